Background: an optimization exercise with open tools, aiming at small area, a short achievable clock period and few clock cycles. Do not read the settings as production practice.
RTL that was checked went through simulation tests only; none was proved equivalent to the original.
The runs stand in the order in which they began. Some may have run side by side, so a run need not build on the results above it, and the first need not be the original design.
The series may have gaps, and a smaller design here may also do less where the tests do not look.
The RTL of runs 1 to 3, 5 to 8 and 10 was laid out without a check of its function.
Power figures rest on the tool's default switching activity, not on a simulated workload.

<file path="design/flow/design.v">
module JAM (
input CLK,
input RST,
output reg [2:0] W,
output reg [2:0] J,
input [6:0] Cost,
output reg [3:0] MatchCount,
output reg [9:0] MinCost,
output reg Valid );
reg [5:0]state;
reg [2:0]num[0:7];
reg [2:0]num_tmp[0:7];
reg [9:0]tmp_cost;
reg [3:0]ix;
reg [9:0]min_cost;
reg [3:0]match_count;
always @(posedge CLK or posedge RST) 
begin
	if(RST)
	begin
		state<=8;
		num_tmp[0]<=0;
		num_tmp[1]<=1;
		num_tmp[2]<=2;
		num_tmp[3]<=3;
		num_tmp[4]<=4;
		num_tmp[5]<=5;
		num_tmp[6]<=6;
		num_tmp[7]<=7;
		num[0]<=0;
		num[1]<=1;
		num[2]<=2;
		num[3]<=3;
		num[4]<=4;
		num[5]<=5;
		num[6]<=6;
		num[7]<=7;
		Valid<=0;
		MinCost<=0;
		MatchCount<=0;
    	end
	else if(Valid)
	begin
		Valid<=0;
	end
    	else 
    	begin
		case(state)
			5'd9:begin
				if(ix==8)
				begin
					num_tmp[0]<=num[0];
					num_tmp[1]<=num[1];
					num_tmp[2]<=num[2];
					num_tmp[3]<=num[3];
					num_tmp[4]<=num[4];
					num_tmp[5]<=num[5];
					num_tmp[6]<=num[6];
					num_tmp[7]<=num[7];
					state<=8;
				end
			end
			5'd8:begin
				if(num[7]>num[6])
				begin
					num[6]<=num[7];
					num[7]<=num[6];
					state<=9;
				end
				else if(num[6]>num[5])
				begin
					if(num[7]>num[5])
					begin
						num[5]<=num[7];
						num[7]<=num[5];
						state<=5;
					end
					else
					begin
						num[5]<=num[6];
						num[6]<=num[5];
						state<=5;
					end
				end
				else if(num[5]>num[4])
				begin
					if(num[7]>num[4])
					begin
						num[4]<=num[7];
						num[7]<=num[4];
						state<=4;
					end
					else if(num[6]>num[4])
					begin
						num[4]<=num[6];
						num[6]<=num[4];
						state<=4;
					end
					else
					begin
						num[4]<=num[5];
						num[5]<=num[4];
						state<=4;
					end
				end
				else if(num[4]>num[3])
				begin
					if(num[7]>num[3])
					begin
						num[3]<=num[7];
						num[7]<=num[3];
						state<=3;
					end
					else if(num[6]>num[3])
					begin
						num[3]<=num[6];
						num[6]<=num[3];
						state<=3;
					end
					else if(num[5]>num[3])
					begin
						num[3]<=num[5];
						num[5]<=num[3];
						state<=3;
					end
					else
					begin
						num[3]<=num[4];
						num[4]<=num[3];
						state<=3;
					end
				end
				else if(num[3]>num[2])
				begin
					if(num[7]>num[2])
					begin
						num[2]<=num[7];
						num[7]<=num[2];
						state<=2;
					end
					else if(num[6]>num[2])
					begin
						num[2]<=num[6];
						num[6]<=num[2];
						state<=2;
					end
					else if(num[5]>=num[2])
					begin
						num[2]<=num[5];
						num[5]<=num[2];
						state<=2;
					end
					else if(num[4]>=num[2])
					begin
						num[2]<=num[4];
						num[4]<=num[2];
						state<=2;
					end
					else
					begin
						num[2]<=num[3];
						num[3]<=num[2];
						state<=2;
					end
				end
				else if(num[2]>num[1])
				begin
					if(num[7]>num[1])
					begin
						num[1]<=num[7];
						num[7]<=num[1];
						state<=1;
					end
					else if(num[6]>num[1])
					begin
						num[1]<=num[6];
						num[6]<=num[1];
						state<=1;
					end
					else if(num[5]>num[1])
					begin
						num[1]<=num[5];
						num[5]<=num[1];
						state<=1;
					end
					else if(num[4]>num[1])
					begin
						num[1]<=num[4];
						num[4]<=num[1];
						state<=1;
					end
					else if(num[3]>num[1])
					begin
						num[1]<=num[3];
						num[3]<=num[1];
						state<=1;
					end
					else
					begin
						num[1]<=num[2];
						num[2]<=num[1];
						state<=1;
					end
				end
				else if(num[1]>num[0])
				begin
					if(num[7]>num[0])
					begin
						num[0]<=num[7];
						num[7]<=num[0];
						state<=0;
					end
					else if(num[6]>num[0])
					begin
						num[0]<=num[6];
						num[6]<=num[0];
						state<=0;
					end
					else if(num[5]>num[0])
					begin
						num[0]<=num[5];
						num[5]<=num[0];
						state<=0;
					end
					else if(num[4]>num[0])
					begin
						num[0]<=num[4];
						num[4]<=num[0];
						state<=0;
					end
					else if(num[3]>num[0])
					begin
						num[0]<=num[3];
						num[3]<=num[0];
						state<=0;
					end
					else if(num[2]>num[0])
					begin
						num[0]<=num[2];
						num[2]<=num[0];
						state<=0;
					end
					else
					begin
						num[0]<=num[1];
						num[1]<=num[0];
						state<=0;
					end
				end
				else
				begin
					state<=10;
				end
			end
			5'd10:begin
				if(ix==9)
					state<=11;
			end
			5'd11:begin
				Valid<=1;
				MinCost<=min_cost;
				MatchCount<=match_count;
				state<=12;
			end
			5'd12:begin
			end
			5'd5:begin
				num[6]<=num[7];
				num[7]<=num[6];
				state<=9;
			end
			5'd4:begin
				num[5]<=num[7];
				num[7]<=num[5];
				state<=9;
			end
			5'd3:begin
				num[4]<=num[7];
				num[5]<=num[6];
				num[6]<=num[5];
				num[7]<=num[4];
				state<=9;
			end
			5'd2:begin
				num[3]<=num[7];
				num[4]<=num[6];
				num[6]<=num[4];
				num[7]<=num[3];
				state<=9;
			end
			5'd1:begin
				num[2]<=num[7];
				num[3]<=num[6];
				num[4]<=num[5];
				num[5]<=num[4];
				num[6]<=num[3];
				num[7]<=num[2];
				state<=9;
			end
			5'd0:begin
				num[1]<=num[7];
				num[2]<=num[6];
				num[3]<=num[5];
				num[5]<=num[3];
				num[6]<=num[2];
				num[7]<=num[1];
				state<=9;
			end
		endcase
    	end
end
always @(posedge CLK or posedge RST)
begin
	if(RST)
	begin
		ix<=0;
		J<=0;
		W<=0;
	end
	else
	begin
		if(ix==8)
		begin
			ix<=ix+1;
		end
		else if(ix==9)
		begin
			ix<=0;
		end
		else
		begin
			J<=num_tmp[ix];
			W<=ix;
			ix<=ix+1;
		end
	end	
end
always @(posedge CLK or posedge RST)
begin
	if(RST)
	begin
		min_cost<=1023;
		match_count<=0;
		tmp_cost<=0;
	end
	else
	begin
		if(ix==9 && Valid==0)
		begin
			if(tmp_cost<min_cost)
			begin
				min_cost<=tmp_cost;
				match_count<=1;
				tmp_cost<=0;
			end
			else if(tmp_cost==min_cost)
			begin
				match_count<=match_count+1;
				tmp_cost<=0;
			end
			else
			begin
				tmp_cost<=0;
			end
		end
		else if(ix>0 && Valid==0)
		begin
			tmp_cost<=tmp_cost+Cost;
		end
	end
end
endmodule
</file>
<file path="design/flow/run.sh">
#!/bin/bash
# synth_recipe.tcl (not shown) runs the flow's synth.tcl, then flattens the netlist and writes it again
# the make line also repeats each setting of config.mk as NAME=value (left out here)
make -C /OpenROAD-flow-scripts/flow DESIGN_CONFIG=/design/flow/config.mk WORK_HOME=/design/flow/orfs CLKGATE_MAP_FILE= SYNTH_SCRIPT=/design/flow/synth_recipe.tcl finish
</file>
<file path="design/flow/config.mk">
export PLATFORM = sky130hd
export DESIGN_NAME = JAM
export DESIGN_NICKNAME = JAM
export VERILOG_FILES = /design/flow/design.v
export SDC_FILE = /design/flow/constraint.sdc
export NUM_CORES = 4
export LEC_CHECK = 0
export CAP_MARGIN = 20
export CORE_MARGIN = 2
export CORE_UTILIZATION = 40
export PLACE_DENSITY = 0.6
export SLEW_MARGIN = 20
</file>
<file path="design/flow/constraint.sdc">
create_clock -name core_clock -period 5.0 [get_ports {CLK}]
set_input_delay 1.0000 -clock core_clock [delete_from_list [all_inputs] [get_ports {CLK}]]
set_output_delay 1.0000 -clock core_clock [all_outputs]
set_load 0.01 [all_outputs]
</file>
==> flow_metrics.tcl, run 1 <==
set metrics [dict create \
    hold_buffers 0 \
    cts_buffer_depth 2 \
    antenna_found_initial 0 \
    dp_hpwl_mm 20.9 \
    htree_levels 3 \
    route.vias.total 8289 \
    syn_inst 1016 \
    clockRootBuffer "clkbuf_16" \
    worst_r2r_path_depth 10 \
    cp-endpoint "num[1][2]$_DFFE_PP0P_" \
    crit_arrival_ns 4.00 \
    cts_resized 0 \
    r2r-end "num[1][2]$_DFFE_PP0P_" \
    slew_viol_final 0 \
    start_util 0.407 \
    row_count 55 \
    period_share 0.751 \
    fin_crit_ns 3.75 \
    hp-class "register to register" \
    synth_area_sq_mm 0.00919 \
    rr_startpoint "num[6][1]$_DFFE_PP1P_" \
    globalRouteOverflowTotal 0 \
    numCtsBuffers 9 \
    io_buffers 29 \
    ant_nets 0 \
    crit_start "num[6][1]$_DFFE_PP1P_" \
    wl_met2_mm 13.1 \
    ff2ff_setup_slack_ns 1.25 \
    setup_viol 0 \
    dr.max_layer_used "met4" \
    core_sq_mm 0.0226 \
    finClkSkew_ns 0.00818 \
    synth.avg_cell_area_sq_um 9.05 \
    path_max_fanout 19 \
    wl_met3_mm 2.09 \
    place_congestion 1.05 \
    synth.distinct_cells 89 \
    grt_max_degree 68 \
    wl_per_cell_microns 22.1 \
    crit_type "register to register" \
    chipWidth_microns 156 \
    synth-seq-cells 101 \
    wirelength_mm 29.1 \
    ys_seq_area_frac 0.280 \
    die_h_microns 156 \
    diodes 0 \
    drive_above_1_share 0.164 \
    tightest_slew_ns 1.15 \
    io_pins 30 \
    grtUsageTotal 0.245 \
    synth_commonest_cells "ha_1, nand2_1, nor2_1" \
    ys_warn_count 3 \
    area_growth_pct 9.33 \
    avgViaCountPerCell 6.30 \
    cap_violations 0 \
    place_ws_ns 1.38 \
    fmax_mhz 266 \
    post_cts_buffers 0 \
    leakage_nw 4.07 \
    rsz0062_at_grt "false" \
    ys.flop_type "dfrtp_1" \
    grt_pass1_vias 7909 \
    grt_pass1_wl_mm 46.1 \
    synth-edff-count 0 \
    final_nets 1143 \
    worst_slack_ns 1.25 \
    start_kind "register" \
    power_w 0.00245 \
    drtIter0Drc 546 \
    synthArstFlopShare 1.00 \
    drc_errors 0 \
    slew-limit-headroom 0.236 \
    synth_top_area_cell "dfrtp_1" \
    clk_pin_slew_ns 0.08 \
    run_status "timing/DRC/antenna clean" \
    powerDensity_mw_per_mm2 244 \
    finalHoldViolCount 0 \
    cp-end-kind "register" \
    wl_met1_mm 12.9 \
    cp.required_ns 5.25 \
    clock-sinks 101 \
    clock_latency_ns 0.36 \
    syn_nets 1134 \
    ir_worst_vdd_mv 0.292 \
    cts_tree "done" \
    synth_most_common_cell "ha_1" \
    synth_top_area_frac 0.180 \
    synth_area_leaders "dfrtp_1, ha_1, dfstp_2" \
    first_pass_iters 5 \
    die_area_sq_mm 0.0242 \
    fin_tns_setup_ns 0 \
]
## critical path: stages, from the launching register on
cell     delay [ns]
dfstp_2        0.92
inv_1          0.33
ha_1           0.40
nor2b_1        0.14
o21ai_1        0.15
a32oi_1        0.08
buf_4          0.20
a21oi_1        0.33
inv_1          0.19
nor4_2         0.50
mux2_2         0.38
## metal layers
layer | GRT usage | vias up
met5 | 0 | -
met2 | 0.386 | 337
met4 | 0.100 | 0
met1 | 0.335 | 4025
met3 | 0.0425 | 73
li1 | - | 3854
## worst min-delay path by stage
| stage | startpoint | endpoint | slack (ns) | cells past startpoint |
|---|---|---|---|---|
| after CTS | num_tmp[1][1]$_DFFE_PP0P_ | num_tmp[1][1]$_DFFE_PP0P_ | 0.51 | 1 |
| after global placement | num_tmp[6][0]$_DFFE_PP0P_ | num_tmp[6][0]$_DFFE_PP0P_ | 0.48 | 1 |
| after detailed placement | num_tmp[1][1]$_DFFE_PP0P_ | num_tmp[1][1]$_DFFE_PP0P_ | 0.49 | 1 |
| after floorplan | min_cost[1]$_DFFE_PP1P_ | min_cost[1]$_DFFE_PP1P_ | 0.47 | 2 |
| after global routing | num_tmp[1][1]$_DFFE_PP0P_ | num_tmp[1][1]$_DFFE_PP0P_ | 0.52 | 1 |
| final | num_tmp[2][2]$_DFFE_PP0P_ | num_tmp[2][2]$_DFFE_PP0P_ | 0.51 | 1 |
## area by class of cell
class	instances	area, sq um
Clock buffer	10	229
Clock inverter	6	55.1
Fill cell	2256	12500
Inverter	68	258
Multi-Input combinational cell	803	6190
Sequential cell	101	2570
Tap cell	285	357
Timing Repair Buffer	42	388
## registers in the layout (all words and copies together), names as in the netlist
| signal | count |
|---|---|
| ix | 4 |
| MatchCount | 4 |
| num | 24 |
| min_cost | 10 |
| J | 3 |
| tmp_cost | 10 |
| match_count | 4 |
| W | 3 |
| num_tmp | 24 |
| MinCost | 10 |
| Valid | 1 |
| state | 4 |
## logic make-up (layout without fill, tap and decap cells)
| family | Yosys count | after routing | share of synthesized area |
|---|---|---|---|
| XOR/XNOR | 8 | 8 | 0.00762 |
| flip-flops | 101 | 101 | 0.280 |
| multiplexers | 99 | 99 | 0.117 |
| adder cells (fa/ha/maj) | 109 | 109 | 0.149 |
| AO/OA/AOI/OAI | 308 | 308 | 0.245 |
| buffers and inverters | 112 | 126 | 0.0482 |
| AND/OR/NAND/NOR | 279 | 279 | 0.153 |
## cells in the final DEF (no fill, tap or decap), types with 8 or more instances in the layout
cell             synthesis  routed
o211ai_1                17      17
dfrtp_1                 66      66
nand2_1                 69      69
o21ai_1                 14      14
or3_1                    8       8
nand3_1                 32      32
mux2i_1                 29      29
a211oi_1                26      26
o21a_1                  12      12
dfstp_2                 35      35
mux2_2                  63      63
o21ai_0                 56      56
clkdlybuf4s50_1          0      29
nor3_1                  20      20
inv_1                   66      65
buf_4                    2      13
nor2_1                  68      67
a21oi_1                 49      49
a21o_1                   8       8
a31oi_1                 15      15
nor2b_1                 30      30
o31ai_1                  8       8
ha_1                   108     108
clkbuf_16                0       9
## through the flow
stage | cell area, sq um | instances | hold slack (ns) | util
after floorplan | 9190 | 1016 | 0.467 | -
after global placement | 9750 | 1299 | 0.484 | 0.432
after detailed placement | 9760 | 1299 | 0.492 | 0.432
after CTS | 10000 | 1315 | 0.510 | 0.445
after global routing | 10000 | 1315 | 0.521 | 0.445
final | 10000 | 1315 | 0.506 | 0.445
## where the power goes
part	switching [W]	internal, W	total, W
registers	0.0000958	0.000969	0.00106
logic	0.000323	0.000372	0.000695
clock network	0.000346	0.000348	0.000695
==> inputs of run 2 (changes only) <==
==> design/flow/design.v (replaced) <==
module JAM (
input CLK,
input RST,
output reg [2:0] W,
output reg [2:0] J,
input [6:0] Cost,
output reg [3:0] MatchCount,
output reg [9:0] MinCost,
output reg Valid );
localparam S_SCAN  = 3'd0;
localparam S_TRANS = 3'd1;
localparam S_UPD   = 3'd2;
localparam S_AUG   = 3'd3;
localparam S_BMP   = 3'd4;
localparam S_DFS   = 3'd5;
localparam S_IDLE  = 3'd6;
reg [2:0] st;
reg [2:0] i;                  
reg [7:0] u  [0:7];           
reg [6:0] nv [0:7];           
reg [6:0] m  [0:7];           
reg [7:0] minf;               
reg [2:0] way [0:7];          
reg [2:0] p  [0:7];           
reg [7:0] pv;                 
reg [7:0] used;               
reg [7:0] rv;                 
reg [63:0] bm;                
reg [9:0] s;                  
reg [6:0] mj;                 
reg       mjinf;
reg [6:0] bestm;
reg       bestinf;
reg [2:0] bestj;
reg [3:0] f;                  
function [3:0] first_zero;    
	input [7:0] msk;
	input [3:0] lo;
	integer k;
	begin
		first_zero = 4'd0;
		for (k = 7; k >= 0; k = k - 1)
			if (!msk[k] && k >= lo)
				first_zero = {1'b1, k[2:0]};
	end
endfunction
function [3:0] first_one;
	input [7:0] msk;
	integer k;
	begin
		first_one = 4'd0;
		for (k = 7; k >= 0; k = k - 1)
			if (msk[k])
				first_one = {1'b1, k[2:0]};
	end
endfunction
wire [9:0] key  = {3'd0, Cost} + s;
wire       kfin = (key[9:7] == 3'd0);
wire       klt  = key[6:0] < mj;
wire       kltb = key[6:0] < bestm;
wire       kupd = kfin & (mjinf | klt);
wire       better = kupd ? (bestinf | kltb) : (~mjinf & (bestinf | (mj < bestm)));
wire [3:0] nxt  = first_zero(used, {1'b0, J} + 4'd1);
wire [2:0] pb   = p[bestj];
wire [7:0] usedb = used | (8'd1 << bestj);
wire [3:0] fzb  = first_zero(usedb, 4'd0);
wire [3:0] fou  = first_one(used);
wire [3:0] forv = first_one(rv);
wire [3:0] jn   = first_one(used & ~(8'd1 << J));
wire [2:0] wr = way[J];
reg  [2:0] nxc;
integer k;
always @(*) begin
	nxc = 3'd0;
	for (k = 0; k < 8; k = k + 1)
		if (pv[k] && p[k] == wr)
			nxc = k[2:0];
end
wire [5:0] wjn = {W, J} + 6'd1;
wire [7:0] row  = bm[{W, 3'd0} +: 8];
wire [7:0] ge   = 8'hff << f[2:0];
wire [7:0] cand = row & ~used & (f[3] ? 8'd0 : ge);
wire [3:0] c1   = first_one(cand);
wire [2:0] Wm1  = W - 3'd1;
wire [2:0] sp   = way[Wm1];
reg  [2:0] uidx;
reg  [2:0] nidx;
reg        uzero;
always @(*) begin
	uidx = W;
	nidx = nxt[2:0];
	uzero = 1'b0;
	case (st)
	S_SCAN:  begin uidx = W;          nidx = nxt[2:0]; end
	S_TRANS: begin uidx = pb;         nidx = pv[bestj] ? fzb[2:0] : fou[2:0]; uzero = ~pv[bestj]; end
	S_UPD:   begin uidx = forv[2:0];  nidx = jn[2:0];  uzero = 1'b1; end
	S_AUG:   begin uidx = 3'd0;       nidx = 3'd0;     uzero = (i != 3'd7); end
	default: begin uidx = wjn[5:3];   nidx = wjn[2:0]; end
	endcase
end
wire [7:0] uport = u[uidx];
wire [6:0] nport = nv[nidx];
wire [6:0] mport = m[nidx];
wire [7:0] anew  = uport - {1'b0, bestm};
wire [7:0] sub   = (st == S_TRANS && pv[bestj]) ? anew : (uzero ? 8'd0 : uport);
wire [9:0] snext = {3'd0, nport} - {{2{sub[7]}}, sub};
always @(posedge CLK or posedge RST) begin
	if (RST) begin
		st <= S_SCAN;
		i <= 3'd0;
		W <= 3'd0;
		J <= 3'd0;
		s <= 10'd0;
		mj <= 7'd0;
		mjinf <= 1'b1;
		minf <= 8'hff;
		bestinf <= 1'b1;
		bestm <= 7'd0;
		bestj <= 3'd0;
		used <= 8'd0;
		rv <= 8'd0;
		pv <= 8'd0;
		f <= 4'd0;
		for (k = 0; k < 8; k = k + 1) begin
			u[k] <= 8'd0;
			nv[k] <= 7'd0;
		end
		MinCost <= 10'd0;
		MatchCount <= 4'd0;
		Valid <= 1'b0;
	end else begin
		case (st)
		S_SCAN: begin
			if (kupd) begin
				m[J] <= key[6:0];
				minf[J] <= 1'b0;
				way[J] <= W;
			end
			if (better) begin
				bestm <= kupd ? key[6:0] : mj;
				bestj <= J;
				bestinf <= 1'b0;
			end
			if (nxt[3]) begin
				J <= nxt[2:0];
				s <= snext;
				mj <= mport;
				mjinf <= minf[nxt[2:0]];
			end else
				st <= S_TRANS;
		end
		S_TRANS: begin
			bestinf <= 1'b1;
			if (pv[bestj]) begin
				u[pb] <= anew;
				rv[pb] <= 1'b1;
				used[bestj] <= 1'b1;
				W <= pb;
				J <= fzb[2:0];
				s <= snext;
				mj <= mport;
				mjinf <= minf[fzb[2:0]];
				st <= S_SCAN;
			end else begin
				MinCost <= MinCost + {3'd0, bestm};
				u[i] <= {1'b0, bestm};
				if (fou[3]) begin
					J <= fou[2:0];
					s <= snext;
					mj <= mport;
					st <= S_UPD;
				end else begin
					J <= bestj;
					st <= S_AUG;
				end
			end
		end
		S_UPD: begin
			u[forv[2:0]] <= uport + {1'b0, bestm};
			rv[forv[2:0]] <= 1'b0;
			nv[J] <= s[6:0] + bestm - mj;
			used[J] <= 1'b0;
			if (jn[3]) begin
				J <= jn[2:0];
				s <= snext;
				mj <= mport;
			end else begin
				J <= bestj;
				st <= S_AUG;
			end
		end
		S_AUG: begin
			p[J] <= wr;
			pv[J] <= 1'b1;
			if (wr == i) begin
				i <= i + 3'd1;
				minf <= 8'hff;
				mjinf <= 1'b1;
				J <= 3'd0;
				s <= snext;
				if (i == 3'd7) begin
					W <= 3'd0;
					st <= S_BMP;
				end else begin
					W <= i + 3'd1;
					st <= S_SCAN;
				end
			end else
				J <= nxc;
		end
		S_BMP: begin
			bm[{W, J}] <= (key == 10'd0);
			{W, J} <= wjn;
			s <= snext;
			if ({W, J} == 6'd63) begin
				f <= 4'd0;
				st <= S_DFS;
			end
		end
		S_DFS: begin
			if (c1[3] && W != 3'd7) begin
				way[W] <= c1[2:0];
				used[c1[2:0]] <= 1'b1;
				W <= W + 3'd1;
				f <= 4'd0;
			end else begin
				if (c1[3])
					MatchCount <= MatchCount + 4'd1;
				if (W == 3'd0) begin
					Valid <= 1'b1;
					st <= S_IDLE;
				end else begin
					W <= Wm1;
					used[sp] <= 1'b0;
					f <= {1'b0, sp} + 4'd1;
				end
			end
		end
		default: ;
		endcase
	end
end
endmodule
==> run 2 against run 1 <==
  * Final area grew to 2.8 times the previous value
  * Via count is 130% higher
  * Global-route usage is 0.34 points lower
  * Now fails the layout checks on setup timing
  * Cell count grew to 2.5 times the previous value
  * Critical endpoint is now s[7]$_DFFE_PP0P_
  * Sequential share of layout area is 11 points higher
  * Fmax is 30% lower
  * Worst setup slack worse by 1.6 ns
==> flow_metrics.tcl, run 2 <==
set metrics [dict create \
    crit_arrival_ns 5.81 \
    cp.required_ns 5.46 \
    drtIter0Drc 1883 \
    drive_above_1_share 0.248 \
    final_cell_mix "buf_4, o21ai_0, nand2_1" \
    syn_inst 2251 \
    ant_nets 0 \
    io_pins 30 \
    fmax_mhz 187 \
    avgViaCountPerCell 5.86 \
    dp_hpwl_mm 53.7 \
    htree_levels 2 \
    fin_crit_ns 5.35 \
    worst_slack_ns -0.352 \
    crit_type "register to register" \
    slew-limit-headroom 0.305 \
    n_fill_cell 5202 \
    synth.avg_cell_area_sq_um 10.2 \
    post_dp_cell_area_sq_mm 0.0260 \
    wirelength_mm 72.8 \
    grt_pass1_vias 19032 \
    finalHoldViolCount 0 \
    violations "setup timing" \
    antenna_found_initial 2 \
    grtUsageTotal 0.242 \
    hold_buffers 0 \
    grt_max_degree 131 \
    die_area_sq_mm 0.0595 \
    clock-sinks 379 \
    synth_commonest_cells "o21ai_0, dfrtp_1, nand2_1" \
    clock_latency_ns 0.60 \
    start_kind "register" \
    synth_most_common_cell "o21ai_0" \
    run_status "finished with violations" \
    ys_warn_count 6 \
    route.vias.total 19422 \
    slowest_stage "or4_4" \
    synth_area_sq_mm 0.0230 \
    clk_pin_slew_ns 0.06 \
    die_h_microns 244 \
    synth_top_area_cell "edfxtp_1" \
    synth_top_area_frac 0.219 \
    cp-end-kind "register" \
    slew_viol_final 0 \
    cap_violations 0 \
    grt_pass1_wl_mm 113 \
    hp-class "register to register" \
    globalRouteOverflowTotal 0 \
    cts_buffer_depth 3 \
    ys.flop_type "dfrtp_1" \
    io_buffers 29 \
    finClkSkew_ns 0.0316 \
    multi_input_area_sq_mm 0.0124 \
    core_sq_mm 0.0566 \
    path_max_fanout 6 \
    design_area_sq_mm 0.0283 \
    final_nets 2663 \
    syn_nets 2393 \
    ys_seq_area_frac 0.449 \
    synth-edff-count 168 \
    largestRegisters "bm (64), u (64)" \
    row_count 87 \
    tightest_slew_ns 1.03 \
    synth_area_leaders "edfxtp_1, dfrtp_1, ha_1" \
    first_pass_iters 8 \
    seq_area_sq_mm 0.0103 \
    period_share 1.07 \
    synthArstFlopShare 0.557 \
    diodes 0 \
    wl_per_cell_microns 22.0 \
    chipWidth_microns 244 \
    area_growth_pct 23.0 \
    drc_errors 0 \
    place_ws_ns -0.521 \
    synth.distinct_cells 98 \
    final_common_cell "buf_4" \
    cpPeakStageDelay_ns 0.46 \
    setup_viol 11 \
    cts_tree "done" \
    synth-seq-cells 379 \
    start_util 0.407 \
    clockRootBuffer "clkbuf_16" \
    numCtsBuffers 46 \
    rsz0062_at_grt "true" \
    place_congestion 0.970 \
]
-- run 2: metrics by stage --
step	util	hold slack [ns]	std cells	setup TNS, ns
detailed placement	0.460	0.460	3193	-8.79
global placement	0.460	0.456	3193	-4.49
global route	0.500	0.501	3314	-2.88
CTS	0.490	0.479	3287	-0.711
finish	0.500	0.473	3314	-0.857
floorplan	-	0.437	2251	-0.335
-- run 2: critical path, delay by kind of cell, from the launching register on --
family	cells	cell delay [ns]
buf+inv	4	0.38
fa+ha+maj	4	0.98
simple gates	1	0.46
mux	2	0.62
xor+xnor	1	0.15
flops	1	0.38
compound gates	13	2.25
-- run 2: layout make-up --
type / instances / area share
well taps: 756 / 0.0334
multi-input cells: 1663 / 0.437
inverters: 99 / 0.0139
repair buffers: 332 / 0.0961
flip-flops and latches: 379 / 0.365
clock buffers: 63 / 0.0451
clock inverters: 22 / 0.00937
-- run 2: kinds of logic after synthesis --
| kind of cell | after synthesis | synth area share |
|---|---|---|
| flip-flops | 379 | 0.449 |
| adder cells (fa/ha/maj) | 133 | 0.0759 |
| XOR/XNOR | 73 | 0.0278 |
| buffers and inverters | 209 | 0.0368 |
| AO/OA/AOI/OAI | 668 | 0.185 |
| AND/OR/NAND/NOR | 582 | 0.119 |
| multiplexers | 207 | 0.106 |
-- run 2: path summary, 6_finish.rpt --
kind	start	to	slack [ns]	cells past startpoint
setup / recovery	bestj[1]$_DFFE_PP0P_	s[7]$_DFFE_PP0P_	-0.35	25
hold / removal	nv[1][4]$_DFFE_PP0P_	nv[1][4]$_DFFE_PP0P_	0.47	2
setup reg to reg	bestj[1]$_DFFE_PP0P_	s[7]$_DFFE_PP0P_	-0.35	25
hold reg to reg	nv[1][4]$_DFFE_PP0P_	nv[1][4]$_DFFE_PP0P_	0.47	2
max in group asynchronous	RST	minf[4]$_DFFE_PP1P_	2.73	4
min in group asynchronous	RST	pv[7]$_DFFE_PP0P_	0.91	2
-- run 2: repair_timing --
item,in CTS,in global routing
setup buffers,9,28
pin swaps,29,40
gates cloned,0,1
gates resized for setup,31,75
setup endpoints to repair,12,47
-- run 2: routing by layer --
metal | part of all wire | GRT usage
met5 | 0.00018 | 0
met4 | 0.033 | 0.0832
met3 | 0.067 | 0.0383
met2 | 0.45 | 0.380
met1 | 0.45 | 0.340
Power of run 2 is not shown: default switching activity piles up to over one toggle a cycle in this logic, so the estimate is an artifact.
==> inputs of run 3 (changes only) <==
--- a/design/flow/design.v
+++ b/design/flow/design.v
@@ -18,3 +18,3 @@
 reg [2:0] i;                  
-reg [7:0] u  [0:7];           
+reg [6:0] uq [0:7];           
 reg [6:0] nv [0:7];           
@@ -26,4 +26,4 @@
 reg [7:0] used;               
-reg [7:0] rv;                 
 reg [63:0] bm;                
+reg [7:0] a;                  
 reg [9:0] s;                  
@@ -63,3 +63,2 @@
 wire [3:0] nxt  = first_zero(used, {1'b0, J} + 4'd1);
-wire [2:0] pb   = p[bestj];
 wire [7:0] usedb = used | (8'd1 << bestj);
@@ -67,4 +66,5 @@
 wire [3:0] fou  = first_one(used);
-wire [3:0] forv = first_one(rv);
+wire [7:0] anew = {1'b0, uq[bestj]} - {1'b0, bestm};
 wire [3:0] jn   = first_one(used & ~(8'd1 << J));
+wire [6:0] diff = bestm - mj;
 wire [2:0] wr = way[J];
@@ -78,3 +78,3 @@
 end
-wire [5:0] wjn = {W, J} + 6'd1;
+wire [2:0] in1 = i + 3'd1;
 wire [7:0] row  = bm[{W, 3'd0} +: 8];
@@ -85,22 +85,19 @@
 wire [2:0] sp   = way[Wm1];
-reg  [2:0] uidx;
 reg  [2:0] nidx;
-reg        uzero;
+reg  [2:0] qidx;
+reg  [7:0] sub;
 always @(*) begin
-	uidx = W;
 	nidx = nxt[2:0];
-	uzero = 1'b0;
+	qidx = in1;
+	sub = a;
 	case (st)
-	S_SCAN:  begin uidx = W;          nidx = nxt[2:0]; end
-	S_TRANS: begin uidx = pb;         nidx = pv[bestj] ? fzb[2:0] : fou[2:0]; uzero = ~pv[bestj]; end
-	S_UPD:   begin uidx = forv[2:0];  nidx = jn[2:0];  uzero = 1'b1; end
-	S_AUG:   begin uidx = 3'd0;       nidx = 3'd0;     uzero = (i != 3'd7); end
-	default: begin uidx = wjn[5:3];   nidx = wjn[2:0]; end
+	S_SCAN:  begin nidx = nxt[2:0]; sub = a; end
+	S_TRANS: begin nidx = pv[bestj] ? fzb[2:0] : fou[2:0]; sub = pv[bestj] ? anew : 8'd0; end
+	S_UPD:   begin nidx = jn[2:0];  sub = 8'd0; end
+	S_AUG:   begin nidx = 3'd0;     qidx = 3'd0; sub = (i != 3'd7) ? 8'd0 : (J == 3'd0) ? {1'b0, bestm} : {1'b0, uq[0]}; end
+	default: begin nidx = J + 3'd1; qidx = (J == 3'd7) ? in1 : i; sub = {1'b0, uq[qidx]}; end
 	endcase
 end
-wire [7:0] uport = u[uidx];
 wire [6:0] nport = nv[nidx];
 wire [6:0] mport = m[nidx];
-wire [7:0] anew  = uport - {1'b0, bestm};
-wire [7:0] sub   = (st == S_TRANS && pv[bestj]) ? anew : (uzero ? 8'd0 : uport);
 wire [9:0] snext = {3'd0, nport} - {{2{sub[7]}}, sub};
@@ -112,2 +109,3 @@
 		J <= 3'd0;
+		a <= 8'd0;
 		s <= 10'd0;
@@ -120,9 +118,6 @@
 		used <= 8'd0;
-		rv <= 8'd0;
 		pv <= 8'd0;
 		f <= 4'd0;
-		for (k = 0; k < 8; k = k + 1) begin
-			u[k] <= 8'd0;
+		for (k = 0; k < 8; k = k + 1)
 			nv[k] <= 7'd0;
-		end
 		MinCost <= 10'd0;
@@ -154,6 +149,5 @@
 			if (pv[bestj]) begin
-				u[pb] <= anew;
-				rv[pb] <= 1'b1;
+				a <= anew;
 				used[bestj] <= 1'b1;
-				W <= pb;
+				W <= p[bestj];
 				J <= fzb[2:0];
@@ -165,3 +159,2 @@
 				MinCost <= MinCost + {3'd0, bestm};
-				u[i] <= {1'b0, bestm};
 				if (fou[3]) begin
@@ -178,5 +171,4 @@
 		S_UPD: begin
-			u[forv[2:0]] <= uport + {1'b0, bestm};
-			rv[forv[2:0]] <= 1'b0;
-			nv[J] <= s[6:0] + bestm - mj;
+			nv[J] <= s[6:0] + diff;
+			uq[J] <= uq[J] + diff;
 			used[J] <= 1'b0;
@@ -195,24 +187,34 @@
 			if (wr == i) begin
-				i <= i + 3'd1;
+				uq[J] <= bestm;
 				minf <= 8'hff;
 				mjinf <= 1'b1;
+				a <= 8'd0;
 				J <= 3'd0;
 				s <= snext;
+				if (i == 3'd7) begin
+					i <= 3'd0;
+					W <= (J == 3'd0) ? wr : p[0];
+					st <= S_BMP;
+				end else begin
+					i <= i + 3'd1;
+					W <= i + 3'd1;
+					st <= S_SCAN;
+				end
+			end else begin
+				uq[J] <= uq[nxc];
+				J <= nxc;
+			end
+		end
+		S_BMP: begin
+			bm[{i, J}] <= (key == 10'd0);
+			J <= J + 3'd1;
+			s <= snext;
+			if (J == 3'd7) begin
+				i <= in1;
+				W <= p[in1];
 				if (i == 3'd7) begin
 					W <= 3'd0;
-					st <= S_BMP;
-				end else begin
-					W <= i + 3'd1;
-					st <= S_SCAN;
-				end
-			end else
-				J <= nxc;
-		end
-		S_BMP: begin
-			bm[{W, J}] <= (key == 10'd0);
-			{W, J} <= wjn;
-			s <= snext;
-			if ({W, J} == 6'd63) begin
-				f <= 4'd0;
-				st <= S_DFS;
+					f <= 4'd0;
+					st <= S_DFS;
+				end
 			end
==> run 3 against run 2 <==
  * The run now finishes clean
  * Final area shrank 5.8%
  * Clock skew grew 0.0014 ns
  * Register-to-register slack gained 0.53 ns
  * Die area grew 0.30%
  * Routed wire length grew 5.1%
  * Utilization shrank 3.5 points
  * Worst hold slack lost 0.0048 ns
  * Non-clock buffer count shrank 140
  * Global-route usage grew 1.3 points
  * Cell count shrank 4.8%
  * Worst setup slack gained 0.53 ns
  * Largest cell class unchanged
  * Sequential share of layout area grew 2.5 points
==> flow_metrics.tcl, run 3 <==
set metrics [dict create \
    crit_type "register to register" \
    finClkSkew_ns 0.0330 \
    first_pass_iters 7 \
    hold_buffers 0 \
    cts_tree "done" \
    wl_per_cell_microns 24.2 \
    row_count 88 \
    synth_commonest_cells "nand2_1, edfxtp_1, o21ai_0" \
    synth_compound_area_frac 0.206 \
    die_h_microns 244 \
    grt_pass1_wl_mm 117 \
    syn_inst 2243 \
    ys_seq_area_frac 0.451 \
    synth.area.mux_share 0.0989 \
    synth.avg_cell_area_sq_um 10.3 \
    design_area_sq_mm 0.0267 \
    syn_nets 2362 \
    crit_top_cell "a21o_1" \
    final_nets 2474 \
    hp-class "register to register" \
    start_util 0.402 \
    grt_max_degree 156 \
    numCtsBuffers 43 \
    crit_arrival_ns 5.28 \
    clk_pin_slew_ns 0.07 \
    ant_nets 0 \
    slew-limit-headroom 0.282 \
    cp-end-kind "register" \
    largest-register "bm" \
    start_kind "register" \
    ys.flop_type "edfxtp_1" \
    synth_area_sq_mm 0.0231 \
    cpPeakStageDelay_ns 0.46 \
    dp_hpwl_mm 55.9 \
    tightest_slew_ns 1.07 \
    largest_reg_flops 64 \
    wirelength_mm 76.5 \
    globalRouteOverflowTotal 0 \
    final_common_cell "nand2_1" \
    post_dp_cell_area_sq_mm 0.0251 \
    drtIter0Drc 1965 \
    antenna_found_initial 0 \
    grt_pass1_vias 19072 \
    clock-sinks 371 \
    crit_chain "ha_1, ha_2, nor2b_1, o22ai_1, nand2b_1, a221oi_1, buf_4, a21o_1, o22ai_4, buf_12, buf_4, mux2_2, o21ai_0, mux2_2, inv_1, ha_1, a21o_1, a21oi_1, o21bai_1, a21o_1, a21o_1, a21oi_1, xnor2_1, a21oi_1" \
    path_max_fanout 6 \
    avgViaCountPerCell 6.07 \
    grtUsageTotal 0.255 \
    period_share 0.965 \
    synthArstFlopShare 0.396 \
    synth-xor-area-share 0.0211 \
    clockRootBuffer "clkbuf_16" \
    yosys.area_share.simple 0.123 \
    die_area_sq_mm 0.0597 \
    place_ws_ns -0.0971 \
    chipWidth_microns 244 \
    htree_levels 2 \
    worst_slack_ns 0.175 \
    fin_crit_ns 4.83 \
    synth-edff-count 224 \
    synth_area_leaders "edfxtp_1, dfrtp_1, ha_1" \
    synth_top_area_cell "edfxtp_1" \
    synth-seq-cells 371 \
    slowest_stage "dfrtp_2" \
    setup_viol 0 \
    synth_top_family_by_area "compound AO/OA/AOI/OAI gates" \
    io_pins 30 \
    area_growth_pct 15.5 \
    synthAdderAreaFrac 0.0619 \
    ys_warn_count 6 \
    synth_most_common_cell "nand2_1" \
    route.vias.total 19137 \
    cp.required_ns 5.45 \
    cts_buffer_depth 3 \
    slew_viol_final 0 \
    diodes 0 \
    cap_violations 0 \
    finalHoldViolCount 0 \
    drc_errors 0 \
    final_cell_mix "nand2_1, edfxtp_1, o21ai_0" \
    clock_latency_ns 0.60 \
    fmax_mhz 207 \
    synth.distinct_cells 101 \
    run_status "timing/DRC/antenna clean" \
    place_congestion 0.966 \
    core_sq_mm 0.0574 \
    synth_top_area_frac 0.291 \
    io_buffers 29 \
    drive_above_1_share 0.170 \
    final_core_util 0.465 \
]
==> run 3: layer usage <==
layer | part of all wire | vias up | track usage
met5 | 0 | - | 0
met4 | 0.045 | 0 | 0.110
met3 | 0.073 | 189 | 0.0441
met2 | 0.47 | 864 | 0.421
met1 | 0.41 | 9376 | 0.329
li1 | - | 8708 | -
==> run 3: final timing paths <==
| path | from | end | slack, ns | depth (start not counted) |
|---|---|---|---|---|
| setup / recovery | J[0]$_DFFE_PP0P_ | s[7]$_DFFE_PP0P_ | 0.17 | 24 |
| hold / removal | MatchCount[3]$_DFFE_PP0P_ | MatchCount[3]$_DFFE_PP0P_ | 0.47 | 1 |
| setup reg to reg | J[0]$_DFFE_PP0P_ | s[7]$_DFFE_PP0P_ | 0.17 | 24 |
| hold reg to reg | MatchCount[3]$_DFFE_PP0P_ | MatchCount[3]$_DFFE_PP0P_ | 0.47 | 1 |
| max in group asynchronous | RST | nv[3][4]$_DFFE_PP0P_ | 2.65 | 3 |
| min in group asynchronous | RST | st[1]$_DFFE_PP0P_ | 1.66 | 3 |
==> run 3: cell families (layout without fill, tap and decap cells) <==
family	Yosys count	after routing
AO/OA/AOI/OAI	709	709
AND/OR/NAND/NOR	603	603
flip-flops	371	371
buffers and inverters	210	357
multiplexers	186	186
adder cells (fa/ha/maj)	110	110
XOR/XNOR	54	54
==> run 3: repair_timing <==
item | 4_1_cts | 5_1_grt
setup buffers | 0 | 4
pin swaps | 0 | 2
setup endpoints to repair | 10 | 36
resized for setup | 2 | 17
==> run 3: critical path, delay by kind of cell, from the launching register on <==
kind	cells	cell delay, ns
and+or+nand+nor	2	0.22
muxes	2	0.55
DFF	1	0.46
buffers and inverters	4	0.45
xor gates and xnor gates	1	0.14
AOI/OAI and AO/OA	12	1.90
adders and majority gates	3	0.99
==> run 3: layout make-up <==
class                           count  area (sq um)
Timing Repair Buffer              192          1580
Multi-Input combinational cell   1662         11900
Tap cell                          765           957
Sequential cell                   371         10400
Fill cell                        5324         30700
Inverter                           85           329
Clock inverter                     30           337
Clock buffer                       50          1110
==> run 3: metrics by stage <==
| step | hold WS [ns] | instances | TNS (ns) |
|---|---|---|---|
| final | 0.469 | 3155 | 0 |
| after floorplan | 0.438 | 2243 | 0 |
| after global routing | 0.494 | 3155 | -0.395 |
| after CTS | 0.473 | 3151 | 0 |
| after detailed placement | 0.462 | 3071 | -1.37 |
| after global placement | 0.456 | 3071 | -0.928 |
Power of run 3 is left out for the same reason.
==> inputs of run 4 (changes only) <==
--- a/design/flow/design.v
+++ b/design/flow/design.v
@@ -13,5 +13,4 @@
 localparam S_AUG   = 3'd3;
-localparam S_BMP   = 3'd4;
-localparam S_DFS   = 3'd5;
-localparam S_IDLE  = 3'd6;
+localparam S_CNT   = 3'd4;
+localparam S_IDLE  = 3'd5;
 reg [2:0] st;
@@ -27,2 +26,4 @@
 reg [63:0] bm;                
+reg       bdone;              
+reg [2:0] lv;                 
 reg [7:0] a;                  
@@ -79,3 +80,17 @@
 wire [2:0] in1 = i + 3'd1;
-wire [7:0] row  = bm[{W, 3'd0} +: 8];
+wire [3:0] jp1 = {1'b0, J} + 4'd1;
+wire [3:0] jnb = (jp1 == {1'b0, i}) ? jp1 + 4'd1 : jp1;    
+wire       rowend = jnb[3];
+wire [2:0] jfirst = (in1 == 3'd0) ? 3'd1 : 3'd0;           
+reg  [63:0] bmw;
+reg  [7:0] rdy;              
+integer q;
+always @(*) begin
+	bmw = bm;
+	for (q = 0; q < 8; q = q + 1) begin
+		bmw[q * 9] = 1'b1;
+		rdy[q] = bdone | (q < i);
+	end
+end
+wire [7:0] row  = bmw[{lv, 3'd0} +: 8];
 wire [7:0] ge   = 8'hff << f[2:0];
@@ -83,4 +98,12 @@
 wire [3:0] c1   = first_one(cand);
-wire [2:0] Wm1  = W - 3'd1;
-wire [2:0] sp   = way[Wm1];
+wire [7:0] nu   = used | (8'd1 << c1[2:0]);
+reg        ok;
+always @(*) begin
+	ok = 1'b1;
+	for (q = 0; q < 8; q = q + 1)
+		if (q > lv && rdy[q] && ((bmw[q * 8 +: 8] & ~nu) == 8'd0))
+			ok = 1'b0;
+end
+wire [2:0] lm1  = lv - 3'd1;
+wire [2:0] sp   = way[lm1];
 reg  [2:0] nidx;
@@ -96,4 +119,4 @@
 	S_UPD:   begin nidx = jn[2:0];  sub = 8'd0; end
-	S_AUG:   begin nidx = 3'd0;     qidx = 3'd0; sub = (i != 3'd7) ? 8'd0 : (J == 3'd0) ? {1'b0, bestm} : {1'b0, uq[0]}; end
-	default: begin nidx = J + 3'd1; qidx = (J == 3'd7) ? in1 : i; sub = {1'b0, uq[qidx]}; end
+	S_AUG:   begin nidx = (i == 3'd7) ? 3'd1 : 3'd0;     qidx = 3'd0; sub = (i != 3'd7) ? 8'd0 : (J == 3'd0) ? {1'b0, bestm} : {1'b0, uq[0]}; end
+	default: begin nidx = rowend ? jfirst : jnb[2:0]; qidx = rowend ? in1 : i; sub = {1'b0, uq[qidx]}; end
 	endcase
@@ -120,2 +143,4 @@
 		f <= 4'd0;
+		bdone <= 1'b0;
+		lv <= 3'd0;
 		for (k = 0; k < 8; k = k + 1)
@@ -191,3 +216,2 @@
 				a <= 8'd0;
-				J <= 3'd0;
 				s <= snext;
@@ -195,6 +219,8 @@
 					i <= 3'd0;
+					J <= 3'd1;
 					W <= (J == 3'd0) ? wr : p[0];
-					st <= S_BMP;
+					st <= S_CNT;
 				end else begin
 					i <= i + 3'd1;
+					J <= 3'd0;
 					W <= i + 3'd1;
@@ -207,32 +233,34 @@
 		end
-		S_BMP: begin
-			bm[{i, J}] <= (key == 10'd0);
-			J <= J + 3'd1;
-			s <= snext;
-			if (J == 3'd7) begin
-				i <= in1;
-				W <= p[in1];
-				if (i == 3'd7) begin
-					W <= 3'd0;
+		S_CNT: begin
+			if (!bdone) begin
+				bm[{i, J}] <= (key == 10'd0);
+				s <= snext;
+				if (rowend) begin
+					J <= jfirst;
+					i <= in1;
+					W <= p[in1];
+					if (i == 3'd7)
+						bdone <= 1'b1;
+				end else
+					J <= jnb[2:0];
+			end
+			if (rdy[lv]) begin
+				if (c1[3] && !ok)
+					f <= {1'b0, c1[2:0]} + 4'd1;
+				else if (c1[3] && lv != 3'd7) begin
+					way[lv] <= c1[2:0];
+					used[c1[2:0]] <= 1'b1;
+					lv <= lv + 3'd1;
 					f <= 4'd0;
-					st <= S_DFS;
-				end
-			end
-		end
-		S_DFS: begin
-			if (c1[3] && W != 3'd7) begin
-				way[W] <= c1[2:0];
-				used[c1[2:0]] <= 1'b1;
-				W <= W + 3'd1;
-				f <= 4'd0;
-			end else begin
-				if (c1[3])
-					MatchCount <= MatchCount + 4'd1;
-				if (W == 3'd0) begin
-					Valid <= 1'b1;
-					st <= S_IDLE;
 				end else begin
-					W <= Wm1;
-					used[sp] <= 1'b0;
-					f <= {1'b0, sp} + 4'd1;
+					if (c1[3])
+						MatchCount <= MatchCount + 4'd1;
+					if (lv == 3'd0) begin
+						Valid <= 1'b1;
+						st <= S_IDLE;
+					end else begin
+						lv <= lm1;
+						used[sp] <= 1'b0;
+						f <= {1'b0, sp} + 4'd1;
+					end
 				end
==> run 4 against run 3 <==
  * Worst hold slack better by 0.0041 ns
  * First-iteration DRC count increased by 34%
  * Critical path depth shrank 7
  * Count of clock-buffer cells in the layout up 10
  * Non-clock buffer count rose by 84
  * Sequential share of layout area down 1.6 points
  * Area after synthesis fell by 0.23%
  * Highest routed layer is now met5
==> flow_metrics.tcl, run 4 <==
set metrics [dict create \
    slew-limit-headroom 0.335 \
    start_util 0.406 \
    worst_slack_ns 0.159 \
    antenna_found_initial 1 \
    finClkSkew_ns 0.0185 \
    place_congestion 0.961 \
    synth_most_common_cell "o21ai_0" \
    hold_buffers 0 \
    rr_startpoint "J[0]$_DFFE_PP0P_" \
    hp-class "register to register" \
    htree_levels 2 \
    cts_tree "done" \
    wirelength_mm 83.2 \
    cp.required_ns 5.33 \
    route.vias.total 20902 \
    ys.flop_type "edfxtp_1" \
    clock_latency_ns 0.59 \
    crit_start "J[0]$_DFFE_PP0P_" \
    tightest_slew_ns 0.987 \
    ys_seq_area_frac 0.446 \
    multi_input_area_sq_mm 0.0122 \
    path_max_fanout 9 \
    first_pass_iters 7 \
    setup_viol 0 \
    core_sq_mm 0.0567 \
    cp-end-kind "register" \
    synth-seq-cells 367 \
    synth_area_sq_mm 0.0230 \
    run_status "timing/DRC/antenna clean" \
    die_h_microns 244 \
    synthArstFlopShare 0.411 \
    crit_buf_inv 4 \
    slew_viol_final 0 \
    ff2ff_setup_slack_ns 0.16 \
    chipWidth_microns 244 \
    holdWs_ns 0.473 \
    synth.avg_cell_area_sq_um 9.61 \
    area_growth_pct 19.2 \
    grt_max_degree 116 \
    fmax_mhz 207 \
    final_common_cell "nand2_1" \
    io_pins 30 \
    synth_commonest_cells "o21ai_0, nand2_1, edfxtp_1" \
    final_cell_mix "nand2_1, o21ai_0, buf_4" \
    hold_end "MinCost[9]$_DFFE_PP0P_" \
    period_share 0.968 \
    synth_top_area_frac 0.282 \
    ant_nets 0 \
    finalHoldViolCount 0 \
    numCtsBuffers 43 \
    globalRouteOverflowTotal 0 \
    hold_depth 1 \
    fin_tns_setup_ns 0 \
    wl_per_cell_microns 24.7 \
    crit_top_cell "buf_4" \
    drive_above_1_share 0.181 \
    io_buffers 29 \
    avgViaCountPerCell 6.21 \
    die_area_sq_mm 0.0595 \
    critPathTopFamily "compound AO/OA/AOI/OAI gates" \
    slowest_stage "or4_1" \
    cpPeakStageDelay_ns 0.61 \
    clockRootBuffer "clkbuf_16" \
    syn_inst 2398 \
    fin_crit_ns 4.84 \
    final_nets 2692 \
    grt_pass1_vias 19867 \
    clock-sinks 367 \
    start_kind "register" \
    seq_area_sq_mm 0.0103 \
    r2r-end "uq[5][2]$_DFFE_PP_" \
    synth_top_area_cell "edfxtp_1" \
    worst_r2r_path_depth 17 \
    place_ws_ns -0.114 \
    cts_buffer_depth 3 \
    clk_pin_slew_ns 0.06 \
    row_count 87 \
    dp_hpwl_mm 62.0 \
    syn_nets 2515 \
    synth.distinct_cells 96 \
    crit_arrival_ns 5.17 \
    drc_errors 0 \
    n_fill_cell 5277 \
    cap_violations 0 \
    ys_warn_count 6 \
    crit_chain "buf_4, ha_1, buf_4, or4_1, or2_4, a31oi_1, buf_4, xnor2_1, a311oi_1, a31oi_1, o21ai_1, a31oi_2, nand2_2, mux2_1, a21oi_1, o21ai_1, buf_4" \
    hp-start "MinCost[9]$_DFFE_PP0P_" \
    grt_pass1_wl_mm 125 \
    crit_type "register to register" \
    synth-edff-count 216 \
    drtIter0Drc 2633 \
    synth_area_leaders "edfxtp_1, dfrtp_1, o21ai_0" \
    grtUsageTotal 0.273 \
]
run 4: cell families (layout without fill, tap and decap cells):
| family | count (synthesis) | count (layout) | synth area share |
|---|---|---|---|
| AND/OR/NAND/NOR | 676 | 676 | 0.135 |
| XOR/XNOR | 76 | 76 | 0.0289 |
| multiplexers | 118 | 118 | 0.0581 |
| other | 0 | 1 | 0 |
| adder cells (fa/ha/maj) | 108 | 108 | 0.0609 |
| flip-flops | 367 | 367 | 0.446 |
| AO/OA/AOI/OAI | 835 | 836 | 0.233 |
| buffers and inverters | 218 | 429 | 0.0376 |
run 4: area by class of cell:
class,instances,share of cell area
Clock buffer,60,0.0441
Sequential cell,367,0.375
Multi-Input combinational cell,1814,0.446
Timing Repair Buffer,276,0.0829
Tap cell,756,0.0345
Antenna cell,1,0.0000912
Clock inverter,20,0.00766
Inverter,73,0.0102
run 4: how the worst max path moves through the flow:
stage | to | cells after the start | slack [ns]
2_1_floorplan | s[7]$_DFFE_PP0P_ | 24 | 0.002
3_3_place_gp | s[7]$_DFFE_PP0P_ | 22 | -0.03
3_5_place_dp | s[7]$_DFFE_PP0P_ | 22 | -0.11
4_1_cts | s[7]$_DFFE_PP0P_ | 23 | 0.01
5_1_grt | s[6]$_DFFE_PP0P_ | 24 | -0.01
6_report | uq[5][2]$_DFFE_PP_ | 17 | 0.16
run 4: per-stage QoR:
step                instance area, sq um  std cells  utilization
floorplan                          23100       2398            -
global placement                   25600       3269        0.451
detailed placement                 25600       3269        0.451
CTS                                27000       3349        0.476
global route                       27400       3366        0.484
finish                             27500       3367        0.484
run 4: timing repair:
action	CTS	global route
resized for setup	4	84
pin swaps	0	20
buffers inserted	0	14
cloned	0	3
setup endpoints to repair	21	101
run 4: metal layers:
layer	up-vias	share of wire	routed length (microns)	GRT usage
met5	-	0.00016	13	0
met4	2	0.021	1770	0.0619
met3	132	0.082	6820	0.0430
met2	1031	0.44	36500	0.417
met1	10366	0.46	38000	0.404
li1	9371	-	-	-
Testbench counts for the RTL of run 4, summed over its fixed seeds: cycles 3,315.
Power of run 4 is left out for the same reason.
==> inputs of run 5 (changes only) <==
--- a/design/flow/design.v
+++ b/design/flow/design.v
@@ -25,2 +25,3 @@
 reg [7:0] used;               
+reg [7:0] rem;                
 reg [63:0] bm;                
@@ -36,14 +37,3 @@
 reg [3:0] f;                  
-function [3:0] first_zero;    
-	input [7:0] msk;
-	input [3:0] lo;
-	integer k;
-	begin
-		first_zero = 4'd0;
-		for (k = 7; k >= 0; k = k - 1)
-			if (!msk[k] && k >= lo)
-				first_zero = {1'b1, k[2:0]};
-	end
-endfunction
-function [3:0] first_one;
+function [3:0] first_one;     
 	input [7:0] msk;
@@ -57,15 +47,20 @@
 endfunction
-wire [9:0] key  = {3'd0, Cost} + s;
-wire       kfin = (key[9:7] == 3'd0);
-wire       klt  = key[6:0] < mj;
-wire       kltb = key[6:0] < bestm;
-wire       kupd = kfin & (mjinf | klt);
-wire       better = kupd ? (bestinf | kltb) : (~mjinf & (bestinf | (mj < bestm)));
-wire [3:0] nxt  = first_zero(used, {1'b0, J} + 4'd1);
-wire [7:0] usedb = used | (8'd1 << bestj);
-wire [3:0] fzb  = first_zero(usedb, 4'd0);
-wire [3:0] fou  = first_one(used);
-wire [7:0] anew = {1'b0, uq[bestj]} - {1'b0, bestm};
-wire [3:0] jn   = first_one(used & ~(8'd1 << J));
-wire [6:0] diff = bestm - mj;
+function lt_c;                
+	input [6:0] c;
+	input [9:0] thr;
+	lt_c = $signed({4'd0, c}) < $signed({thr[9], thr});
+endfunction
+wire [9:0] key   = {3'd0, Cost} + s;
+wire [9:0] thr_m = {2'd0, mjinf, mjinf ? 7'd0 : mj} - s;
+wire [9:0] thr_b = {3'd0, bestm} - s;
+wire       kupd  = lt_c(Cost, thr_m);
+wire       better = kupd ? (bestinf | lt_c(Cost, thr_b)) : (~mjinf & (bestinf | (mj < bestm)));
+wire [3:0] nxt   = first_one(rem);
+wire [7:0] remn  = rem & (rem - 8'd1);
+wire [7:0] freeb = ~(used | (8'd1 << bestj));
+wire [3:0] fzb   = first_one(freeb);
+wire [3:0] fou   = first_one(used);
+wire [7:0] anew  = {1'b0, uq[bestj]} - {1'b0, bestm};
+wire [7:0] usedn = used & (used - 8'd1);
+wire [3:0] jn    = first_one(usedn);
 wire [2:0] wr = way[J];
@@ -79,7 +74,5 @@
 end
-wire [2:0] in1 = i + 3'd1;
-wire [3:0] jp1 = {1'b0, J} + 4'd1;
-wire [3:0] jnb = (jp1 == {1'b0, i}) ? jp1 + 4'd1 : jp1;    
-wire       rowend = jnb[3];
-wire [2:0] jfirst = (in1 == 3'd0) ? 3'd1 : 3'd0;           
+wire [2:0] in1    = i + 3'd1;
+wire       rowend = (rem == 8'd0);
+wire [7:0] rem1   = 8'hfe & ~(8'd1 << in1);    
 reg  [63:0] bmw;
@@ -111,12 +104,15 @@
 reg  [7:0] sub;
+reg        mdiff;
 always @(*) begin
 	nidx = nxt[2:0];
-	qidx = in1;
+	qidx = i;
 	sub = a;
+	mdiff = 1'b0;
 	case (st)
 	S_SCAN:  begin nidx = nxt[2:0]; sub = a; end
-	S_TRANS: begin nidx = pv[bestj] ? fzb[2:0] : fou[2:0]; sub = pv[bestj] ? anew : 8'd0; end
-	S_UPD:   begin nidx = jn[2:0];  sub = 8'd0; end
-	S_AUG:   begin nidx = (i == 3'd7) ? 3'd1 : 3'd0;     qidx = 3'd0; sub = (i != 3'd7) ? 8'd0 : (J == 3'd0) ? {1'b0, bestm} : {1'b0, uq[0]}; end
-	default: begin nidx = rowend ? jfirst : jnb[2:0]; qidx = rowend ? in1 : i; sub = {1'b0, uq[qidx]}; end
+	S_TRANS: begin nidx = pv[bestj] ? fzb[2:0] : fou[2:0]; sub = pv[bestj] ? anew : 8'd0; mdiff = ~pv[bestj]; end
+	S_UPD:   begin nidx = jn[2:0];  sub = 8'd0; mdiff = 1'b1; end
+	S_AUG:   begin nidx = (i == 3'd7) ? 3'd1 : 3'd0; qidx = 3'd0;
+	               sub = (i != 3'd7) ? 8'd0 : (J == 3'd0) ? {1'b0, bestm} : {1'b0, uq[0]}; end
+	default: begin nidx = rowend ? 3'd0 : nxt[2:0]; qidx = rowend ? in1 : i; sub = {1'b0, uq[qidx]}; end
 	endcase
@@ -126,2 +122,3 @@
 wire [9:0] snext = {3'd0, nport} - {{2{sub[7]}}, sub};
+wire [6:0] mnext = mdiff ? bestm - mport : mport;
 always @(posedge CLK or posedge RST) begin
@@ -141,2 +138,3 @@
 		used <= 8'd0;
+		rem <= 8'hfe;
 		pv <= 8'd0;
@@ -165,4 +163,5 @@
 				J <= nxt[2:0];
-				s <= snext;
-				mj <= mport;
+				rem <= remn;
+				s <= snext;
+				mj <= mnext;
 				mjinf <= minf[nxt[2:0]];
@@ -178,4 +177,5 @@
 				J <= fzb[2:0];
-				s <= snext;
-				mj <= mport;
+				rem <= freeb & (freeb - 8'd1);
+				s <= snext;
+				mj <= mnext;
 				mjinf <= minf[fzb[2:0]];
@@ -187,3 +187,3 @@
 					s <= snext;
-					mj <= mport;
+					mj <= mnext;
 					st <= S_UPD;
@@ -196,5 +196,5 @@
 		S_UPD: begin
-			nv[J] <= s[6:0] + diff;
-			uq[J] <= uq[J] + diff;
-			used[J] <= 1'b0;
+			nv[J] <= s[6:0] + mj;
+			uq[J] <= uq[J] + mj;
+			used <= usedn;
 			if (jn[3]) begin
@@ -202,3 +202,3 @@
 				s <= snext;
-				mj <= mport;
+				mj <= mnext;
 			end else begin
@@ -220,2 +220,3 @@
 					J <= 3'd1;
+					rem <= 8'hfc;
 					W <= (J == 3'd0) ? wr : p[0];
@@ -225,2 +226,3 @@
 					J <= 3'd0;
+					rem <= 8'hfe;
 					W <= i + 3'd1;
@@ -238,3 +240,4 @@
 				if (rowend) begin
-					J <= jfirst;
+					J <= 3'd0;
+					rem <= rem1;
 					i <= in1;
@@ -243,4 +246,6 @@
 						bdone <= 1'b1;
-				end else
-					J <= jnb[2:0];
+				end else begin
+					J <= nxt[2:0];
+					rem <= remn;
+				end
 			end
--- a/design/flow/config.mk
+++ b/design/flow/config.mk
@@ -11,2 +11,3 @@
 export PLACE_DENSITY = 0.6
+export SETUP_SLACK_MARGIN = 1.5
 export SLEW_MARGIN = 20
==> run 5 against run 4 <==
  * Largest cell class unchanged
  * Critical path depth is 6 higher
  * Routed wire length is 13% higher
  * Still clean on timing, DRC and antenna
  * Fmax is 2.4% higher
  * Utilization is 5.9 points higher
  * Cell count is 9.7% higher
  * Synthesized cell count is 6.0% higher
==> flow_metrics.tcl, run 5 <==
set metrics [dict create \
    hp-class "register to register" \
    placed_cells 3412 \
    io_buffers 29 \
    cap_violations 0 \
    clk_pin_slew_ns 0.07 \
    grt_max_degree 159 \
    antenna_found_initial 0 \
    drtIter0Drc 2782 \
    synth.avg_cell_area_sq_um 9.50 \
    htree_levels 2 \
    row_count 90 \
    fmax_mhz 211 \
    dp_hpwl_mm 64.2 \
    ys_warn_count 6 \
    slew_viol_final 0 \
    synth_area_leaders "edfxtp_1, dfrtp_1, ha_1" \
    die_area_sq_mm 0.0623 \
    wl_per_cell_microns 25.5 \
    fin_crit_ns 4.73 \
    seq_area_sq_mm 0.0105 \
    io_pins 30 \
    grt_pass1_wl_mm 139 \
    rsz0062_at_grt "true" \
    final_cells 3693 \
    critPathTopFamily "compound AO/OA/AOI/OAI gates" \
    start_util 0.402 \
    syn_nets 2682 \
    wirelength_mm 94.1 \
    run_status "timing/DRC/antenna clean" \
    synth_commonest_cells "o21ai_0, nand2_1, edfxtp_1" \
    cp.required_ns 5.47 \
    clock_latency_ns 0.61 \
    chipWidth_microns 250 \
    synthArstFlopShare 0.422 \
    drive_above_1_share 0.312 \
    crit_arrival_ns 5.20 \
    crit_type "register to register" \
    area_growth_pct 35.0 \
    finalHoldViolCount 0 \
    avgViaCountPerCell 6.25 \
    cts_tree "done" \
    start_kind "register" \
    cts_buffer_depth 3 \
    synth_top_area_frac 0.269 \
    synth.distinct_cells 90 \
    diodes 0 \
    final_common_cell "buf_4" \
    route.vias.total 23067 \
    tightest_slew_ns 1.01 \
    crit_top_cell "buf_4" \
    period_share 0.946 \
    final_cell_mix "buf_4, nand2_1, o21ai_0" \
    core_sq_mm 0.0600 \
    cp-end-kind "register" \
    first_pass_iters 9 \
    slowest_stage "dfrtp_2" \
    place_congestion 0.978 \
    final_nets 3014 \
    setup_viol 0 \
    crit_chain "buf_12, buf_8, nand2b_4, a32o_2, o311a_1, o21ba_4, nand2_4, a31oi_4, inv_2, ha_4, ha_4, nor2_4, buf_4, a22oi_1, o311ai_1, a221o_1, a211oi_2, a211o_1, nor3_1, buf_4, a21oi_1, buf_4, o32a_1" \
    crit_buf_inv 6 \
    cpPeakStageDelay_ns 0.42 \
    globalRouteOverflowTotal 0 \
    n_fill_cell 5219 \
    finClkSkew_ns 0.0418 \
    multi_input_area_sq_mm 0.0151 \
    die_h_microns 250 \
    numCtsBuffers 45 \
    synth_top_area_cell "edfxtp_1" \
    slew-limit-headroom 0.321 \
    drc_errors 0 \
    synth_area_sq_mm 0.0241 \
    clockRootBuffer "clkbuf_16" \
    grtUsageTotal 0.289 \
    ys.flop_type "edfxtp_1" \
    ant_nets 0 \
    synth_most_common_cell "o21ai_0" \
    clock-sinks 374 \
    synth-edff-count 216 \
    synth-seq-cells 374 \
    ys_seq_area_frac 0.433 \
    path_max_fanout 11 \
    grt_pass1_vias 21903 \
    syn_inst 2542 \
]
==> run 5: cell types whose count changed after synthesis, moves of 10 or more <==
| cell | delta |
|---|---|
| o21ai_0 | +13 |
| o21ai_1 | -15 |
| a21oi_1 | +16 |
| nand3_1 | -10 |
| clkbuf_1 | +10 |
| o21a_1 | +13 |
| ha_1 | +21 |
| nor3_1 | +19 |
| inv_1 | +13 |
| nand2b_1 | +11 |
| nor2_1 | +43 |
| a31oi_1 | -14 |
| mux2i_1 | +28 |
==> run 5: path summary, 6_finish.rpt <==
path | start | end | slack [ns] | depth (start not counted)
setup / recovery | lv[0]$_DFFE_PP0P_ | used[7]$_DFFE_PP0P_ | 0.27 | 23
hold / removal | minf[3]$_DFFE_PP1P_ | minf[3]$_DFFE_PP1P_ | 0.46 | 2
setup reg to reg | lv[0]$_DFFE_PP0P_ | used[7]$_DFFE_PP0P_ | 0.27 | 23
hold reg to reg | minf[3]$_DFFE_PP1P_ | minf[3]$_DFFE_PP1P_ | 0.46 | 2
max in group asynchronous | RST | s[0]$_DFFE_PP0P_ | 3.00 | 4
min in group asynchronous | RST | a[0]$_DFFE_PP0P_ | 1.31 | 4
==> run 5: layout make-up <==
cell class | count | share of cell area
Tap cell | 782 | 0.0300
Timing Repair Buffer | 429 | 0.130
Multi-Input combinational cell | 1939 | 0.462
Sequential cell | 374 | 0.321
Clock buffer | 58 | 0.0370
Inverter | 85 | 0.0102
Clock inverter | 26 | 0.00959
==> run 5: tightest hold or removal path: cells and delay by family, from the launching register on <==
kind	cells	cell delay [ns]
DFF	1	0.37
and+or+nand+nor	1	0.05
AOI/OAI and AO/OA	1	0.04
==> run 5: layer usage <==
layer	global-route usage	vias to the layer above	wire, microns
li1	-	10198	-
met3	0.0549	240	8890
met5	0	-	0
met2	0.444	1289	41800
met4	0.106	0	3480
met1	0.405	11340	39900
==> run 5: logic make-up after synthesis <==
kind of cell | share of synthesized area
AOI/OAI and AO/OA | 0.234
and+or+nand+nor | 0.136
DFF | 0.433
buffers and inverters | 0.0378
adders and majority gates | 0.0715
muxes | 0.0568
xor gates and xnor gates | 0.0312
==> run 5: metrics by stage <==
stage	TNS, ns	utilization	area (sq um)	hold slack (ns)	setup WS [ns]
floorplan	0	-	24400	0.438	0.181
global placement	0	0.444	26700	0.456	0.0312
detailed placement	-0.549	0.444	26700	0.447	-0.0575
CTS	0	0.513	30800	0.467	0.248
global route	0	0.543	32600	0.471	0.115
finish	0	0.543	32600	0.459	0.271
==> run 5: what timing repair did <==
item / CTS / global route
buffers inserted: 120 / 67
gates cloned: 7 / 3
endpoints found under the hold margin: 0 / 0
gates resized for setup: 319 / 305
hold buffers: 0 / 0
pin swaps: 131 / 193
setup endpoints to repair: 281 / 272
Power of run 5 is not shown: the default activity estimate is doubtful for this run.
==> inputs of run 6 (changes only) <==
--- a/design/flow/config.mk
+++ b/design/flow/config.mk
@@ -11,3 +11,2 @@
 export PLACE_DENSITY = 0.6
-export SETUP_SLACK_MARGIN = 1.5
 export SLEW_MARGIN = 20
==> run 6 against run 5 <==
  * Still clean on timing, DRC and antenna
  * Area after synthesis stayed put
  * Utilization down 6.5 points
  * Worst setup slack got worse by 0.17 ns
  * Synthesized cell count unchanged
  * Via count down 5.4%
  * Register-to-register slack worse by 0.17 ns
  * Count of clock-buffer cells in the layout fell by 5
  * Non-clock buffer count down 156
  * Fmax fell by 3.4%
  * Critical path depth increased by 1
  * Routed wire length shrank 6.7%
  * Critical path type unchanged
  * Critical endpoint is now st[0]$_DFFE_PP0P_
==> flow_metrics.tcl, run 6 <==
set metrics [dict create \
    run_status "timing/DRC/antenna clean" \
    setup_viol 0 \
    die_h_microns 250 \
    synth-seq-cells 374 \
    period_share 0.979 \
    htree_levels 2 \
    grt_pass1_vias 21039 \
    cp-end-kind "register" \
    synthAdderAreaFrac 0.0715 \
    syn_nets 2682 \
    dp_hpwl_mm 65.1 \
    worst_r2r_path_depth 24 \
    cp.required_ns 5.52 \
    synth.distinct_cells 90 \
    synth-edff-count 216 \
    post_dp_cell_area_sq_mm 0.0266 \
    synth-xor-area-share 0.0312 \
    rsz0062_at_grt "true" \
    fmax_mhz 204 \
    row_count 90 \
    final_common_cell "o21ai_0" \
    ys.flop_type "edfxtp_1" \
    ant_nets 0 \
    antenna_found_initial 2 \
    synth_top_area_frac 0.269 \
    synth_top_family_by_area "compound AO/OA/AOI/OAI gates" \
    numCtsBuffers 44 \
    clock-sinks 374 \
    seq_area_sq_mm 0.0105 \
    multi_input_area_sq_mm 0.0132 \
    grt_max_degree 81 \
    final_cell_mix "o21ai_0, nand2_1, buf_4" \
    ys_seq_area_frac 0.433 \
    drive_above_1_share 0.173 \
    route.vias.total 21824 \
    area_growth_pct 19.0 \
    synth_top_area_cell "edfxtp_1" \
    yosys.area_share.simple 0.136 \
    crit_type "register to register" \
    syn_inst 2542 \
    slew_viol_final 0 \
    hold_depth 1 \
    ys_warn_count 6 \
    first_pass_iters 9 \
    io_buffers 29 \
    place_congestion 0.999 \
    die_area_sq_mm 0.0623 \
    grtUsageTotal 0.275 \
    cts_buffer_depth 3 \
    tightest_slew_ns 0.999 \
    cts_tree "done" \
    io_pins 30 \
    core_sq_mm 0.0600 \
    synth_area_leaders "edfxtp_1, dfrtp_1, ha_1" \
    cap_violations 0 \
    chipWidth_microns 250 \
    drc_errors 0 \
    slew-limit-headroom 0.332 \
    grt_pass1_wl_mm 132 \
    synth.avg_cell_area_sq_um 9.50 \
    clock_latency_ns 0.60 \
    crit_arrival_ns 5.42 \
    avgViaCountPerCell 6.17 \
    synthArstFlopShare 0.422 \
    hp-class "register to register" \
    drtIter0Drc 2437 \
    synth_commonest_cells "o21ai_0, nand2_1, edfxtp_1" \
    design_area_sq_mm 0.0287 \
    finalHoldViolCount 0 \
    synth_area_sq_mm 0.0241 \
    globalRouteOverflowTotal 0 \
    start_util 0.402 \
    synth_compound_area_frac 0.234 \
    path_max_fanout 7 \
    wirelength_mm 87.8 \
    synth.area.mux_share 0.0568 \
    wl_per_cell_microns 24.8 \
    clk_pin_slew_ns 0.06 \
    final_nets 2856 \
    fin_crit_ns 4.89 \
    start_kind "register" \
    synth_most_common_cell "o21ai_0" \
    n_fill_cell 5599 \
    finClkSkew_ns 0.0302 \
    ff2ff_setup_slack_ns 0.11 \
    clockRootBuffer "clkbuf_16" \
]
[run 6: cell type report]
type	instances	share of cell area
antenna	3	0.000261
clock buffer	53	0.0398
clock inverter	29	0.0107
inverter	85	0.0113
multi-input combinational	1938	0.459
sequential	374	0.364
tap	782	0.0341
timing repair buffer	273	0.0803
[run 6: routing by layer]
layer,share of wire,global-route usage
met5,0.00015,0
met3,0.089,0.0530
met2,0.43,0.418
met4,0.039,0.104
met1,0.44,0.388
[run 6: worst paths after layout]
check	startpoint	to
worst max-delay path	lv[0]$_DFFE_PP0P_	st[0]$_DFFE_PP0P_
worst min-delay path	Valid$_DFFE_PP0P_	Valid$_DFFE_PP0P_
worst max register to register	lv[0]$_DFFE_PP0P_	st[0]$_DFFE_PP0P_
worst min register to register	Valid$_DFFE_PP0P_	Valid$_DFFE_PP0P_
max in group asynchronous	RST	nv[3][4]$_DFFE_PP0P_
min in group asynchronous	RST	st[1]$_DFFE_PP0P_
[run 6: stage by stage]
step | utilization | TNS (ns) | instances | setup slack [ns] | hold slack (ns)
finish | 0.479 | 0 | 3537 | 0.106 | 0.462
global route | 0.479 | -0.105 | 3534 | -0.0564 | 0.480
CTS | 0.468 | 0 | 3513 | 0.0256 | 0.466
detailed placement | 0.444 | -0.544 | 3431 | -0.0748 | 0.452
global placement | 0.444 | 0 | 3431 | 0.0470 | 0.455
floorplan | - | -0.0513 | 2542 | -0.00734 | 0.438
[run 6: what timing repair did]
item | in CTS | in global routing
resized for setup | 4 | 103
pin swaps | 1 | 22
endpoints found under the hold margin | 0 | 0
buffers inserted | 0 | 19
endpoints found under the setup margin | 23 | 65
cloned | 0 | 3
hold buffers | 0 | 0
[run 6: worst max-delay path, cell delays in order, from the launching register on]
cell      delay [ns]
dfrtp_2         0.43
buf_12          0.16
clkbuf_4        0.19
mux2i_1         0.26
o21ai_2         0.09
a221oi_4        0.33
buf_4           0.19
o21ai_2         0.05
a31oi_1         0.14
buf_4           0.15
inv_1           0.07
ha_4            0.17
ha_4            0.16
nor2_4          0.11
buf_6           0.12
a22oi_1         0.08
o311ai_1        0.09
a221o_1         0.20
a211oi_2        0.05
a211o_1         0.35
nor4_4          0.43
buf_4           0.19
nor2_2          0.04
or4_4           0.60
a31oi_4         0.16
[run 6: cell families after synthesis]
group | after synthesis
AOI/OAI and AO/OA | 870
xor gates and xnor gates | 86
adders and majority gates | 133
buffers and inverters | 230
DFF | 374
muxes | 126
and+or+nand+nor | 723
Power of run 6 is not shown: the default activity estimate is doubtful for this run.
==> inputs of run 7 (changes only) <==
--- a/design/flow/design.v
+++ b/design/flow/design.v
@@ -27,4 +27,5 @@
 reg [63:0] bm;                
-reg       bdone;              
+reg [7:0] rdy;                
 reg [2:0] lv;                 
+reg [7:0] fm;                 
 reg [7:0] a;                  
@@ -36,3 +37,3 @@
 reg [2:0] bestj;
-reg [3:0] f;                  
+reg [6:0] ubest;              
 function [3:0] first_one;     
@@ -59,2 +60,4 @@
 wire [7:0] remn  = rem & (rem - 8'd1);
+wire       trmode   = (st == S_TRANS) | ((st == S_SCAN) & ~nxt[3]);
+wire       do_trans = (st == S_TRANS) | ((st == S_SCAN) & ~nxt[3] & ~better & ~bestinf);
 wire [7:0] freeb = ~(used | (8'd1 << bestj));
@@ -62,3 +65,2 @@
 wire [3:0] fou   = first_one(used);
-wire [7:0] anew  = {1'b0, uq[bestj]} - {1'b0, bestm};
 wire [7:0] usedn = used & (used - 8'd1);
@@ -78,9 +80,15 @@
 reg  [63:0] bmw;
-reg  [7:0] rdy;              
+reg  [7:0] bad;               
+reg  [7:0] fr;
 integer q;
+wire [7:0] deeper = 8'hfe << lv;
 always @(*) begin
 	bmw = bm;
+	for (q = 0; q < 8; q = q + 1)
+		bmw[q * 9] = 1'b1;
+	bad = 8'd0;
 	for (q = 0; q < 8; q = q + 1) begin
-		bmw[q * 9] = 1'b1;
-		rdy[q] = bdone | (q < i);
+		fr = bmw[q * 8 +: 8] & ~used;
+		if (deeper[q] && rdy[q] && ((fr & (fr - 8'd1)) == 8'd0))
+			bad = bad | fr | {8{fr == 8'd0}};
 	end
@@ -88,13 +96,4 @@
 wire [7:0] row  = bmw[{lv, 3'd0} +: 8];
-wire [7:0] ge   = 8'hff << f[2:0];
-wire [7:0] cand = row & ~used & (f[3] ? 8'd0 : ge);
+wire [7:0] cand = row & ~used & fm & ~bad;
 wire [3:0] c1   = first_one(cand);
-wire [7:0] nu   = used | (8'd1 << c1[2:0]);
-reg        ok;
-always @(*) begin
-	ok = 1'b1;
-	for (q = 0; q < 8; q = q + 1)
-		if (q > lv && rdy[q] && ((bmw[q * 8 +: 8] & ~nu) == 8'd0))
-			ok = 1'b0;
-end
 wire [2:0] lm1  = lv - 3'd1;
@@ -110,5 +109,5 @@
 	mdiff = 1'b0;
-	case (st)
+	case (trmode ? S_TRANS : st)
 	S_SCAN:  begin nidx = nxt[2:0]; sub = a; end
-	S_TRANS: begin nidx = pv[bestj] ? fzb[2:0] : fou[2:0]; sub = pv[bestj] ? anew : 8'd0; mdiff = ~pv[bestj]; end
+	S_TRANS: begin nidx = pv[bestj] ? fzb[2:0] : fou[2:0]; sub = 8'd0; mdiff = ~pv[bestj]; end
 	S_UPD:   begin nidx = jn[2:0];  sub = 8'd0; mdiff = 1'b1; end
@@ -122,2 +121,3 @@
 wire [9:0] snext = {3'd0, nport} - {{2{sub[7]}}, sub};
+wire [9:0] stran = {3'd0, nport} - {3'd0, ubest} + {3'd0, bestm};
 wire [6:0] mnext = mdiff ? bestm - mport : mport;
@@ -137,2 +137,3 @@
 		bestj <= 3'd0;
+		ubest <= 7'd0;
 		used <= 8'd0;
@@ -140,4 +141,4 @@
 		pv <= 8'd0;
-		f <= 4'd0;
-		bdone <= 1'b0;
+		fm <= 8'hff;
+		rdy <= 8'd0;
 		lv <= 3'd0;
@@ -159,2 +160,3 @@
 				bestj <= J;
+				ubest <= uq[J];
 				bestinf <= 1'b0;
@@ -167,9 +169,86 @@
 				mjinf <= minf[nxt[2:0]];
-			end else
+			end else if (better | bestinf)
 				st <= S_TRANS;
 		end
-		S_TRANS: begin
+		S_UPD: begin
+			nv[J] <= s[6:0] + mj;
+			uq[J] <= uq[J] + mj;
+			used <= usedn;
+			if (jn[3]) begin
+				J <= jn[2:0];
+				s <= snext;
+				mj <= mnext;
+			end else begin
+				J <= bestj;
+				st <= S_AUG;
+			end
+		end
+		S_AUG: begin
+			p[J] <= wr;
+			pv[J] <= 1'b1;
+			if (wr == i) begin
+				uq[J] <= bestm;
+				minf <= 8'hff;
+				mjinf <= 1'b1;
+				a <= 8'd0;
+				s <= snext;
+				if (i == 3'd7) begin
+					i <= 3'd0;
+					J <= 3'd1;
+					rem <= 8'hfc;
+					W <= (J == 3'd0) ? wr : p[0];
+					st <= S_CNT;
+				end else begin
+					i <= i + 3'd1;
+					J <= 3'd0;
+					rem <= 8'hfe;
+					W <= i + 3'd1;
+					st <= S_SCAN;
+				end
+			end else begin
+				uq[J] <= uq[nxc];
+				J <= nxc;
+			end
+		end
+		S_CNT: begin
+			if (!rdy[7]) begin
+				bm[{i, J}] <= (key == 10'd0);
+				s <= snext;
+				if (rowend) begin
+					rdy[i] <= 1'b1;
+					J <= 3'd0;
+					rem <= rem1;
+					i <= in1;
+					W <= p[in1];
+				end else begin
+					J <= nxt[2:0];
+					rem <= remn;
+				end
+			end
+			if (rdy[lv]) begin
+				if (c1[3] && lv != 3'd7) begin
+					way[lv] <= c1[2:0];
+					used[c1[2:0]] <= 1'b1;
+					lv <= lv + 3'd1;
+					fm <= 8'hff;
+				end else begin
+					if (c1[3])
+						MatchCount <= MatchCount + 4'd1;
+					if (lv == 3'd0) begin
+						Valid <= 1'b1;
+						st <= S_IDLE;
+					end else begin
+						lv <= lm1;
+						used[sp] <= 1'b0;
+						fm <= 8'hfe << sp;
+					end
+				end
+			end
+		end
+		default: ;
+		endcase
+		if (do_trans) begin
 			bestinf <= 1'b1;
 			if (pv[bestj]) begin
-				a <= anew;
+				a <= {1'b0, ubest} - {1'b0, bestm};
 				used[bestj] <= 1'b1;
@@ -178,5 +257,10 @@
 				rem <= freeb & (freeb - 8'd1);
-				s <= snext;
-				mj <= mnext;
-				mjinf <= minf[fzb[2:0]];
+				s <= stran;
+				if (st == S_SCAN && fzb[2:0] == J && kupd) begin
+					mj <= key[6:0];            
+					mjinf <= 1'b0;
+				end else begin
+					mj <= mnext;
+					mjinf <= minf[fzb[2:0]];
+				end
 				st <= S_SCAN;
@@ -195,82 +279,2 @@
 		end
-		S_UPD: begin
-			nv[J] <= s[6:0] + mj;
-			uq[J] <= uq[J] + mj;
-			used <= usedn;
-			if (jn[3]) begin
-				J <= jn[2:0];
-				s <= snext;
-				mj <= mnext;
-			end else begin
-				J <= bestj;
-				st <= S_AUG;
-			end
-		end
-		S_AUG: begin
-			p[J] <= wr;
-			pv[J] <= 1'b1;
-			if (wr == i) begin
-				uq[J] <= bestm;
-				minf <= 8'hff;
-				mjinf <= 1'b1;
-				a <= 8'd0;
-				s <= snext;
-				if (i == 3'd7) begin
-					i <= 3'd0;
-					J <= 3'd1;
-					rem <= 8'hfc;
-					W <= (J == 3'd0) ? wr : p[0];
-					st <= S_CNT;
-				end else begin
-					i <= i + 3'd1;
-					J <= 3'd0;
-					rem <= 8'hfe;
-					W <= i + 3'd1;
-					st <= S_SCAN;
-				end
-			end else begin
-				uq[J] <= uq[nxc];
-				J <= nxc;
-			end
-		end
-		S_CNT: begin
-			if (!bdone) begin
-				bm[{i, J}] <= (key == 10'd0);
-				s <= snext;
-				if (rowend) begin
-					J <= 3'd0;
-					rem <= rem1;
-					i <= in1;
-					W <= p[in1];
-					if (i == 3'd7)
-						bdone <= 1'b1;
-				end else begin
-					J <= nxt[2:0];
-					rem <= remn;
-				end
-			end
-			if (rdy[lv]) begin
-				if (c1[3] && !ok)
-					f <= {1'b0, c1[2:0]} + 4'd1;
-				else if (c1[3] && lv != 3'd7) begin
-					way[lv] <= c1[2:0];
-					used[c1[2:0]] <= 1'b1;
-					lv <= lv + 3'd1;
-					f <= 4'd0;
-				end else begin
-					if (c1[3])
-						MatchCount <= MatchCount + 4'd1;
-					if (lv == 3'd0) begin
-						Valid <= 1'b1;
-						st <= S_IDLE;
-					end else begin
-						lv <= lm1;
-						used[sp] <= 1'b0;
-						f <= {1'b0, sp} + 4'd1;
-					end
-				end
-			end
-		end
-		default: ;
-		endcase
 	end
==> run 7 against run 6 <==
  * Now fails the layout checks on setup timing
  * Global-route usage grew 0.91 points
  * Utilization grew 0.55 points
  * Via count grew 13%
  * Fmax shrank 2.7%
  * Critical path type unchanged
  * Largest cell class unchanged
==> flow_metrics.tcl, run 7 <==
set metrics [dict create \
    syn_nets 3002 \
    rsz0062_at_grt "true" \
    synth_commonest_cells "nand2_1, o21ai_0, edfxtp_1" \
    ys_seq_area_frac 0.410 \
    synthArstFlopShare 0.452 \
    setup_viol 4 \
    critPathTopFamily "compound AO/OA/AOI/OAI gates" \
    cts_tree "done" \
    synth-seq-cells 394 \
    crit_top_cell "a21oi_2" \
    numCtsBuffers 44 \
    synth.distinct_cells 106 \
    area_growth_pct 19.5 \
    violations "setup timing" \
    crit_cells 30 \
    ant_nets 0 \
    grtUsageMet1 0.392 \
    slowest_stage "fa_2" \
    io_buffers 29 \
    start_util 0.405 \
    antenna_found_initial 2 \
    die_area_sq_mm 0.0689 \
    fin_tns_setup_ns -0.0552 \
    crit_buf_inv 6 \
    fin_crit_ns 5.03 \
    synth.avg_cell_area_sq_um 9.40 \
    hp-class "register to register" \
    path_max_fanout 10 \
    io_pins 30 \
    finalHoldViolCount 0 \
    clockRootBuffer "clkbuf_16" \
    top_usage_layer "met2" \
    hold_depth 1 \
    grt_pass1_vias 23736 \
    place_ws_ns -0.235 \
    start_kind "register" \
    synth-edff-count 216 \
    dp_hpwl_mm 76.1 \
    slew_viol_final 0 \
    die_h_microns 263 \
    met3_usage 0.0515 \
    final_cell_mix "nand2_1, buf_4, o21ai_0" \
    wirelength_mm 101 \
    ys.flop_type "edfxtp_1" \
    cp-end-kind "register" \
    clock_latency_ns 0.60 \
    cpPeakStageDelay_ns 0.43 \
    run_status "finished with violations" \
    worst_r2r_path_depth 30 \
    htree_levels 2 \
    drive_above_1_share 0.194 \
    tightest_slew_ns 1.02 \
    cap_violations 0 \
    drtIter0Drc 2823 \
    row_count 94 \
    route.vias.total 24687 \
    final_core_util 0.484 \
    worst_slack_ns -0.0314 \
    place_congestion 0.953 \
    grtUsageTotal 0.284 \
    wl_per_cell_microns 25.3 \
    fmax_mhz 199 \
    crit_arrival_ns 5.54 \
    cts_buffer_depth 3 \
    placed_cells 3874 \
    syn_inst 2845 \
    slew-limit-headroom 0.321 \
    synth_most_common_cell "nand2_1" \
    finClkSkew_ns 0.0295 \
    grt_pass1_wl_mm 150 \
    core_sq_mm 0.0660 \
    synth_area_leaders "edfxtp_1, dfrtp_1, ha_1" \
    crit_type "register to register" \
    avgViaCountPerCell 6.20 \
    globalRouteMet2Util 0.455 \
    grt_max_degree 179 \
    synth_area_sq_mm 0.0267 \
    chipWidth_microns 263 \
    synth_top_area_cell "edfxtp_1" \
    globalRouteOverflowTotal 0 \
    cp.required_ns 5.51 \
    final_nets 3238 \
    final_common_cell "nand2_1" \
    first_pass_iters 8 \
    period_share 1.01 \
    clock-sinks 394 \
    synth_top_area_frac 0.243 \
    ys_warn_count 6 \
    final_cells 3981 \
    drc_errors 0 \
    clk_pin_slew_ns 0.06 \
]
[run 7: through the flow]
stage,hold slack (ns),instance area [sq um]
2_1_floorplan,0.435,26900
3_3_place_gp,0.456,29800
3_5_place_dp,0.468,29800
4_1_cts,0.480,31500
5_1_grt,0.499,31900
6_report,0.470,31900
[run 7: path summary, 6_finish.rpt]
path | from | endpoint | slack [ns]
max reg2reg | bestj[0]$_DFFE_PP0P_ | s[7]$_DFF_PP0_ | -0.03
min in group asynchronous | RST | st[1]$_DFFE_PP0P_ | 1.48
min | MatchCount[3]$_DFFE_PP0P_ | MatchCount[3]$_DFFE_PP0P_ | 0.47
min reg2reg | MatchCount[3]$_DFFE_PP0P_ | MatchCount[3]$_DFFE_PP0P_ | 0.47
max | bestj[0]$_DFFE_PP0P_ | s[7]$_DFF_PP0_ | -0.03
max in group asynchronous | RST | J[2]$_DFFE_PP0P_ | 2.76
[run 7: cell families (layout without fill, tap and decap cells)]
kind of cell               after synthesis  after routing  share of synthesized area
adders and majority gates              151            151                     0.0735
AOI/OAI and AO/OA                      923            923                      0.222
muxes                                  141            141                     0.0635
other                                    0              1                          0
xor gates and xnor gates                98             98                     0.0321
DFF                                    394            394                      0.410
buffers and inverters                  240            511                     0.0368
and+or+nand+nor                        898            898                      0.162
[run 7: per-layer routing]
layer  vias up  routed length (microns)
met1     12271                    43100
met2      1098                    46000
met3       186                     8450
met4         0                     3060
li1      11132                        -
met5         -                        0
[run 7: area by class of cell]
cell class              instances  area (sq um)
repair buffers                326          2660
multi-input cells            2211         15300
flip-flops and latches        394         11000
inverters                     104           394
clock buffers                  60          1270
fillers                      6087         34000
diodes                          1          2.50
well taps                     864          1080
clock inverters                21           309
[run 7: what timing repair did]
item	CTS	global route
pin swaps	9	28
hold buffers	0	0
buffers inserted	10	14
setup endpoints to repair	6	99
resized for setup	22	73
gates cloned	1	0
Power of run 7 is not shown: the default activity estimate is doubtful for this run.
==> inputs of run 8 (changes only) <==
--- a/design/flow/design.v
+++ b/design/flow/design.v
@@ -31,3 +31,3 @@
 reg [7:0] a;                  
-reg [9:0] s;                  
+reg [6:0] s;                  
 reg [6:0] mj;                 
@@ -48,2 +48,16 @@
 endfunction
+function amo;                 
+	input [7:0] x;
+	reg [3:0] a2, o2;
+	reg a4l, a4h, o4l, o4h;
+	begin
+		a2 = {~(x[7] & x[6]), ~(x[5] & x[4]), ~(x[3] & x[2]), ~(x[1] & x[0])};
+		o2 = {x[7] | x[6], x[5] | x[4], x[3] | x[2], x[1] | x[0]};
+		a4h = a2[3] & a2[2] & ~(o2[3] & o2[2]);
+		a4l = a2[1] & a2[0] & ~(o2[1] & o2[0]);
+		o4h = o2[3] | o2[2];
+		o4l = o2[1] | o2[0];
+		amo = a4h & a4l & ~(o4h & o4l);
+	end
+endfunction
 function lt_c;                
@@ -53,5 +67,6 @@
 endfunction
-wire [9:0] key   = {3'd0, Cost} + s;
-wire [9:0] thr_m = {2'd0, mjinf, mjinf ? 7'd0 : mj} - s;
-wire [9:0] thr_b = {3'd0, bestm} - s;
+wire [9:0] sa    = {3'd0, s} - {{2{a[7]}}, a};          
+wire [9:0] key   = {3'd0, Cost} + sa;
+wire [9:0] thr_m = {2'd0, mjinf, mjinf ? 7'd0 : mj} - sa;
+wire [9:0] thr_b = {3'd0, bestm} - sa;
 wire       kupd  = lt_c(Cost, thr_m);
@@ -91,3 +106,3 @@
 		fr = bmw[q * 8 +: 8] & ~used;
-		if (deeper[q] && rdy[q] && ((fr & (fr - 8'd1)) == 8'd0))
+		if (deeper[q] && rdy[q] && amo(fr))
 			bad = bad | fr | {8{fr == 8'd0}};
@@ -101,4 +116,2 @@
 reg  [2:0] nidx;
-reg  [2:0] qidx;
-reg  [7:0] sub;
 reg        mdiff;
@@ -106,18 +119,13 @@
 	nidx = nxt[2:0];
-	qidx = i;
-	sub = a;
 	mdiff = 1'b0;
 	case (trmode ? S_TRANS : st)
-	S_SCAN:  begin nidx = nxt[2:0]; sub = a; end
-	S_TRANS: begin nidx = pv[bestj] ? fzb[2:0] : fou[2:0]; sub = 8'd0; mdiff = ~pv[bestj]; end
-	S_UPD:   begin nidx = jn[2:0];  sub = 8'd0; mdiff = 1'b1; end
-	S_AUG:   begin nidx = (i == 3'd7) ? 3'd1 : 3'd0; qidx = 3'd0;
-	               sub = (i != 3'd7) ? 8'd0 : (J == 3'd0) ? {1'b0, bestm} : {1'b0, uq[0]}; end
-	default: begin nidx = rowend ? 3'd0 : nxt[2:0]; qidx = rowend ? in1 : i; sub = {1'b0, uq[qidx]}; end
+	S_SCAN:  nidx = nxt[2:0];
+	S_TRANS: begin nidx = pv[bestj] ? fzb[2:0] : fou[2:0]; mdiff = ~pv[bestj]; end
+	S_UPD:   begin nidx = jn[2:0]; mdiff = 1'b1; end
+	S_AUG:   nidx = (i == 3'd7) ? 3'd1 : 3'd0;
+	default: nidx = rowend ? 3'd0 : nxt[2:0];
 	endcase
 end
-wire [6:0] nport = nv[nidx];
+wire [6:0] nport = pv[nidx] ? nv[nidx] : 7'd0;    
 wire [6:0] mport = m[nidx];
-wire [9:0] snext = {3'd0, nport} - {{2{sub[7]}}, sub};
-wire [9:0] stran = {3'd0, nport} - {3'd0, ubest} + {3'd0, bestm};
 wire [6:0] mnext = mdiff ? bestm - mport : mport;
@@ -130,3 +138,3 @@
 		a <= 8'd0;
-		s <= 10'd0;
+		s <= 7'd0;
 		mj <= 7'd0;
@@ -144,4 +152,2 @@
 		lv <= 3'd0;
-		for (k = 0; k < 8; k = k + 1)
-			nv[k] <= 7'd0;
 		MinCost <= 10'd0;
@@ -166,3 +172,3 @@
 				rem <= remn;
-				s <= snext;
+				s <= nport;
 				mj <= mnext;
@@ -178,3 +184,3 @@
 				J <= jn[2:0];
-				s <= snext;
+				s <= nport;
 				mj <= mnext;
@@ -188,2 +194,4 @@
 			pv[J] <= 1'b1;
+			if (!pv[J])
+				nv[J] <= 7'd0;                 
 			if (wr == i) begin
@@ -192,4 +200,4 @@
 				mjinf <= 1'b1;
-				a <= 8'd0;
-				s <= snext;
+				a <= (i != 3'd7) ? 8'd0 : (J == 3'd0) ? {1'b0, bestm} : {1'b0, uq[0]};
+				s <= nport;
 				if (i == 3'd7) begin
@@ -215,5 +223,6 @@
 				bm[{i, J}] <= (key == 10'd0);
-				s <= snext;
+				s <= nport;
 				if (rowend) begin
 					rdy[i] <= 1'b1;
+					a <= {1'b0, uq[in1]};
 					J <= 3'd0;
@@ -257,3 +266,3 @@
 				rem <= freeb & (freeb - 8'd1);
-				s <= stran;
+				s <= nport;
 				if (st == S_SCAN && fzb[2:0] == J && kupd) begin
@@ -270,3 +279,3 @@
 					J <= fou[2:0];
-					s <= snext;
+					s <= nport;
 					mj <= mnext;
==> run 8 against run 7 <==
  * Still fails the layout checks on setup timing
  * Via count is 7.4% lower
  * Final area down 4.5%
  * Synthesized cell count down 10%
  * Worst hold slack got worse by 0.0010 ns
  * Routed wire length shrank 8.7%
  * Utilization is essentially flat
  * Die area down 4.7%
  * Highest routed layer is now met5
  * Global-route usage down 1.2 points
==> flow_metrics.tcl, run 8 <==
set metrics [dict create \
    clk_pin_slew_ns 0.06 \
    route.vias.total 22857 \
    fin_crit_ns 5.06 \
    synth_top_area_frac 0.321 \
    violations "setup timing" \
    avgViaCountPerCell 6.26 \
    ys_seq_area_frac 0.439 \
    die_area_sq_mm 0.0657 \
    design_area_sq_mm 0.0305 \
    synth_top_area_cell "edfxtp_1" \
    final_core_util 0.484 \
    antenna_found_initial 2 \
    row_count 92 \
    synth.distinct_cells 102 \
    synthArstFlopShare 0.304 \
    drtIter0Drc 2619 \
    cts_buffer_depth 3 \
    drc_errors 0 \
    synth_commonest_cells "edfxtp_1, nor2_1, o21ai_0" \
    cts_tree "done" \
    path_max_fanout 4 \
    crit_buf_inv 3 \
    ant_nets 0 \
    syn_inst 2556 \
    tightest_slew_ns 1.10 \
    n_fill_cell 5873 \
    ys.flop_type "edfxtp_1" \
    syn_nets 2695 \
    finalHoldViolCount 0 \
    place_congestion 0.955 \
    worst_slack_ns -0.0619 \
    final_cell_mix "edfxtp_1, buf_4, nor2_1" \
    core_sq_mm 0.0630 \
    synth-edff-count 272 \
    slowest_stage "or4_4" \
    rsz0062_at_grt "true" \
    critPathTopFamily "simple AND/OR/NAND/NOR gates" \
    clock-sinks 391 \
    ys_warn_count 6 \
    chipWidth_microns 256 \
    start_kind "register" \
    grt_pass1_vias 21957 \
    crit_start "a[0]$_DFF_PP0_" \
    slew_viol_final 0 \
    clock_latency_ns 0.61 \
    globalRouteOverflowTotal 0 \
    numCtsBuffers 45 \
    io_buffers 29 \
    synth.avg_cell_area_sq_um 9.96 \
    slew-limit-headroom 0.269 \
    cp-end-kind "register" \
    start_util 0.404 \
    synth_area_leaders "edfxtp_1, dfrtp_1, ha_1" \
    io_pins 30 \
    final_common_cell "edfxtp_1" \
    dp_hpwl_mm 69.7 \
    synth_area_sq_mm 0.0255 \
    grt_pass1_wl_mm 138 \
    cap_violations 0 \
    post_dp_cell_area_sq_mm 0.0282 \
    rr_startpoint "a[0]$_DFF_PP0_" \
    setup_viol 5 \
    hp-start "MatchCount[3]$_DFFE_PP0P_" \
    drive_above_1_share 0.202 \
    fmax_mhz 198 \
    hp-class "register to register" \
    wl_per_cell_microns 25.2 \
    cpPeakStageDelay_ns 0.54 \
    grt_max_degree 62 \
    hold_buffers 0 \
    htree_levels 2 \
    crit_type "register to register" \
    place_ws_ns -0.302 \
    cp.required_ns 5.51 \
    first_pass_iters 8 \
    synth_most_common_cell "edfxtp_1" \
    die_h_microns 256 \
    diodes 0 \
    period_share 1.01 \
    area_growth_pct 19.8 \
    final_nets 2907 \
    wirelength_mm 91.8 \
    clockRootBuffer "clkbuf_16" \
    crit_chain "ha_4, inv_2, fa_2, a211oi_2, nor2_1, buf_4, o21a_1, nor2_2, xnor2_2, inv_2, ha_4, xnor2_1, ha_1, o21a_1, o22ai_2, or4_4, a21oi_4, nor3_4, o31a_1, or3_4, or4_1, nand3_1" \
    run_status "finished with violations" \
    finClkSkew_ns 0.0461 \
    synth-seq-cells 391 \
    grtUsageTotal 0.272 \
    crit_arrival_ns 5.58 \
]
[run 8: final timing paths]
check	end	slack, ns	depth (start not counted)
max	used[0]$_DFF_PP0_	-0.06	22
min	MatchCount[3]$_DFFE_PP0P_	0.47	1
max reg2reg	used[0]$_DFF_PP0_	-0.06	22
min reg2reg	MatchCount[3]$_DFFE_PP0P_	0.47	1
max in group asynchronous	bestm[4]$_DFFE_PP0P_	2.43	5
min in group asynchronous	W[2]$_DFF_PP0_	1.20	4
[run 8: per-layer routing]
layer,up-vias,global-route usage,share of wire
li1,10196,-,-
met1,11321,0.393,0.44
met2,1162,0.411,0.43
met3,176,0.0549,0.093
met4,2,0.0841,0.030
met5,-,0,0.00013
[run 8: cell families (layout without fill, tap and decap cells)]
logic type | count (synthesis) | after routing | share of synthesized area
compound gates | 848 | 848 | 0.228
xor+xnor | 76 | 76 | 0.0261
fa+ha+maj | 131 | 131 | 0.0669
buf+inv | 242 | 490 | 0.0387
flops | 391 | 391 | 0.439
mux | 114 | 114 | 0.0555
simple gates | 754 | 754 | 0.145
[run 8: repair_timing]
action,in CTS,in global routing
pin swaps,32,35
setup endpoints to repair,80,160
buffers inserted,15,8
gates cloned,0,1
gates resized for setup,55,96
[run 8: metrics by stage]
| stage | TNS (ns) | cells | hold slack, ns |
|---|---|---|---|
| floorplan | 0 | 2556 | 0.432 |
| global placement | -6.05 | 3544 | 0.461 |
| detailed placement | -9.78 | 3544 | 0.462 |
| CTS | -0.000155 | 3641 | 0.474 |
| global route | -8.85 | 3650 | 0.499 |
| finish | -0.0996 | 3650 | 0.469 |
[run 8: layout make-up]
class,instances,area (sq um),share of cell area
clock inverter,28,284,0.00931
sequential,391,11200,0.367
clock buffer,55,1180,0.0389
inverter,109,415,0.0136
multi-input combinational,1923,13900,0.456
tap,846,1060,0.0347
timing repair buffer,298,2450,0.0805
Power of run 8 is left out: the tool's default activity adds up to more than one toggle a clock period on the data nets, which glitch-free logic cannot reach.
==> inputs of run 9 (changes only) <==
--- a/design/flow/design.v
+++ b/design/flow/design.v
@@ -65,3 +65,3 @@
 	input [9:0] thr;
-	lt_c = $signed({4'd0, c}) < $signed({thr[9], thr});
+	lt_c = ~thr[9] & ({3'd0, c} < thr);
 endfunction
==> run 9 against run 8 <==
  * The layout still fails its checks (setup timing)
  * Via count increased by 0.48%
  * Worst hold slack got worse by 0.0064 ns
  * Sequential cell count unchanged
  * Register-to-register slack barely moved
  * Synthesized cell count grew 1.6%
  * Cell count up 0.52%
  * Routed wire length up 2.2%
  * Largest cell class unchanged
  * Highest routed layer is now met4
==> flow_metrics.tcl, run 9 <==
set metrics [dict create \
    slew-limit-headroom 0.282 \
    finalHoldViolCount 0 \
    numCtsBuffers 44 \
    place_congestion 0.986 \
    drtIter0Drc 3230 \
    final_cell_mix "edfxtp_1, nand2_1, o21ai_0" \
    hold_buffers 0 \
    route.vias.total 22966 \
    die_area_sq_mm 0.0662 \
    crit_buf_inv 4 \
    first_pass_iters 9 \
    synth_commonest_cells "edfxtp_1, o21ai_0, nand2_1" \
    fmax_mhz 197 \
    final_common_cell "edfxtp_1" \
    wirelength_mm 93.8 \
    placed_cells 3559 \
    grt_pass1_vias 21569 \
    io_pins 30 \
    clockRootBuffer "clkbuf_16" \
    crit_type "register to register" \
    grt_pass1_wl_mm 138 \
    drive_above_1_share 0.212 \
    synth_top_area_cell "edfxtp_1" \
    cp-end-kind "register" \
    hp-class "register to register" \
    ant_nets 0 \
    avgViaCountPerCell 6.26 \
    period_share 1.01 \
    grt_max_degree 71 \
    crit_arrival_ns 5.60 \
    syn_inst 2597 \
    rsz0062_at_grt "true" \
    cts_tree "done" \
    cap_violations 0 \
    cpPeakStageDelay_ns 0.43 \
    ys.flop_type "edfxtp_1" \
    slowest_stage "a2111o_1" \
    area_growth_pct 20.7 \
    dp_hpwl_mm 70.1 \
    fin_crit_ns 5.07 \
    ff2ff_setup_slack_ns -0.07 \
    drc_errors 0 \
    final_nets 2924 \
    cp-endpoint "W[2]$_DFF_PP0_" \
    run_status "finished with violations" \
    slew_viol_final 0 \
    synth_top_area_frac 0.318 \
    synth.distinct_cells 111 \
    setup_viol 13 \
    synth-edff-count 272 \
    start_kind "register" \
    antenna_found_initial 1 \
    clock_latency_ns 0.62 \
    r2r-end "W[2]$_DFF_PP0_" \
    grtUsageTotal 0.272 \
    row_count 92 \
    globalRouteOverflowTotal 0 \
    cts_buffer_depth 3 \
    tightest_slew_ns 1.07 \
    path_max_fanout 5 \
    worst_r2r_path_depth 26 \
    worst_slack_ns -0.0663 \
    violations "setup timing" \
    synth-seq-cells 391 \
    wl_per_cell_microns 25.6 \
    final_cells 3669 \
    crit_cells 26 \
    cp.required_ns 5.53 \
    rr_startpoint "s[1]$_DFF_PP0_" \
    htree_levels 2 \
    finClkSkew_ns 0.0573 \
    chipWidth_microns 257 \
    synth_area_sq_mm 0.0257 \
    synth_area_leaders "edfxtp_1, dfrtp_1, ha_1" \
    final_core_util 0.489 \
    die_h_microns 257 \
    crit_start "s[1]$_DFF_PP0_" \
    critPathTopFamily "compound AO/OA/AOI/OAI gates" \
    clock-sinks 391 \
    syn_nets 2735 \
    core_sq_mm 0.0633 \
    synth_most_common_cell "edfxtp_1" \
    ys_warn_count 6 \
    ys_seq_area_frac 0.435 \
    io_buffers 29 \
    start_util 0.405 \
    synth.avg_cell_area_sq_um 9.88 \
    synthArstFlopShare 0.304 \
    clk_pin_slew_ns 0.06 \
]
run 9: metal layers:
layer / GRT usage / vias to the layer above / share of wire
met5: 0 / - / 0
met4: 0.0816 / 0 / 0.031
met3: 0.0760 / 167 / 0.12
met2: 0.392 / 1302 / 0.42
met1: 0.395 / 11210 / 0.43
li1: - / 10287 / -
run 9: area by class of cell:
cell class	count	area (sq um)
Tap cell	846	1060
Clock buffer	53	1160
Inverter	90	347
Fill cell	5768	32300
Multi-Input combinational cell	1973	14400
Antenna cell	1	2.50
Timing Repair Buffer	286	2490
Sequential cell	391	11200
Clock inverter	29	345
run 9: worst min path at each step:
| stage | from | endpoint | cells after the start |
|---|---|---|---|
| detailed placement | MatchCount[3]$_DFFE_PP0P_ | MatchCount[3]$_DFFE_PP0P_ | 1 |
| floorplan | fm[0]$_DFFE_PP1P_ | fm[0]$_DFFE_PP1P_ | 2 |
| CTS | MatchCount[3]$_DFFE_PP0P_ | MatchCount[3]$_DFFE_PP0P_ | 1 |
| global route | MatchCount[3]$_DFFE_PP0P_ | MatchCount[3]$_DFFE_PP0P_ | 1 |
| global placement | fm[0]$_DFFE_PP1P_ | fm[0]$_DFFE_PP1P_ | 2 |
| finish | MinCost[9]$_DFFE_PP0P_ | MinCost[9]$_DFFE_PP0P_ | 1 |
run 9: repair_timing:
item	in CTS	in global routing
gates cloned	0	6
pin swaps	10	59
gates resized for setup	61	175
buffers inserted	5	16
setup endpoints to repair	162	189
run 9: cells by family (layout without fill, tap and decap cells):
group                    Yosys count  count (layout)  synth area share
AO/OA/AOI/OAI                    859             859             0.223
AND/OR/NAND/NOR                  793             793             0.157
flip-flops                       391             391             0.435
buffers and inverters            233             458            0.0400
adder cells (fa/ha/maj)          131             131            0.0663
multiplexers                     108             108            0.0510
XOR/XNOR                          82              82            0.0280
other                              0               1                 0
run 9: through the flow:
stage / area, sq um / worst slack [ns] / TNS [ns] / hold WS [ns]
CTS: 30000 / 0.00476 / 0 / 0.476
global placement: 28200 / -0.651 / -33.37 / 0.449
global route: 31000 / -0.299 / -11.97 / 0.487
detailed placement: 28200 / -0.682 / -39.39 / 0.467
finish: 31000 / -0.0663 / -0.369 / 0.463
floorplan: 25700 / 0.00135 / 0 / 0.436
run 9: worst reg2reg max path, stage by stage (launching register included):
cell	delay, ns
dfrtp_1	0.40
ha_1	0.31
nor2b_4	0.13
o21ai_1	0.12
inv_1	0.06
or3_1	0.31
and2_4	0.18
inv_4	0.06
ha_4	0.19
o21a_1	0.11
o31ai_2	0.07
nand2_1	0.10
a21oi_2	0.13
xor2_1	0.16
ha_1	0.27
a2111o_1	0.43
o22ai_2	0.19
nor2_2	0.08
a41oi_2	0.21
o211ai_1	0.16
or2_4	0.29
a31oi_4	0.32
nand2b_4	0.28
buf_6	0.14
buf_6	0.13
nor2_4	0.04
a31oi_2	0.15
Testbench counts for the RTL of run 9, summed over its fixed seeds: cycles 3,065.
Power of run 9 is left out for the same reason.
==> inputs of run 10 (changes only) <==
--- a/design/flow/design.v
+++ b/design/flow/design.v
@@ -11,4 +11,4 @@
 localparam S_TRANS = 3'd1;
-localparam S_UPD   = 3'd2;
-localparam S_AUG   = 3'd3;
+localparam S_AUG   = 3'd2;
+localparam S_CS    = 3'd3;
 localparam S_CNT   = 3'd4;
@@ -17,3 +17,3 @@
 reg [2:0] i;                  
-reg [6:0] uq [0:7];           
+reg [6:0] u  [0:7];           
 reg [6:0] nv [0:7];           
@@ -22,2 +22,3 @@
 reg [2:0] way [0:7];          
+reg [7:0] rf;                 
 reg [2:0] p  [0:7];           
@@ -25,2 +26,5 @@
 reg [7:0] used;               
+reg [7:0] rv;                 
+reg [7:0] rvp;                
+reg [6:0] Dold;               
 reg [7:0] rem;                
@@ -31,3 +35,3 @@
 reg [7:0] a;                  
-reg [6:0] s;                  
+reg [9:0] s;                  
 reg [6:0] mj;                 
@@ -37,3 +41,5 @@
 reg [2:0] bestj;
-reg [6:0] ubest;              
+reg [2:0] ap;                 
+reg [2:0] ai;                 
+reg       aact;
 function [3:0] first_one;     
@@ -67,6 +73,7 @@
 endfunction
-wire [9:0] sa    = {3'd0, s} - {{2{a[7]}}, a};          
-wire [9:0] key   = {3'd0, Cost} + sa;
-wire [9:0] thr_m = {2'd0, mjinf, mjinf ? 7'd0 : mj} - sa;
-wire [9:0] thr_b = {3'd0, bestm} - sa;
+integer k;
+wire [7:0] acnt  = (st == S_CNT) ? a : 8'd0;
+wire [9:0] key   = {3'd0, Cost} + s - {{2{acnt[7]}}, acnt};
+wire [9:0] thr_m = {2'd0, mjinf, mjinf ? 7'd0 : mj} - s;
+wire [9:0] thr_b = {3'd0, bestm} - s;
 wire       kupd  = lt_c(Cost, thr_m);
@@ -75,3 +82,3 @@
 wire [7:0] remn  = rem & (rem - 8'd1);
-wire       trmode   = (st == S_TRANS) | ((st == S_SCAN) & ~nxt[3]);
+wire       rootscan = (W == i);                         
 wire       do_trans = (st == S_TRANS) | ((st == S_SCAN) & ~nxt[3] & ~better & ~bestinf);
@@ -79,8 +86,9 @@
 wire [3:0] fzb   = first_one(freeb);
-wire [3:0] fou   = first_one(used);
-wire [7:0] usedn = used & (used - 8'd1);
-wire [3:0] jn    = first_one(usedn);
-wire [2:0] wr = way[J];
+wire [2:0] pb    = p[bestj];
+wire [6:0] anew  = u[pb] - bestm;                      
+wire [7:0] anew8 = {1'b0, u[pb]} - {1'b0, bestm};
+wire [7:0] rfnow = (rf | ((st == S_SCAN && kupd && rootscan) ? (8'd1 << J) : 8'd0))
+                   & ~((st == S_SCAN && kupd && !rootscan) ? (8'd1 << J) : 8'd0);
+wire [2:0] wr = way[ap];
 reg  [2:0] nxc;
-integer k;
 always @(*) begin
@@ -91,2 +99,4 @@
 end
+wire aug_step = aact;
+wire aug_done = aact & (wr == ai);
 wire [2:0] in1    = i + 3'd1;
@@ -94,2 +104,4 @@
 wire [7:0] rem1   = 8'hfe & ~(8'd1 << in1);    
+wire [2:0] rown   = (st == S_CS) ? p[0] : p[in1];
+wire [6:0] urow   = u[rown] + (rvp[rown] ? Dold : 7'd0);
 reg  [63:0] bmw;
@@ -115,18 +127,24 @@
 wire [2:0] sp   = way[lm1];
-reg  [2:0] nidx;
-reg        mdiff;
+reg  [2:0] pidx;
+reg  [6:0] dsrc;
 always @(*) begin
-	nidx = nxt[2:0];
-	mdiff = 1'b0;
-	case (trmode ? S_TRANS : st)
-	S_SCAN:  nidx = nxt[2:0];
-	S_TRANS: begin nidx = pv[bestj] ? fzb[2:0] : fou[2:0]; mdiff = ~pv[bestj]; end
-	S_UPD:   begin nidx = jn[2:0]; mdiff = 1'b1; end
-	S_AUG:   nidx = (i == 3'd7) ? 3'd1 : 3'd0;
-	default: nidx = rowend ? 3'd0 : nxt[2:0];
-	endcase
+	dsrc = Dold;
+	if (st == S_CNT)
+		pidx = rowend ? 3'd0 : nxt[2:0];
+	else if (st == S_CS)
+		pidx = 3'd1;
+	else if (do_trans && pv[bestj])
+		pidx = fzb[2:0];
+	else if (do_trans) begin
+		pidx = 3'd0;                                    
+		dsrc = bestm;
+	end else
+		pidx = nxt[2:0];
 end
-wire [6:0] nport = pv[nidx] ? nv[nidx] : 7'd0;    
-wire [6:0] mport = m[nidx];
-wire [6:0] mnext = mdiff ? bestm - mport : mport;
+wire       owes  = used[pidx] & ((st != S_CNT) | (i == 3'd0));
+wire [6:0] mport = m[pidx];
+wire [6:0] nvr   = nv[pidx];
+wire [6:0] nvp   = nvr + (owes ? dsrc - mport : 7'd0);
+wire [9:0] sscan = owes ? {3'd0, nvp} : {3'd0, nvr} - {{2{a[7]}}, a};
+wire [9:0] stran = {3'd0, nv[fzb[2:0]]} - {3'd0, u[pb]} + {3'd0, bestm};
 always @(posedge CLK or posedge RST) begin
@@ -138,3 +156,3 @@
 		a <= 8'd0;
-		s <= 7'd0;
+		s <= 10'd0;
 		mj <= 7'd0;
@@ -145,4 +163,7 @@
 		bestj <= 3'd0;
-		ubest <= 7'd0;
 		used <= 8'd0;
+		rv <= 8'd0;
+		rvp <= 8'd0;
+		rf <= 8'd0;
+		Dold <= 7'd0;
 		rem <= 8'hfe;
@@ -152,2 +173,7 @@
 		lv <= 3'd0;
+		aact <= 1'b0;
+		ap <= 3'd0;
+		ai <= 3'd0;
+		for (k = 0; k < 8; k = k + 1)
+			nv[k] <= 7'd0;
 		MinCost <= 10'd0;
@@ -156,2 +182,10 @@
 	end else begin
+		if (aug_step) begin
+			p[ap] <= wr;
+			pv[ap] <= 1'b1;
+			if (aug_done)
+				aact <= 1'b0;
+			else
+				ap <= nxc;
+		end
 		case (st)
@@ -161,3 +195,8 @@
 				minf[J] <= 1'b0;
-				way[J] <= W;
+				if (rootscan)
+					rf[J] <= 1'b1;
+				else begin
+					way[J] <= W;
+					rf[J] <= 1'b0;
+				end
 			end
@@ -166,5 +205,8 @@
 				bestj <= J;
-				ubest <= uq[J];
 				bestinf <= 1'b0;
 			end
+			if (rootscan && rvp[J]) begin
+				u[J] <= u[J] + Dold;                       
+				rvp[J] <= 1'b0;
+			end
 			if (nxt[3]) begin
@@ -172,4 +214,8 @@
 				rem <= remn;
-				s <= nport;
-				mj <= mnext;
+				s <= sscan;
+				if (owes) begin
+					nv[pidx] <= nvp;
+					used[pidx] <= 1'b0;
+				end
+				mj <= mport;
 				mjinf <= minf[nxt[2:0]];
@@ -178,43 +224,18 @@
 		end
-		S_UPD: begin
-			nv[J] <= s[6:0] + mj;
-			uq[J] <= uq[J] + mj;
-			used <= usedn;
-			if (jn[3]) begin
-				J <= jn[2:0];
-				s <= nport;
-				mj <= mnext;
-			end else begin
-				J <= bestj;
-				st <= S_AUG;
-			end
-		end
 		S_AUG: begin
-			p[J] <= wr;
-			pv[J] <= 1'b1;
-			if (!pv[J])
-				nv[J] <= 7'd0;                 
-			if (wr == i) begin
-				uq[J] <= bestm;
-				minf <= 8'hff;
-				mjinf <= 1'b1;
-				a <= (i != 3'd7) ? 8'd0 : (J == 3'd0) ? {1'b0, bestm} : {1'b0, uq[0]};
-				s <= nport;
-				if (i == 3'd7) begin
-					i <= 3'd0;
-					J <= 3'd1;
-					rem <= 8'hfc;
-					W <= (J == 3'd0) ? wr : p[0];
-					st <= S_CNT;
-				end else begin
-					i <= i + 3'd1;
-					J <= 3'd0;
-					rem <= 8'hfe;
-					W <= i + 3'd1;
-					st <= S_SCAN;
-				end
-			end else begin
-				uq[J] <= uq[nxc];
-				J <= nxc;
+			if (aug_done)
+				st <= S_CS;
+		end
+		S_CS: begin
+			i <= 3'd0;
+			W <= rown;
+			a <= {1'b0, urow};
+			J <= 3'd1;
+			rem <= 8'hfc;
+			s <= {3'd0, nvp};
+			if (owes) begin
+				nv[pidx] <= nvp;
+				used[pidx] <= 1'b0;
 			end
+			st <= S_CNT;
 		end
@@ -223,6 +244,10 @@
 				bm[{i, J}] <= (key == 10'd0);
-				s <= nport;
+				s <= {3'd0, nvp};
+				if (owes) begin
+					nv[pidx] <= nvp;
+					used[pidx] <= 1'b0;
+				end
 				if (rowend) begin
 					rdy[i] <= 1'b1;
-					a <= {1'b0, uq[in1]};
+					a <= {1'b0, urow};
 					J <= 3'd0;
@@ -230,3 +255,3 @@
 					i <= in1;
-					W <= p[in1];
+					W <= rown;
 				end else begin
@@ -261,8 +286,10 @@
 			if (pv[bestj]) begin
-				a <= {1'b0, ubest} - {1'b0, bestm};
+				u[pb] <= anew;
+				rv[pb] <= 1'b1;
+				a <= anew8;
 				used[bestj] <= 1'b1;
-				W <= p[bestj];
+				W <= pb;
 				J <= fzb[2:0];
 				rem <= freeb & (freeb - 8'd1);
-				s <= nport;
+				s <= stran;
 				if (st == S_SCAN && fzb[2:0] == J && kupd) begin
@@ -271,3 +298,3 @@
 				end else begin
-					mj <= mnext;
+					mj <= mport;
 					mjinf <= minf[fzb[2:0]];
@@ -277,10 +304,29 @@
 				MinCost <= MinCost + {3'd0, bestm};
-				if (fou[3]) begin
-					J <= fou[2:0];
-					s <= nport;
-					mj <= mnext;
-					st <= S_UPD;
-				end else begin
-					J <= bestj;
+				u[i] <= bestm;
+				rvp <= rv;
+				rv <= 8'd0;
+				Dold <= bestm;
+				for (k = 0; k < 8; k = k + 1)
+					if (rfnow[k])
+						way[k] <= i;
+				rf <= 8'd0;
+				ap <= bestj;
+				ai <= i;
+				aact <= 1'b1;
+				if (i == 3'd7)
 					st <= S_AUG;
+				else begin
+					i <= i + 3'd1;
+					W <= i + 3'd1;
+					J <= 3'd0;
+					rem <= 8'hfe;
+					a <= 8'd0;
+					minf <= 8'hff;
+					mjinf <= 1'b1;
+					s <= {3'd0, nvp};
+					if (owes) begin
+						nv[pidx] <= nvp;
+						used[pidx] <= 1'b0;
+					end
+					st <= S_SCAN;
 				end
==> run 10 against run 9 <==
  * The layout still fails its checks (setup timing)
  * Cell count is 41% higher
  * Final area rose by 33%
  * Synthesized cell count is 39% higher
  * Die area grew 27%
  * First-iteration DRC count rose by 14%
  * Critical endpoint is now nv[4][6]$_DFF_PP0_
  * Largest cell class unchanged
==> flow_metrics.tcl, run 10 <==
set metrics [dict create \
    run_status "finished with violations" \
    violations "setup timing" \
    fmax_mhz 136 \
    ant_nets 0 \
    period_share 1.47 \
    hold_end "MinCost[9]$_DFFE_PP0P_" \
    die_area_sq_mm 0.0842 \
    cp.required_ns 5.51 \
    chipWidth_microns 290 \
    wl_per_cell_microns 24.7 \
    htree_levels 2 \
    io_pins 30 \
    dp_hpwl_mm 95.8 \
    cts_buffer_depth 3 \
    clock-sinks 425 \
    synth_top_area_frac 0.198 \
    synth_commonest_cells "nand2_1, o21ai_0, a21oi_1" \
    crit_arrival_ns 7.85 \
    grt_pass1_wl_mm 191 \
    slew-limit-headroom 0.217 \
    ys.flop_type "edfxtp_1" \
    synth-edff-count 216 \
    row_count 104 \
    synth_top_area_cell "edfxtp_1" \
    synth.avg_cell_area_sq_um 9.05 \
    clockRootBuffer "clkbuf_16" \
    synth-seq-cells 425 \
    cap_violations 0 \
    io_buffers 29 \
    path_max_fanout 8 \
    slew_viol_final 0 \
    antenna_found_initial 2 \
    hp-start "MinCost[9]$_DFFE_PP0P_" \
    crit_top_cell "ha_4" \
    ff2ff_setup_slack_ns -2.34 \
    syn_inst 3618 \
    synth.distinct_cells 102 \
    drtIter0Drc 3678 \
    fin_tns_setup_ns -149.20 \
    drive_above_1_share 0.259 \
    area_growth_pct 26.2 \
    n_fill_cell 7417 \
    drc_errors 0 \
    diodes 0 \
    finClkSkew_ns 0.0344 \
    finalHoldViolCount 0 \
    crit_type "register to register" \
    start_kind "register" \
    worst_r2r_path_depth 37 \
    core_sq_mm 0.0808 \
    hold_depth 1 \
    synth_most_common_cell "nand2_1" \
    route.vias.total 31654 \
    numCtsBuffers 51 \
    first_pass_iters 8 \
    cts_tree "done" \
    final_nets 4262 \
    tightest_slew_ns 1.17 \
    place_congestion 0.993 \
    synthArstFlopShare 0.492 \
    fin_crit_ns 7.34 \
    cpPeakStageDelay_ns 0.58 \
    holdWs_ns 0.464 \
    hp-class "register to register" \
    rr_startpoint "mjinf$_DFF_PP1_" \
    syn_nets 3817 \
    die_h_microns 290 \
    final_core_util 0.512 \
    ys_warn_count 6 \
    grt_max_degree 137 \
    avgViaCountPerCell 6.13 \
    start_util 0.405 \
    r2r-end "nv[4][6]$_DFF_PP0_" \
    ys_seq_area_frac 0.359 \
    worst_slack_ns -2.34 \
    final_cell_mix "buf_4, nand2_1, o21ai_0" \
    synth_area_sq_mm 0.0327 \
    grt_pass1_vias 30129 \
    setup_viol 116 \
    grtUsageTotal 0.293 \
    rsz0062_at_grt "true" \
    wirelength_mm 128 \
    clk_pin_slew_ns 0.07 \
    final_common_cell "buf_4" \
    slowest_stage "dfstp_2" \
    globalRouteOverflowTotal 0 \
    synth_area_leaders "edfxtp_1, dfrtp_1, ha_1" \
    cp-end-kind "register" \
    clock_latency_ns 0.63 \
]
-- run 10: changes by cell type after synthesis, sizes merged, moves of 83 or more --
cell,change
dfrtp,+90
a21oi,+94
clkbuf,+95
nand2,+106
mux2i,+83
mux2,+104
-- run 10: area by class of cell --
cell class                 instances  area (sq um)  share of cell area
sequential                       425         11800               0.284
tap                             1060          1330              0.0321
multi-input combinational       2800         20700               0.502
timing repair buffer             616          5180               0.125
inverter                         169           647              0.0156
clock buffer                      70          1430              0.0346
clock inverter                    26           260             0.00629
-- run 10: through the flow --
step / worst slack (ns) / std cells / instance area (sq um)
floorplan: -2.16 / 3618 / 33400
global placement: -2.28 / 5017 / 38300
detailed placement: -2.40 / 5017 / 38300
CTS: -2.23 / 5138 / 40700
global route: -2.58 / 5166 / 41300
finish: -2.34 / 5166 / 41300
-- run 10: what timing repair did --
item	in CTS	in global routing
hold buffers	0	0
pin swaps	35	42
setup buffers	46	35
cloned	0	0
endpoints found under the hold margin	0	0
setup endpoints to repair	139	174
resized for setup	105	103
-- run 10: how the worst max path moves through the flow --
stage | start | to | slack [ns] | depth (start not counted)
after floorplan | mjinf$_DFF_PP1_ | s[5]$_DFF_PP0_ | -2.16 | 36
after global placement | mjinf$_DFF_PP1_ | s[5]$_DFF_PP0_ | -2.28 | 37
after detailed placement | mjinf$_DFF_PP1_ | s[5]$_DFF_PP0_ | -2.40 | 37
after CTS | mjinf$_DFF_PP1_ | s[5]$_DFF_PP0_ | -2.23 | 37
after global routing | mjinf$_DFF_PP1_ | nv[4][6]$_DFF_PP0_ | -2.58 | 37
final | mjinf$_DFF_PP1_ | nv[4][6]$_DFF_PP0_ | -2.34 | 37
-- run 10: per-layer routing --
layer | GRT usage | vias up | share of wire
met5 | 0 | - | 0.000070
li1 | - | 14458 | -
met2 | 0.455 | 1523 | 0.44
met1 | 0.411 | 15408 | 0.44
met3 | 0.0548 | 263 | 0.087
met4 | 0.0951 | 2 | 0.033
-- run 10: cell families (layout without fill, tap and decap cells) --
family	Yosys count	after routing	share of synthesized area
adders and majority gates	191	191	0.0770
xor gates and xnor gates	112	112	0.0304
muxes	298	298	0.103
AOI/OAI and AO/OA	1204	1204	0.241
buffers and inverters	393	881	0.0467
DFF	425	425	0.359
and+or+nand+nor	995	995	0.143
-- run 10: worst max-delay path, delay by kind of cell (launching register included) --
family,cells,cell delay [ns]
AO/OA/AOI/OAI,12,2.16
XOR/XNOR,4,0.60
adder cells (fa/ha/maj),7,1.64
buffers and inverters,5,0.50
flip-flops,1,0.58
multiplexers,1,0.29
AND/OR/NAND/NOR,8,1.41
Power of run 10 is left out for the same reason.
==> inputs of run 11 (changes only) <==
==> design/flow/design.v (replaced) <==
module JAM (
input CLK,
input RST,
output reg [2:0] W,
output reg [2:0] J,
input [6:0] Cost,
output reg [3:0] MatchCount,
output reg [9:0] MinCost,
output reg Valid );
localparam S_SCAN  = 3'd0;
localparam S_TRANS = 3'd1;
localparam S_UPD   = 3'd2;
localparam S_AUG   = 3'd3;
localparam S_CNT   = 3'd4;
localparam S_IDLE  = 3'd5;
reg [2:0] st;
reg [2:0] i;                  
reg [6:0] uq [0:7];           
reg [6:0] nv [0:7];           
reg [6:0] m  [0:7];           
reg [7:0] minf;               
reg [2:0] way [0:7];          
reg [2:0] p  [0:7];           
reg [7:0] pv;                 
reg [7:0] used;               
reg [63:0] bm;                
reg       bdone;              
reg [2:0] lv;                 
reg [7:0] a;                  
reg [9:0] s;                  
reg [6:0] mj;                 
reg       mjinf;
reg [6:0] bestm;
reg       bestinf;
reg [2:0] bestj;
reg [3:0] f;                  
function [3:0] first_zero;    
	input [7:0] msk;
	input [3:0] lo;
	integer k;
	begin
		first_zero = 4'd0;
		for (k = 7; k >= 0; k = k - 1)
			if (!msk[k] && k >= lo)
				first_zero = {1'b1, k[2:0]};
	end
endfunction
function [3:0] first_one;
	input [7:0] msk;
	integer k;
	begin
		first_one = 4'd0;
		for (k = 7; k >= 0; k = k - 1)
			if (msk[k])
				first_one = {1'b1, k[2:0]};
	end
endfunction
wire [9:0] key  = {3'd0, Cost} + s;
wire       kfin = (key[9:7] == 3'd0);
wire       klt  = key[6:0] < mj;
wire       kltb = key[6:0] < bestm;
wire       kupd = kfin & (mjinf | klt);
wire       better = kupd ? (bestinf | kltb) : (~mjinf & (bestinf | (mj < bestm)));
wire [3:0] nxt  = first_zero(used, {1'b0, J} + 4'd1);
wire [7:0] usedb = used | (8'd1 << bestj);
wire [3:0] fzb  = first_zero(usedb, 4'd0);
wire [3:0] fou  = first_one(used);
wire [7:0] anew = {1'b0, uq[bestj]} - {1'b0, bestm};
wire [3:0] jn   = first_one(used & ~(8'd1 << J));
wire [6:0] diff = bestm - mj;
wire [2:0] wr = way[J];
reg  [2:0] nxc;
integer k;
always @(*) begin
	nxc = 3'd0;
	for (k = 0; k < 8; k = k + 1)
		if (pv[k] && p[k] == wr)
			nxc = k[2:0];
end
wire [2:0] in1 = i + 3'd1;
wire [3:0] jp1 = {1'b0, J} + 4'd1;
wire [3:0] jnb = (jp1 == {1'b0, i}) ? jp1 + 4'd1 : jp1;    
wire       rowend = jnb[3];
wire [2:0] jfirst = (in1 == 3'd0) ? 3'd1 : 3'd0;           
reg  [63:0] bmw;
reg  [7:0] rdy;              
integer q;
always @(*) begin
	bmw = bm;
	for (q = 0; q < 8; q = q + 1) begin
		bmw[q * 9] = 1'b1;
		rdy[q] = bdone | (q < i);
	end
end
wire [7:0] row  = bmw[{lv, 3'd0} +: 8];
wire [7:0] ge   = 8'hff << f[2:0];
wire [7:0] cand = row & ~used & (f[3] ? 8'd0 : ge);
wire [3:0] c1   = first_one(cand);
wire [7:0] nu   = used | (8'd1 << c1[2:0]);
reg        ok;
always @(*) begin
	ok = 1'b1;
	for (q = 0; q < 8; q = q + 1)
		if (q > lv && rdy[q] && ((bmw[q * 8 +: 8] & ~nu) == 8'd0))
			ok = 1'b0;
end
wire [2:0] lm1  = lv - 3'd1;
wire [2:0] sp   = way[lm1];
wire       trmode   = (st == S_TRANS) | ((st == S_SCAN) & ~nxt[3]);
wire       do_trans = (st == S_TRANS) | ((st == S_SCAN) & ~nxt[3] & ~better & ~bestinf);
reg  [2:0] nidx;
reg  [2:0] qidx;
reg  [7:0] sub;
always @(*) begin
	nidx = nxt[2:0];
	qidx = in1;
	sub = a;
	case (trmode ? S_TRANS : st)
	S_SCAN:  begin nidx = nxt[2:0]; sub = a; end
	S_TRANS: begin nidx = pv[bestj] ? fzb[2:0] : fou[2:0]; sub = pv[bestj] ? anew : 8'd0; end
	S_UPD:   begin nidx = jn[2:0];  sub = 8'd0; end
	S_AUG:   begin nidx = (i == 3'd7) ? 3'd1 : 3'd0;     qidx = 3'd0; sub = (i != 3'd7) ? 8'd0 : (J == 3'd0) ? {1'b0, bestm} : {1'b0, uq[0]}; end
	default: begin nidx = rowend ? jfirst : jnb[2:0]; qidx = rowend ? in1 : i; sub = {1'b0, uq[qidx]}; end
	endcase
end
wire [6:0] nport = pv[nidx] ? nv[nidx] : 7'd0;    
wire [6:0] mport = m[nidx];
wire [9:0] snext = {3'd0, nport} - {{2{sub[7]}}, sub};
always @(posedge CLK or posedge RST) begin
	if (RST) begin
		st <= S_SCAN;
		i <= 3'd0;
		W <= 3'd0;
		J <= 3'd0;
		a <= 8'd0;
		s <= 10'd0;
		mj <= 7'd0;
		mjinf <= 1'b1;
		minf <= 8'hff;
		bestinf <= 1'b1;
		bestm <= 7'd0;
		bestj <= 3'd0;
		used <= 8'd0;
		pv <= 8'd0;
		f <= 4'd0;
		bdone <= 1'b0;
		lv <= 3'd0;
		MinCost <= 10'd0;
		MatchCount <= 4'd0;
		Valid <= 1'b0;
	end else begin
		case (st)
		S_SCAN: begin
			if (kupd) begin
				m[J] <= key[6:0];
				minf[J] <= 1'b0;
				way[J] <= W;
			end
			if (better) begin
				bestm <= kupd ? key[6:0] : mj;
				bestj <= J;
				bestinf <= 1'b0;
			end
			if (nxt[3]) begin
				J <= nxt[2:0];
				s <= snext;
				mj <= mport;
				mjinf <= minf[nxt[2:0]];
			end else if (better | bestinf)
				st <= S_TRANS;
		end
		S_UPD: begin
			nv[J] <= s[6:0] + diff;
			uq[J] <= uq[J] + diff;
			used[J] <= 1'b0;
			if (jn[3]) begin
				J <= jn[2:0];
				s <= snext;
				mj <= mport;
			end else begin
				J <= bestj;
				st <= S_AUG;
			end
		end
		S_AUG: begin
			p[J] <= wr;
			pv[J] <= 1'b1;
			if (!pv[J])
				nv[J] <= 7'd0;                 
			if (wr == i) begin
				uq[J] <= bestm;
				minf <= 8'hff;
				mjinf <= 1'b1;
				a <= 8'd0;
				s <= snext;
				if (i == 3'd7) begin
					i <= 3'd0;
					J <= 3'd1;
					W <= (J == 3'd0) ? wr : p[0];
					st <= S_CNT;
				end else begin
					i <= i + 3'd1;
					J <= 3'd0;
					W <= i + 3'd1;
					st <= S_SCAN;
				end
			end else begin
				uq[J] <= uq[nxc];
				J <= nxc;
			end
		end
		S_CNT: begin
			if (!bdone) begin
				bm[{i, J}] <= (key == 10'd0);
				s <= snext;
				if (rowend) begin
					J <= jfirst;
					i <= in1;
					W <= p[in1];
					if (i == 3'd7)
						bdone <= 1'b1;
				end else
					J <= jnb[2:0];
			end
			if (rdy[lv]) begin
				if (c1[3] && !ok)
					f <= {1'b0, c1[2:0]} + 4'd1;
				else if (c1[3] && lv != 3'd7) begin
					way[lv] <= c1[2:0];
					used[c1[2:0]] <= 1'b1;
					lv <= lv + 3'd1;
					f <= 4'd0;
				end else begin
					if (c1[3])
						MatchCount <= MatchCount + 4'd1;
					if (lv == 3'd0) begin
						Valid <= 1'b1;
						st <= S_IDLE;
					end else begin
						lv <= lm1;
						used[sp] <= 1'b0;
						f <= {1'b0, sp} + 4'd1;
					end
				end
			end
		end
		default: ;
		endcase
		if (do_trans) begin
			bestinf <= 1'b1;
			if (pv[bestj]) begin
				a <= anew;
				used[bestj] <= 1'b1;
				W <= p[bestj];
				J <= fzb[2:0];
				s <= snext;
				if (st == S_SCAN && fzb[2:0] == J && kupd) begin
					mj <= key[6:0];            
					mjinf <= 1'b0;
				end else begin
					mj <= mport;
					mjinf <= minf[fzb[2:0]];
				end
				st <= S_SCAN;
			end else begin
				MinCost <= MinCost + {3'd0, bestm};
				if (fou[3]) begin
					J <= fou[2:0];
					s <= snext;
					mj <= mport;
					st <= S_UPD;
				end else begin
					J <= bestj;
					st <= S_AUG;
				end
			end
				end
	end
end
endmodule
--- a/design/flow/config.mk
+++ b/design/flow/config.mk
@@ -11,2 +11,3 @@
 export PLACE_DENSITY = 0.6
+export SETUP_SLACK_MARGIN = 0.3
 export SLEW_MARGIN = 20
==> run 11 against run 10 <==
  * Still fails the layout checks on setup timing
  * Count of clock-buffer cells in the layout decreased by 20
  * Synthesized cell count decreased by 35%
  * Global-route usage rose by 0.14 points
  * Die area decreased by 28%
  * Cell count decreased by 32%
  * Critical endpoint is now lv[1]$_DFFE_PP0P_
==> flow_metrics.tcl, run 11 <==
set metrics [dict create \
    run_status "finished with violations" \
    violations "setup timing" \
    wl_per_cell_microns 26.0 \
    synth_top_area_frac 0.348 \
    fin_crit_ns 5.07 \
    first_pass_iters 9 \
    seq_area_sq_mm 0.0106 \
    crit_type "register to register" \
    slew-limit-headroom 0.259 \
    ys_warn_count 6 \
    htree_levels 2 \
    avgViaCountPerCell 6.25 \
    synth_commonest_cells "edfxtp_1, nand2_1, o21ai_0" \
    dp_hpwl_mm 68.3 \
    io_pins 30 \
    route.vias.total 21830 \
    rr_startpoint "lv[1]$_DFFE_PP0P_" \
    synth.area.mux_share 0.0576 \
    slew_viol_final 0 \
    antenna_found_initial 4 \
    ff2ff_setup_slack_ns -0.07 \
    synthArstFlopShare 0.261 \
    place_ws_ns -0.299 \
    final_nets 2816 \
    period_share 1.01 \
    ys_seq_area_frac 0.451 \
    final_common_cell "buf_4" \
    powerDensity_mw_per_mm2 231 \
    start_util 0.406 \
    start_kind "register" \
    synth.avg_cell_area_sq_um 9.96 \
    power_w 0.00694 \
    synthAdderAreaFrac 0.0615 \
    grtUsageMet1 0.421 \
    cp-end-kind "register" \
    finClkSkew_ns 0.0210 \
    crit_arrival_ns 5.52 \
    final_cells 3494 \
    clock-sinks 368 \
    synth-seq-cells 368 \
    ant_nets 0 \
    multi_input_area_sq_mm 0.0132 \
    hp-class "register to register" \
    synth_most_common_cell "edfxtp_1" \
    cp.required_ns 5.46 \
    met3_usage 0.0599 \
    chipWidth_microns 246 \
    hold_buffers 0 \
    synth_area_leaders "edfxtp_1, dfrtp_1, ha_1" \
    fin_tns_setup_ns -0.683 \
    clk_pin_slew_ns 0.05 \
    grt_pass1_vias 21001 \
    place_congestion 1.04 \
    cap_violations 0 \
    io_buffers 29 \
    final_core_util 0.520 \
    diodes 0 \
    r2r-end "lv[1]$_DFFE_PP0P_" \
    drc_errors 0 \
    syn_nets 2474 \
    grtUsageTotal 0.294 \
    core_sq_mm 0.0578 \
    clockRootBuffer "clkbuf_16" \
    cts_tree "done" \
    worst_slack_ns -0.0676 \
    synth.distinct_cells 88 \
    slowest_stage "dfrtp_4" \
    rsz0062_at_grt "true" \
    synth_compound_area_frac 0.228 \
    grt_max_degree 57 \
    setup_viol 17 \
    leakage_nw 11.6 \
    hp-start "MatchCount[3]$_DFFE_PP0P_" \
    yosys.area_share.simple 0.138 \
    hold_end "MatchCount[3]$_DFFE_PP0P_" \
    tightest_slew_ns 1.10 \
    synth_area_sq_mm 0.0234 \
    hold_depth 1 \
    placed_cells 3351 \
    globalRouteOverflowTotal 0 \
    top_usage_layer "met2" \
    die_area_sq_mm 0.0606 \
    row_count 88 \
    wirelength_mm 90.9 \
    cpPeakStageDelay_ns 0.55 \
    ys.flop_type "edfxtp_1" \
    path_max_fanout 10 \
    grt_pass1_wl_mm 134 \
    drive_above_1_share 0.259 \
    clock_latency_ns 0.59 \
    n_fill_cell 5174 \
    area_growth_pct 28.1 \
    fmax_mhz 197 \
    die_h_microns 246 \
    finalHoldViolCount 0 \
    numCtsBuffers 43 \
    drtIter0Drc 2881 \
    synth-edff-count 272 \
    synth_top_area_cell "edfxtp_1" \
    synth-xor-area-share 0.0288 \
    final_cell_mix "buf_4, edfxtp_1, nand2_1" \
    ir_worst_vdd_mv 0.210 \
    worst_r2r_path_depth 25 \
    cts_buffer_depth 3 \
    globalRouteMet2Util 0.454 \
    crit_top_cell "buf_4" \
    syn_inst 2354 \
    synth_top_family_by_area "compound AO/OA/AOI/OAI gates" \
]
[run 11: cell count changes in the layout (fill, tap and decap cells not counted), sizes merged, moves of 95 or more]
cell and change:
a21oi -119, buf -193, dfrtp -98, mux2 -105
nand2 -120, o21ai -95
[run 11: per-layer routing]
metal | wire length [microns] | up-vias | part of all wire
met3 | 8590 | 187 | 0.094
met1 | 39600 | 10763 | 0.44
met4 | 2470 | 2 | 0.027
met2 | 40200 | 1167 | 0.44
li1 | - | 9711 | -
met5 | 13 | - | 0.00014
[run 11: logic make-up (layout without fill, tap and decap cells)]
| family | after synthesis | in the layout |
|---|---|---|
| adders and majority gates | 111 | 111 |
| muxes | 116 | 116 |
| and+or+nand+nor | 688 | 688 |
| DFF | 368 | 368 |
| xor gates and xnor gates | 77 | 77 |
| AOI/OAI and AO/OA | 792 | 792 |
| buffers and inverters | 202 | 577 |
[run 11: cell type report]
class                      count  area share
multi-input combinational   1784       0.439
sequential                   368       0.352
clock inverter                28     0.00850
timing repair buffer         424       0.121
tap                          765      0.0319
inverter                      75     0.00983
clock buffer                  50      0.0374
[run 11: through the flow]
stage	hold slack [ns]	cell area [sq um]
global placement	0.466	27200
floorplan	0.462	23900
finish	0.483	30000
global route	0.502	30000
CTS	0.486	29400
detailed placement	0.472	27200
[run 11: critical path, delay by kind of cell (launching register included)]
family / cells / cell delay, ns
multiplexers: 1 / 0.53
AND/OR/NAND/NOR: 3 / 0.26
AO/OA/AOI/OAI: 11 / 2.12
buffers and inverters: 9 / 1.33
adder cells (fa/ha/maj): 1 / 0.13
flip-flops: 1 / 0.55
[run 11: power breakdown]
part,switching (W),internal (W),total [W]
Sequential,0.0000114,0.00333,0.00334
Combinational,0.000287,0.000164,0.000450
Clock,0.00133,0.00182,0.00315
[run 11: how the worst max path moves through the flow]
| stage | startpoint | to | slack, ns | cells past startpoint |
|---|---|---|---|---|
| detailed placement | Cost[0] | st[0]$_DFFE_PP0P_ | -0.30 | 18 |
| finish | lv[1]$_DFFE_PP0P_ | lv[1]$_DFFE_PP0P_ | -0.07 | 25 |
| global route | lv[1]$_DFFE_PP0P_ | f[2]$_DFFE_PP0P_ | -0.19 | 22 |
| floorplan | lv[1]$_DFFE_PP0P_ | way[0][0]$_DFFE_PP_ | 0.25 | 21 |
| CTS | lv[1]$_DFFE_PP0P_ | way[2][0]$_DFFE_PP_ | 0.12 | 21 |
| global placement | Cost[0] | st[0]$_DFFE_PP0P_ | -0.27 | 18 |
[run 11: what timing repair did]
| action | in CTS | in global routing |
|---|---|---|
| cloned | 0 | 1 |
| pin swaps | 50 | 54 |
| setup buffers | 37 | 27 |
| gates resized for setup | 105 | 110 |
| setup endpoints to repair | 105 | 135 |
Testbench counts for the RTL of run 11, summed over its fixed seeds: cycles 3,111.
==> inputs of run 12 (changes only) <==
--- a/design/flow/design.v
+++ b/design/flow/design.v
@@ -26,3 +26,3 @@
 reg [63:0] bm;                
-reg       bdone;              
+reg [7:0] rdy;                
 reg [2:0] lv;                 
@@ -35,3 +35,3 @@
 reg [2:0] bestj;
-reg [3:0] f;                  
+reg [7:0] fm;                 
 function [3:0] first_zero;    
@@ -45,2 +45,16 @@
 				first_zero = {1'b1, k[2:0]};
+	end
+endfunction
+function amo;                 
+	input [7:0] x;
+	reg [3:0] a2, o2;
+	reg a4l, a4h, o4l, o4h;
+	begin
+		a2 = {~(x[7] & x[6]), ~(x[5] & x[4]), ~(x[3] & x[2]), ~(x[1] & x[0])};
+		o2 = {x[7] | x[6], x[5] | x[4], x[3] | x[2], x[1] | x[0]};
+		a4h = a2[3] & a2[2] & ~(o2[3] & o2[2]);
+		a4l = a2[1] & a2[0] & ~(o2[1] & o2[0]);
+		o4h = o2[3] | o2[2];
+		o4l = o2[1] | o2[0];
+		amo = a4h & a4l & ~(o4h & o4l);
 	end
@@ -85,9 +99,15 @@
 reg  [63:0] bmw;
-reg  [7:0] rdy;              
+reg  [7:0] bad;               
+reg  [7:0] fr;
 integer q;
+wire [7:0] deeper = 8'hfe << lv;
 always @(*) begin
 	bmw = bm;
+	for (q = 0; q < 8; q = q + 1)
+		bmw[q * 9] = 1'b1;
+	bad = 8'd0;
 	for (q = 0; q < 8; q = q + 1) begin
-		bmw[q * 9] = 1'b1;
-		rdy[q] = bdone | (q < i);
+		fr = bmw[q * 8 +: 8] & ~used;
+		if (deeper[q] && rdy[q] && amo(fr))
+			bad = bad | fr | {8{fr == 8'd0}};
 	end
@@ -95,13 +115,4 @@
 wire [7:0] row  = bmw[{lv, 3'd0} +: 8];
-wire [7:0] ge   = 8'hff << f[2:0];
-wire [7:0] cand = row & ~used & (f[3] ? 8'd0 : ge);
+wire [7:0] cand = row & ~used & fm & ~bad;
 wire [3:0] c1   = first_one(cand);
-wire [7:0] nu   = used | (8'd1 << c1[2:0]);
-reg        ok;
-always @(*) begin
-	ok = 1'b1;
-	for (q = 0; q < 8; q = q + 1)
-		if (q > lv && rdy[q] && ((bmw[q * 8 +: 8] & ~nu) == 8'd0))
-			ok = 1'b0;
-end
 wire [2:0] lm1  = lv - 3'd1;
@@ -144,4 +155,4 @@
 		pv <= 8'd0;
-		f <= 4'd0;
-		bdone <= 1'b0;
+		fm <= 8'hff;
+		rdy <= 8'd0;
 		lv <= 3'd0;
@@ -212,3 +223,3 @@
 		S_CNT: begin
-			if (!bdone) begin
+			if (!rdy[7]) begin
 				bm[{i, J}] <= (key == 10'd0);
@@ -216,2 +227,3 @@
 				if (rowend) begin
+					rdy[i] <= 1'b1;
 					J <= jfirst;
@@ -219,4 +231,2 @@
 					W <= p[in1];
-					if (i == 3'd7)
-						bdone <= 1'b1;
 				end else
@@ -225,5 +235,3 @@
 			if (rdy[lv]) begin
-				if (c1[3] && !ok)
-					f <= {1'b0, c1[2:0]} + 4'd1;
-				else if (c1[3] && lv != 3'd7) begin
+				if (c1[3] && lv != 3'd7) begin
 					way[lv] <= c1[2:0];
@@ -231,3 +239,3 @@
 					lv <= lv + 3'd1;
-					f <= 4'd0;
+					fm <= 8'hff;
 				end else begin
@@ -241,3 +249,3 @@
 						used[sp] <= 1'b0;
-						f <= {1'b0, sp} + 4'd1;
+						fm <= 8'hfe << sp;
 					end
==> run 12 against run 11 <==
  * Still fails the layout checks on setup timing
  * Sequential cell count grew 11
  * Via count rose by 6.2%
  * Critical path depth up 3
  * Synthesized cell count rose by 6.0%
  * Utilization down 1.6 points
  * Global-route usage up 0.69 points
  * Register-to-register slack worse by 0.34 ns
  * Count of clock-buffer cells in the layout rose by 9
  * Final area increased by 3.0%
  * Highest routed layer is now met4
==> flow_metrics.tcl, run 12 <==
set metrics [dict create \
    route.vias.total 23185 \
    place_congestion 1.02 \
    avgViaCountPerCell 6.30 \
    crit_arrival_ns 5.90 \
    synth_area_leaders "edfxtp_1, dfrtp_1, ha_1" \
    period_share 1.08 \
    cp.required_ns 5.49 \
    path_max_fanout 7 \
    synth_area_sq_mm 0.0247 \
    clock-sinks 379 \
    syn_inst 2495 \
    hold_buffers 0 \
    crit_type "register to register" \
    ys_seq_area_frac 0.439 \
    antenna_found_initial 5 \
    hp-class "register to register" \
    synth-edff-count 272 \
    synth.distinct_cells 108 \
    clk_pin_slew_ns 0.06 \
    core_sq_mm 0.0614 \
    finClkSkew_ns 0.0273 \
    setup_viol 3 \
    grtUsageTotal 0.301 \
    synth.avg_cell_area_sq_um 9.91 \
    synth_compound_area_frac 0.227 \
    slew_viol_final 0 \
    synth.area.mux_share 0.0528 \
    synth_top_family_by_area "compound AO/OA/AOI/OAI gates" \
    grt_pass1_wl_mm 144 \
    cp-end-kind "register" \
    ys_warn_count 6 \
    numCtsBuffers 44 \
    worst_slack_ns -0.405 \
    fin_crit_ns 5.40 \
    ys.flop_type "edfxtp_1" \
    clockRootBuffer "clkbuf_16" \
    area_growth_pct 25.1 \
    clock_latency_ns 0.61 \
    cts_tree "done" \
    drtIter0Drc 2998 \
    row_count 91 \
    final_cell_mix "buf_4, edfxtp_1, o21ai_0" \
    htree_levels 2 \
    grt_max_degree 57 \
    violations "setup timing" \
    cpPeakStageDelay_ns 0.43 \
    rsz0062_at_grt "true" \
    finalHoldViolCount 0 \
    synth_top_area_cell "edfxtp_1" \
    place_ws_ns -0.480 \
    multi_input_area_sq_mm 0.0137 \
    fmax_mhz 185 \
    synthArstFlopShare 0.282 \
    drc_errors 0 \
    drive_above_1_share 0.254 \
    wirelength_mm 97.8 \
    io_pins 30 \
    grt_pass1_vias 22415 \
    cap_violations 0 \
    start_kind "register" \
    first_pass_iters 8 \
    slowest_stage "dfrtp_2" \
    synthAdderAreaFrac 0.0598 \
    tightest_slew_ns 1.04 \
    final_nets 2974 \
    yosys.area_share.simple 0.154 \
    start_util 0.403 \
    synth_commonest_cells "edfxtp_1, o21ai_0, nand2_1" \
    synth_top_area_frac 0.330 \
    cts_buffer_depth 3 \
    die_area_sq_mm 0.0638 \
    chipWidth_microns 253 \
    io_buffers 29 \
    run_status "finished with violations" \
    synth_most_common_cell "edfxtp_1" \
    final_common_cell "buf_4" \
    die_h_microns 253 \
    ant_nets 0 \
    synth-xor-area-share 0.0286 \
    seq_area_sq_mm 0.0109 \
    dp_hpwl_mm 73.9 \
    n_fill_cell 5506 \
    synth-seq-cells 379 \
    wl_per_cell_microns 26.6 \
    slew-limit-headroom 0.302 \
    syn_nets 2618 \
    globalRouteOverflowTotal 0 \
]
==> run 12: metrics by stage <==
stage / utilization / setup TNS [ns] / cells / hold slack, ns / area [sq um]
finish: 0.504 / -1.04 / 3678 / 0.467 / 30900
global route: 0.504 / -1.90 / 3676 / 0.492 / 30900
CTS: 0.493 / -0.964 / 3643 / 0.474 / 30300
detailed placement: 0.464 / -16.12 / 3541 / 0.466 / 28400
global placement: 0.464 / -9.33 / 3541 / 0.458 / 28400
floorplan: - / -0.563 / 2495 / 0.432 / 25000
==> run 12: path summary, 6_finish.rpt <==
kind	start	to	slack (ns)	cells after the start
worst max-delay path	J[0]$_DFFE_PP0P_	s[9]$_DFF_PP0_	-0.40	28
worst min-delay path	MinCost[9]$_DFFE_PP0P_	MinCost[9]$_DFFE_PP0P_	0.47	1
worst max register to register	J[0]$_DFFE_PP0P_	s[9]$_DFF_PP0_	-0.40	28
worst min register to register	MinCost[9]$_DFFE_PP0P_	MinCost[9]$_DFFE_PP0P_	0.47	1
max in group asynchronous	RST	Valid$_DFFE_PP0P_	2.13	4
min in group asynchronous	RST	pv[7]$_DFFE_PP0P_	1.56	3
==> run 12: what timing repair did <==
| item | CTS | global route |
|---|---|---|
| pin swaps | 22 | 58 |
| cloned | 1 | 0 |
| gates resized for setup | 46 | 100 |
| endpoints found under the setup margin | 77 | 111 |
| buffers inserted | 20 | 33 |
==> run 12: area by class of cell <==
type | count | area share
Timing Repair Buffer | 446 | 0.117
Antenna cell | 2 | 0.000162
Clock buffer | 59 | 0.0381
Multi-Input combinational cell | 1901 | 0.442
Inverter | 79 | 0.00995
Clock inverter | 22 | 0.00975
Tap cell | 790 | 0.0319
Sequential cell | 379 | 0.351
==> run 12: per-layer routing <==
| layer | routed length [microns] | GRT usage | vias up |
|---|---|---|---|
| li1 | - | - | 10253 |
| met1 | 42800 | 0.442 | 11411 |
| met2 | 41200 | 0.439 | 1318 |
| met3 | 11000 | 0.0758 | 203 |
| met4 | 2780 | 0.0800 | 0 |
| met5 | 0 | 0 | - |
==> run 12: logic make-up (layout without fill, tap and decap cells) <==
group | count (synthesis) | in the layout
other cells | 0 | 2
simple gates | 782 | 782
xor+xnor | 80 | 80
compound gates | 826 | 827
buf+inv | 216 | 606
flops | 379 | 379
fa+ha+maj | 114 | 114
mux | 98 | 98
==> run 12: critical path, delay by kind of cell (launching register included) <==
family          cells  cell delay, ns
fa+ha+maj           4            0.99
flops               1            0.43
buf+inv             3            0.44
simple gates        9            1.65
compound gates     12            1.77
Testbench counts for the RTL of run 12, summed over its fixed seeds: cycles 3,065.
Power of run 12 is not shown: default switching activity piles up to over one toggle a cycle in this logic, so the estimate is an artifact.
==> inputs of run 13 (changes only) <==
--- a/design/flow/design.v
+++ b/design/flow/design.v
@@ -47,16 +47,2 @@
 endfunction
-function amo;                 
-	input [7:0] x;
-	reg [3:0] a2, o2;
-	reg a4l, a4h, o4l, o4h;
-	begin
-		a2 = {~(x[7] & x[6]), ~(x[5] & x[4]), ~(x[3] & x[2]), ~(x[1] & x[0])};
-		o2 = {x[7] | x[6], x[5] | x[4], x[3] | x[2], x[1] | x[0]};
-		a4h = a2[3] & a2[2] & ~(o2[3] & o2[2]);
-		a4l = a2[1] & a2[0] & ~(o2[1] & o2[0]);
-		o4h = o2[3] | o2[2];
-		o4l = o2[1] | o2[0];
-		amo = a4h & a4l & ~(o4h & o4l);
-	end
-endfunction
 function [3:0] first_one;
@@ -99,4 +85,2 @@
 reg  [63:0] bmw;
-reg  [7:0] bad;               
-reg  [7:0] fr;
 integer q;
@@ -107,12 +91,14 @@
 		bmw[q * 9] = 1'b1;
-	bad = 8'd0;
-	for (q = 0; q < 8; q = q + 1) begin
-		fr = bmw[q * 8 +: 8] & ~used;
-		if (deeper[q] && rdy[q] && amo(fr))
-			bad = bad | fr | {8{fr == 8'd0}};
-	end
 end
 wire [7:0] row  = bmw[{lv, 3'd0} +: 8];
-wire [7:0] cand = row & ~used & fm & ~bad;
+wire [7:0] cand = row & ~used & fm;
 wire [3:0] c1   = first_one(cand);
+wire [7:0] nu   = used | (8'd1 << c1[2:0]);
+reg        ok;
+always @(*) begin
+	ok = 1'b1;
+	for (q = 0; q < 8; q = q + 1)
+		if (deeper[q] && rdy[q] && ((bmw[q * 8 +: 8] & ~nu) == 8'd0))
+			ok = 1'b0;
+end
 wire [2:0] lm1  = lv - 3'd1;
@@ -235,3 +221,5 @@
 			if (rdy[lv]) begin
-				if (c1[3] && lv != 3'd7) begin
+				if (c1[3] && !ok)
+					fm <= fm & ~(8'd1 << c1[2:0]);
+				else if (c1[3] && lv != 3'd7) begin
 					way[lv] <= c1[2:0];
==> run 13 against run 12 <==
  * The layout still fails its checks (setup timing)
  * Critical path depth decreased by 5
  * Register-to-register slack improved by 0.29 ns
  * Utilization increased by 1.6 points
  * Clock skew decreased by 0.00073 ns
  * Critical endpoint unchanged
==> flow_metrics.tcl, run 13 <==
set metrics [dict create \
    run_status "finished with violations" \
    violations "setup timing" \
    area_growth_pct 28.3 \
    ys_seq_area_frac 0.454 \
    period_share 1.02 \
    row_count 89 \
    final_nets 2900 \
    antenna_found_initial 1 \
    rsz0062_at_grt "true" \
    start_util 0.405 \
    avgViaCountPerCell 6.26 \
    critPathTopFamily "compound AO/OA/AOI/OAI gates" \
    final_core_util 0.520 \
    crit_type "register to register" \
    clk_pin_slew_ns 0.06 \
    grt_max_degree 57 \
    r2r-end "s[9]$_DFF_PP0_" \
    synthArstFlopShare 0.282 \
    grt_pass1_wl_mm 138 \
    final_common_cell "buf_4" \
    synth_commonest_cells "edfxtp_1, o21ai_0, nand2_1" \
    core_sq_mm 0.0591 \
    grt_pass1_vias 21513 \
    crit_chain "inv_2, ha_4, nor2_1, a221o_1, a211oi_4, a211oi_2, a211oi_2, and2_4, mux2i_1, mux2_4, o21ai_4, a21boi_2, ha_1, nor2b_4, o21ai_2, nand2b_1, a21o_1, a21o_1, a21oi_2, a21oi_1, a211o_1, a21boi_2, a21o_1" \
    syn_inst 2409 \
    grtUsageTotal 0.293 \
    ant_nets 0 \
    chipWidth_microns 249 \
    route.vias.total 22438 \
    synth.avg_cell_area_sq_um 9.95 \
    crit_arrival_ns 5.67 \
    synth_area_leaders "edfxtp_1, dfrtp_1, ha_1" \
    hp-start "MatchCount[3]$_DFFE_PP0P_" \
    clock-sinks 379 \
    hold_end "MatchCount[3]$_DFFE_PP0P_" \
    finClkSkew_ns 0.0266 \
    syn_nets 2534 \
    fin_crit_ns 5.12 \
    io_buffers 29 \
    io_pins 30 \
    dp_hpwl_mm 70.4 \
    crit_buf_inv 1 \
    path_max_fanout 7 \
    numCtsBuffers 44 \
    globalRouteOverflowTotal 0 \
    wl_per_cell_microns 26.1 \
    cts_tree "done" \
    crit_top_cell "a21o_1" \
    worst_r2r_path_depth 23 \
    clock_latency_ns 0.61 \
    setup_viol 2 \
    rr_startpoint "J[1]$_DFFE_PP0P_" \
    die_h_microns 249 \
    cpPeakStageDelay_ns 0.44 \
    synth-seq-cells 379 \
    slew-limit-headroom 0.247 \
    cp.required_ns 5.56 \
    die_area_sq_mm 0.0619 \
    ff2ff_setup_slack_ns -0.12 \
    worst_slack_ns -0.116 \
    drtIter0Drc 2970 \
    hp-class "register to register" \
    cap_violations 0 \
    place_congestion 1.02 \
    cp-end-kind "register" \
    start_kind "register" \
    cts_buffer_depth 3 \
    synth_most_common_cell "edfxtp_1" \
    ys_warn_count 6 \
    finalHoldViolCount 0 \
    post_dp_cell_area_sq_mm 0.0280 \
    synth.distinct_cells 96 \
    slew_viol_final 0 \
    slowest_stage "dfrtp_2" \
    synth_top_area_frac 0.341 \
    ys.flop_type "edfxtp_1" \
    wirelength_mm 93.6 \
    drc_errors 0 \
    fin_tns_setup_ns -0.231 \
    synth-edff-count 272 \
    tightest_slew_ns 1.12 \
    synth_area_sq_mm 0.0240 \
    hold_depth 1 \
    clockRootBuffer "clkbuf_16" \
    final_cell_mix "buf_4, edfxtp_1, nand2_1" \
    design_area_sq_mm 0.0307 \
    htree_levels 2 \
    fmax_mhz 195 \
    drive_above_1_share 0.268 \
    synth_top_area_cell "edfxtp_1" \
    first_pass_iters 20 \
]
==> run 13: worst max-delay path by stage <==
stage,from,end,slack (ns),cells after the start
2_1_floorplan,J[0]$_DFFE_PP0P_,s[8]$_DFF_PP0_,0.27,24
3_3_place_gp,J[1]$_DFFE_PP0P_,s[8]$_DFF_PP0_,-0.30,24
3_5_place_dp,J[1]$_DFFE_PP0P_,s[8]$_DFF_PP0_,-0.36,26
4_1_cts,J[0]$_DFFE_PP0P_,s[8]$_DFF_PP0_,-0.05,22
5_1_grt,J[0]$_DFFE_PP0P_,s[8]$_DFF_PP0_,-0.27,25
6_report,J[1]$_DFFE_PP0P_,s[9]$_DFF_PP0_,-0.12,23
==> run 13: worst register-to-register path: stages, from the launching register on <==
cell and delay (ns):
dfrtp_2 0.44, inv_2 0.09, ha_4 0.35, nor2_1 0.09, a221o_1 0.35, a211oi_4 0.37, a211oi_2 0.16, a211oi_2 0.24
and2_4 0.25, mux2i_1 0.09, mux2_4 0.32, o21ai_4 0.29, a21boi_2 0.23, ha_1 0.26, nor2b_4 0.14, o21ai_2 0.12
nand2b_1 0.09, a21o_1 0.17, a21o_1 0.18, a21oi_2 0.18, a21oi_1 0.09, a211o_1 0.29, a21boi_2 0.16, a21o_1 0.13
==> run 13: layout make-up <==
class	instances	area (sq um)
clock buffer	49	1150
fill	5279	28400
sequential	379	10900
timing repair buffer	451	3820
clock inverter	32	304
tap	773	967
inverter	89	349
multi-input combinational	1810	13300
antenna	1	2.50
==> run 13: through the flow <==
stage,instances,setup WS [ns],hold WS [ns]
2_1_floorplan,2409,0.274,0.432
3_3_place_gp,3451,-0.304,0.460
3_5_place_dp,3451,-0.359,0.472
4_1_cts,3558,-0.0466,0.481
5_1_grt,3583,-0.269,0.497
6_report,3584,-0.116,0.468
==> run 13: cell families after synthesis <==
logic type	after synthesis	share of synthesized area
xor gates and xnor gates	73	0.0267
and+or+nand+nor	713	0.141
adders and majority gates	116	0.0628
DFF	379	0.454
muxes	121	0.0589
buffers and inverters	220	0.0363
AOI/OAI and AO/OA	787	0.221
==> run 13: repair_timing <==
item,4_1_cts,5_1_grt
endpoints found under the hold margin,0,0
gates cloned,1,3
gates resized for setup,91,95
buffers inserted,25,22
hold buffers,0,0
pin swaps,29,44
setup endpoints to repair,109,116
==> run 13: per-layer routing <==
| layer | share of wire | vias to the layer above | GRT usage |
|---|---|---|---|
| li1 | - | 9929 | - |
| met1 | 0.43 | 11029 | 0.414 |
| met2 | 0.43 | 1282 | 0.442 |
| met3 | 0.10 | 198 | 0.0672 |
| met4 | 0.035 | 0 | 0.0994 |
| met5 | 0 | - | 0 |
Testbench counts for the RTL of run 13, summed over its fixed seeds: cycles 3,111.
Power of run 13 is left out for the same reason.
==> inputs of run 14 (changes only) <==
--- a/design/flow/config.mk
+++ b/design/flow/config.mk
@@ -11,3 +11,2 @@
 export PLACE_DENSITY = 0.6
-export SETUP_SLACK_MARGIN = 0.3
 export SLEW_MARGIN = 20
==> run 14 against run 13 <==
  * Still fails the layout checks on setup timing
  * Register-to-register slack improved by 0.03 ns
  * First-iteration DRC count decreased by 5.7%
  * Fmax increased by 0.52%
  * Die area unchanged
  * Routed wire length increased by 7.6%
  * Count of clock-buffer cells in the layout increased by 1
  * Via count increased by 1.5%
  * Utilization increased by 0.44 points
  * Area after synthesis unchanged
  * Synthesized cell count unchanged
  * Global-route usage increased by 2.5 points
  * Critical path type unchanged
==> flow_metrics.tcl, run 14 <==
set metrics [dict create \
    ff2ff_setup_slack_ns -0.09 \
    cp.required_ns 5.51 \
    drive_above_1_share 0.267 \
    grt_max_degree 62 \
    route.vias.total 22784 \
    io_pins 30 \
    finClkSkew_ns 0.0219 \
    clk_pin_slew_ns 0.07 \
    r2r-end "s[9]$_DFF_PP0_" \
    slew-limit-headroom 0.284 \
    place_ws_ns -0.725 \
    synth_commonest_cells "edfxtp_1, o21ai_0, nand2_1" \
    ys_warn_count 6 \
    synth_most_common_cell "edfxtp_1" \
    worst_slack_ns -0.0898 \
    wirelength_mm 101 \
    synth-edff-count 272 \
    antenna_found_initial 7 \
    rr_startpoint "J[1]$_DFFE_PP0P_" \
    clock-sinks 379 \
    row_count 89 \
    io_buffers 29 \
    finalHoldViolCount 0 \
    grt_pass1_wl_mm 148 \
    dp_hpwl_mm 76.8 \
    synth_area_leaders "edfxtp_1, dfrtp_1, ha_1" \
    synth_top_area_cell "edfxtp_1" \
    start_util 0.405 \
    cts_tree "done" \
    rsz0062_at_grt "true" \
    hp-class "register to register" \
    diodes 0 \
    wl_per_cell_microns 27.6 \
    numCtsBuffers 45 \
    die_area_sq_mm 0.0619 \
    ant_nets 0 \
    chipWidth_microns 249 \
    synth.distinct_cells 96 \
    crit_arrival_ns 5.60 \
    die_h_microns 249 \
    synth_top_area_frac 0.341 \
    avgViaCountPerCell 6.24 \
    clockRootBuffer "clkbuf_16" \
    run_status "finished with violations" \
    grt_pass1_vias 22082 \
    fmax_mhz 196 \
    drc_errors 0 \
    synthArstFlopShare 0.282 \
    grtUsageTotal 0.318 \
    area_growth_pct 29.4 \
    final_nets 2968 \
    drtIter0Drc 2800 \
    hold_depth 1 \
    place_congestion 1.06 \
    ys_seq_area_frac 0.454 \
    violations "setup timing" \
    cp-end-kind "register" \
    hp-start "MinCost[9]$_DFFE_PP0P_" \
    final_core_util 0.524 \
    crit_type "register to register" \
    tightest_slew_ns 1.07 \
    synth.avg_cell_area_sq_um 9.95 \
    cap_violations 0 \
    globalRouteOverflowTotal 0 \
    setup_viol 2 \
    path_max_fanout 4 \
    worst_r2r_path_depth 25 \
    final_common_cell "buf_4" \
    synth-seq-cells 379 \
    syn_inst 2409 \
    hold_end "MinCost[9]$_DFFE_PP0P_" \
    cts_buffer_depth 3 \
    period_share 1.02 \
    htree_levels 2 \
    first_pass_iters 20 \
    fin_crit_ns 5.09 \
    slew_viol_final 0 \
    start_kind "register" \
    final_cell_mix "buf_4, edfxtp_1, nand2_1" \
    core_sq_mm 0.0591 \
    synth_area_sq_mm 0.0240 \
    syn_nets 2534 \
    ys.flop_type "edfxtp_1" \
    clock_latency_ns 0.62 \
]
[run 14: cell counts after synthesis]
Identical to the previous run, type by type.
[run 14: through the flow]
step,TNS (ns),area [sq um],hold WS [ns],instances
after floorplan,0,24100,0.432,2409
after detailed placement,-11.71,28300,0.475,3522
after global routing,-0.430,31000,0.500,3653
after global placement,-6.04,28300,0.455,3522
after CTS,-0.000864,30500,0.487,3633
final,-0.158,31000,0.480,3653
[run 14: layout make-up]
type	count	area [sq um]
clock buffers	50	1140
clock inverters	34	488
fillers	5273	28100
inverters	89	342
multi-input cells	1810	13000
flip-flops and latches	379	10900
well taps	773	967
repair buffers	518	4230
[run 14: layer usage]
metal,part of all wire,GRT usage,vias to the layer above
met5,0.00027,0,-
met3,0.085,0.0552,236
li1,-,-,10072
met2,0.44,0.493,1146
met1,0.43,0.444,11326
met4,0.039,0.118,4
[run 14: how the worst max path moves through the flow]
stage / startpoint / to / slack [ns] / depth (start not counted)
global placement: J[0]$_DFFE_PP0P_ / s[9]$_DFF_PP0_ / -0.67 / 23
floorplan: J[0]$_DFFE_PP0P_ / s[8]$_DFF_PP0_ / 0.006 / 26
detailed placement: J[0]$_DFFE_PP0P_ / s[8]$_DFF_PP0_ / -0.72 / 23
finish: J[1]$_DFFE_PP0P_ / s[9]$_DFF_PP0_ / -0.09 / 25
global route: J[1]$_DFFE_PP0P_ / s[9]$_DFF_PP0_ / -0.19 / 26
CTS: J[1]$_DFFE_PP0P_ / s[8]$_DFF_PP0_ / -0.0009 / 28
[run 14: repair_timing]
item	in CTS	in global routing
cloned	1	2
setup buffers	26	23
hold buffers	0	0
pin swaps	28	50
endpoints found under the setup margin	42	97
gates resized for setup	69	90
[run 14: worst max-delay path, cell delays in order (launching register included)]
cell and delay [ns]:
dfrtp_2 0.46, ha_4 0.20, ha_4 0.27, a221o_1 0.38
a211oi_2 0.21, buf_4 0.17, a211oi_4 0.07, buf_4 0.15
a211oi_4 0.23, and2_4 0.23, mux2i_1 0.10, mux2_4 0.32
o21ai_4 0.21, o221ai_2 0.14, ha_2 0.23, fa_2 0.41
nor2b_2 0.14, o21ai_2 0.06, nand2b_1 0.09, a21o_1 0.12
a21o_1 0.14, a21oi_2 0.07, buf_4 0.16, o22ai_4 0.14
a21boi_2 0.08, a21o_1 0.17
[run 14: kinds of logic (layout without fill, tap and decap cells)]
kind of cell             count (synthesis)  after routing  synth area share
AO/OA/AOI/OAI                          787            787             0.221
XOR/XNOR                                73             73            0.0267
adder cells (fa/ha/maj)                116            116            0.0628
buffers and inverters                  220            691            0.0363
flip-flops                             379            379             0.454
multiplexers                           121            121            0.0589
AND/OR/NAND/NOR                        713            713             0.141
Power of run 14 is left out for the same reason.
==> inputs of run 15 (changes only) <==
--- a/design/flow/design.v
+++ b/design/flow/design.v
@@ -122,3 +122,3 @@
 end
-wire [6:0] nport = pv[nidx] ? nv[nidx] : 7'd0;    
+wire [6:0] nport = nv[nidx];
 wire [6:0] mport = m[nidx];
@@ -144,2 +144,4 @@
 		lv <= 3'd0;
+		for (k = 0; k < 8; k = k + 1)
+			nv[k] <= 7'd0;
 		MinCost <= 10'd0;
@@ -184,4 +186,2 @@
 			pv[J] <= 1'b1;
-			if (!pv[J])
-				nv[J] <= 7'd0;                 
 			if (wr == i) begin
==> run 15 against run 14 <==
  * The layout still fails its checks (setup timing)
  * Worst hold slack lost 0.010 ns
  * Via count shrank 2.7%
  * Non-clock buffer count shrank 175
  * Routed wire length shrank 9.4%
  * Clock skew grew 0.015 ns
  * Sequential share of layout area grew 0.60 points
  * First-iteration DRC count shrank 3.3%
  * Synthesized cell count grew 3.1%
  * Fmax shrank 0.33%
  * Critical path depth is the same
  * Area after synthesis grew 1.4%
  * Register-to-register slack lost 0.02 ns
  * Critical path type unchanged
  * Critical endpoint is now s[8]$_DFF_PP0_
==> flow_metrics.tcl, run 15 <==
set metrics [dict create \
    syn_nets 2609 \
    grt_max_degree 161 \
    run_status "finished with violations" \
    clock-sinks 379 \
    final_nets 2860 \
    seq_area_sq_mm 0.0106 \
    cap_violations 0 \
    slew_viol_final 0 \
    io_pins 30 \
    synthArstFlopShare 0.430 \
    drtIter0Drc 2707 \
    htree_levels 2 \
    tightest_slew_ns 1.16 \
    worst_slack_ns -0.106 \
    synth-seq-cells 379 \
    path_max_fanout 8 \
    dp_hpwl_mm 68.7 \
    first_pass_iters 9 \
    synth-edff-count 216 \
    wirelength_mm 91.2 \
    ant_nets 0 \
    numCtsBuffers 47 \
    start_kind "register" \
    fin_crit_ns 5.11 \
    n_fill_cell 5489 \
    core_sq_mm 0.0602 \
    hold_buffers 0 \
    grt_pass1_vias 21523 \
    place_ws_ns -0.279 \
    antenna_found_initial 1 \
    synth_commonest_cells "nand2_1, o21ai_0, edfxtp_1" \
    row_count 90 \
    synth_area_leaders "edfxtp_1, dfrtp_1, o21ai_0" \
    drive_above_1_share 0.217 \
    clock_latency_ns 0.61 \
    chipWidth_microns 251 \
    grt_pass1_wl_mm 136 \
    fmax_mhz 196 \
    synth.distinct_cells 112 \
    start_util 0.403 \
    post_dp_cell_area_sq_mm 0.0275 \
    die_h_microns 251 \
    crit_arrival_ns 5.61 \
    route.vias.total 22166 \
    cp-end-kind "register" \
    final_cells 3557 \
    grtUsageTotal 0.284 \
    avgViaCountPerCell 6.23 \
    cts_buffer_depth 3 \
    syn_inst 2484 \
    die_area_sq_mm 0.0628 \
    finalHoldViolCount 0 \
    setup_viol 2 \
    ys.flop_type "edfxtp_1" \
    globalRouteOverflowTotal 0 \
    cp.required_ns 5.50 \
    final_cell_mix "buf_4, nand2_1, o21ai_0" \
    finClkSkew_ns 0.0370 \
    clockRootBuffer "clkbuf_16" \
    area_growth_pct 22.2 \
    drc_errors 0 \
    synth_most_common_cell "nand2_1" \
    synth_top_area_cell "edfxtp_1" \
    place_congestion 0.993 \
    placed_cells 3450 \
    design_area_sq_mm 0.0297 \
    violations "setup timing" \
    hp-class "register to register" \
    wl_per_cell_microns 25.7 \
    period_share 1.02 \
    final_common_cell "buf_4" \
    synth_top_area_frac 0.267 \
    multi_input_area_sq_mm 0.0133 \
    cts_tree "done" \
    synth.avg_cell_area_sq_um 9.78 \
    ys_seq_area_frac 0.436 \
    clk_pin_slew_ns 0.06 \
    crit_type "register to register" \
    synth_area_sq_mm 0.0243 \
    io_buffers 29 \
    rsz0062_at_grt "true" \
    slew-limit-headroom 0.219 \
    ys_warn_count 6 \
]
==> run 15: changes by cell type after synthesis, moves of 14 or more <==
cell,change
nor2_1,-36
a221oi_1,+14
a21oi_1,+14
o21ai_1,-19
nand2_1,+53
dfrtp_1,+56
mux2_2,+21
edfxtp_1,-56
o21ai_0,+46
a22oi_1,-22
==> run 15: final cells by class <==
type / count / share of cell area
repair buffers: 343 / 0.0976
inverters: 87 / 0.0114
flip-flops and latches: 379 / 0.357
clock buffers: 62 / 0.0422
multi-input cells: 1877 / 0.449
clock inverters: 26 / 0.0105
well taps: 782 / 0.0330
diodes: 1 / 0.0000843
==> run 15: metrics by stage <==
stage | hold slack, ns | util | TNS, ns
after floorplan | 0.432 | - | 0
after global placement | 0.457 | 0.456 | -4.68
after detailed placement | 0.461 | 0.456 | -12.42
after CTS | 0.473 | 0.484 | 0
after global routing | 0.486 | 0.493 | -0.611
final | 0.469 | 0.493 | -0.196
==> run 15: cells by family (layout without fill, tap and decap cells) <==
logic type      count (synthesis)  after routing  synth area share
other cells                     0              1                 0
simple gates                  719            719             0.139
flops                         379            379             0.436
mux                           141            141            0.0694
compound gates                820            820             0.226
fa+ha+maj                     116            116            0.0619
xor+xnor                       81             81            0.0292
buf+inv                       228            518            0.0391
==> run 15: worst paths after layout <==
check                      cells past startpoint  slack, ns                 startpoint                   endpoint
max                                           25      -0.11           J[1]$_DFFE_PP0P_             s[8]$_DFF_PP0_
min                                            1       0.47  MatchCount[3]$_DFFE_PP0P_  MatchCount[3]$_DFFE_PP0P_
max reg2reg                                   25      -0.11           J[1]$_DFFE_PP0P_             s[8]$_DFF_PP0_
min reg2reg                                    1       0.47  MatchCount[3]$_DFFE_PP0P_  MatchCount[3]$_DFFE_PP0P_
max in group asynchronous                      3       2.54                        RST          lv[0]$_DFFE_PP0P_
min in group asynchronous                      2       1.22                        RST          pv[7]$_DFFE_PP0P_
==> run 15: per-layer routing <==
layer | routed length (microns) | global-route usage | up-vias
met5 | 12 | 0 | -
met4 | 3430 | 0.105 | 2
met3 | 9540 | 0.0741 | 233
met2 | 39700 | 0.429 | 1231
met1 | 38500 | 0.392 | 10842
li1 | - | - | 9858
==> run 15: worst max-delay path, stage by stage, from the launching register on <==
cell       delay [ns]
dfrtp_2          0.42
buf_4            0.16
buf_4            0.19
and3_1           0.25
nor3_1           0.35
a211oi_4         0.11
a21oi_4          0.20
nor3_4           0.07
a2111oi_4        0.52
or2_4            0.25
buf_12           0.12
buf_4            0.10
o21ai_0          0.06
a21boi_0         0.19
o22ai_1          0.10
ha_2             0.20
fa_2             0.35
nor2b_2          0.12
o21ai_1          0.06
nand2b_1         0.10
a21o_1           0.13
a21o_1           0.14
a21o_1           0.18
nor3_1           0.08
or2_2            0.32
a31o_2           0.23
==> run 15: timing repair <==
action | CTS | global route
resized for setup | 13 | 100
endpoints found under the hold margin | 0 | 0
pin swaps | 4 | 34
gates cloned | 0 | 3
setup endpoints to repair | 38 | 97
buffers inserted | 5 | 11
Testbench counts for the RTL of run 15, summed over its fixed seeds: cycles 3,111.
Power of run 15 is not shown: the default activity estimate is doubtful for this run.

## port drivers added, routing unchanged
In the flow no input, the clock included, has a driving cell. The finished layouts below were timed again as built, in two steps. Step 1 assumes that a clkbuf_16 drives the clock port and a buf_2 every other input. Step 2 moves the port delays by t, midway between the first and last clock arrival at a register: inputs arrive t later, outputs are due t later. That takes back most of the time a late clock gives input paths. a / b / c = ideal / step 1 / step 2; a / b = the first two.
run	t (ns)	slack for setup (ns)	hold slack, ns	clock arrival spread, ns	worst slew at a driven data input, ns
run 1	0.397	1.245 / 1.245 / 1.245	0.506 / 0.506 / 0.506	0.010 / 0.009	0.03
run 2	0.635	-0.352 / -0.352 / -0.352	0.473 / 0.473 / 0.473	0.039 / 0.039	0.04
run 3	0.644	0.175 / 0.175 / -0.114	0.469 / 0.469 / 0.469	0.036 / 0.036	0.04
run 4	0.643	0.159 / 0.159 / -0.050	0.473 / 0.473 / 0.473	0.019 / 0.019	0.04
run 5	0.651	0.271 / 0.271 / 0.271	0.459 / 0.459 / 0.459	0.043 / 0.043	0.05
run 6	0.647	0.106 / 0.106 / 0.106	0.462 / 0.462 / 0.462	0.031 / 0.031	0.06
run 7	0.636	-0.031 / -0.031 / -0.031	0.470 / 0.470 / 0.470	0.030 / 0.030	0.11
run 8	0.645	-0.062 / -0.062 / -0.062	0.469 / 0.469 / 0.469	0.046 / 0.047	0.03
run 9	0.657	-0.066 / -0.066 / -0.066	0.463 / 0.463 / 0.463	0.058 / 0.058	0.04
run 10	0.679	-2.340 / -2.340 / -2.340	0.464 / 0.464 / 0.464	0.034 / 0.034	0.04
run 11	0.638	-0.068 / -0.068 / -0.291	0.483 / 0.483 / 0.483	0.022 / 0.022	0.05
run 12	0.657	-0.405 / -0.405 / -0.405	0.467 / 0.467 / 0.467	0.029 / 0.029	0.03
run 13	0.659	-0.116 / -0.116 / -0.190	0.468 / 0.468 / 0.468	0.027 / 0.026	0.04
run 14	0.673	-0.090 / -0.090 / -0.305	0.480 / 0.480 / 0.480	0.022 / 0.022	0.03
run 15	0.653	-0.106 / -0.106 / -0.333	0.469 / 0.469 / 0.469	0.037 / 0.037	0.03
With both steps, setup timing fails in run 3 and run 4, where it was met with ideal ports. For run 3, which loses most, drivers alone change the setup slack by 0.000 ns; drivers and shift together by -0.289 ns.
